Context: an optimization exercise on an open-source flow, tuned for small area. The choices shown serve that exercise and are no tape-out recipe. In this exercise RTL edits were held to simulation tests only and were not proved equivalent to the original. Runs are listed by start time; runs that overlapped did not see each other's results, and the first one shown may already differ from the original design. Not every run is shown, and edits may drop behaviour that the tests do not exercise. The clock port is modelled as an ideal driver; clocking choices that lean on that would not hold on a real chip. Power is estimated from default activity; no workload was simulated.

File: flow/config.mk
export PLATFORM = sky130hd
export DESIGN_NAME = processor
export DESIGN_NICKNAME = processor
export VERILOG_FILES = /design/flow/design.v
export SDC_FILE = /design/flow/constraint.sdc
export NUM_CORES = 4
export LEC_CHECK = 0
export CAP_MARGIN = 20
export CORE_MARGIN = 2
export CORE_UTILIZATION = 40
export SLEW_MARGIN = 20
File: flow/run.sh
#!/bin/bash
# synth_recipe.tcl (not shown) runs the flow's synth.tcl, then flattens the netlist and writes it again
# the make line also repeats each setting of config.mk as NAME=value (left out here)
make -C /OpenROAD-flow-scripts/flow DESIGN_CONFIG=/design/flow/config.mk WORK_HOME=/design/flow/orfs CLKGATE_MAP_FILE= SYNTH_SCRIPT=/design/flow/synth_recipe.tcl finish
File: flow/constraint.sdc
create_clock -name core_clock -period 20.0 [get_ports {clk}]
set_input_delay 4.0000 -clock core_clock [delete_from_list [all_inputs] [get_ports {clk}]]
set_output_delay 4.0000 -clock core_clock [all_outputs]
set_load 0.01 [all_outputs]
File: flow/design.v
module controller (input clk,
                   input reset,
                   input posedge_sample_clock,
                   input note_is_last,
                   input osc_choice_is_noise,
                   input event_key_press,
                   input event_key_release,
                   input event_increase,
                   input event_decrease,
                   input event_menu_change,
                   input current_menu_volume,
                   input current_menu_filter,
                   input current_menu_osc,
                   input should_write_out_history,
                   output reg en_previous_sample_clock,
                   output reg en_note,
                   output reg en_note_on,
                   output reg en_note_phase,
                   output reg en_note_duration,
                   output reg en_osc_choice,
                   output reg en_osc_noise,
                   output reg en_osc_out,
                   output reg en_filter_choice,
                   output reg en_filter,
                   output reg en_volume,
                   output reg en_mix,
                   output reg en_mix_out,
                   output reg en_menu_choice,
                   output reg en_out_history_index,
                   output reg en_wait_history_index,
                   output reg s_menu_choice,
                   output reg s_previous_sample_clock,
                   output reg [1:0] s_note,
                   output reg s_note_on,
                   output reg s_note_phase,
                   output reg s_note_duration,
                   output reg s_osc_choice,
                   output reg s_osc_noise,
                   output reg [1:0] s_osc_out,
                   output reg [2:0] s_ram_raddr,
                   output reg [2:0] s_ram_waddr,
                   output reg [2:0] s_ram_din,
                   output reg s_filter_choice,
                   output reg s_filter,
                   output reg s_clear_evt,
                   output reg s_volume,
                   output reg s_mix,
                   output reg s_mix_out,
                   output reg s_out_history_index,
                   output reg s_wait_history_index,
                   output reg en_ram_w);
    parameter INIT                              = 6'd0;
    parameter WAIT                              = 6'd1;
    parameter OSC_READ_CHOICE_0                 = 6'd2;
    parameter OSC_READ_CHOICE_1                 = 6'd3;
    parameter OSC_ADVANCE_PHASE                 = 6'd4;
    parameter OSC_LOOKUP                        = 6'd5;
    parameter OSC_NOISE_OUT_0                   = 6'd7;
    parameter OSC_NOISE_OUT_1                   = 6'd8;
    parameter FILTER_READ_CHOICE_0              = 6'd9;
    parameter FILTER_READ_CHOICE_1              = 6'd10;
    parameter FILTER                            = 6'd11;
    parameter EVT_KEY_PRESS_0                   = 6'd12;
    parameter EVT_KEY_PRESS_1                   = 6'd13;
    parameter EVT_KEY_PRESS_2                   = 6'd14;
    parameter EVT_KEY_PRESS_3                   = 6'd15;
    parameter EVT_KEY_RELEASE_0                 = 6'd16;
    parameter EVT_KEY_RELEASE_1                 = 6'd17;
    parameter NOTE_READ_START                   = 6'd18;
    parameter NOTE_READ_0                       = 6'd19;
    parameter NOTE_READ_1                       = 6'd20;
    parameter NOTE_READ_2                       = 6'd21;
    parameter NOTE_READ_3                       = 6'd22;
    parameter NOTE_WRITE_0                      = 6'd23;
    parameter NOTE_WRITE_1                      = 6'd24;
    parameter MIX                               = 6'd25;
    parameter MIX_OUT                           = 6'd26;
    parameter MENU_READ_VOLUME                  = 6'd27;
    parameter MENU_READ_FILTER_CHOICE           = 6'd28;
    parameter MENU_READ_OSC_CHOICE              = 6'd29;
    parameter MENU_READ_CURRENT_MENU            = 6'd30;
    parameter MENU_FINAL_READ                   = 6'd31;
    parameter MENU_UPDATE_CURRENT_MENU          = 6'd32;
    parameter MENU_DETERMINE_CHANGING_PARAMETER = 6'd33;
    parameter MENU_CHANGE_VOLUME                = 6'd34;
    parameter MENU_CHANGE_FILTER_CHOICE         = 6'd35;
    parameter MENU_CHANGE_OSC_CHOICE            = 6'd36;
    parameter MENU_CHANGE_CURRENT_MENU          = 6'd37;
    parameter READ_VOLUME_0                     = 6'd38;
    parameter READ_VOLUME_1                     = 6'd39;
    parameter WRITE_OUT_HISTORY                 = 6'd40;
    parameter WRITE_OUT_INCREMENT_WAIT          = 6'd41;
    parameter WRITE_OUT_INCREMENT_INDEX         = 6'd42;
    reg [5:0] state, next_state;
    always @(posedge clk)
        if (reset)
            state <= INIT;
        else
            state <= next_state;
    always @(*) begin
        en_previous_sample_clock = 0;
        en_note                  = 0;
        en_note_on               = 0;
        en_note_phase            = 0;
        en_note_duration         = 0;
        en_osc_choice            = 0;
        en_osc_noise             = 0;
        en_osc_out               = 0;
        en_menu_choice           = 0;
        en_filter_choice         = 0;
        en_filter                = 0;
        en_volume                = 0;
        en_mix                   = 0;
        en_mix_out               = 0;
        en_out_history_index     = 0;
        en_wait_history_index    = 0;
        s_previous_sample_clock = 0;
        s_note                  = 0;
        s_note_on               = 0;
        s_note_phase            = 0;
        s_note_duration         = 0;
        s_osc_choice            = 0;
        s_osc_noise             = 0;
        s_osc_out               = 0;
        s_menu_choice           = 0;
        s_ram_raddr             = 0;
        s_ram_waddr             = 0;
        s_ram_din               = 0;
        s_filter_choice         = 0;
        s_filter                = 0;
        s_clear_evt             = 0;
        s_volume                = 0;
        s_mix                   = 0;
        s_mix_out               = 0;
        s_out_history_index     = 0;
        s_wait_history_index    = 0;
        en_ram_w = 0;
        case (state)
            INIT: begin
                en_previous_sample_clock = 1;
                en_note                  = 1;
                en_note_on               = 1;
                en_note_phase            = 1;
                en_note_duration         = 1;
                en_osc_choice            = 1;
                en_osc_noise             = 1;
                en_osc_out               = 1;
                en_menu_choice           = 1;
                en_filter_choice         = 1;
                en_filter                = 1;
                en_volume                = 1;
                en_mix                   = 1;
                en_mix_out               = 1;
                en_out_history_index     = 1;
                en_wait_history_index    = 1;
                next_state = WAIT;
            end
            WAIT: begin
                en_previous_sample_clock = 1;
                s_previous_sample_clock  = 1;
                if (posedge_sample_clock)
                    next_state = OSC_READ_CHOICE_0;
                else if (event_key_press)
                    next_state = EVT_KEY_PRESS_0;
                else if (event_key_release)
                    next_state = EVT_KEY_RELEASE_0;
                else if (event_increase | event_decrease | event_menu_change)
                    next_state = MENU_READ_VOLUME;
                else
                    next_state = WAIT;
            end
            EVT_KEY_PRESS_0: begin
                s_clear_evt = 1;  
                en_note = 1;  
                s_note  = 1;  
                next_state = EVT_KEY_PRESS_1;
            end
            EVT_KEY_PRESS_1: begin
                en_ram_w    = 1;  
                s_ram_waddr = 3;  
                s_ram_din   = 1;   
                next_state = EVT_KEY_PRESS_2;
            end
            EVT_KEY_PRESS_2: begin
                en_ram_w    = 1;  
                s_ram_waddr = 4;  
                s_ram_din   = 0;   
                next_state = WAIT;
            end
            EVT_KEY_RELEASE_0: begin
                s_clear_evt = 1;  
                en_note = 1;  
                s_note  = 1;  
                next_state = EVT_KEY_RELEASE_1;
            end
            EVT_KEY_RELEASE_1: begin
                en_ram_w    = 1;  
                s_ram_waddr = 3;  
                s_ram_din   = 0;  
                next_state = WAIT;
            end
            MENU_READ_VOLUME: begin
                s_ram_raddr = 0;
                next_state  = MENU_READ_FILTER_CHOICE;
            end
            MENU_READ_FILTER_CHOICE: begin
                en_volume   = 1;
                s_volume    = 1;
                s_ram_raddr = 1;
                next_state  = MENU_READ_OSC_CHOICE;
            end
            MENU_READ_OSC_CHOICE: begin
                en_filter_choice = 1;
                s_filter_choice  = 1;
                s_ram_raddr      = 2;
                next_state       = MENU_READ_CURRENT_MENU;
            end
            MENU_READ_CURRENT_MENU: begin
                en_osc_choice = 1;
                s_osc_choice  = 1;
                s_ram_raddr   = 5;
                next_state    = MENU_FINAL_READ;
            end
            MENU_FINAL_READ: begin
                en_menu_choice = 1;
                s_menu_choice  = 1;
                next_state     = MENU_DETERMINE_CHANGING_PARAMETER;
            end
            MENU_DETERMINE_CHANGING_PARAMETER: begin
                if (event_menu_change)
                    next_state = MENU_CHANGE_CURRENT_MENU;
                else if (current_menu_volume)
                    next_state = MENU_CHANGE_VOLUME;
                else if (current_menu_filter)
                    next_state = MENU_CHANGE_FILTER_CHOICE;
                else if (current_menu_osc)
                    next_state = MENU_CHANGE_OSC_CHOICE;
                else
                    next_state = WAIT;
            end
            MENU_CHANGE_VOLUME: begin
                s_clear_evt = 1;
                en_ram_w    = 1;
                s_ram_waddr = 0;
                s_ram_din   = 2;
                next_state  = WAIT;
            end
            MENU_CHANGE_FILTER_CHOICE: begin
                s_clear_evt = 1;
                en_ram_w    = 1;
                s_ram_waddr = 1;
                s_ram_din   = 3;
                next_state  = WAIT;
            end
            MENU_CHANGE_OSC_CHOICE: begin
                s_clear_evt = 1;
                en_ram_w    = 1;
                s_ram_waddr = 2;
                s_ram_din   = 4;
                next_state  = WAIT;
            end
            MENU_CHANGE_CURRENT_MENU: begin
                s_clear_evt = 1;
                en_ram_w    = 1;
                s_ram_waddr = 5;
                s_ram_din   = 6;
                next_state  = WAIT;
            end
            OSC_READ_CHOICE_0: begin
                s_ram_raddr = 2;
                next_state  = OSC_READ_CHOICE_1;
            end
            OSC_READ_CHOICE_1: begin
                en_osc_choice = 1;
                s_osc_choice  = 1;
                next_state    = NOTE_READ_START;
            end
            NOTE_READ_START: begin
                en_note = 1;  
                s_note  = 0;  
                en_mix = 1;  
                s_mix  = 0;  
                next_state = NOTE_READ_0;
            end
            NOTE_READ_0: begin
                s_ram_raddr = 3;  
                next_state = NOTE_READ_1;
            end
            NOTE_READ_1: begin
                s_ram_raddr = 4;  
                en_note_on = 1;  
                s_note_on  = 1;  
                next_state = NOTE_READ_2;
            end
            NOTE_READ_2: begin
                en_note_phase = 1;  
                s_note_phase  = 1;  
                if (osc_choice_is_noise)
                    next_state = OSC_NOISE_OUT_0;
                else
                    next_state = OSC_LOOKUP;
            end
            OSC_LOOKUP: begin
                en_osc_out = 1;
                s_osc_out  = 1;
                next_state = MIX;
            end
            OSC_NOISE_OUT_0: begin
                en_osc_noise = 1;
                s_osc_noise  = 1;
                next_state = OSC_NOISE_OUT_1;
            end
            OSC_NOISE_OUT_1: begin
                en_osc_out = 1;
                s_osc_out  = 2;
                next_state = MIX;
            end
            MIX: begin
                en_mix = 1;  
                s_mix  = 1;  
                next_state = NOTE_WRITE_0;
            end
            NOTE_WRITE_0: begin
                en_ram_w    = 1;  
                s_ram_waddr = 4;  
                s_ram_din   = 5;  
                next_state = NOTE_WRITE_1;
            end
            NOTE_WRITE_1: begin
                en_note = 1;  
                s_note  = 2;  
                if (note_is_last)
                    next_state = MIX_OUT;
                else
                    next_state = NOTE_READ_0;
            end
            MIX_OUT: begin
                en_mix_out = 1;
                s_mix_out  = 1;
                next_state = FILTER_READ_CHOICE_0;
            end
            FILTER_READ_CHOICE_0: begin
                s_ram_raddr = 1;
                next_state = FILTER_READ_CHOICE_1;
            end
            FILTER_READ_CHOICE_1: begin
                en_filter_choice = 1;
                s_filter_choice  = 1;
                next_state = FILTER;
            end
            FILTER: begin
                en_filter = 1;
                s_filter  = 1;
                next_state = READ_VOLUME_0;
            end
            READ_VOLUME_0: begin
                s_ram_raddr = 0;
                next_state = READ_VOLUME_1;
            end
            READ_VOLUME_1: begin
                en_volume = 1;
                s_volume = 1;
                if (should_write_out_history)
                    next_state = WRITE_OUT_HISTORY;
                else
                    next_state = WRITE_OUT_INCREMENT_WAIT;
            end
            WRITE_OUT_HISTORY: begin
                en_ram_w = 1;
                s_ram_waddr = 6;
                s_ram_din = 7;  
                next_state = WRITE_OUT_INCREMENT_INDEX;
            end
            WRITE_OUT_INCREMENT_INDEX: begin
                en_out_history_index = 1;  
                s_out_history_index = 1;
                next_state = WRITE_OUT_INCREMENT_WAIT;
            end
            WRITE_OUT_INCREMENT_WAIT: begin
                en_wait_history_index = 1;
                s_wait_history_index = 1;
                next_state = WAIT;
            end
            default: begin
                next_state = INIT;
            end
        endcase
    end
endmodule
module datapath_noise(
    input clk,
    input en_noise,
    input s_noise,
    output reg [31:0] out
    );
    always @(posedge clk)
        if (en_noise)
            if (s_noise)
                out <= {out[30:0], out[1] ^ out[5] ^ out[6] ^ out[31]};
            else
                out <= 32'd4190284019;
endmodule
module datapath_oscillator (input clk,
                            input [4:0] note,
                            input [31:0] note_phase,
                            input [2:0] osc_choice,         
                            input [31:0] osc_rom_dout,      
                            input en_osc_noise,
                            input en_osc_out,
                            input s_osc_noise,
                            input [1:0] s_osc_out,
                            output [31:0] next_note_phase,
                            output [9:0] osc_rom_raddr,     
                            output osc_choice_is_noise,
                            output reg signed [31:0] out);  
    localparam BASE_FREQ_STEP = 32'd89478;
    localparam OSC_CHOICE_NOISE = 4;
    reg [31:0] freq;
    wire [31:0] osc_phase_step;
    wire signed [31:0] noise_out;
    datapath_noise datapath_noise(
    .clk(clk),
    .en_noise(en_osc_noise),
    .s_noise(s_osc_noise),
    .out(noise_out)
    );
    always @(posedge clk)
        if (en_osc_out)
            case (s_osc_out)
                2'd0:    out <= 0;
                2'd1:    out <= osc_rom_dout;
                2'd2:    out <= noise_out;
                default: out <= 0;
            endcase
    assign osc_phase_step = BASE_FREQ_STEP * freq;
    assign next_note_phase = note_phase + osc_phase_step;
    assign osc_rom_raddr = {osc_choice[1:0], note_phase[31:24]};
    assign osc_choice_is_noise = osc_choice == OSC_CHOICE_NOISE;
    always @(*)
        case (note)
            5'd0:    freq = 32'd261;
            5'd1:    freq = 32'd277;
            5'd2:    freq = 32'd294;
            5'd3:    freq = 32'd311;
            5'd4:    freq = 32'd330;
            5'd5:    freq = 32'd349;
            5'd6:    freq = 32'd370;
            5'd7:    freq = 32'd392;
            5'd8:    freq = 32'd415;
            5'd9:    freq = 32'd440;
            5'd10:   freq = 32'd466;
            5'd11:   freq = 32'd494;
            5'd12:   freq = 32'd523;
            5'd13:   freq = 32'd554;
            5'd14:   freq = 32'd587;
            5'd15:   freq = 32'd622;
            5'd16:   freq = 32'd659;
            5'd17:   freq = 32'd698;
            5'd18:   freq = 32'd740;
            5'd19:   freq = 32'd784;
            5'd20:   freq = 32'd831;
            5'd21:   freq = 32'd880;
            5'd22:   freq = 32'd932;
            5'd23:   freq = 32'd988;
            default: freq = 0;
        endcase
endmodule
module datapath_filter (input clk,                      
                        input en_filter,
                        input s_filter,
                        input signed [31:0] in,         
                        input filter_choice,            
                        output reg signed [31:0] out);  
    localparam FILTER_CHOICE_ON  = 0;
    localparam FILTER_CHOICE_OFF = 1;
    localparam LOGALPHA = 3;
    reg signed [32:0] filtered_out;
    always @(posedge clk)
        if (en_filter)
            if (s_filter)
                filtered_out <= (filtered_out + ({in[31], in} - filtered_out) >>> LOGALPHA) >> 1; 
            else
                filtered_out <= 0;
    always @(*)
        case (filter_choice)
            FILTER_CHOICE_ON:   out = filtered_out >> 1;
            FILTER_CHOICE_OFF:  out = in;
            default:            out = in;
        endcase
endmodule
module datapath(input clk,                       
                input sample_clock,              
                input [7:0] evt,                 
                input [31:0] osc_rom_dout,       
                input [31:0] ram_dout,           
                input en_previous_sample_clock,
                input en_note,
                input en_note_on,
                input en_note_phase,
                input en_note_duration,
                input en_osc_choice,
                input en_osc_noise,
                input en_osc_out,
                input en_filter_choice,
                input en_filter,
                input en_volume,
                input en_mix,
                input en_mix_out,
                input en_menu_choice,
                input en_out_history_index,
                input en_wait_history_index,
                input s_menu_choice,
                input s_previous_sample_clock,
                input [1:0] s_note,
                input s_note_on,
                input s_note_phase,
                input s_note_duration,
                input s_osc_choice,
                input s_osc_noise,
                input [1:0] s_osc_out,
                input [2:0] s_ram_raddr,
                input [2:0] s_ram_waddr,
                input [2:0] s_ram_din,
                input s_filter_choice,
                input s_filter,
                input s_clear_evt,
                input s_volume,
                input s_mix,
                input s_mix_out,
                input s_out_history_index,
                input s_wait_history_index,
                output [9:0] osc_rom_raddr,      
                output reg [7:0] ram_raddr,      
                output reg [7:0] ram_waddr,      
                output reg [31:0] ram_din,       
                output clear_evt,                
                output signed [31:0] out,    
                output posedge_sample_clock,     
                output note_is_last,
                output osc_choice_is_noise,
                output event_key_press,
                output event_key_release,
                output event_increase,
                output event_decrease,
                output event_menu_change,
                output current_menu_volume,
                output current_menu_filter,
                output current_menu_osc,
                output should_write_out_history);
    localparam VOLUME_RAM_ADDRESS          = 8'd0;
    localparam FILTER_CHOICE_ADDRESS       = 8'd1;
    localparam OSC_CHOICE_ADDRESS          = 8'd2;
    localparam SETTINGS_MENU_ADDRESS       = 8'd3;
    localparam NOTE_ON_START_ADDRESS       = 8'd4;
    localparam NOTE_PHASE_START_ADDRESS    = NOTE_ON_START_ADDRESS + 8'd24;
    localparam OUT_HISTORY_START_ADDRESS   = NOTE_PHASE_START_ADDRESS + 8'd24;
    localparam EVT_INVALID     = 3'h0;
    localparam EVT_PRESS_KEY   = 3'h1;
    localparam EVT_RELEASE_KEY = 3'h2;
    localparam EVT_INCREASE    = 3'h3;
    localparam EVT_DECREASE    = 3'h4;
    localparam EVT_CHANGE_MENU = 3'h5;
    localparam OSC_CHOICE_NOISE = 4;
    reg previous_sample_clock;
    reg [4:0] note;
    reg note_on;
    reg [31:0] note_phase;
    wire [31:0] next_note_phase;
    reg [2:0] osc_choice;
    wire signed [31:0] osc_out, filter_out;
    wire signed [36:0] osc_out_ext;
    reg signed [36:0] out_mix_sum;
    reg signed [31:0] out_mix;
    reg [1:0] filter_choice;
    reg [1:0] menu_choice;
    reg [2:0] volume;
	reg [2:0] next_volume, next_osc_choice;
    reg [1:0] next_filter_choice;
    wire [1:0] next_menu_choice;
    reg [7:0] out_history_index;
    reg [2:0] wait_history_index;
    always @(posedge clk)
        if (en_previous_sample_clock)
            if (s_previous_sample_clock)
                previous_sample_clock <= sample_clock;
            else
                previous_sample_clock <= 0;
    always @(posedge clk)
        if (en_note)
            case (s_note)
                2'd0: note    <= 5'd0;
                2'd1: note    <= evt[4:0];
                2'd2: note    <= note + 5'd1;
                default: note <= 5'd0;
            endcase
    always @(posedge clk)
        if (en_mix)
            if (s_mix)
                out_mix_sum <= out_mix_sum + (note_on ? osc_out_ext : 37'd0);
            else
                out_mix_sum <= 0;
    always @(posedge clk)
        if (en_mix_out)
            if (s_mix_out)
                out_mix <= out_mix_sum / 24;
            else
                out_mix <= 0;
    always @(posedge clk)
        if (en_filter_choice)
            if (s_filter_choice)
                filter_choice <= ram_dout;
            else
                filter_choice <= 0;
    always @(posedge clk)
        if (en_osc_choice)
            if (s_osc_choice)
                osc_choice <= ram_dout;
            else
                osc_choice <= 0;
    always @(posedge clk)
        if (en_note_on)
            if (s_note_on)
                note_on <= ram_dout;
            else
                note_on <= 0;
    always @(posedge clk)
        if (en_note_phase)
            if (s_note_phase)
                note_phase <= ram_dout;
            else
                note_phase <= 0;
    always @(posedge clk)
        if (en_volume)
            if (s_volume)
                volume <= ram_dout;
            else
                volume <= 0;
    always @(posedge clk)
        if (en_menu_choice)
            if (s_menu_choice)
                menu_choice <= ram_dout;
            else
                menu_choice <= 0;
    always @(posedge clk)
        if (en_out_history_index)
            if (s_out_history_index)
                out_history_index <= (out_history_index == 8'd159) ? 8'd0 : (out_history_index + 8'd1);
            else
                out_history_index <= 0;
    always @(posedge clk)
        if (en_wait_history_index)
            if (s_wait_history_index)
                wait_history_index <= wait_history_index + 1;
            else
                wait_history_index <= 0;
    datapath_oscillator datapath_oscillator(
    .clk(clk),
    .note(note),
    .note_phase(note_phase),
    .osc_choice(osc_choice),
    .osc_rom_dout(osc_rom_dout),
    .en_osc_noise(en_osc_noise),
    .en_osc_out(en_osc_out),
    .s_osc_noise(s_osc_noise),
    .s_osc_out(s_osc_out),
    .next_note_phase(next_note_phase),
    .osc_rom_raddr(osc_rom_raddr),
    .osc_choice_is_noise(osc_choice_is_noise),
    .out(osc_out)
    );
    datapath_filter datapath_filter(
    .clk(clk),
    .en_filter(en_filter),
    .s_filter(s_filter),
    .in(out_mix),
    .filter_choice(filter_choice),
    .out(filter_out)
    );
    assign out = filter_out >>> (3'd4 - volume);
    assign posedge_sample_clock = !previous_sample_clock && sample_clock;
    assign note_is_last = (note == 5'd23);
    always @(*)
        case (s_ram_raddr)
            0: ram_raddr       = VOLUME_RAM_ADDRESS;
            1: ram_raddr       = FILTER_CHOICE_ADDRESS;
            2: ram_raddr       = OSC_CHOICE_ADDRESS;
            3: ram_raddr       = NOTE_ON_START_ADDRESS + {3'd0, note};
            4: ram_raddr       = NOTE_PHASE_START_ADDRESS + {3'd0, note};
            5: ram_raddr       = SETTINGS_MENU_ADDRESS;
            default: ram_raddr = 0;
        endcase
    always @(*)
        case (s_ram_waddr)
            0: ram_waddr       = VOLUME_RAM_ADDRESS;
            1: ram_waddr       = FILTER_CHOICE_ADDRESS;
            2: ram_waddr       = OSC_CHOICE_ADDRESS;
            3: ram_waddr       = NOTE_ON_START_ADDRESS + {3'd0, note};
            4: ram_waddr       = NOTE_PHASE_START_ADDRESS + {3'd0, note};
            5: ram_waddr       = SETTINGS_MENU_ADDRESS;
            6: ram_waddr       = OUT_HISTORY_START_ADDRESS + out_history_index;
            default: ram_waddr = 0;
        endcase
    always @(*)
        case (s_ram_din)
            0: ram_din       = 0;
            1: ram_din       = 1;
            2: ram_din       = next_volume;
            3: ram_din       = next_filter_choice;
            4: ram_din       = next_osc_choice;
            5: ram_din       = next_note_phase;
            6: ram_din       = next_menu_choice;
            7: ram_din       = out;
            default: ram_din = 0;
        endcase
    always @(*)
        if (event_increase) begin
            next_volume = (volume == 3'd4) ? 3'd0 : volume + 3'd1; 
            next_filter_choice = (filter_choice == 1'd1) ? 1'd0 : filter_choice + 1'd1;
            next_osc_choice = (osc_choice == 3'd4) ? 3'd0 : osc_choice + 3'd1;
        end
        else begin
            next_volume = (volume == 3'd0) ? 3'd4 : volume - 3'd1;
            next_filter_choice = (filter_choice == 1'd0) ? 1'd1 : filter_choice - 1'd1;
            next_osc_choice = (osc_choice == 3'd0) ? 3'd4 : osc_choice - 3'd1;
        end
    assign next_menu_choice = (menu_choice == 2'd2) ? 2'd0 : menu_choice + 2'd1;
    assign event_key_press   = evt[7:5] == EVT_PRESS_KEY;
    assign event_key_release = evt[7:5] == EVT_RELEASE_KEY;
    assign event_increase    = evt[7:5] == EVT_INCREASE;
    assign event_decrease    = evt[7:5] == EVT_DECREASE;
    assign event_menu_change = evt[7:5] == EVT_CHANGE_MENU;
    assign current_menu_volume = menu_choice == 2'h0;
    assign current_menu_filter = menu_choice == 2'h1;
    assign current_menu_osc    = menu_choice == 2'h2;
    assign osc_out_ext = {osc_out[31], osc_out[31], osc_out[31], osc_out[31], osc_out[31], osc_out[31:0]};
    assign clear_evt = s_clear_evt;
    assign should_write_out_history = (wait_history_index == 8'd0);
endmodule
module processor (input clk,                   
                  input reset,                 
                  input sample_clock,          
                  input [7:0] evt,             
                  input [31:0] ram_dout,
                  input [31:0] osc_rom_dout,
                  output [7:0] ram_raddr,
                  output [7:0] ram_waddr,
                  output [31:0] ram_din,
                  output ram_wen,
                  output [9:0] osc_rom_raddr,
                  output clear_evt,            
                  output [31:0] out);          
    wire posedge_sample_clock;
    wire note_is_last;
    wire osc_choice_is_noise;
    wire event_key_press;
    wire event_key_release;
    wire event_increase;
    wire event_decrease;
    wire event_menu_change;
    wire current_menu_volume;
    wire current_menu_filter;
    wire current_menu_osc;
    wire should_write_out_history;
    wire en_previous_sample_clock;
    wire en_note;
    wire en_note_on;
    wire en_note_phase;
    wire en_note_duration;
    wire en_osc_choice;
    wire en_osc_noise;
    wire en_osc_out;
    wire en_filter_choice;
    wire en_filter;
    wire en_volume;
    wire en_mix;
    wire en_mix_out;
    wire en_menu_choice;
    wire en_out_history_index;
    wire en_wait_history_index;
    wire s_menu_choice;
    wire s_previous_sample_clock;
    wire [1:0] s_note;
    wire s_note_on;
    wire s_note_phase;
    wire s_note_duration;
    wire s_osc_choice;
    wire s_osc_noise;
    wire [1:0] s_osc_out;
    wire [2:0] s_ram_raddr;
    wire [2:0] s_ram_waddr;
    wire [2:0] s_ram_din;
    wire s_filter_choice;
    wire s_filter;
    wire s_volume;
    wire s_clear_evt;
    wire s_mix;
    wire s_mix_out;
    wire s_out_history_index;
    wire s_wait_history_index;
    controller controller(
    .clk(clk),
    .reset(reset),
    .posedge_sample_clock(posedge_sample_clock),
    .note_is_last(note_is_last),
    .osc_choice_is_noise(osc_choice_is_noise),
    .event_key_press(event_key_press),
    .event_key_release(event_key_release),
    .event_increase(event_increase),
    .event_decrease(event_decrease),
    .event_menu_change(event_menu_change),
    .current_menu_volume(current_menu_volume),
    .current_menu_filter(current_menu_filter),
    .current_menu_osc(current_menu_osc),
    .should_write_out_history(should_write_out_history),
    .en_previous_sample_clock(en_previous_sample_clock),
    .en_note(en_note),
    .en_note_on(en_note_on),
    .en_note_phase(en_note_phase),
    .en_note_duration(en_note_duration),
    .en_osc_choice(en_osc_choice),
    .en_osc_noise(en_osc_noise),
    .en_osc_out(en_osc_out),
    .en_filter_choice(en_filter_choice),
    .en_filter(en_filter),
    .en_volume(en_volume),
    .en_mix(en_mix),
    .en_mix_out(en_mix_out),
    .en_menu_choice(en_menu_choice),
    .en_out_history_index(en_out_history_index),
    .en_wait_history_index(en_wait_history_index),
    .s_menu_choice(s_menu_choice),
    .s_previous_sample_clock(s_previous_sample_clock),
    .s_note(s_note),
    .s_note_on(s_note_on),
    .s_note_phase(s_note_phase),
    .s_note_duration(s_note_duration),
    .s_osc_choice(s_osc_choice),
    .s_osc_noise(s_osc_noise),
    .s_osc_out(s_osc_out),
    .s_ram_raddr(s_ram_raddr),
    .s_ram_waddr(s_ram_waddr),
    .s_ram_din(s_ram_din),
    .s_filter_choice(s_filter_choice),
    .s_filter(s_filter),
    .s_clear_evt(s_clear_evt),
    .s_volume(s_volume),
    .s_mix(s_mix),
    .s_mix_out(s_mix_out),
    .s_out_history_index(s_out_history_index),
    .s_wait_history_index(s_wait_history_index),
    .en_ram_w(ram_wen)
    );
    datapath datapath(
    .clk(clk),
    .sample_clock(sample_clock),
    .evt(evt),
    .osc_rom_dout(osc_rom_dout),
    .ram_dout(ram_dout),
    .en_previous_sample_clock(en_previous_sample_clock),
    .en_note(en_note),
    .en_note_on(en_note_on),
    .en_note_phase(en_note_phase),
    .en_note_duration(en_note_duration),
    .en_osc_choice(en_osc_choice),
    .en_osc_noise(en_osc_noise),
    .en_osc_out(en_osc_out),
    .en_filter_choice(en_filter_choice),
    .en_filter(en_filter),
    .en_volume(en_volume),
    .en_mix(en_mix),
    .en_mix_out(en_mix_out),
    .en_menu_choice(en_menu_choice),
    .en_out_history_index(en_out_history_index),
    .en_wait_history_index(en_wait_history_index),
    .s_menu_choice(s_menu_choice),
    .s_previous_sample_clock(s_previous_sample_clock),
    .s_note(s_note),
    .s_note_on(s_note_on),
    .s_note_phase(s_note_phase),
    .s_note_duration(s_note_duration),
    .s_osc_choice(s_osc_choice),
    .s_osc_noise(s_osc_noise),
    .s_osc_out(s_osc_out),
    .s_ram_raddr(s_ram_raddr),
    .s_ram_waddr(s_ram_waddr),
    .s_ram_din(s_ram_din),
    .s_filter_choice(s_filter_choice),
    .s_filter(s_filter),
    .s_clear_evt(s_clear_evt),
    .s_volume(s_volume),
    .s_mix(s_mix),
    .s_mix_out(s_mix_out),
    .s_out_history_index(s_out_history_index),
    .s_wait_history_index(s_wait_history_index),
    .osc_rom_raddr(osc_rom_raddr),
    .ram_raddr(ram_raddr),
    .ram_waddr(ram_waddr),
    .ram_din(ram_din),
    .clear_evt(clear_evt),
    .out(out),
    .posedge_sample_clock(posedge_sample_clock),
    .note_is_last(note_is_last),
    .osc_choice_is_noise(osc_choice_is_noise),
    .event_key_press(event_key_press),
    .event_key_release(event_key_release),
    .event_increase(event_increase),
    .event_decrease(event_decrease),
    .event_menu_change(event_menu_change),
    .current_menu_volume(current_menu_volume),
    .current_menu_filter(current_menu_filter),
    .current_menu_osc(current_menu_osc),
    .should_write_out_history(should_write_out_history)
    );
endmodule
==> results of run 1 <==
## flip-flops by register name (all words and copies together), names as in the netlist, 2 cells and up
name	flops
datapath.filter_choice	2
datapath.datapath_oscillator.freq	10
datapath.wait_history_index	3
datapath.out_mix	32
datapath.menu_choice	2
datapath.osc_choice	3
datapath.note	5
controller.state	6
datapath.datapath_oscillator.out	32
datapath.note_phase	32
datapath.out_mix_sum	37
datapath.volume	3
datapath.datapath_oscillator.datapath_noise.out	32
datapath.datapath_filter.filtered_out	29
datapath.out_history_index	8
## layout by cell type, fill, tap and decap left out, drive strengths merged, types with 16 or more instances in the layout
cell type | netlist | layout
o22ai | 28 | 28
nor2 | 290 | 290
a21boi | 26 | 26
nor3 | 94 | 94
o31ai | 37 | 37
o211ai | 19 | 19
nor2b | 51 | 51
nand4 | 23 | 23
a21o | 16 | 16
or2 | 17 | 17
edfxtp | 222 | 222
o2bb2ai | 18 | 18
fa | 44 | 44
xor2 | 89 | 89
mux4 | 28 | 28
nand2 | 236 | 236
nor4 | 24 | 24
clkdlybuf4s50 | 0 | 164
a22oi | 44 | 44
inv | 255 | 258
nand2b | 51 | 51
a21oi | 174 | 174
nand3 | 62 | 62
and2 | 95 | 95
o41ai | 23 | 23
clkbuf | 101 | 30
a211oi | 19 | 19
dfxtp | 16 | 16
ha | 238 | 238
and3 | 37 | 37
or3 | 18 | 18
o21ai | 192 | 192
buf | 45 | 27
xnor2 | 106 | 106
a31oi | 26 | 26
mux2i | 53 | 53
## logic make-up (layout without fill, tap and decap cells)
family                   count (synthesis)  count (layout)  synth area share (%)
adder cells (fa/ha/maj)                284             284                  15.1
AND/OR/NAND/NOR                       1020            1020                  19.7
other                                    1               3                0.0146
multiplexers                            91              91                  4.99
buffers and inverters                  401             500                  6.35
flip-flops                             238             238                  27.2
AO/OA/AOI/OAI                          741             741                  19.8
XOR/XNOR                               195             195                  6.75
## per-stage QoR
step	hold slack [ps]	setup WS (ps)
global placement	511	8070
global route	562	6660
finish	528	7310
detailed placement	521	7920
CTS	533	7300
floorplan	506	9470
## layer usage
| metal | vias to the layer above | wire length, um | GRT usage, % |
|---|---|---|---|
| met5 | - | 21 | 0 |
| met1 | 10500 | 33600 | 29.7 |
| met2 | 618 | 31600 | 33.5 |
| met3 | 92 | 3690 | 2.50 |
| met4 | 4 | 1440 | 4.68 |
| li1 | 10900 | - | - |
## cells in the mapped netlist (19+ instances only)
cell type	n
sky130_fd_sc_hd__fa_1	44
sky130_fd_sc_hd__a21oi_1	174
sky130_fd_sc_hd__nor2_1	288
sky130_fd_sc_hd__nor2b_1	51
sky130_fd_sc_hd__a31oi_1	25
sky130_fd_sc_hd__inv_1	255
sky130_fd_sc_hd__buf_4	19
sky130_fd_sc_hd__and2_1	93
sky130_fd_sc_hd__o21ai_0	181
sky130_fd_sc_hd__xor2_1	86
sky130_fd_sc_hd__edfxtp_1	222
sky130_fd_sc_hd__nand2_1	230
sky130_fd_sc_hd__a22oi_1	44
sky130_fd_sc_hd__o31ai_1	31
sky130_fd_sc_hd__nor4_1	19
sky130_fd_sc_hd__nand3_1	61
sky130_fd_sc_hd__clkbuf_1	101
sky130_fd_sc_hd__nand4_1	21
sky130_fd_sc_hd__and3_1	36
sky130_fd_sc_hd__xnor2_1	106
sky130_fd_sc_hd__nor3_1	90
sky130_fd_sc_hd__ha_1	238
sky130_fd_sc_hd__a21boi_0	26
sky130_fd_sc_hd__nand2b_1	51
sky130_fd_sc_hd__o22ai_1	27
sky130_fd_sc_hd__mux2i_1	51
sky130_fd_sc_hd__mux4_2	28
## cell type report
type	instances	share of cell area, %
antenna	1	0.00865
clock buffer	30	2.52
clock inverter	24	0.736
inverter	255	3.31
multi-input combinational	2333	59.2
sequential	238	24.2
tap	846	3.66
timing repair buffer	191	6.45
## worst max-delay path by stage
stage                                                       from                            endpoint  slack (ps)  depth (start not counted)
finish              datapath.datapath_oscillator.freq[8]$_DFF_P_                         ram_din[30]        7310                         35
global route        datapath.datapath_oscillator.freq[8]$_DFF_P_                         ram_din[30]        6660                         35
CTS                 datapath.datapath_oscillator.freq[8]$_DFF_P_                         ram_din[30]        7300                         35
detailed placement        datapath.out_mix_sum[15]$_SDFFCE_PN0P_  datapath.out_mix[22]$_SDFFCE_PN0P_        7920                         32
global placement    datapath.datapath_oscillator.freq[1]$_DFF_P_                         ram_din[30]        8070                         35
floorplan           datapath.datapath_oscillator.freq[5]$_DFF_P_                         ram_din[30]        9470                         33
## worst max-delay path, delay by kind of cell, from the launching register on
kind	cells	cell delay, ps
AO/OA/AOI/OAI	16	3080
XOR/XNOR	2	300
adder cells (fa/ha/maj)	7	2560
buffers and inverters	4	780
flip-flops	1	630
AND/OR/NAND/NOR	6	760
==> metrics.json, run 1 <==
{
  "finalSetupViolCount": 0,
  "setup_slack_of_the_worst_register_to_register_path_ps": 7670,
  "cts_max_path_buffers": 3,
  "timing.hold.worst.class": "flip-flop to flip-flop",
  "first_global_vias": 21300,
  "die_y_um": 257,
  "die_area_mm2": 0.0662,
  "starting_density_of_the_core_pct": 40.6,
  "dr.pass1.iters": 6,
  "hpwlAfterDp_mm": 55.5,
  "finalCritPeriodShare_pct": 63.4,
  "dp_cells": 3862,
  "die_w_um": 257,
  "stdcell_area_mm2": 0.0289,
  "final_core_density_pct": 45.8,
  "cts_tree": "done",
  "worst_r2r_startpoint": "datapath.out_mix_sum[15]$_SDFFCE_PN0P_",
  "cts.sink_count": 238,
  "synth.cell_area_mm2": 0.0257,
  "cts.htree.levels": 1,
  "period_needed_ps": 12690,
  "avgSynthCellArea_um2": 8.63,
  "cts_hold_buffers": 0,
  "synth-async-reset-ratio_pct": 0,
  "synth_warnings": 6,
  "vias": 22100,
  "hold_path_cells": 1,
  "yosysUniqueCellTypes": 113,
  "critical_path.reg2reg.endpoint": "datapath.out_mix[22]$_SDFFCE_PN0P_",
  "crit_path_frequent_cell": "sky130_fd_sc_hd__o21ai_0",
  "timing.critical_path.fanout_max": 8,
  "ys_seq_area_share_pct": 27.2,
  "run_status": "timing/DRC/antenna clean",
  "design.core.area_mm2": 0.0632,
  "worst_clock_skew_ps": 15.0,
  "critPathSlowestCell": "sky130_fd_sc_hd__dfxtp_1",
  "detail_route.drc_violations": 0,
  "clk_pin_slew_worst_paths_ps": 60,
  "max_slew.worst_pin.slew_ps": 1040,
  "post_cts.resized_instances": 0,
  "nature_of_the_critical_path_endpoint": "output pin",
  "worst-endpoint-required_ps": 16000,
  "worstPathArrival_ps": 8690,
  "yosysTopAreaCellShare_pct": 26.0,
  "ys_dominant_reg_cell": "sky130_fd_sc_hd__edfxtp_1",
  "reg2regPathDepth": 32,
  "max_slew_margin_pct": 30.7,
  "critical-path-max-stage-delay_ps": 630,
  "route.final.wire_length_mm": 70.4,
  "port_buffers": 164,
  "dpl-instance-area_mm2": 0.0279,
  "design.final.nets": 3405,
  "drive_above_1_share_pct": 6.61,
  "rsz0062_at_grt": "no",
  "post_drt_wl_per_cell_um": 18.0,
  "maxCapViolCount": 0,
  "row_count": 92,
  "yosys.area.top_type": "sky130_fd_sc_hd__edfxtp_1",
  "flow.area_growth_from_synthesis_pct": 12.7,
  "critical_path_class": "flip-flop to output pin",
  "seq_area_mm2": 0.00699,
  "timing.setup.tns_ps": 0,
  "startpoint_type": "flip-flop",
  "netlist_top_cells_area": "sky130_fd_sc_hd__edfxtp_1 26%, sky130_fd_sc_hd__ha_1 12%, sky130_fd_sc_hd__nor2_1 4.2%",
  "finalHoldViolCount": 0,
  "final_cells": 3918,
  "netlist_instances": 2971,
  "synth_edf_count": 222,
  "gp_congestion": 0.939,
  "synth-seq-cells": 238,
  "clock_latency_at_the_later_pin_of_the_worst_skew_pair_ps": 580,
  "number_of_buffers_created_by_cts": 29,
  "via_per_inst": 5.65,
  "max_clock_freq_mhz": 78.8,
  "multi_input_comb_area_mm2": 0.0171,
  "grt_antenna_before_repair": 2,
  "grt.total_usage_pct": 20.8,
  "cts.root.buffer_cell": "sky130_fd_sc_hd__clkbuf_16",
  "grt_max_degree": 88,
  "antenna_violating_nets_post_route": 0,
  "n_fill_cell": 6081,
  "slew_viol_final": 0,
  "globalRouteOverflowTotal": 0,
  "number_of_buffers_inserted_by_post_cts_setup_repair": 0,
  "first_iteration_detailed_routing_drc_count": 1627,
  "i_o_pins": 167,
  "wire_length_of_the_first_global_routing_pass_mm": 114
}
Power of run 1 is left out: the tool's default activity adds up to more than one toggle a clock period on the data nets, which glitch-free logic cannot reach.
==> inputs of run 2 (changes only) <==
==> flow/design.v (replaced) <==
module processor (input clk,
                  input reset,
                  input sample_clock,
                  input [7:0] evt,
                  input [31:0] ram_dout,
                  input [31:0] osc_rom_dout,
                  output reg [7:0] ram_raddr,
                  output reg [7:0] ram_waddr,
                  output reg [31:0] ram_din,
                  output reg ram_wen,
                  output [9:0] osc_rom_raddr,
                  output reg clear_evt,
                  output [31:0] out);
    localparam [5:0] INIT  = 6'd0,  WAIT  = 6'd1,
                     KP0   = 6'd2,  KP1   = 6'd3,  KP2  = 6'd4,
                     KR0   = 6'd5,  KR1   = 6'd6,
                     MRV   = 6'd7,  MRF   = 6'd8,  MRO  = 6'd9,  MRC = 6'd10,
                     MFR   = 6'd11, MDC   = 6'd12,
                     MCV   = 6'd13, MCF   = 6'd14, MCO  = 6'd15, MCC = 6'd16,
                     ORC0  = 6'd17, ORC1  = 6'd18, NRS  = 6'd19,
                     NR0   = 6'd20, NR1   = 6'd21, NR2  = 6'd22,
                     LK    = 6'd23, N0    = 6'd24, N1   = 6'd25, MIX = 6'd26,
                     NW0   = 6'd27, NW1   = 6'd28, MOUT = 6'd29,
                     FRC0  = 6'd30, FRC1  = 6'd31, FILT = 6'd32,
                     RV0   = 6'd33, RV1   = 6'd34,
                     WOH   = 6'd35, WOII  = 6'd36, WOIW = 6'd37;
    reg [5:0]  state, next_state;
    reg        prev_sc;
    reg [4:0]  note;
    reg [31:0] phase;
    reg [2:0]  osc;
    reg [31:0] lfsr;
    reg [36:0] sum;       
    reg [31:0] om;        
    reg [1:0]  fc;
    reg [1:0]  menu;
    reg [2:0]  vol;
    reg [7:0]  hist;      
    reg [2:0]  widx;
    function [36:0] add37(input [36:0] a, input [36:0] b);
        integer k;
        reg c;
        begin
            c = 1'b0;
            for (k = 0; k < 37; k = k + 1) begin
                add37[k] = a[k] ^ b[k] ^ c;
                c = (a[k] & b[k]) | (c & (a[k] ^ b[k]));
            end
        end
    endfunction
    function [31:0] add32(input [31:0] a, input [31:0] b);
        integer k;
        reg c;
        begin
            c = 1'b0;
            for (k = 0; k < 32; k = k + 1) begin
                add32[k] = a[k] ^ b[k] ^ c;
                c = (a[k] & b[k]) | (c & (a[k] ^ b[k]));
            end
        end
    endfunction
    wire [2:0] et = evt[7:5];
    wire ev_press   = et == 3'd1;
    wire ev_release = et == 3'd2;
    wire ev_inc     = et == 3'd3;
    wire ev_dec     = et == 3'd4;
    wire ev_menu    = et == 3'd5;
    wire is_noise  = osc == 3'd4;
    wire note_last = note == 5'd23;
    always @(posedge clk)
        if (reset) state <= INIT;
        else       state <= next_state;
    always @(*) begin
        next_state = INIT;
        case (state)
            INIT: next_state = WAIT;
            WAIT:
                if (!prev_sc && sample_clock)          next_state = ORC0;
                else if (ev_press)                     next_state = KP0;
                else if (ev_release)                   next_state = KR0;
                else if (ev_inc | ev_dec | ev_menu)    next_state = MRV;
                else                                   next_state = WAIT;
            KP0:  next_state = KP1;
            KP1:  next_state = KP2;
            KP2:  next_state = WAIT;
            KR0:  next_state = KR1;
            KR1:  next_state = WAIT;
            MRV:  next_state = MRF;
            MRF:  next_state = MRO;
            MRO:  next_state = MRC;
            MRC:  next_state = MFR;
            MFR:  next_state = MDC;
            MDC:
                if (ev_menu)           next_state = MCC;
                else if (menu == 2'd0) next_state = MCV;
                else if (menu == 2'd1) next_state = MCF;
                else if (menu == 2'd2) next_state = MCO;
                else                   next_state = WAIT;
            MCV, MCF, MCO, MCC: next_state = WAIT;
            ORC0: next_state = ORC1;
            ORC1: next_state = NRS;
            NRS:  next_state = NR0;
            NR0:  next_state = NR1;
            NR1:  next_state = NR2;
            NR2:  next_state = is_noise ? N0 : LK;
            LK:   next_state = MIX;
            N0:   next_state = N1;
            N1:   next_state = MIX;
            MIX:  next_state = NW0;
            NW0:  next_state = NW1;
            NW1:  next_state = note_last ? MOUT : NR0;
            MOUT: next_state = FRC0;
            FRC0: next_state = FRC1;
            FRC1: next_state = FILT;
            FILT: next_state = RV0;
            RV0:  next_state = RV1;
            RV1:  next_state = (widx == 3'd0) ? WOH : WOIW;
            WOH:  next_state = WOII;
            WOII: next_state = WOIW;
            WOIW: next_state = WAIT;
            default: next_state = INIT;
        endcase
    end
    always @(posedge clk)
        if (state == INIT)      prev_sc <= 1'b0;
        else if (state == WAIT) prev_sc <= sample_clock;
    always @(posedge clk)
        if (state == KP0 || state == KR0) note <= evt[4:0];
        else if (state == NRS)            note <= 5'd0;
        else if (state == NW1)            note <= note + 5'd1;
    always @(posedge clk)
        if (state == INIT)     phase[31:24] <= 8'd0;
        else if (state == NR2) phase[31:24] <= ram_dout[31:24];
    always @(posedge clk)
        if (state == NR2)      phase[23:0] <= ram_dout[23:0];
    always @(posedge clk)
        if (state == INIT)                     osc[1:0] <= 2'd0;
        else if (state == ORC1 || state == MRC) osc[1:0] <= ram_dout[1:0];
    always @(posedge clk)
        if (state == ORC1 || state == MRC)     osc[2] <= ram_dout[2];
    wire [31:0] lfsr_nx = {lfsr[30:0], lfsr[1] ^ lfsr[5] ^ lfsr[6] ^ lfsr[31]};
    always @(posedge clk)
        if (state == INIT)                    lfsr <= 32'd4190284019;
        else if (state == NR1 && is_noise)    lfsr <= lfsr_nx;
    wire [31:0] smp  = is_noise ? lfsr_nx : osc_rom_dout;
    wire        acc  = (state == NR1) && ram_dout[0];
    wire        corr   = (state == NR2) && note_last && sum[36];
    wire        dstep  = (state == MIX || state == NW0 || state == NW1) && note_last;
    wire [36:0] addend = acc  ? {{5{smp[31]}}, smp} :
                         corr ? 37'd23 : 37'd0;
    wire [36:0] base   = (state == NRS) ? 37'd0 : sum;
    reg        rr0;
    reg        r0, r1, nr0, nr1, b;
    reg [10:0] q;
    integer i;
    always @(*) begin
        r1 = sum[36];
        r0 = (state == MIX) ? 1'b0 : rr0;
        for (i = 10; i >= 0; i = i - 1) begin
            b    = sum[25 + i];
            q[i] = r1 | (r0 & b);
            nr0  = (~r1 & ~r0 & b) | (r1 & ~b);
            nr1  = (r0 & ~b) | (r1 & b);
            r0   = nr0;
            r1   = nr1;
        end
    end
    always @(posedge clk)
        if (dstep) begin
            sum <= {r1, sum[24:0], q};
            rr0 <= r0;
        end else
            sum <= add37(base, addend);
    always @(posedge clk)
        if (state == INIT)      om <= 32'd0;
        else if (state == FILT) om <= sum[31:0];
    always @(posedge clk)
        if (state == INIT)                      fc[0] <= 1'b0;
        else if (state == MRO || state == FRC1) fc[0] <= ram_dout[0];
    always @(posedge clk)
        if (state == MRO || state == FRC1)      fc[1] <= ram_dout[1];
    always @(posedge clk)
        if (state == MFR) menu <= ram_dout[1:0];
    always @(posedge clk)
        if (state == INIT)                    vol <= 3'd0;
        else if (state == MRF || state == RV1) vol <= ram_dout[2:0];
    always @(posedge clk)
        if (state == INIT)      hist <= 8'd52;
        else if (state == WOII) hist <= (hist == 8'd211) ? 8'd52 : hist + 8'd1;
    always @(posedge clk)
        if (state == INIT)      widx <= 3'd0;
        else if (state == WOIW) widx <= widx + 3'd1;
    wire        window = (state == FRC0) || (state == FRC1) || (state == FILT);
    wire [31:0] mix    = window ? sum[31:0] : om;
    wire signed [31:0] fout = fc[0] ? mix : {4'd0, om[31], om[31:5]};
    assign out = fout >>> (3'd4 - vol);
    assign osc_rom_raddr = {osc[1:0], phase[31:24]};
    reg [26:0] step;
    always @(*)
        case (note)
            5'd0:  step = 27'd23353758;
            5'd1:  step = 27'd24785406;
            5'd2:  step = 27'd26306532;
            5'd3:  step = 27'd27827658;
            5'd4:  step = 27'd29527740;
            5'd5:  step = 27'd31227822;
            5'd6:  step = 27'd33106860;
            5'd7:  step = 27'd35075376;
            5'd8:  step = 27'd37133370;
            5'd9:  step = 27'd39370320;
            5'd10: step = 27'd41696748;
            5'd11: step = 27'd44202132;
            5'd12: step = 27'd46796994;
            5'd13: step = 27'd49570812;
            5'd14: step = 27'd52523586;
            5'd15: step = 27'd55655316;
            5'd16: step = 27'd58966002;
            5'd17: step = 27'd62455644;
            5'd18: step = 27'd66213720;
            5'd19: step = 27'd70150752;
            5'd20: step = 27'd74356218;
            5'd21: step = 27'd78740640;
            5'd22: step = 27'd83393496;
            5'd23: step = 27'd88404264;
            default: step = 27'd0;
        endcase
    wire [31:0] next_phase = add32(phase, {5'd0, step});
    wire [2:0] next_vol = ev_inc ? ((vol == 3'd4) ? 3'd0 : vol + 3'd1)
                                 : ((vol == 3'd0) ? 3'd4 : vol - 3'd1);
    wire [1:0] next_fc  = ev_inc ? ((fc == 2'd1) ? 2'd0 : fc + 2'd1)
                                 : ((fc == 2'd0) ? 2'd1 : fc - 2'd1);
    wire [2:0] next_osc = ev_inc ? ((osc == 3'd4) ? 3'd0 : osc + 3'd1)
                                 : ((osc == 3'd0) ? 3'd4 : osc - 3'd1);
    wire [1:0] next_menu = (menu == 2'd2) ? 2'd0 : menu + 2'd1;
    always @(*) begin
        ram_raddr = 8'd0;
        ram_waddr = 8'd0;
        ram_din   = 32'd0;
        ram_wen   = 1'b0;
        clear_evt = 1'b0;
        case (state)
            KP0, KR0: clear_evt = 1'b1;
            KP1:  begin ram_wen = 1'b1; ram_waddr = 8'd4 + note;  ram_din = 32'd1; end
            KP2:  begin ram_wen = 1'b1; ram_waddr = 8'd28 + note; end
            KR1:  begin ram_wen = 1'b1; ram_waddr = 8'd4 + note;  end
            MRF:  ram_raddr = 8'd1;
            MRO:  ram_raddr = 8'd2;
            MRC:  ram_raddr = 8'd3;
            MCV:  begin clear_evt = 1'b1; ram_wen = 1'b1; ram_waddr = 8'd0; ram_din = {29'd0, next_vol}; end
            MCF:  begin clear_evt = 1'b1; ram_wen = 1'b1; ram_waddr = 8'd1; ram_din = {30'd0, next_fc}; end
            MCO:  begin clear_evt = 1'b1; ram_wen = 1'b1; ram_waddr = 8'd2; ram_din = {29'd0, next_osc}; end
            MCC:  begin clear_evt = 1'b1; ram_wen = 1'b1; ram_waddr = 8'd3; ram_din = {30'd0, next_menu}; end
            ORC0: ram_raddr = 8'd2;
            NR0:  ram_raddr = 8'd4 + note;
            NR1:  ram_raddr = 8'd28 + note;
            NW0:  begin ram_wen = 1'b1; ram_waddr = 8'd28 + note; ram_din = next_phase; end
            FRC0: ram_raddr = 8'd1;
            WOH:  begin ram_wen = 1'b1; ram_waddr = hist; ram_din = out; end
            default: ;
        endcase
    end
endmodule
--- a/flow/config.mk
+++ b/flow/config.mk
@@ -5,6 +5,7 @@
 export SDC_FILE = /design/flow/constraint.sdc
 export NUM_CORES = 4
 export LEC_CHECK = 0
+export ABC_AREA = 1
 export CAP_MARGIN = 20
 export CORE_MARGIN = 2
 export CORE_UTILIZATION = 40
==> run 2 against run 1 <==
Sequential cell count fell by 45. Sequential share of layout area rose by 3.1 points. Via count fell by 43%. Synthesized cell count fell by 39%.
==> metrics.json, run 2 <==
{
  "worstHoldStart": "prev_sc$_SDFFE_PP0P_",
  "cts.sink_count": 193,
  "design.final.nets": 2088,
  "timing.setup.tns_ps": 0,
  "yosys.cell_count.top_type": "sky130_fd_sc_hd__nand2_1",
  "i_o_pins": 167,
  "flow.area_growth_from_synthesis_pct": 19.0,
  "die_w_um": 184,
  "number_of_buffers_created_by_cts": 17,
  "post_drt_wl_per_cell_um": 18.6,
  "wire_length_of_the_first_global_routing_pass_mm": 67.5,
  "grt_max_degree": 62,
  "via_per_inst": 5.39,
  "finalCritPeriodShare_pct": 93.7,
  "first_global_vias": 12200,
  "clock_latency_at_the_later_pin_of_the_worst_skew_pair_ps": 450,
  "design.core.area_mm2": 0.0317,
  "ys_seq_area_share_pct": 32.4,
  "timing.critical_path.fanout_max": 11,
  "nature_of_the_critical_path_endpoint": "flip-flop",
  "cts_max_path_buffers": 2,
  "synth-async-reset-ratio_pct": 0,
  "netlist_instances": 1813,
  "reg2regPathDepth": 56,
  "clk_pin_slew_worst_paths_ps": 80,
  "first_iteration_detailed_routing_drc_count": 1062,
  "synth-seq-cells": 193,
  "avgSynthCellArea_um2": 7.15,
  "drive_above_1_share_pct": 5.39,
  "max_slew.worst_pin.slew_ps": 1030,
  "ys_dominant_reg_cell": "sky130_fd_sc_hd__dfxtp_1",
  "yosysUniqueCellTypes": 56,
  "worst_ir_drop_vdd_mv": 0.0833,
  "total_power_uw": 1630,
  "hold_path_cells": 2,
  "starting_density_of_the_core_pct": 40.9,
  "port_buffers": 164,
  "synth_warnings": 1,
  "finalHoldViolCount": 0,
  "power_leakage_uw": 0.00698,
  "die_area_mm2": 0.0339,
  "cp-startpoint": "ram_dout[0]",
  "globalRouteOverflowTotal": 0,
  "route.final.wire_length_mm": 43.3,
  "period_needed_ps": 18740,
  "cts.htree.levels": 4,
  "setup_slack_of_the_worst_register_to_register_path_ps": 4350,
  "max_slew_margin_pct": 30.7,
  "largest_reg_flops": 37,
  "antenna_violating_nets_post_route": 0,
  "finalSetupViolCount": 0,
  "maxCapViolCount": 0,
  "worstPathArrival_ps": 19140,
  "netlist_top_cells_area": "sky130_fd_sc_hd__dfxtp_1 25%, sky130_fd_sc_hd__nand2_1 12%, sky130_fd_sc_hd__fa_1 9.3%",
  "mostFrequentLayoutCells": "424 x sky130_fd_sc_hd__nand2_1, 234 x sky130_fd_sc_hd__o21ai_0, 229 x sky130_fd_sc_hd__inv_1",
  "grt.total_usage_pct": 26.0,
  "rsz0062_at_grt": "no",
  "crit_path_frequent_cell": "sky130_fd_sc_hd__fa_1",
  "row_count": 65,
  "dr.pass1.iters": 5,
  "hpwlAfterDp_mm": 33.3,
  "die_y_um": 184,
  "critical-path-max-stage-delay_ps": 550,
  "worst_r2r_startpoint": "state[1]$_SDFF_PP0_",
  "max_flop_register": "sum",
  "max_clock_freq_mhz": 53.4,
  "startpoint_type": "primary input",
  "worst_clock_skew_ps": 12.1,
  "critPathSlowestCell": "sky130_fd_sc_hd__clkdlybuf4s50_1",
  "cts_hold_buffers": 0,
  "whs_endpoint": "prev_sc$_SDFFE_PP0P_",
  "yosysTopAreaCellShare_pct": 24.5,
  "number_of_buffers_inserted_by_post_cts_setup_repair": 0,
  "critical_path.reg2reg.endpoint": "sum[36]$_DFF_P_",
  "run_status": "timing/DRC/antenna clean",
  "synth.cell_area_mm2": 0.0130,
  "vias": 12500,
  "cts_tree": "done",
  "post_cts.resized_instances": 0,
  "worst-endpoint-required_ps": 20400,
  "antenna-diode-count": 0,
  "gp_congestion": 0.951,
  "cts.root.buffer_cell": "sky130_fd_sc_hd__clkbuf_16",
  "detail_route.drc_violations": 0,
  "yosys.area.top_type": "sky130_fd_sc_hd__dfxtp_1",
  "ys_top_cells_by_count": "424 x sky130_fd_sc_hd__nand2_1, 234 x sky130_fd_sc_hd__o21ai_0, 229 x sky130_fd_sc_hd__inv_1, 159 x sky130_fd_sc_hd__dfxtp_1, 151 x sky130_fd_sc_hd__a21oi_1",
  "synth_edf_count": 34,
  "slew_viol_final": 0,
  "grt_antenna_before_repair": 2,
  "layout.cells.most_common": "sky130_fd_sc_hd__nand2_1",
  "critical_path_class": "primary input to flip-flop",
  "timing.hold.worst.class": "flip-flop to flip-flop",
  "power_density_mw_per_mm2": 106
}
==> run 2: cell count changes after synthesis, moves of 73 or more <==
cell                       delta
sky130_fd_sc_hd__nor2_1     -192
sky130_fd_sc_hd__nand2_1    +194
sky130_fd_sc_hd__ha_1       -200
sky130_fd_sc_hd__xor2_1      -78
sky130_fd_sc_hd__and2_1      -93
sky130_fd_sc_hd__dfxtp_1    +143
sky130_fd_sc_hd__edfxtp_1   -188
sky130_fd_sc_hd__xnor2_1    -101
sky130_fd_sc_hd__nor3_1      -73
==> run 2: power breakdown <==
part           switching, uW  internal, uW
Clock                    162           190
Combinational            523           245
Sequential              48.9           464
Total                    734           899
==> run 2: area by class of cell <==
type | count | area, um^2
flip-flops and latches | 193 | 4200
repair buffers | 180 | 1760
multi-input cells | 1279 | 7440
fillers | 3223 | 16300
clock inverters | 8 | 62.6
inverters | 244 | 916
clock buffers | 24 | 536
well taps | 402 | 503
==> run 2: how the worst max path moves through the flow <==
stage	to	slack, ps	cells after the start
floorplan	sum[36]$_DFF_P_	2280	50
global placement	sum[36]$_DFF_P_	980	51
detailed placement	sum[36]$_DFF_P_	810	51
CTS	sum[36]$_DFF_P_	1310	51
global route	sum[36]$_DFF_P_	510	51
finish	sum[36]$_DFF_P_	1260	51
==> run 2: cell families (layout without fill, tap and decap cells) <==
family	after synthesis	after routing	synth area share [%]
xor gates and xnor gates	13	13	0.878
buffers and inverters	342	456	10.4
adders and majority gates	98	98	12.9
muxes	7	7	0.540
other	1	2	0.0289
and+or+nand+nor	667	667	22.1
DFF	193	193	32.4
AOI/OAI and AO/OA	492	492	20.7
==> run 2: metrics by stage <==
stage | util [%] | std cells | setup WS [ps] | hold slack, ps | instance area [um^2]
global route | 48.6 | 2330 | 515 | 480 | 15400
floorplan | - | 1814 | 2280 | 422 | 13000
global placement | 46.7 | 2298 | 980 | 441 | 14800
finish | 48.6 | 2330 | 1260 | 458 | 15400
detailed placement | 46.7 | 2298 | 811 | 445 | 14800
CTS | 48.6 | 2330 | 1310 | 456 | 15400
==> run 2: layer usage <==
layer / share of wire, % / wire [um] / track usage (%) / vias up
met1: 44 / 19000 / 33.9 / 5950
met5: 0.062 / 27 / 0 / -
li1: - / - / - / 6152
met4: 2.3 / 1010 / 8.00 / 4
met3: 6.8 / 2930 / 6.12 / 61
met2: 47 / 20400 / 42.7 / 382
==> run 2: critical path, delay by kind of cell <==
kind | cells | cell delay [ps]
fa+ha+maj | 36 | 12880
buf+inv | 8 | 1080
simple gates | 3 | 540
xor+xnor | 2 | 350
compound gates | 2 | 270
==> inputs of run 3 (changes only) <==
--- a/flow/config.mk
+++ b/flow/config.mk
@@ -6,7 +6,7 @@
 export NUM_CORES = 4
 export LEC_CHECK = 0
 export ABC_AREA = 1
-export CAP_MARGIN = 20
+export CAP_MARGIN = 0
 export CORE_MARGIN = 2
-export CORE_UTILIZATION = 40
-export SLEW_MARGIN = 20
+export CORE_UTILIZATION = 60
+export SLEW_MARGIN = 0
==> run 3 against run 2 <==
Still clean. Via count up 4.6%. Core utilization increased by 24 points. Global-route usage rose by 11 points. Critical path depth unchanged. Critical endpoint unchanged. Largest cell class unchanged.
==> metrics.json, run 3 <==
{
  "power_density_mw_per_mm2": 107,
  "yosysTopAreaCellShare_pct": 24.5,
  "vias": 13100,
  "final.hold.worst_slack_ps": 460,
  "largest_reg_flops": 37,
  "synth_compound_area_share_pct": 20.7,
  "yosys.cell_count.top_type": "sky130_fd_sc_hd__nand2_1",
  "netlist_top_cells_area": "sky130_fd_sc_hd__dfxtp_1 25%, sky130_fd_sc_hd__nand2_1 12%, sky130_fd_sc_hd__fa_1 9.3%",
  "run_status": "timing/DRC/antenna clean",
  "clk_pin_slew_worst_paths_ps": 80,
  "hpwlAfterDp_mm": 31.7,
  "cts_max_path_buffers": 2,
  "grt_max_degree": 62,
  "startpoint_type": "primary input",
  "port_buffers": 164,
  "flow.area_growth_from_synthesis_pct": 17.5,
  "mostFrequentLayoutCells": "424 x sky130_fd_sc_hd__nand2_1, 234 x sky130_fd_sc_hd__o21ai_0, 229 x sky130_fd_sc_hd__inv_1",
  "cts.htree.levels": 4,
  "avgSynthCellArea_um2": 7.15,
  "critical-path-max-stage-delay_ps": 620,
  "worst_ir_drop_vdd_mv": 0.0768,
  "i_o_pins": 167,
  "synth.cell_area_mm2": 0.0130,
  "row_count": 53,
  "max_slew.worst_pin.slew_ps": 1160,
  "max_slew_margin_pct": 22.5,
  "timing.setup.tns_ps": 0,
  "die_y_um": 151,
  "ys_seq_area_share_pct": 32.4,
  "layout.cells.most_common": "sky130_fd_sc_hd__nand2_1",
  "post-route-worst-setup-slack_ps": 1150,
  "ys_top_cells_by_count": "424 x sky130_fd_sc_hd__nand2_1, 234 x sky130_fd_sc_hd__o21ai_0, 229 x sky130_fd_sc_hd__inv_1, 159 x sky130_fd_sc_hd__dfxtp_1, 151 x sky130_fd_sc_hd__a21oi_1",
  "finalSetupViolCount": 0,
  "synth_xor_xnor_area_share_pct": 0.878,
  "wire_length_of_the_first_global_routing_pass_mm": 64.8,
  "antenna_violating_nets_post_route": 0,
  "maxCapViolCount": 0,
  "cts_hold_buffers": 0,
  "dr.pass1.iters": 8,
  "clock_latency_at_the_later_pin_of_the_worst_skew_pair_ps": 450,
  "first_iteration_detailed_routing_drc_count": 1183,
  "stdcell_area_mm2": 0.0152,
  "synth_adder_area_share_pct": 12.9,
  "worst-endpoint-required_ps": 20390,
  "antenna-diode-count": 0,
  "timing.critical_path.fanout_max": 29,
  "detail_route.drc_violations": 0,
  "nature_of_the_critical_path_endpoint": "flip-flop",
  "cts.root.buffer_cell": "sky130_fd_sc_hd__clkbuf_16",
  "worst_clock_skew_ps": 18.8,
  "ys_dominant_reg_cell": "sky130_fd_sc_hd__dfxtp_1",
  "critical_path_class": "primary input to flip-flop",
  "finalHoldViolCount": 0,
  "n_fill_cell": 1709,
  "synth_edf_count": 34,
  "yosysUniqueCellTypes": 56,
  "netlist_instances": 1813,
  "grt.total_usage_pct": 37.1,
  "total_power_uw": 1630,
  "preCtsSetupSlack_ps": 927,
  "gp_congestion": 0.989,
  "synth_warnings": 1,
  "power_leakage_uw": 0.00698,
  "dpl-instance-area_mm2": 0.0147,
  "crit_path_frequent_cell": "sky130_fd_sc_hd__fa_1",
  "rsz0062_at_grt": "no",
  "finalCritPeriodShare_pct": 94.2,
  "route.final.wire_length_mm": 42.1,
  "muxShareOfSynthArea_pct": 0.540,
  "number_of_buffers_created_by_cts": 17,
  "worstPathArrival_ps": 19240,
  "number_of_buffers_inserted_by_post_cts_setup_repair": 0,
  "synth-simple-area-share_pct": 22.1,
  "die_area_mm2": 0.0228,
  "post_drt_wl_per_cell_um": 19.1,
  "yosys.area.top_type": "sky130_fd_sc_hd__dfxtp_1",
  "via_per_inst": 5.96,
  "max_clock_freq_mhz": 53.1,
  "critPathSlowestCell": "sky130_fd_sc_hd__clkdlybuf4s50_1",
  "period_needed_ps": 18850,
  "drive_above_1_share_pct": 5.40,
  "die_w_um": 151,
  "synth-seq-cells": 193,
  "design.final.nets": 2087,
  "timing.hold.worst.class": "flip-flop to flip-flop",
  "first_global_vias": 12200,
  "starting_density_of_the_core_pct": 61.5,
  "slew_viol_final": 0,
  "synth_top_family_by_area": "simple AND/OR/NAND/NOR gates",
  "post_cts.resized_instances": 0,
  "synth-async-reset-ratio_pct": 0,
  "grt_antenna_before_repair": 1,
  "cts_tree": "done",
  "max_flop_register": "sum",
  "globalRouteOverflowTotal": 0,
  "cts.sink_count": 193,
  "design.core.area_mm2": 0.0211
}
[run 3: final timing paths]
| path | start | end | slack [ps] | cells past startpoint |
|---|---|---|---|---|
| worst min-delay path | prev_sc$_SDFFE_PP0P_ | prev_sc$_SDFFE_PP0P_ | 460 | 2 |
| worst min register to register | prev_sc$_SDFFE_PP0P_ | prev_sc$_SDFFE_PP0P_ | 460 | 2 |
| worst max register to register | state[0]$_SDFF_PP0_ | sum[36]$_DFF_P_ | 4130 | 57 |
| worst max-delay path | ram_dout[0] | sum[36]$_DFF_P_ | 1150 | 51 |
[run 3: metrics by stage]
step	utilization, %	cells
2_1_floorplan	-	1814
3_3_place_gp	69.5	2170
3_5_place_dp	69.5	2170
4_1_cts	72.3	2202
5_1_grt	72.3	2202
6_report	72.3	2202
[run 3: routing by layer]
layer  share of wire, %  wire length (um)  up-vias  track usage, %
li1                   -                 -     6144               -
met1                 40             16900     6188            47.4
met2                 47             19800      652            61.8
met3                8.0              3360      142            6.36
met4                4.9              2050        2            17.1
met5              0.038                16        -               0
[run 3: worst max-delay path, delay by kind of cell]
family | cells | cell delay [ps]
buf+inv | 8 | 1230
simple gates | 3 | 290
xor+xnor | 2 | 380
fa+ha+maj | 36 | 13080
compound gates | 2 | 250
[run 3: cell families (layout without fill, tap and decap cells)]
logic type / Yosys count / after routing
compound gates: 492 / 492
buf+inv: 342 / 455
simple gates: 667 / 667
flops: 193 / 193
mux: 7 / 7
xor+xnor: 13 / 13
fa+ha+maj: 98 / 98
other cells: 1 / 2
[run 3: final cells by class]
class / count / area [um^2] / share of cell area [%]
sequential: 193 / 4200 / 27.6
inverter: 244 / 916 / 6.01
tap: 275 / 344 / 2.26
clock buffer: 19 / 444 / 2.91
clock inverter: 13 / 139 / 0.911
multi-input combinational: 1279 / 7440 / 48.8
timing repair buffer: 179 / 1750 / 11.5
[run 3: report_power, final]
part / internal (uW) / leakage [uW] / switching [uW]
clock: 171 / 0.000291 / 174
sequential: 464 / 0.00160 / 49.7
combinational: 246 / 0.00508 / 528
==> inputs of run 4 (changes only) <==
==> flow/design.v (replaced) <==
module processor (input clk,
                  input reset,
                  input sample_clock,
                  input [7:0] evt,
                  input [31:0] ram_dout,
                  input [31:0] osc_rom_dout,
                  output [7:0] ram_raddr,
                  output [7:0] ram_waddr,
                  output [31:0] ram_din,
                  output ram_wen,
                  output [9:0] osc_rom_raddr,
                  output clear_evt,
                  output [31:0] out);
    localparam [5:0] INIT  = 6'd0;
    localparam [5:0] WAIT  = 6'd1;
    localparam [5:0] KP0   = 6'd2;
    localparam [5:0] KP1   = 6'd3;
    localparam [5:0] KP2   = 6'd4;
    localparam [5:0] KR0   = 6'd5;
    localparam [5:0] KR1   = 6'd6;
    localparam [5:0] MRV   = 6'd7;
    localparam [5:0] MRF   = 6'd8;
    localparam [5:0] MRO   = 6'd9;
    localparam [5:0] MRC   = 6'd10;
    localparam [5:0] MFR   = 6'd11;
    localparam [5:0] MDC   = 6'd12;
    localparam [5:0] MCV   = 6'd13;
    localparam [5:0] MCF   = 6'd14;
    localparam [5:0] MCO   = 6'd15;
    localparam [5:0] MCC   = 6'd16;
    localparam [5:0] ORC0  = 6'd17;
    localparam [5:0] ORC1  = 6'd18;
    localparam [5:0] NRS   = 6'd19;
    localparam [5:0] NR0   = 6'd20;
    localparam [5:0] NR1   = 6'd21;
    localparam [5:0] NR2   = 6'd22;
    localparam [5:0] LK    = 6'd23;
    localparam [5:0] N0    = 6'd24;
    localparam [5:0] N1    = 6'd25;
    localparam [5:0] MIX   = 6'd26;
    localparam [5:0] NW0   = 6'd27;
    localparam [5:0] NW1   = 6'd28;
    localparam [5:0] MOUT  = 6'd29;
    localparam [5:0] FRC0  = 6'd30;
    localparam [5:0] FRC1  = 6'd31;
    localparam [5:0] FILT  = 6'd32;
    localparam [5:0] RV0   = 6'd33;
    localparam [5:0] RV1   = 6'd34;
    localparam [5:0] WOH   = 6'd35;
    localparam [5:0] WOII  = 6'd36;
    localparam [5:0] WOIW  = 6'd37;
    reg [5:0]  state, next_state;
    reg        prev_sc;
    reg [4:0]  note;
    reg [31:0] phase;
    reg [2:0]  osc;
    reg [31:0] lfsr;
    reg [36:0] sum;       
    reg        rr0;       
    reg [31:0] om;        
    reg [1:0]  fc;
    reg [1:0]  menu;
    reg [2:0]  vol;
    reg [7:0]  hist;      
    reg [2:0]  widx;
    function [36:0] add37(input [36:0] a, input [36:0] b);
        integer k;
        reg c;
        begin
            c = 1'b0;
            for (k = 0; k < 37; k = k + 1) begin
                add37[k] = a[k] ^ b[k] ^ c;
                c = (a[k] & b[k]) | (c & (a[k] ^ b[k]));
            end
        end
    endfunction
    function [31:0] add32(input [31:0] a, input [31:0] b);
        integer k;
        reg c;
        begin
            c = 1'b0;
            for (k = 0; k < 32; k = k + 1) begin
                add32[k] = a[k] ^ b[k] ^ c;
                c = (a[k] & b[k]) | (c & (a[k] ^ b[k]));
            end
        end
    endfunction
    wire [2:0] et = evt[7:5];
    wire ev_press   = et == 3'd1;
    wire ev_release = et == 3'd2;
    wire ev_inc     = et == 3'd3;
    wire ev_dec     = et == 3'd4;
    wire ev_menu    = et == 3'd5;
    wire is_noise  = osc == 3'd4;
    wire note_last = note == 5'd23;
    always @(posedge clk)
        if (reset) state <= INIT;
        else       state <= next_state;
    always @(*) begin
        next_state = 6'bx;
        case (state)
            INIT: next_state = WAIT;
            WAIT:
                if (!prev_sc && sample_clock)          next_state = ORC0;
                else if (ev_press)                     next_state = KP0;
                else if (ev_release)                   next_state = KR0;
                else if (ev_inc | ev_dec | ev_menu)    next_state = MRV;
                else                                   next_state = WAIT;
            KP0:  next_state = KP1;
            KP1:  next_state = KP2;
            KP2:  next_state = WAIT;
            KR0:  next_state = KR1;
            KR1:  next_state = WAIT;
            MRV:  next_state = MRF;
            MRF:  next_state = MRO;
            MRO:  next_state = MRC;
            MRC:  next_state = MFR;
            MFR:  next_state = MDC;
            MDC:
                if (ev_menu)           next_state = MCC;
                else if (menu == 2'd0) next_state = MCV;
                else if (menu == 2'd1) next_state = MCF;
                else if (menu == 2'd2) next_state = MCO;
                else                   next_state = WAIT;
            MCV, MCF, MCO, MCC: next_state = WAIT;
            ORC0: next_state = ORC1;
            ORC1: next_state = NRS;
            NRS:  next_state = NR0;
            NR0:  next_state = NR1;
            NR1:  next_state = NR2;
            NR2:  next_state = is_noise ? N0 : LK;
            LK:   next_state = MIX;
            N0:   next_state = N1;
            N1:   next_state = MIX;
            MIX:  next_state = NW0;
            NW0:  next_state = NW1;
            NW1:  next_state = note_last ? MOUT : NR0;
            MOUT: next_state = FRC0;
            FRC0: next_state = FRC1;
            FRC1: next_state = FILT;
            FILT: next_state = RV0;
            RV0:  next_state = RV1;
            RV1:  next_state = (widx == 3'd0) ? WOH : WOIW;
            WOH:  next_state = WOII;
            WOII: next_state = WOIW;
            WOIW: next_state = WAIT;
            default: next_state = 6'bx;
        endcase
    end
    wire st_init = state == INIT;
    wire st_wait = state == WAIT;
    wire st_kp0  = state == KP0;
    wire st_kp1  = state == KP1;
    wire st_kp2  = state == KP2;
    wire st_kr0  = state == KR0;
    wire st_kr1  = state == KR1;
    wire st_mrv  = state == MRV;
    wire st_mrf  = state == MRF;
    wire st_mro  = state == MRO;
    wire st_mrc  = state == MRC;
    wire st_mfr  = state == MFR;
    wire st_mdc  = state == MDC;
    wire st_mcv  = state == MCV;
    wire st_mcf  = state == MCF;
    wire st_mco  = state == MCO;
    wire st_mcc  = state == MCC;
    wire st_orc0 = state == ORC0;
    wire st_orc1 = state == ORC1;
    wire st_nrs  = state == NRS;
    wire st_nr0  = state == NR0;
    wire st_nr1  = state == NR1;
    wire st_nr2  = state == NR2;
    wire st_lk   = state == LK;
    wire st_n0   = state == N0;
    wire st_n1   = state == N1;
    wire st_mix  = state == MIX;
    wire st_nw0  = state == NW0;
    wire st_nw1  = state == NW1;
    wire st_mout = state == MOUT;
    wire st_frc0 = state == FRC0;
    wire st_frc1 = state == FRC1;
    wire st_filt = state == FILT;
    wire st_rv0  = state == RV0;
    wire st_rv1  = state == RV1;
    wire st_woh  = state == WOH;
    wire st_woii = state == WOII;
    wire st_woiw = state == WOIW;
    always @(posedge clk)
        if (st_init)      prev_sc <= 1'b0;
        else if (st_wait) prev_sc <= sample_clock;
    always @(posedge clk)
        if (st_kp0 || st_kr0) note <= evt[4:0];
        else if (st_nrs)      note <= 5'd0;
        else if (st_nw1)      note <= note + 5'd1;
    always @(posedge clk)
        if (st_init)     phase[31:24] <= 8'd0;
        else if (st_nr2) phase[31:24] <= ram_dout[31:24];
    always @(posedge clk)
        if (st_nr2)      phase[23:0] <= ram_dout[23:0];
    always @(posedge clk)
        if (st_init)                osc[1:0] <= 2'd0;
        else if (st_orc1 || st_mrc) osc[1:0] <= ram_dout[1:0];
    always @(posedge clk)
        if (st_orc1 || st_mrc)      osc[2] <= ram_dout[2];
    wire [31:0] lfsr_nx = {lfsr[30:0], lfsr[1] ^ lfsr[5] ^ lfsr[6] ^ lfsr[31]};
    always @(posedge clk)
        if (st_init)                lfsr <= 32'd4190284019;
        else if (st_nr1 && is_noise) lfsr <= lfsr_nx;
    wire acc_rom   = st_nr1 && ram_dout[0] && !is_noise;
    wire acc_noise = st_nr1 && ram_dout[0] && is_noise;
    wire [31:0] smp = ({32{acc_rom}} & osc_rom_dout) | ({32{acc_noise}} & lfsr_nx);
    wire        corr   = st_nr2 && note_last && sum[36];
    wire        dstep  = (st_mix || st_nw0 || st_nw1) && note_last;
    wire        keep   = !st_nrs && !dstep;
    wire [36:0] addend = {{5{smp[31]}}, smp[31:5], smp[4:0] | {corr, 1'b0, corr, corr, corr}};
    reg        r0, r1, nr0, nr1, b;
    reg [10:0] q;
    integer i;
    always @(*) begin
        r1 = sum[36];
        r0 = st_mix ? 1'b0 : rr0;
        for (i = 10; i >= 0; i = i - 1) begin
            b    = sum[25 + i];
            q[i] = r1 | (r0 & b);
            nr0  = (~r1 & ~r0 & b) | (r1 & ~b);
            nr1  = (r0 & ~b) | (r1 & b);
            r0   = nr0;
            r1   = nr1;
        end
    end
    wire [36:0] shifted = {r1, sum[24:0], q};
    wire [36:0] base    = ({37{keep}} & sum) | ({37{dstep}} & shifted);
    always @(posedge clk)
        sum <= add37(base, addend);
    always @(posedge clk)
        if (dstep) rr0 <= r0;
    always @(posedge clk)
        if (st_init)      om <= 32'd0;
        else if (st_filt) om <= sum[31:0];
    always @(posedge clk)
        if (st_init)                fc[0] <= 1'b0;
        else if (st_mro || st_frc1) fc[0] <= ram_dout[0];
    always @(posedge clk)
        if (st_mro || st_frc1)      fc[1] <= ram_dout[1];
    always @(posedge clk)
        if (st_mfr) menu <= ram_dout[1:0];
    always @(posedge clk)
        if (st_init)               vol <= 3'd0;
        else if (st_mrf || st_rv1) vol <= ram_dout[2:0];
    always @(posedge clk)
        if (st_init)      hist <= 8'd52;
        else if (st_woii) hist <= (hist == 8'd211) ? 8'd52 : hist + 8'd1;
    always @(posedge clk)
        if (st_init)      widx <= 3'd0;
        else if (st_woiw) widx <= widx + 3'd1;
    wire        window = st_frc0 || st_frc1 || st_filt;
    wire [31:0] mix    = (window && fc[0]) ? sum[31:0] : om;
    wire signed [31:0] fout = fc[0] ? mix : {4'd0, om[31], om[31:5]};
    assign out = fout >>> (3'd4 - vol);
    assign osc_rom_raddr = {osc[1:0], phase[31:24]};
    reg [26:0] step;
    always @(*)
        case (note)
            5'd0:  step = 27'd23353758;
            5'd1:  step = 27'd24785406;
            5'd2:  step = 27'd26306532;
            5'd3:  step = 27'd27827658;
            5'd4:  step = 27'd29527740;
            5'd5:  step = 27'd31227822;
            5'd6:  step = 27'd33106860;
            5'd7:  step = 27'd35075376;
            5'd8:  step = 27'd37133370;
            5'd9:  step = 27'd39370320;
            5'd10: step = 27'd41696748;
            5'd11: step = 27'd44202132;
            5'd12: step = 27'd46796994;
            5'd13: step = 27'd49570812;
            5'd14: step = 27'd52523586;
            5'd15: step = 27'd55655316;
            5'd16: step = 27'd58966002;
            5'd17: step = 27'd62455644;
            5'd18: step = 27'd66213720;
            5'd19: step = 27'd70150752;
            5'd20: step = 27'd74356218;
            5'd21: step = 27'd78740640;
            5'd22: step = 27'd83393496;
            5'd23: step = 27'd88404264;
            default: step = 27'd0;
        endcase
    wire [31:0] next_phase = add32(phase, {5'd0, step});
    wire [2:0] next_vol = ev_inc ? ((vol == 3'd4) ? 3'd0 : vol + 3'd1)
                                 : ((vol == 3'd0) ? 3'd4 : vol - 3'd1);
    wire [1:0] next_fc  = ev_inc ? ((fc == 2'd1) ? 2'd0 : fc + 2'd1)
                                 : ((fc == 2'd0) ? 2'd1 : fc - 2'd1);
    wire [2:0] next_osc = ev_inc ? ((osc == 3'd4) ? 3'd0 : osc + 3'd1)
                                 : ((osc == 3'd0) ? 3'd4 : osc - 3'd1);
    wire [1:0] next_menu = (menu == 2'd2) ? 2'd0 : menu + 2'd1;
    wire wr = st_kp1 || st_kp2 || st_kr1 || st_mcv || st_mcf || st_mco || st_mcc || st_nw0 || st_woh;
    wire [7:0] addr = ((st_nr0 || st_kp1 || st_kr1) ? 8'd4 + note : 8'd0)
                    | ((st_nr1 || st_kp2 || st_nw0) ? 8'd28 + note : 8'd0)
                    | (st_woh ? hist : 8'd0)
                    | {6'd0, (st_mro || st_mrc || st_orc0 || st_mco || st_mcc),
                             (st_mrf || st_mrc || st_frc0 || st_mcf || st_mcc)};
    assign ram_wen   = wr;
    assign ram_waddr = addr;
    assign ram_raddr = wr ? 8'd0 : addr;
    assign clear_evt = st_kp0 || st_kr0 || st_mcv || st_mcf || st_mco || st_mcc;
    assign ram_din   = (st_nw0 ? next_phase : 32'd0)
                     | (st_woh ? out : 32'd0)
                     | {29'd0, (st_mcv ? next_vol : 3'd0) | (st_mco ? next_osc : 3'd0)
                             | {1'b0, st_mcf ? next_fc : 2'd0} | {1'b0, st_mcc ? next_menu : 2'd0}
                             | {2'b0, st_kp1}};
endmodule
--- a/flow/config.mk
+++ b/flow/config.mk
@@ -6,7 +6,7 @@
 export NUM_CORES = 4
 export LEC_CHECK = 0
 export ABC_AREA = 1
-export CAP_MARGIN = 0
+export CAP_MARGIN = 20
 export CORE_MARGIN = 2
-export CORE_UTILIZATION = 60
-export SLEW_MARGIN = 0
+export CORE_UTILIZATION = 40
+export SLEW_MARGIN = 20
==> run 4 against run 3 <==
Still clean. Clock skew down 4.3 ps. Global-route usage down 11 points. Hold slack about the same. Critical path depth down 6. Sequential cell count unchanged. Maximum frequency down 0.95%. Final cell count about the same. Wire length up 3.3%. Area after synthesis down 3.3%. Synthesized cell count down 7.3%. Register-to-register slack worse by 2300 ps. Via count down 7.9%. Largest cell class unchanged.
==> metrics.json, run 4 <==
{
  "run_status": "timing/DRC/antenna clean",
  "dr.pass1.iters": 8,
  "power.share.clock_pct": 19.6,
  "detail_route.drc_violations": 0,
  "netlist_top_cells_area": "sky130_fd_sc_hd__dfxtp_1 25%, sky130_fd_sc_hd__fa_1 9.6%, sky130_fd_sc_hd__nand2_1 9.2%",
  "critPathTopFamily": "adder cells",
  "timing.setup.tns_ps": 0,
  "ys_top_cells_by_count": "308 x sky130_fd_sc_hd__nand2_1, 229 x sky130_fd_sc_hd__o21ai_0, 221 x sky130_fd_sc_hd__inv_1, 159 x sky130_fd_sc_hd__dfxtp_1, 127 x sky130_fd_sc_hd__nor2_1",
  "maxCapViolCount": 0,
  "critPathSlowestCell": "sky130_fd_sc_hd__clkdlybuf4s50_1",
  "number_of_buffers_created_by_cts": 17,
  "max_slew_margin_pct": 36.3,
  "cts.sink_count": 193,
  "antenna_violating_nets_post_route": 0,
  "power_leakage_uw": 0.00644,
  "preCtsSetupSlack_ps": 600,
  "grt.total_usage_pct": 26.5,
  "total_switching_power_uw": 850,
  "worstPathBufferInverterCount": 3,
  "finalSetupViolCount": 0,
  "timing.critical_path.fanout_max": 13,
  "timing.hold.worst.class": "flip-flop to flip-flop",
  "power_density_mw_per_mm2": 120,
  "via_per_inst": 5.49,
  "yosys.cell_count.top_type": "sky130_fd_sc_hd__nand2_1",
  "vias": 12100,
  "netlist_instances": 1681,
  "p_seq_share_pct": 29.0,
  "starting_density_of_the_core_pct": 40.8,
  "share_comb_of_total_power_pct": 51.4,
  "cts.htree.levels": 4,
  "first_iteration_detailed_routing_drc_count": 1071,
  "n_fill_cell": 3147,
  "antenna-diode-count": 0,
  "layout.cells.most_common": "sky130_fd_sc_hd__nand2_1",
  "internal_power_uw": 953,
  "total_power_uw": 1800,
  "drt-met1-wl_mm": 20.1,
  "synth-async-reset-ratio_pct": 0,
  "design.core.area_mm2": 0.0307,
  "row_count": 64,
  "startpoint_type": "primary input",
  "number_of_buffers_inserted_by_post_cts_setup_repair": 0,
  "crit_path_frequent_cell": "sky130_fd_sc_hd__fa_1",
  "cts_max_path_buffers": 2,
  "synth_compound_area_share_pct": 20.7,
  "yosys.area.top_type": "sky130_fd_sc_hd__dfxtp_1",
  "first_global_vias": 11700,
  "ys_seq_area_share_pct": 33.5,
  "yosysUniqueCellTypes": 59,
  "synth_xor_xnor_area_share_pct": 1.05,
  "detailroute.wirelength.met2_mm": 20.2,
  "worstPathArrival_ps": 19380,
  "flow.area_growth_from_synthesis_pct": 20.0,
  "finalHoldViolCount": 0,
  "finalCritPeriodShare_pct": 95.1,
  "synth_adder_area_share_pct": 13.5,
  "i_o_pins": 167,
  "design.final.nets": 1968,
  "cts.root.buffer_cell": "sky130_fd_sc_hd__clkbuf_16",
  "synth.cell_area_mm2": 0.0125,
  "post_drt_wl_per_cell_um": 19.8,
  "worst_ir_drop_vdd_mv": 0.0864,
  "worst-endpoint-required_ps": 20350,
  "period_needed_ps": 19030,
  "die_w_um": 181,
  "wire_length_of_the_first_global_routing_pass_mm": 66.9,
  "synth-simple-area-share_pct": 20.1,
  "drive_above_1_share_pct": 6.47,
  "hpwlAfterDp_mm": 34.3,
  "cts_hold_buffers": 0,
  "nature_of_the_critical_path_endpoint": "flip-flop",
  "rsz0062_at_grt": "no",
  "avgSynthCellArea_um2": 7.46,
  "synth-seq-cells": 193,
  "critical-path-max-stage-delay_ps": 420,
  "grt_antenna_before_repair": 0,
  "cts_tree": "done",
  "critical_path_class": "primary input to flip-flop",
  "gp_congestion": 0.937,
  "wl_met3_mm": 2.45,
  "globalRouteOverflowTotal": 0,
  "mostFrequentLayoutCells": "308 x sky130_fd_sc_hd__nand2_1, 228 x sky130_fd_sc_hd__o21ai_0, 220 x sky130_fd_sc_hd__inv_1",
  "synth_edf_count": 34,
  "max_clock_freq_mhz": 52.6,
  "highest_layer": "met4",
  "synth_warnings": 1,
  "post-route-worst-setup-slack_ps": 972,
  "die_area_mm2": 0.0328,
  "synth_top_family_by_area": "compound AO/OA/AOI/OAI gates",
  "port_buffers": 164,
  "largest_reg_flops": 37,
  "yosysTopAreaCellShare_pct": 25.4,
  "max_slew.worst_pin.slew_ps": 955,
  "swShare_pct": 47.1,
  "ys_dominant_reg_cell": "sky130_fd_sc_hd__dfxtp_1",
  "post_cts.resized_instances": 0,
  "muxShareOfSynthArea_pct": 0.798,
  "clock_latency_at_the_later_pin_of_the_worst_skew_pair_ps": 460,
  "route.final.wire_length_mm": 43.5,
  "worst_clock_skew_ps": 14.5,
  "slew_viol_final": 0,
  "clk_pin_slew_worst_paths_ps": 70,
  "max_flop_register": "sum",
  "grt_max_degree": 86,
  "die_y_um": 181
}
==> run 4: layout make-up <==
type	count	area, um^2	share of cell area (%)
Clock inverter	13	130	0.864
Sequential cell	193	4200	27.9
Inverter	244	916	6.08
Clock buffer	19	475	3.16
Timing Repair Buffer	182	1780	11.8
Multi-Input combinational cell	1156	7060	46.9
Tap cell	396	495	3.29
==> run 4: per-layer routing <==
layer / track usage, % / up-vias
li1: - / 5785
met1: 37.1 / 5865
met2: 42.5 / 390
met3: 4.56 / 47
met4: 6.41 / 0
met5: 0 / -
==> run 4: worst reg2reg max path: cells and delay by family (launching register included) <==
family          cells  cell delay (ps)
fa+ha+maj          36            14060
buf+inv             9             1870
simple gates        7             1410
flops               1              360
xor+xnor            1              210
compound gates      2              200
==> run 4: logic make-up after synthesis <==
logic type	count (synthesis)
buf+inv	333
mux	10
compound gates	450
simple gates	580
fa+ha+maj	99
flops	193
xor+xnor	15
other cells	1
==> run 4: through the flow <==
stage / utilization [%] / std cells / cell area, um^2 / hold slack, ps
floorplan: - / 1682 / 12500 / 429
global placement: 47.0 / 2171 / 14500 / 440
detailed placement: 47.0 / 2171 / 14500 / 444
CTS: 49.0 / 2203 / 15100 / 463
global route: 49.0 / 2203 / 15100 / 503
finish: 49.0 / 2203 / 15100 / 460
==> run 4: worst paths after layout <==
path / start / to / slack [ps] / cells past startpoint
max: ram_dout[0] / sum[36]$_DFF_P_ / 970 / 45
min: lfsr[30]$_SDFFE_PP1P_ / lfsr[30]$_SDFFE_PP1P_ / 460 / 2
max reg2reg: state[3]$_SDFF_PP0_ / sum[36]$_DFF_P_ / 1820 / 55
min reg2reg: lfsr[30]$_SDFFE_PP1P_ / lfsr[30]$_SDFFE_PP1P_ / 460 / 2
==> run 4: power by group through the flow <==
stage	Combinational (uW)	Sequential, uW	Clock, uW
after global routing	1030	530	375
after CTS	918	522	360
after detailed placement	912	531	0
after floorplan	612	513	0
final	927	523	352
after global placement	914	529	0
==> inputs of run 5 (changes only) <==
==> flow/flow/run.sh (new file) <==
#!/bin/bash
# Own layout flow: the standard flow (standard.sh, its synthesis unchanged), with the
# port buffers made of the smallest buffer and no dummy loads in the clock tree.
set -euo pipefail
export BUFFER_PORTS_ARGS="-buffer_cell sky130_fd_sc_hd__buf_1"
export CTS_ARGS="-sink_clustering_enable -repair_clock_nets -dont_use_dummy_load"
bash standard.sh > standard_flow.log 2>&1
==> flow/standard.sh (new file) <==
#!/bin/bash
# synth_recipe.tcl (not shown) runs the flow's synth.tcl, then flattens the netlist and writes it again
# the make line also repeats each setting of config.mk as NAME=value (left out here)
make -C /OpenROAD-flow-scripts/flow DESIGN_CONFIG=/design/flow/config.mk WORK_HOME=/design/flow/orfs CLKGATE_MAP_FILE= SYNTH_SCRIPT=/design/flow/synth_recipe.tcl "${@:-finish}"
removed: flow/run.sh
==> run 5 against run 4 <==
Still clean on timing, DRC and antenna. Die area is the same. Wire length decreased by 4.4%. Final cell count is 0.64% lower. Global-route usage decreased by 0.67 points. First-iteration DRC count is 24% higher. Critical endpoint unchanged. Largest power group unchanged.
==> metrics.json, run 5 <==
{
  "run_status": "timing/DRC/antenna clean",
  "drt-met1-wl_mm": 18.6,
  "synth-seq-cells": 193,
  "die_y_um": 181,
  "route.final.wire_length_mm": 41.6,
  "yosys.cell_count.top_type": "sky130_fd_sc_hd__nand2_1",
  "crit_path_frequent_cell": "sky130_fd_sc_hd__fa_1",
  "via_per_inst": 5.42,
  "design.final.nets": 1969,
  "post_cts.resized_instances": 0,
  "synth.cell_area_mm2": 0.0125,
  "antenna_violating_nets_post_route": 0,
  "worst_ir_drop_vdd_mv": 0.145,
  "antenna-diode-count": 0,
  "p_seq_share_pct": 31.0,
  "number_of_buffers_created_by_cts": 17,
  "mostFrequentLayoutCells": "308 x sky130_fd_sc_hd__nand2_1, 228 x sky130_fd_sc_hd__o21ai_0, 220 x sky130_fd_sc_hd__inv_1",
  "die_w_um": 181,
  "critPathSlowestCell": "sky130_fd_sc_hd__fa_1",
  "worst-endpoint-required_ps": 20330,
  "ys_seq_area_share_pct": 33.5,
  "i_o_pins": 167,
  "globalRouteOverflowTotal": 0,
  "power.share.clock_pct": 16.9,
  "worstPathArrival_ps": 19030,
  "clock_latency_at_the_later_pin_of_the_worst_skew_pair_ps": 450,
  "startpoint_type": "primary input",
  "dp_cells": 2172,
  "cts.htree.levels": 4,
  "worstPathBufferInverterCount": 5,
  "power_density_mw_per_mm2": 122,
  "total_switching_power_uw": 804,
  "largest_reg_flops": 37,
  "die_area_mm2": 0.0328,
  "n_fill_cell": 3189,
  "cts.sink_count": 193,
  "max_slew.worst_pin.slew_ps": 957,
  "dr.pass1.iters": 5,
  "critical-path-max-stage-delay_ps": 420,
  "netlist_top_cells_area": "sky130_fd_sc_hd__dfxtp_1 25%, sky130_fd_sc_hd__fa_1 9.6%, sky130_fd_sc_hd__nand2_1 9.2%",
  "dpl-instance-area_mm2": 0.0134,
  "max_clock_freq_mhz": 53.5,
  "yosysUniqueCellTypes": 59,
  "power_leakage_uw": 0.00596,
  "post_drt_wl_per_cell_um": 19.0,
  "timing.hold.worst.class": "flip-flop to flip-flop",
  "yosys.area.top_type": "sky130_fd_sc_hd__dfxtp_1",
  "swShare_pct": 47.7,
  "slew_viol_final": 0,
  "max_slew_margin_pct": 36.1,
  "stdcell_area_mm2": 0.0139,
  "wl_met3_mm": 2.74,
  "timing.critical_path.fanout_max": 18,
  "cts_max_path_buffers": 2,
  "maxCapViolCount": 0,
  "ys_top_cells_by_count": "308 x sky130_fd_sc_hd__nand2_1, 229 x sky130_fd_sc_hd__o21ai_0, 221 x sky130_fd_sc_hd__inv_1, 159 x sky130_fd_sc_hd__dfxtp_1, 127 x sky130_fd_sc_hd__nor2_1",
  "number_of_buffers_inserted_by_post_cts_setup_repair": 0,
  "drive_above_1_share_pct": 5.74,
  "starting_density_of_the_core_pct": 40.8,
  "synth_edf_count": 34,
  "synth-async-reset-ratio_pct": 0,
  "grt_antenna_before_repair": 1,
  "finalCritPeriodShare_pct": 93.5,
  "layout.cells.most_common": "sky130_fd_sc_hd__nand2_1",
  "worst_clock_skew_ps": 23.5,
  "grt.total_usage_pct": 25.8,
  "clk_pin_slew_worst_paths_ps": 60,
  "gp_congestion": 0.953,
  "timing.setup.tns_ps": 0,
  "row_count": 64,
  "cts_hold_buffers": 0,
  "first_iteration_detailed_routing_drc_count": 1327,
  "synth_warnings": 1,
  "detailroute.wirelength.met2_mm": 19.3,
  "netlist_instances": 1681,
  "design.core.area_mm2": 0.0307,
  "yosysTopAreaCellShare_pct": 25.4,
  "critical_path_class": "primary input to flip-flop",
  "final_cells": 2189,
  "cts_tree": "done",
  "finalHoldViolCount": 0,
  "port_buffers": 164,
  "max_flop_register": "sum",
  "critPathTopFamily": "adder cells",
  "rsz0062_at_grt": "no",
  "avgSynthCellArea_um2": 7.46,
  "first_global_vias": 11600,
  "internal_power_uw": 883,
  "highest_layer": "met5",
  "wire_length_of_the_first_global_routing_pass_mm": 65.3,
  "detail_route.drc_violations": 0,
  "finalSetupViolCount": 0,
  "vias": 11900,
  "nature_of_the_critical_path_endpoint": "flip-flop",
  "share_comb_of_total_power_pct": 52.1,
  "flow.area_growth_from_synthesis_pct": 10.5,
  "period_needed_ps": 18700,
  "ys_dominant_reg_cell": "sky130_fd_sc_hd__dfxtp_1",
  "cts.root.buffer_cell": "sky130_fd_sc_hd__clkbuf_16",
  "hpwlAfterDp_mm": 33.0,
  "grt_max_degree": 85
}
## run 5: cell counts after synthesis
Identical to the previous run, type by type.
## run 5: metal layers
layer  vias to the layer above  global-route usage [%]
met1                      5620                    34.6
met2                       400                    41.8
met3                        63                    5.22
met4                         2                    7.93
li1                       5784                       -
met5                         -                       0
## run 5: layout make-up
type	instances	area (um^2)	share of cell area (%)
inverter	244	916	6.61
clock buffer	17	425	3.07
sequential	193	4200	30.3
tap	396	495	3.58
timing repair buffer	183	758	5.47
multi-input combinational	1156	7060	50.9
## run 5: worst register-to-register path: cells and delay by family (launching register included)
family          cells  cell delay, ps
fa+ha+maj          36           14020
buf+inv             9            1860
simple gates        7            1350
flops               1             360
compound gates      2             220
xor+xnor            1             200
## run 5: cells by family (layout without fill, tap and decap cells)
kind of cell	count (synthesis)	in the layout	synth area share [%]
AO/OA/AOI/OAI	450	450	20.7
XOR/XNOR	15	15	1.05
buffers and inverters	333	444	10.4
adder cells (fa/ha/maj)	99	99	13.5
multiplexers	10	10	0.798
other	1	2	0.0299
flip-flops	193	193	33.5
AND/OR/NAND/NOR	580	580	20.1
## run 5: per-stage QoR
| step | total power, uW | worst slack [ps] | utilization [%] | hold WS [ps] |
|---|---|---|---|---|
| 5_1_grt | 1820 | 758 | 45.1 | 489 |
| 4_1_cts | 1680 | 1410 | 45.1 | 461 |
| 3_3_place_gp | 1390 | 1170 | 43.7 | 439 |
| 2_1_floorplan | 1130 | 1510 | - | 429 |
| 3_5_place_dp | 1400 | 961 | 43.7 | 449 |
| 6_report | 1690 | 1300 | 45.1 | 457 |
## run 5: final timing paths
kind	start	endpoint	slack (ps)	cells after the start
setup / recovery	ram_dout[0]	sum[36]$_DFF_P_	1300	45
hold / removal	lfsr[28]$_SDFFE_PP1P_	lfsr[28]$_SDFFE_PP1P_	460	2
setup reg to reg	state[3]$_SDFF_PP0_	sum[36]$_DFF_P_	1870	55
hold reg to reg	lfsr[28]$_SDFFE_PP1P_	lfsr[28]$_SDFFE_PP1P_	460	2
## run 5: power groups by stage
stage	clock network [uW]	registers, uW	logic, uW
finish	285	523	879
global route	307	530	986
CTS	293	522	868
detailed placement	0	531	865
global placement	0	529	865
floorplan	0	513	612
==> inputs of run 6 (changes only) <==
==> flow/flow/run.sh (replaced) <==
#!/bin/bash
# Own layout flow: the standard flow (standard.sh) with three changes:
#  - synthesis is the standard synthesis script, except that ABC maps the logic with
#    flow/abc_deep.script (deeper area optimisation, no timing-driven buffering or upsizing)
#    in place of ORFS's abc_area.script; registers are mapped before ABC runs, so they are the
#    standard synthesis's;
#  - the port buffers are the smallest buffer (buf_1);
#  - clock tree synthesis adds no dummy loads.
# Every tool's output goes to standard_flow.log here and to ORFS's own logs under orfs/logs.
set -euo pipefail
HERE=$(pwd)
export BUFFER_PORTS_ARGS="-buffer_cell sky130_fd_sc_hd__buf_1"
export CTS_ARGS="-sink_clustering_enable -repair_clock_nets -dont_use_dummy_load"
cat > "$HERE/own_synth.tcl" <<EOT
proc abc {args} {
  set i [lsearch -exact \$args -script]
  if {\$i >= 0} { lset args [expr {\$i + 1}] $HERE/flow/abc_deep.script }
  yosys abc {*}\$args
}
source $HERE/synth_recipe.tcl
EOT
sed "s#SYNTH_SCRIPT=[^ ]*#SYNTH_SCRIPT=$HERE/own_synth.tcl#" standard.sh > own_standard.sh
grep -q "SYNTH_SCRIPT=$HERE/own_synth.tcl" own_standard.sh
bash own_standard.sh > standard_flow.log 2>&1
==> flow/flow/abc_deep.script (new file) <==
strash
&get -n
&deepsyn -T 60
&put
dch -f
map -a
amap
topo
dnsize -c
==> run 6 against run 5 <==
Still clean on timing, DRC and antenna. Register-to-register slack got worse by 870 ps. Die area decreased by 9.1%. Setup slack got worse by 300 ps. Hold slack got worse by 17 ps. Via count decreased by 6.5%. Critical path depth increased by 16. Clock skew increased by 12 ps. Area after synthesis decreased by 9.3%. Largest power group unchanged. Highest routed layer is now met4.
==> metrics.json, run 6 <==
{
  "internal_power_uw": 894,
  "dpl-instance-area_mm2": 0.0125,
  "worstPathArrival_ps": 19290,
  "worst-endpoint-required_ps": 20300,
  "n_fill_cell": 2808,
  "worst_clock_skew_ps": 35.7,
  "largest_reg_flops": 37,
  "first_iteration_detailed_routing_drc_count": 1457,
  "busiest_layer": "met2",
  "flow.area_growth_from_synthesis_pct": 13.6,
  "cts_hold_buffers": 0,
  "gp_congestion": 0.966,
  "ys_top_cells_by_count": "255 x sky130_fd_sc_hd__clkinv_1, 159 x sky130_fd_sc_hd__dfxtp_1, 144 x sky130_fd_sc_hd__o22ai_1, 143 x sky130_fd_sc_hd__nor2_1, 125 x sky130_fd_sc_hd__o21ai_0",
  "finalHoldViolCount": 0,
  "dr.pass1.iters": 7,
  "layout.cells.most_common": "sky130_fd_sc_hd__clkinv_1",
  "synth_warnings": 1,
  "share_comb_of_total_power_pct": 52.1,
  "row_count": 61,
  "ys_seq_area_share_pct": 37.0,
  "netlist_top_cells_area": "sky130_fd_sc_hd__dfxtp_1 28%, sky130_fd_sc_hd__fa_1 11%, sky130_fd_sc_hd__edfxtp_1 9.0%",
  "cts.root.buffer_cell": "sky130_fd_sc_hd__clkbuf_16",
  "antenna_violating_nets_post_route": 0,
  "route.final.wire_length_mm": 40.1,
  "timing.setup.tns_ps": 0,
  "critical_path_class": "flip-flop to flip-flop",
  "grt.total_usage_pct": 26.7,
  "number_of_buffers_created_by_cts": 17,
  "drive_above_1_share_pct": 2.30,
  "cts_max_path_buffers": 2,
  "synth.cell_area_mm2": 0.0114,
  "critPathSlowestCell": "sky130_fd_sc_hd__dfxtp_1",
  "maxCapViolCount": 0,
  "design.final.nets": 1700,
  "slew_viol_final": 0,
  "rsz0062_at_grt": "no",
  "die_w_um": 173,
  "clk_pin_slew_worst_paths_ps": 90,
  "yosys.cell_count.top_type": "sky130_fd_sc_hd__clkinv_1",
  "max_clock_freq_mhz": 52.6,
  "globalRouteOverflowTotal": 0,
  "crit_path_frequent_cell": "sky130_fd_sc_hd__fa_1",
  "max_slew_margin_pct": 27.5,
  "power.share.clock_pct": 17.1,
  "cts.htree.levels": 4,
  "grt_antenna_before_repair": 1,
  "number_of_buffers_inserted_by_post_cts_setup_repair": 0,
  "grt_use_met3_pct": 4.33,
  "grt_use_met1_pct": 36.8,
  "clock_latency_at_the_later_pin_of_the_worst_skew_pair_ps": 440,
  "nature_of_the_critical_path_endpoint": "flip-flop",
  "ys_dominant_reg_cell": "sky130_fd_sc_hd__dfxtp_1",
  "use_met2_pct": 42.5,
  "first_global_vias": 10500,
  "die_y_um": 173,
  "power_density_mw_per_mm2": 131,
  "cts.sink_count": 193,
  "startpoint_type": "flip-flop",
  "power_leakage_uw": 0.00449,
  "run_status": "timing/DRC/antenna clean",
  "avgSynthCellArea_um2": 8.47,
  "critical-path-max-stage-delay_ps": 460,
  "antenna-diode-count": 0,
  "max_slew.worst_pin.slew_ps": 1090,
  "hpwlAfterDp_mm": 31.2,
  "yosysTopAreaCellShare_pct": 28.0,
  "p_seq_share_pct": 30.9,
  "via_per_inst": 5.83,
  "yosys.area.top_type": "sky130_fd_sc_hd__dfxtp_1",
  "wire_length_of_the_first_global_routing_pass_mm": 62.0,
  "netlist_instances": 1343,
  "detail_route.drc_violations": 0,
  "total_switching_power_uw": 805,
  "worst_ir_drop_vdd_mv": 0.0594,
  "finalSetupViolCount": 0,
  "synth_edf_count": 34,
  "cts_tree": "done",
  "finalCritPeriodShare_pct": 95.0,
  "stdcell_area_mm2": 0.0129,
  "synth-async-reset-ratio_pct": 0,
  "timing.hold.worst.class": "flip-flop to flip-flop",
  "mostFrequentLayoutCells": "254 x sky130_fd_sc_hd__clkinv_1, 164 x sky130_fd_sc_hd__buf_1, 159 x sky130_fd_sc_hd__dfxtp_1",
  "starting_density_of_the_core_pct": 40.8,
  "vias": 11100,
  "max_flop_register": "sum",
  "synth-seq-cells": 193,
  "port_buffers": 164,
  "grt_max_degree": 35,
  "yosysUniqueCellTypes": 51,
  "die_area_mm2": 0.0298,
  "design.core.area_mm2": 0.0279,
  "period_needed_ps": 19000,
  "post_drt_wl_per_cell_um": 21.1,
  "swShare_pct": 47.4,
  "timing.critical_path.fanout_max": 11,
  "i_o_pins": 167
}
==> run 6: kinds of logic after synthesis <==
family | count (synthesis) | share of synthesized area, %
adders and majority gates | 99 | 14.8
other | 1 | 0.0330
AOI/OAI and AO/OA | 481 | 28.2
DFF | 193 | 37.0
buffers and inverters | 267 | 9.21
xor gates and xnor gates | 1 | 0.0770
and+or+nand+nor | 301 | 10.7
==> run 6: repair_timing <==
item / in CTS / in global routing
resized for setup: 0 / 5
endpoints found under the setup margin: 0 / 1
hold endpoints to repair: 0 / 0
==> run 6: area by class of cell <==
cell class / instances / area [um^2] / share of cell area [%]
multi-input combinational: 884 / 6160 / 47.7
timing repair buffer: 175 / 698 / 5.40
sequential: 193 / 4200 / 32.5
inverter: 255 / 961 / 7.44
tap: 378 / 473 / 3.66
clock buffer: 17 / 425 / 3.29
==> run 6: power groups by stage <==
stage	clock (uW)	sequential (uW)	combinational [uW]
2_1_floorplan	0	515	572
3_3_place_gp	0	530	868
3_5_place_dp	0	531	860
4_1_cts	295	522	864
5_1_grt	308	531	970
6_report	290	524	884
==> run 6: layer usage <==
| metal | wire length, um | vias to the layer above | part of all wire [%] |
|---|---|---|---|
| li1 | - | 5198 | - |
| met1 | 17800 | 5352 | 44 |
| met2 | 18500 | 471 | 46 |
| met3 | 2520 | 71 | 6.3 |
| met4 | 1300 | 0 | 3.3 |
| met5 | 0 | - | 0 |
==> run 6: worst max-delay path: cells and delay by family, from the launching register on <==
| family | cells | cell delay [ps] |
|---|---|---|
| AOI/OAI and AO/OA | 15 | 2930 |
| adders and majority gates | 36 | 14080 |
| buffers and inverters | 2 | 400 |
| DFF | 1 | 460 |
| and+or+nand+nor | 8 | 950 |
==> run 6: final timing paths <==
path                              start                    end  slack [ps]  cells past startpoint
setup reg to reg    state[5]$_SDFF_PP0_        sum[36]$_DFF_P_        1000                     61
setup / recovery    state[5]$_SDFF_PP0_        sum[36]$_DFF_P_        1000                     61
hold reg to reg   lfsr[26]$_SDFFE_PP0P_  lfsr[27]$_SDFFE_PP1P_         440                      2
hold / removal    lfsr[26]$_SDFFE_PP0P_  lfsr[27]$_SDFFE_PP1P_         440                      2
==> run 6: stage by stage <==
stage | util (%) | instances | setup WS, ps | hold slack [ps] | power (uW)
3_3_place_gp | 44.8 | 1885 | 950 | 434 | 1400
3_5_place_dp | 44.8 | 1885 | 751 | 446 | 1390
2_1_floorplan | - | 1344 | 1470 | 425 | 1090
6_report | 46.4 | 1902 | 1000 | 439 | 1700
4_1_cts | 46.3 | 1902 | 1000 | 442 | 1680
5_1_grt | 46.4 | 1902 | 15.2 | 462 | 1810
==> inputs of run 7 (changes only) <==
--- a/flow/flow/run.sh
+++ b/flow/flow/run.sh
@@ -10,7 +10,7 @@
 set -euo pipefail
 HERE=$(pwd)
 export BUFFER_PORTS_ARGS="-buffer_cell sky130_fd_sc_hd__buf_1"
-export CTS_ARGS="-sink_clustering_enable -repair_clock_nets -dont_use_dummy_load"
+export CTS_ARGS="-sink_clustering_enable -repair_clock_nets -dont_use_dummy_load -buf_list {sky130_fd_sc_hd__clkbuf_8}"
 cat > "$HERE/own_synth.tcl" <<EOT
 proc abc {args} {
   set i [lsearch -exact \$args -script]
--- a/flow/config.mk
+++ b/flow/config.mk
@@ -8,5 +8,5 @@
 export ABC_AREA = 1
 export CAP_MARGIN = 20
 export CORE_MARGIN = 2
-export CORE_UTILIZATION = 40
+export CORE_UTILIZATION = 65
 export SLEW_MARGIN = 20
==> run 7 against run 6 <==
Sequential share of layout area grew 0.98 points. Sequential cell count did not move. Final cell count fell by 7.9%. Global-route usage increased by 15 points. Core utilization grew 27 points. Non-clock buffer count rose by 2. Clock skew up 12 ps. Maximum frequency fell by 1.1%. Sequential power fell by 0.8%. Setup slack got worse by 210 ps. Critical endpoint unchanged. Largest cell class unchanged. Largest power group unchanged.
==> metrics.json, run 7 <==
{
  "cts.root.buffer_cell": "sky130_fd_sc_hd__clkbuf_8",
  "ys_dominant_reg_cell": "sky130_fd_sc_hd__dfxtp_1",
  "synth.cell_area_mm2": 0.0114,
  "yosys.cell_count.top_type": "sky130_fd_sc_hd__clkinv_1",
  "finalHoldViolCount": 0,
  "nature_of_the_critical_path_endpoint": "flip-flop",
  "synth_warnings": 1,
  "dr.pass1.iters": 12,
  "crit_path_frequent_cell": "sky130_fd_sc_hd__fa_1",
  "synth-seq-cells": 193,
  "max_slew_margin_pct": 30.0,
  "avgSynthCellArea_um2": 8.47,
  "n_fill_cell": 1351,
  "critPathSlowestCell": "sky130_fd_sc_hd__fa_1",
  "number_of_buffers_inserted_by_post_cts_setup_repair": 0,
  "detail_route.drc_violations": 0,
  "netlist_top_cells_area": "sky130_fd_sc_hd__dfxtp_1 28%, sky130_fd_sc_hd__fa_1 11%, sky130_fd_sc_hd__edfxtp_1 9.0%",
  "via_per_inst": 6.71,
  "post_drt_wl_per_cell_um": 22.1,
  "cts.htree.levels": 4,
  "cts_max_path_buffers": 2,
  "startpoint_type": "flip-flop",
  "gp_congestion": 1.00,
  "worst_clock_skew_ps": 48.1,
  "post-route-worst-setup-slack_ps": 796,
  "first_iteration_detailed_routing_drc_count": 2250,
  "max_slew.worst_pin.slew_ps": 1050,
  "timing.hold.worst.class": "flip-flop to flip-flop",
  "preCtsSetupSlack_ps": 726,
  "first_global_vias": 10700,
  "finalCritPeriodShare_pct": 96.0,
  "power_leakage_uw": 0.00442,
  "starting_density_of_the_core_pct": 66.2,
  "critical_path_class": "flip-flop to flip-flop",
  "drive_above_1_share_pct": 2.23,
  "globalRouteOverflowTotal": 0,
  "grt_max_degree": 38,
  "total_power_uw": 1600,
  "design.final.nets": 1702,
  "die_y_um": 136,
  "die_area_mm2": 0.0186,
  "critical-path-max-stage-delay_ps": 430,
  "cts.sink_count": 193,
  "cts_hold_buffers": 0,
  "number_of_buffers_created_by_cts": 17,
  "power_density_mw_per_mm2": 128,
  "flow.area_growth_from_synthesis_pct": 10.2,
  "worst-endpoint-required_ps": 20340,
  "yosysUniqueCellTypes": 51,
  "synth-async-reset-ratio_pct": 0,
  "finalSetupViolCount": 0,
  "ys_seq_area_share_pct": 37.0,
  "worst_ir_drop_vdd_mv": 0.101,
  "cts_tree": "done",
  "timing.critical_path.fanout_max": 11,
  "design.core.area_mm2": 0.0172,
  "yosys.area.top_type": "sky130_fd_sc_hd__dfxtp_1",
  "period_needed_ps": 19200,
  "row_count": 48,
  "clock_latency_at_the_later_pin_of_the_worst_skew_pair_ps": 490,
  "synth_edf_count": 34,
  "mostFrequentLayoutCells": "255 x sky130_fd_sc_hd__clkinv_1, 164 x sky130_fd_sc_hd__buf_1, 159 x sky130_fd_sc_hd__dfxtp_1",
  "grt_antenna_before_repair": 0,
  "max_flop_register": "sum",
  "timing.setup.tns_ps": 0,
  "worstPathArrival_ps": 19540,
  "i_o_pins": 167,
  "wire_length_of_the_first_global_routing_pass_mm": 58.4,
  "antenna-diode-count": 0,
  "port_buffers": 164,
  "max_clock_freq_mhz": 52.1,
  "largest_reg_flops": 37,
  "rsz0062_at_grt": "no",
  "layout.cells.most_common": "sky130_fd_sc_hd__clkinv_1",
  "run_status": "timing/DRC/antenna clean",
  "antenna_violating_nets_post_route": 0,
  "netlist_instances": 1343,
  "yosysTopAreaCellShare_pct": 28.0,
  "ys_top_cells_by_count": "255 x sky130_fd_sc_hd__clkinv_1, 159 x sky130_fd_sc_hd__dfxtp_1, 144 x sky130_fd_sc_hd__o22ai_1, 143 x sky130_fd_sc_hd__nor2_1, 125 x sky130_fd_sc_hd__o21ai_0",
  "final.hold.worst_slack_ps": 435,
  "grt.total_usage_pct": 41.5,
  "maxCapViolCount": 0,
  "route.final.wire_length_mm": 38.6,
  "vias": 11700,
  "clk_pin_slew_worst_paths_ps": 120,
  "die_w_um": 136,
  "slew_viol_final": 0,
  "post_cts.resized_instances": 0,
  "hpwlAfterDp_mm": 29.9
}
[run 7: cell families (layout without fill, tap and decap cells)]
family | count (synthesis) | after routing | synth area share [%]
XOR/XNOR | 1 | 1 | 0.0770
AND/OR/NAND/NOR | 301 | 301 | 10.7
buffers and inverters | 267 | 449 | 9.21
other | 1 | 2 | 0.0330
AO/OA/AOI/OAI | 481 | 481 | 28.2
flip-flops | 193 | 193 | 37.0
adder cells (fa/ha/maj) | 99 | 99 | 14.8
[run 7: report_power, final]
part,switching (uW),internal [uW]
sequential,44.2,476
combinational,615,269
clock,124,75.4
total,783,820
[run 7: critical path, delay by kind of cell (launching register included)]
kind                     cells  cell delay [ps]
adder cells (fa/ha/maj)     36            14270
AO/OA/AOI/OAI               15             3120
AND/OR/NAND/NOR              7              900
buffers and inverters        3              440
flip-flops                   1              370
[run 7: area by class of cell]
type,instances,area [um^2],area share (%)
clock buffers,17,234,1.87
inverters,255,957,7.63
multi-input cells,884,6150,49.0
flip-flops and latches,193,4200,33.5
well taps,225,282,2.25
repair buffers,177,713,5.69
[run 7: path summary, 6_finish.rpt]
kind              cells past startpoint                    to  slack (ps)                 start
setup / recovery                     61       sum[36]$_DFF_P_         800   state[5]$_SDFF_PP0_
hold / removal                        2  lfsr[5]$_SDFFE_PP1P_         430  lfsr[4]$_SDFFE_PP1P_
setup reg to reg                     61       sum[36]$_DFF_P_         800   state[5]$_SDFF_PP0_
hold reg to reg                       2  lfsr[5]$_SDFFE_PP1P_         430  lfsr[4]$_SDFFE_PP1P_
[run 7: routing by layer]
layer	vias to the layer above	part of all wire (%)	global-route usage [%]
met5	-	0	0
met3	131	13	9.13
li1	5214	-	-
met2	909	44	63.6
met1	5491	40	58.2
met4	0	3.4	14.8
[run 7: through the flow]
step	cell area, um^2	cells	utilization, %
6_report	12500	1751	73.0
5_1_grt	12500	1751	73.0
4_1_cts	12500	1751	73.0
3_5_place_dp	12300	1734	71.6
3_3_place_gp	12300	1734	71.6
2_1_floorplan	11400	1344	-
==> inputs of run 8 (changes only) <==
--- a/flow/design.v
+++ b/flow/design.v
@@ -218,7 +218,7 @@
     integer i;
     always @(*) begin
         r1 = sum[36];
-        r0 = st_mix ? 1'b0 : rr0;
+        r0 = rr0;
         for (i = 10; i >= 0; i = i - 1) begin
             b    = sum[25 + i];
             q[i] = r1 | (r0 & b);
@@ -233,7 +233,8 @@
     always @(posedge clk)
         sum <= add37(base, addend);
     always @(posedge clk)
-        if (dstep) rr0 <= r0;
+        if (st_nr2)     rr0 <= 1'b0;
+        else if (dstep) rr0 <= r0;
     always @(posedge clk)
         if (st_init)      om <= 32'd0;
         else if (st_filt) om <= sum[31:0];
@@ -258,35 +259,32 @@
     wire signed [31:0] fout = fc[0] ? mix : {4'd0, om[31], om[31:5]};
     assign out = fout >>> (3'd4 - vol);
     assign osc_rom_raddr = {osc[1:0], phase[31:24]};
-    reg [26:0] step;
-    always @(*)
-        case (note)
-            5'd0:  step = 27'd23353758;
-            5'd1:  step = 27'd24785406;
-            5'd2:  step = 27'd26306532;
-            5'd3:  step = 27'd27827658;
-            5'd4:  step = 27'd29527740;
-            5'd5:  step = 27'd31227822;
-            5'd6:  step = 27'd33106860;
-            5'd7:  step = 27'd35075376;
-            5'd8:  step = 27'd37133370;
-            5'd9:  step = 27'd39370320;
-            5'd10: step = 27'd41696748;
-            5'd11: step = 27'd44202132;
-            5'd12: step = 27'd46796994;
-            5'd13: step = 27'd49570812;
-            5'd14: step = 27'd52523586;
-            5'd15: step = 27'd55655316;
-            5'd16: step = 27'd58966002;
-            5'd17: step = 27'd62455644;
-            5'd18: step = 27'd66213720;
-            5'd19: step = 27'd70150752;
-            5'd20: step = 27'd74356218;
-            5'd21: step = 27'd78740640;
-            5'd22: step = 27'd83393496;
-            5'd23: step = 27'd88404264;
-            default: step = 27'd0;
-        endcase
+    wire [26:0] step = 
+          ({27{note == 5'd0}} & 27'd23353758)
+        | ({27{note == 5'd1}} & 27'd24785406)
+        | ({27{note == 5'd2}} & 27'd26306532)
+        | ({27{note == 5'd3}} & 27'd27827658)
+        | ({27{note == 5'd4}} & 27'd29527740)
+        | ({27{note == 5'd5}} & 27'd31227822)
+        | ({27{note == 5'd6}} & 27'd33106860)
+        | ({27{note == 5'd7}} & 27'd35075376)
+        | ({27{note == 5'd8}} & 27'd37133370)
+        | ({27{note == 5'd9}} & 27'd39370320)
+        | ({27{note == 5'd10}} & 27'd41696748)
+        | ({27{note == 5'd11}} & 27'd44202132)
+        | ({27{note == 5'd12}} & 27'd46796994)
+        | ({27{note == 5'd13}} & 27'd49570812)
+        | ({27{note == 5'd14}} & 27'd52523586)
+        | ({27{note == 5'd15}} & 27'd55655316)
+        | ({27{note == 5'd16}} & 27'd58966002)
+        | ({27{note == 5'd17}} & 27'd62455644)
+        | ({27{note == 5'd18}} & 27'd66213720)
+        | ({27{note == 5'd19}} & 27'd70150752)
+        | ({27{note == 5'd20}} & 27'd74356218)
+        | ({27{note == 5'd21}} & 27'd78740640)
+        | ({27{note == 5'd22}} & 27'd83393496)
+        | ({27{note == 5'd23}} & 27'd88404264)
+        ;
     wire [31:0] next_phase = add32(phase, {5'd0, step});
     wire [2:0] next_vol = ev_inc ? ((vol == 3'd4) ? 3'd0 : vol + 3'd1)
                                  : ((vol == 3'd0) ? 3'd4 : vol - 3'd1);
--- a/flow/flow/run.sh
+++ b/flow/flow/run.sh
@@ -5,7 +5,7 @@
 #    in place of ORFS's abc_area.script; registers are mapped before ABC runs, so they are the
 #    standard synthesis's;
 #  - the port buffers are the smallest buffer (buf_1);
-#  - clock tree synthesis adds no dummy loads.
+#  - clock tree synthesis uses clkbuf_8 only and adds no dummy loads.
 # Every tool's output goes to standard_flow.log here and to ORFS's own logs under orfs/logs.
 set -euo pipefail
 HERE=$(pwd)
==> run 8 against run 7 <==
Still clean on timing, DRC and antenna. Final cell count shrank 7.3%. Die area shrank 7.0%. Area after synthesis down 7.2%. Combinational power shrank 28%. Via count fell by 4.4%. Sequential share of layout area shrank 2.1 points. Critical path type is now primary input to flip-flop. Largest cell class unchanged.
==> metrics.json, run 8 <==
{
  "period_needed_ps": 19360,
  "i_o_pins": 167,
  "critical-path-max-stage-delay_ps": 460,
  "power.share.clock_pct": 14.7,
  "cts.root.buffer_cell": "sky130_fd_sc_hd__clkbuf_8",
  "netlist_instances": 1227,
  "vias": 11200,
  "critPathSlowestCell": "sky130_fd_sc_hd__fa_1",
  "worst_ir_drop_vdd_mv": 0.0724,
  "die_area_mm2": 0.0173,
  "finalHoldViolCount": 0,
  "die_y_um": 131,
  "route.final.wire_length_mm": 36.1,
  "design.final.nets": 1576,
  "starting_density_of_the_core_pct": 66.4,
  "startpoint_type": "primary input",
  "finalSetupViolCount": 0,
  "worst-endpoint-required_ps": 20330,
  "cts.htree.levels": 4,
  "netlist_top_cells_area": "sky130_fd_sc_hd__dfxtp_1 25%, sky130_fd_sc_hd__fa_1 11%, sky130_fd_sc_hd__edfxtp_1 9.4%",
  "worst_clock_skew_ps": 45.1,
  "total_switching_power_uw": 571,
  "max_clock_freq_mhz": 51.7,
  "clock_latency_at_the_later_pin_of_the_worst_skew_pair_ps": 480,
  "number_of_buffers_created_by_cts": 17,
  "die_w_um": 131,
  "post_drt_wl_per_cell_um": 22.2,
  "row_count": 46,
  "avgSynthCellArea_um2": 8.60,
  "max_slew.worst_pin.slew_ps": 1010,
  "nature_of_the_critical_path_endpoint": "flip-flop",
  "design.core.area_mm2": 0.0159,
  "power_leakage_uw": 0.00411,
  "gp_congestion": 1.03,
  "globalRouteOverflowTotal": 0,
  "highest_layer": "met4",
  "ys_dominant_reg_cell": "sky130_fd_sc_hd__dfxtp_1",
  "drive_above_1_share_pct": 2.49,
  "number_of_buffers_inserted_by_post_cts_setup_repair": 0,
  "ys_top_cells_by_count": "220 x sky130_fd_sc_hd__clkinv_1, 150 x sky130_fd_sc_hd__o22ai_1, 134 x sky130_fd_sc_hd__dfxtp_1, 119 x sky130_fd_sc_hd__nor2_1, 92 x sky130_fd_sc_hd__o21ai_0",
  "finalCritPeriodShare_pct": 96.8,
  "timing.setup.tns_ps": 0,
  "swShare_pct": 45.9,
  "grt.total_usage_pct": 41.3,
  "largest_reg_flops": 37,
  "preCtsSetupSlack_ps": 421,
  "rsz0062_at_grt": "no",
  "timing.critical_path.fanout_max": 29,
  "detailroute.wirelength.met2_mm": 15.9,
  "first_global_vias": 10200,
  "dpl-instance-area_mm2": 0.0115,
  "synth_warnings": 1,
  "antenna-diode-count": 0,
  "timing.hold.worst.class": "flip-flop to flip-flop",
  "slew_viol_final": 0,
  "yosysUniqueCellTypes": 48,
  "cts_tree": "done",
  "hpwlAfterDp_mm": 27.6,
  "mostFrequentLayoutCells": "220 x sky130_fd_sc_hd__clkinv_1, 164 x sky130_fd_sc_hd__buf_1, 150 x sky130_fd_sc_hd__o22ai_1",
  "layout.cells.most_common": "sky130_fd_sc_hd__clkinv_1",
  "yosys.cell_count.top_type": "sky130_fd_sc_hd__clkinv_1",
  "power_density_mw_per_mm2": 106,
  "flow.area_growth_from_synthesis_pct": 10.8,
  "drt-met1-wl_mm": 14.0,
  "max_slew_margin_pct": 32.5,
  "max_flop_register": "sum",
  "grt_max_degree": 40,
  "synth.cell_area_mm2": 0.0106,
  "post_cts.resized_instances": 0,
  "worstPathArrival_ps": 19690,
  "detail_route.drc_violations": 0,
  "post-route-worst-setup-slack_ps": 639,
  "antenna_violating_nets_post_route": 0,
  "port_buffers": 164,
  "clk_pin_slew_worst_paths_ps": 110,
  "total_power_uw": 1240,
  "crit_path_frequent_cell": "sky130_fd_sc_hd__fa_1",
  "ys_seq_area_share_pct": 34.8,
  "synth-async-reset-ratio_pct": 0,
  "grt_antenna_before_repair": 0,
  "share_comb_of_total_power_pct": 51.2,
  "wl_met3_mm": 4.38,
  "cts.sink_count": 167,
  "setup_slack_of_the_worst_register_to_register_path_ps": 1060,
  "cts_hold_buffers": 0,
  "yosys.area.top_type": "sky130_fd_sc_hd__dfxtp_1",
  "critical_path_class": "primary input to flip-flop",
  "first_iteration_detailed_routing_drc_count": 1614,
  "stdcell_area_mm2": 0.0117,
  "via_per_inst": 6.92,
  "wire_length_of_the_first_global_routing_pass_mm": 55.9,
  "internal_power_uw": 672,
  "cts_max_path_buffers": 2,
  "maxCapViolCount": 0,
  "synth-seq-cells": 167,
  "synth_edf_count": 33,
  "dr.pass1.iters": 7,
  "p_seq_share_pct": 34.0,
  "run_status": "timing/DRC/antenna clean",
  "yosysTopAreaCellShare_pct": 25.4
}
==> run 8: changes by cell type after synthesis, moves of 12 or more <==
cell	previous run	this run
sky130_fd_sc_hd__a21oi_1	49	35
sky130_fd_sc_hd__a22o_1	4	26
sky130_fd_sc_hd__nand2_1	116	86
sky130_fd_sc_hd__or3_1	3	15
sky130_fd_sc_hd__nor2_1	143	119
sky130_fd_sc_hd__o21ai_0	125	92
sky130_fd_sc_hd__a32o_1	10	28
sky130_fd_sc_hd__clkinv_1	255	220
sky130_fd_sc_hd__dfxtp_1	159	134
==> run 8: stage by stage <==
step	cells	hold WS (ps)	util (%)
floorplan	1228	426	-
global placement	1607	437	72.1
detailed placement	1607	450	72.1
CTS	1624	453	73.6
global route	1624	476	73.6
finish	1624	453	73.6
==> run 8: layer usage <==
metal  GRT usage, %  vias to the layer above
met5              0                        -
met4           17.9                        0
met3           7.06                      173
met2           64.7                      942
met1           56.6                     5202
li1               -                     4916
==> run 8: power groups by stage <==
| stage | Sequential [uW] | Clock, uW | Combinational, uW |
|---|---|---|---|
| finish | 423 | 183 | 637 |
| global placement | 427 | 0 | 588 |
| global route | 427 | 195 | 695 |
| floorplan | 419 | 0 | 407 |
| detailed placement | 429 | 0 | 613 |
| CTS | 421 | 183 | 616 |
==> run 8: final cells by class <==
class,instances,area (um^2)
inverter,220,826
timing repair buffer,175,698
tap,216,270
sequential,167,3670
clock buffer,17,234
fill,1214,4190
multi-input combinational,829,5990
==> run 8: cells by family after synthesis <==
group	count (synthesis)	synth area share (%)
AO/OA/AOI/OAI	451	29.7
AND/OR/NAND/NOR	284	11.7
buffers and inverters	232	8.68
flip-flops	167	34.8
adder cells (fa/ha/maj)	91	15.1
XOR/XNOR	1	0.0830
other	1	0.0355
==> run 8: worst paths after layout <==
kind                               from                    end  cells after the start
setup / recovery            ram_dout[0]        sum[36]$_DFF_P_                     45
hold / removal    lfsr[14]$_SDFFE_PP0P_  lfsr[15]$_SDFFE_PP1P_                      2
setup reg to reg        sum[35]$_DFF_P_        sum[36]$_DFF_P_                     57
hold reg to reg   lfsr[14]$_SDFFE_PP0P_  lfsr[15]$_SDFFE_PP1P_                      2
==> run 8: critical path, delay by kind of cell <==
kind / cells / cell delay [ps]
AND/OR/NAND/NOR: 1 / 50
buffers and inverters: 5 / 790
AO/OA/AOI/OAI: 3 / 530
adder cells (fa/ha/maj): 36 / 14290
==> inputs of run 9 (changes only) <==
--- a/flow/flow/run.sh
+++ b/flow/flow/run.sh
@@ -10,7 +10,7 @@
 set -euo pipefail
 HERE=$(pwd)
 export BUFFER_PORTS_ARGS="-buffer_cell sky130_fd_sc_hd__buf_1"
-export CTS_ARGS="-sink_clustering_enable -repair_clock_nets -dont_use_dummy_load -buf_list {sky130_fd_sc_hd__clkbuf_8}"
+export CTS_ARGS="-sink_clustering_enable -repair_clock_nets -dont_use_dummy_load -buf_list {sky130_fd_sc_hd__clkbuf_8} -sink_clustering_size 30 -sink_clustering_max_diameter 150"
 cat > "$HERE/own_synth.tcl" <<EOT
 proc abc {args} {
   set i [lsearch -exact \$args -script]
==> run 9 against run 8 <==
Maximum frequency up 0.58%. Die area grew 0.46%. Clock skew increased by 6.7 ps. Total power down 1.1%. Setup slack improved by 110 ps. Sequential share of layout area down 0.18 points. Synthesized cell count increased by 2.4%. Area after synthesis is 0.49% higher. Core utilization grew 0.17 points. Sequential cell count unchanged. Wire length decreased by 0.95%. Register-to-register slack got worse by 50 ps. Critical endpoint unchanged. Highest routed layer unchanged.
==> metrics.json, run 9 <==
{
  "layout.cells.most_common": "sky130_fd_sc_hd__clkinv_1",
  "cts_hold_buffers": 0,
  "detail_route.drc_violations": 0,
  "die_w_um": 132,
  "yosysUniqueCellTypes": 48,
  "swShare_pct": 46.2,
  "timing.setup.tns_ps": 0,
  "antenna-diode-count": 0,
  "power_leakage_uw": 0.00415,
  "finalSetupViolCount": 0,
  "synth_edf_count": 33,
  "grt_antenna_before_repair": 0,
  "worst-endpoint-required_ps": 20340,
  "p_seq_share_pct": 34.4,
  "max_slew.worst_pin.slew_ps": 1030,
  "maxCapViolCount": 0,
  "synth-seq-cells": 167,
  "number_of_buffers_inserted_by_post_cts_setup_repair": 0,
  "timing.hold.worst.class": "flip-flop to flip-flop",
  "ys_top_cells_by_count": "229 x sky130_fd_sc_hd__clkinv_1, 138 x sky130_fd_sc_hd__o22ai_1, 134 x sky130_fd_sc_hd__dfxtp_1, 130 x sky130_fd_sc_hd__nor2_1, 108 x sky130_fd_sc_hd__o21ai_0",
  "crit_path_frequent_cell": "sky130_fd_sc_hd__fa_1",
  "critical_path_class": "primary input to flip-flop",
  "drive_above_1_share_pct": 2.64,
  "design.final.nets": 1606,
  "dpl-instance-area_mm2": 0.0115,
  "worst_r2r_startpoint": "sum[35]$_DFF_P_",
  "first_iteration_detailed_routing_drc_count": 1745,
  "worstHoldStart": "lfsr[4]$_SDFFE_PP1P_",
  "run_status": "timing/DRC/antenna clean",
  "row_count": 46,
  "finalCritPeriodShare_pct": 96.2,
  "worst_clock_skew_ps": 51.8,
  "preCtsSetupSlack_ps": 510,
  "slew_viol_final": 0,
  "die_y_um": 132,
  "mostFrequentLayoutCells": "229 x sky130_fd_sc_hd__clkinv_1, 164 x sky130_fd_sc_hd__buf_1, 138 x sky130_fd_sc_hd__o22ai_1",
  "share_comb_of_total_power_pct": 50.5,
  "design.core.area_mm2": 0.0159,
  "worstPathArrival_ps": 19590,
  "rsz0062_at_grt": "no",
  "period_needed_ps": 19250,
  "cts_tree": "done",
  "first_global_vias": 10500,
  "hpwlAfterDp_mm": 27.7,
  "worst_ir_drop_vdd_mv": 0.0706,
  "netlist_top_cells_area": "sky130_fd_sc_hd__dfxtp_1 25%, sky130_fd_sc_hd__fa_1 11%, sky130_fd_sc_hd__edfxtp_1 9.3%",
  "antenna_violating_nets_post_route": 0,
  "dp_cells": 1637,
  "ys_dominant_reg_cell": "sky130_fd_sc_hd__dfxtp_1",
  "power_density_mw_per_mm2": 105,
  "post_cts.resized_instances": 0,
  "final_cells": 1654,
  "i_o_pins": 167,
  "clock_latency_at_the_later_pin_of_the_worst_skew_pair_ps": 490,
  "timing.critical_path.fanout_max": 29,
  "critical-path-max-stage-delay_ps": 440,
  "max_flop_register": "sum",
  "highest_layer": "met4",
  "critPathSlowestCell": "sky130_fd_sc_hd__fa_1",
  "internal_power_uw": 662,
  "finalHoldViolCount": 0,
  "gp_congestion": 1.06,
  "wire_length_of_the_first_global_routing_pass_mm": 55.5,
  "max_slew_margin_pct": 29.3,
  "stdcell_area_mm2": 0.0118,
  "clk_pin_slew_worst_paths_ps": 80,
  "cts.htree.levels": 4,
  "post-route-worst-setup-slack_ps": 751,
  "route.final.wire_length_mm": 35.8,
  "yosysTopAreaCellShare_pct": 25.3,
  "ys_seq_area_share_pct": 34.6,
  "globalRouteOverflowTotal": 0,
  "startpoint_type": "primary input",
  "cts.root.buffer_cell": "sky130_fd_sc_hd__clkbuf_8",
  "detailroute.wirelength.met2_mm": 16.2,
  "final.hold.worst_slack_ps": 453,
  "drt-met1-wl_mm": 13.4,
  "total_switching_power_uw": 568,
  "starting_density_of_the_core_pct": 66.5,
  "vias": 11200,
  "avgSynthCellArea_um2": 8.44,
  "wl_met3_mm": 4.43,
  "power.share.clock_pct": 15.2,
  "cp-startpoint": "ram_dout[0]",
  "post_drt_wl_per_cell_um": 21.6,
  "number_of_buffers_created_by_cts": 17,
  "flow.area_growth_from_synthesis_pct": 10.9,
  "yosys.area.top_type": "sky130_fd_sc_hd__dfxtp_1",
  "synth-async-reset-ratio_pct": 0,
  "synth.cell_area_mm2": 0.0106,
  "grt_max_degree": 39,
  "port_buffers": 164,
  "largest_reg_flops": 37,
  "max_clock_freq_mhz": 51.9,
  "dr.pass1.iters": 12,
  "cts.sink_count": 167,
  "via_per_inst": 6.75,
  "yosys.cell_count.top_type": "sky130_fd_sc_hd__clkinv_1",
  "nature_of_the_critical_path_endpoint": "flip-flop",
  "grt.total_usage_pct": 40.8,
  "die_area_mm2": 0.0174,
  "cts_max_path_buffers": 2,
  "netlist_instances": 1256,
  "synth_warnings": 1
}
run 9: cell types whose count changed after synthesis, sizes merged, moves of 4 or more:
cell / delta
a21oi: +5
clkinv: +9
o21a: +6
nor2: +11
o22a: +7
a31oi: +6
nand3: -4
a32o: -20
o22ai: -12
o21ai: +16
run 9: cell families (layout without fill, tap and decap cells):
kind of cell	after synthesis	after routing	synth area share, %
AOI/OAI and AO/OA	455	455	28.9
xor gates and xnor gates	1	1	0.0826
adders and majority gates	91	91	15.0
buffers and inverters	241	422	8.95
DFF	167	167	34.6
other	1	2	0.0354
and+or+nand+nor	300	300	12.4
run 9: cell type report:
type / instances / area, um^2
Timing Repair Buffer: 176 / 709
Tap cell: 216 / 270
Fill cell: 1183 / 4180
Sequential cell: 167 / 3670
Clock buffer: 17 / 234
Inverter: 229 / 860
Multi-Input combinational cell: 849 / 6020
run 9: stage by stage:
stage               total power [uW]  utilization [%]
floorplan                        825                -
global placement                1000             72.3
detailed placement              1030             72.3
CTS                             1210             73.8
global route                    1300             73.8
finish                          1230             73.8
run 9: final timing paths:
check / to / slack [ps] / depth (start not counted)
worst max-delay path: sum[36]$_DFF_P_ / 750 / 46
worst max register to register: sum[36]$_DFF_P_ / 1010 / 61
worst min register to register: lfsr[5]$_SDFFE_PP1P_ / 450 / 2
worst min-delay path: lfsr[5]$_SDFFE_PP1P_ / 450 / 2
run 9: critical path: cells and delay by family:
family	cells	cell delay (ps)
buffers and inverters	4	610
and+or+nand+nor	3	200
adders and majority gates	36	14440
AOI/OAI and AO/OA	3	300
run 9: metal layers:
layer / vias up / track usage, %
met3: 160 / 11.0
met1: 5105 / 52.5
met4: 0 / 17.3
met2: 923 / 65.6
li1: 4980 / -
met5: - / 0
run 9: power by group through the flow:
stage / clock network [uW] / registers, uW / logic, uW
3_5_place_dp: 0 / 428 / 599
2_1_floorplan: 0 / 418 / 407
3_3_place_gp: 0 / 425 / 577
5_1_grt: 197 / 425 / 679
6_report: 187 / 423 / 621
4_1_cts: 186 / 420 / 601
==> inputs of run 10 (changes only) <==
--- a/flow/design.v
+++ b/flow/design.v
@@ -97,7 +97,7 @@
         if (reset) state <= INIT;
         else       state <= next_state;
     always @(*) begin
-        next_state = 6'bx;
+        next_state = INIT;
         case (state)
             INIT: next_state = WAIT;
             WAIT:
@@ -144,7 +144,7 @@
             WOH:  next_state = WOII;
             WOII: next_state = WOIW;
             WOIW: next_state = WAIT;
-            default: next_state = 6'bx;
+            default: next_state = INIT;
         endcase
     end
     wire st_init = state == INIT;
--- a/flow/flow/run.sh
+++ b/flow/flow/run.sh
@@ -10,7 +10,7 @@
 set -euo pipefail
 HERE=$(pwd)
 export BUFFER_PORTS_ARGS="-buffer_cell sky130_fd_sc_hd__buf_1"
-export CTS_ARGS="-sink_clustering_enable -repair_clock_nets -dont_use_dummy_load -buf_list {sky130_fd_sc_hd__clkbuf_8} -sink_clustering_size 30 -sink_clustering_max_diameter 150"
+export CTS_ARGS="-sink_clustering_enable -repair_clock_nets -dont_use_dummy_load -buf_list {sky130_fd_sc_hd__clkbuf_8}"
 cat > "$HERE/own_synth.tcl" <<EOT
 proc abc {args} {
   set i [lsearch -exact \$args -script]
==> run 10 against run 9 <==
Global-route usage grew 0.24 points. Largest cell class unchanged. Largest power group unchanged. Total power rose by 21%. Register-to-register slack better by 50 ps. Final cell count is 0.24% lower. Still clean on timing, DRC and antenna. Die area decreased by 0.70%.
==> metrics.json, run 10 <==
{
  "synth-seq-cells": 167,
  "ys_seq_area_share_pct": 34.9,
  "reg2regPathDepth": 60,
  "yosysTopAreaCellShare_pct": 25.5,
  "timing.setup.tns_ps": 0,
  "starting_density_of_the_core_pct": 66.3,
  "post_cts.resized_instances": 0,
  "detail_route.drc_violations": 0,
  "finalCritPeriodShare_pct": 94.8,
  "critical-path-max-stage-delay_ps": 450,
  "max_flop_register": "sum",
  "timing.critical_path.fanout_max": 30,
  "preCtsSetupSlack_ps": 805,
  "worstHoldStart": "lfsr[27]$_SDFFE_PP1P_",
  "max_slew.worst_pin.slew_ps": 991,
  "period_needed_ps": 18960,
  "i_o_pins": 167,
  "nature_of_the_critical_path_endpoint": "flip-flop",
  "cts.sink_count": 167,
  "hold_path_cells": 2,
  "mostFrequentLayoutCells": "195 x sky130_fd_sc_hd__clkinv_1, 164 x sky130_fd_sc_hd__buf_1, 136 x sky130_fd_sc_hd__o21ai_0",
  "synth_warnings": 1,
  "number_of_buffers_inserted_by_post_cts_setup_repair": 0,
  "critical_path_class": "primary input to flip-flop",
  "largest_reg_flops": 37,
  "globalRouteOverflowTotal": 0,
  "run_status": "timing/DRC/antenna clean",
  "gp_congestion": 1.02,
  "cts_max_path_buffers": 2,
  "maxCapViolCount": 0,
  "number_of_buffers_created_by_cts": 17,
  "startpoint_type": "primary input",
  "cts_hold_buffers": 0,
  "first_iteration_detailed_routing_drc_count": 1485,
  "power_density_mw_per_mm2": 127,
  "wire_length_of_the_first_global_routing_pass_mm": 55.2,
  "die_area_mm2": 0.0172,
  "post_drt_wl_per_cell_um": 21.6,
  "netlist_instances": 1252,
  "cts_tree": "done",
  "antenna-diode-count": 0,
  "worst_r2r_startpoint": "sum[35]$_DFF_P_",
  "slew_viol_final": 0,
  "max_clock_freq_mhz": 52.8,
  "netlist_top_cells_area": "sky130_fd_sc_hd__dfxtp_1 25%, sky130_fd_sc_hd__fa_1 11%, sky130_fd_sc_hd__edfxtp_1 9.4%",
  "final_core_density_pct": 73.4,
  "via_per_inst": 6.66,
  "finalSetupViolCount": 0,
  "post-route-worst-setup-slack_ps": 1040,
  "clk_pin_slew_worst_paths_ps": 110,
  "power_leakage_uw": 0.00418,
  "ys_dominant_reg_cell": "sky130_fd_sc_hd__dfxtp_1",
  "grt.total_usage_pct": 41.1,
  "worst_clock_skew_ps": 41.4,
  "antenna_violating_nets_post_route": 0,
  "first_global_vias": 10200,
  "synth-async-reset-ratio_pct": 0,
  "cts.root.buffer_cell": "sky130_fd_sc_hd__clkbuf_8",
  "cp-startpoint": "ram_dout[0]",
  "route.final.wire_length_mm": 35.6,
  "drive_above_1_share_pct": 2.16,
  "grt_antenna_before_repair": 0,
  "rsz0062_at_grt": "no",
  "cts.htree.levels": 4,
  "design.final.nets": 1602,
  "hpwlAfterDp_mm": 27.5,
  "vias": 11000,
  "grt_max_degree": 38,
  "critPathSlowestCell": "sky130_fd_sc_hd__fa_1",
  "avgSynthCellArea_um2": 8.41,
  "yosys.area.top_type": "sky130_fd_sc_hd__dfxtp_1",
  "total_power_uw": 1480,
  "row_count": 46,
  "flow.area_growth_from_synthesis_pct": 10.8,
  "die_y_um": 131,
  "yosysUniqueCellTypes": 51,
  "worst-endpoint-required_ps": 20340,
  "port_buffers": 164,
  "dr.pass1.iters": 9,
  "layout.cells.most_common": "sky130_fd_sc_hd__clkinv_1",
  "die_w_um": 131,
  "synth.cell_area_mm2": 0.0105,
  "clock_latency_at_the_later_pin_of_the_worst_skew_pair_ps": 490,
  "crit_path_frequent_cell": "sky130_fd_sc_hd__fa_1",
  "worstPathArrival_ps": 19300,
  "worst_ir_drop_vdd_mv": 0.0856,
  "yosys.cell_count.top_type": "sky130_fd_sc_hd__clkinv_1",
  "timing.hold.worst.class": "flip-flop to flip-flop",
  "design.core.area_mm2": 0.0159,
  "synth_edf_count": 33,
  "max_slew_margin_pct": 33.8,
  "finalHoldViolCount": 0,
  "ys_top_cells_by_count": "195 x sky130_fd_sc_hd__clkinv_1, 136 x sky130_fd_sc_hd__o21ai_0, 134 x sky130_fd_sc_hd__dfxtp_1, 127 x sky130_fd_sc_hd__nor2_1"
}
-- run 10: metal layers --
layer,global-route usage [%],vias to the layer above,routed length [um]
met5,0,-,0
met4,16.2,0,1400
met3,9.84,120,4090
met2,63.2,811,15900
met1,56.3,5143,14200
li1,-,4917,-
-- run 10: final cells by class --
cell class | count | area, um^2
clock buffers | 17 | 234
fillers | 1252 | 4220
inverters | 195 | 732
multi-input cells | 879 | 6050
flip-flops and latches | 167 | 3670
well taps | 216 | 270
repair buffers | 176 | 706
-- run 10: logic make-up after synthesis --
group / count (synthesis) / share of synthesized area (%)
compound gates: 457 / 28.5
simple gates: 328 / 13.5
buf+inv: 207 / 7.81
flops: 167 / 34.9
fa+ha+maj: 91 / 15.1
xor+xnor: 1 / 0.0832
other cells: 1 / 0.0356
-- run 10: final timing paths --
path | endpoint | slack [ps]
min reg2reg | lfsr[28]$_SDFFE_PP1P_ | 450
min | lfsr[28]$_SDFFE_PP1P_ | 450
max | sum[36]$_DFF_P_ | 1040
max reg2reg | sum[36]$_DFF_P_ | 1060
-- run 10: report_power, final --
| group | internal [uW] | switching (uW) | total (uW) |
|---|---|---|---|
| Combinational | 293 | 567 | 860 |
| Clock | 75.1 | 113 | 189 |
| Sequential | 392 | 44.0 | 436 |
| Total | 760 | 724 | 1480 |
-- run 10: per-stage QoR --
stage | instances | hold WS [ps] | area [um^2]
after floorplan | 1253 | 425 | 10500
after global placement | 1633 | 434 | 11400
after detailed placement | 1633 | 447 | 11400
after CTS | 1650 | 446 | 11700
after global routing | 1650 | 474 | 11700
final | 1650 | 447 | 11700
-- run 10: critical path, delay by kind of cell --
family	cells	cell delay (ps)
fa+ha+maj	35	14150
buf+inv	2	450
compound gates	3	390
simple gates	3	300
==> inputs of run 11 (changes only) <==
--- a/flow/flow/run.sh
+++ b/flow/flow/run.sh
@@ -5,7 +5,8 @@
 #    in place of ORFS's abc_area.script; registers are mapped before ABC runs, so they are the
 #    standard synthesis's;
 #  - the port buffers are the smallest buffer (buf_1);
-#  - clock tree synthesis uses clkbuf_8 only and adds no dummy loads.
+#  - clock tree synthesis uses clkbuf_8 only and adds no dummy loads; then flow/cts_down.tcl
+#    turns the leaf clock buffers that can be into clkbuf_4.
 # Every tool's output goes to standard_flow.log here and to ORFS's own logs under orfs/logs.
 set -euo pipefail
 HERE=$(pwd)
@@ -21,4 +22,6 @@
 EOT
 sed "s#SYNTH_SCRIPT=[^ ]*#SYNTH_SCRIPT=$HERE/own_synth.tcl#" standard.sh > own_standard.sh
 grep -q "SYNTH_SCRIPT=$HERE/own_synth.tcl" own_standard.sh
+bash own_standard.sh cts > standard_flow_to_cts.log 2>&1
+RES="$HERE/orfs/results/sky130hd/processor/base" openroad -no_init -exit "$HERE/flow/cts_down.tcl" > cts_down.log 2>&1
 bash own_standard.sh > standard_flow.log 2>&1
==> flow/flow/cts_down.tcl (new file) <==
# Downsizes leaf clock buffers (clkbuf_8 to clkbuf_4) of the clock tree that CTS built, one
# at a time, keeping each change only while every flip-flop clock pin's estimated slew stays
# under 0.115 ns. Reads and rewrites results/4_cts.odb.
set platform /OpenROAD-flow-scripts/flow/platforms/sky130hd
read_lef $platform/lef/sky130_fd_sc_hd.tlef
read_lef $platform/lef/sky130_fd_sc_hd_merged.lef
read_liberty $platform/lib/sky130_fd_sc_hd__tt_025C_1v80.lib
read_db $::env(RES)/4_cts.odb
read_sdc $::env(RES)/4_cts.sdc
source $platform/setRC.tcl
set_propagated_clock [all_clocks]
estimate_parasitics -placement
proc maxslew {} {
  set mx 0
  foreach pin [get_pins -hierarchical */CLK] {
    set s [get_property $pin slew_max]
    if {$s > $mx} { set mx $s }
  }
  return $mx
}
puts "max clock pin slew before: [maxslew]"
set small [get_lib_cells */sky130_fd_sc_hd__clkbuf_4]
set big [get_lib_cells */sky130_fd_sc_hd__clkbuf_8]
set n 0
foreach inst [get_cells clkbuf_*] {
  if {[get_property $inst ref_name] ne "sky130_fd_sc_hd__clkbuf_8"} { continue }
  if {[string match "clkbuf_0_*" [get_property $inst name]]} { continue }
  replace_cell $inst $small
  estimate_parasitics -placement
  if {[maxslew] > 0.115} {
    replace_cell $inst $big
    estimate_parasitics -placement
  } else {
    incr n
  }
}
puts "downsized $n clock buffers; max clock pin slew after: [maxslew]"
write_db $::env(RES)/4_cts.odb
--- a/flow/config.mk
+++ b/flow/config.mk
@@ -8,5 +8,5 @@
 export ABC_AREA = 1
 export CAP_MARGIN = 20
 export CORE_MARGIN = 2
-export CORE_UTILIZATION = 65
+export CORE_UTILIZATION = 50
 export SLEW_MARGIN = 20
==> run 11 against run 10 <==
Sequential power about the same. Via count fell by 4.3%. Area after synthesis unchanged. Non-clock buffer count did not move. Core utilization fell by 17 points. Critical path type unchanged.
==> metrics.json, run 11 <==
{
  "max_clock_freq_mhz": 53.6,
  "first_global_vias": 9564,
  "multi_input_comb_area_mm2": 0.00605,
  "synth-simple-area-share_pct": 13.5,
  "timing.critical_path.fanout_max": 6,
  "nature_of_the_critical_path_endpoint": "flip-flop",
  "post_cts.resized_instances": 0,
  "grt_antenna_before_repair": 0,
  "seq_area_mm2": 0.00367,
  "die_area_mm2": 0.0222,
  "hpwlAfterDp_mm": 28.5,
  "synth.cell_area_mm2": 0.0105,
  "cts.root.buffer_cell": "sky130_fd_sc_hd__clkbuf_8",
  "muxShareOfSynthArea_pct": 0,
  "antenna_violating_nets_post_route": 0,
  "largest_reg_flops": 37,
  "power_leakage_uw": 0.00418,
  "ys_dominant_reg_cell": "sky130_fd_sc_hd__dfxtp_1",
  "ys_seq_area_share_pct": 34.9,
  "period_needed_ps": 18660,
  "ys_top_cells_by_count": "195 x sky130_fd_sc_hd__clkinv_1, 136 x sky130_fd_sc_hd__o21ai_0, 134 x sky130_fd_sc_hd__dfxtp_1, 127 x sky130_fd_sc_hd__nor2_1",
  "maxCapViolCount": 0,
  "grt.total_usage_pct": 32.5,
  "cts_hold_buffers": 0,
  "vias": 10500,
  "synth_adder_area_share_pct": 15.1,
  "finalSetupViolCount": 0,
  "via_per_inst": 6.15,
  "power_density_mw_per_mm2": 126,
  "first_iteration_detailed_routing_drc_count": 1051,
  "mostFrequentLayoutCells": "195 x sky130_fd_sc_hd__clkinv_1, 164 x sky130_fd_sc_hd__buf_1, 136 x sky130_fd_sc_hd__o21ai_0",
  "timing.hold.worst.class": "flip-flop to flip-flop",
  "post_drt_wl_per_cell_um": 21.2,
  "synth-seq-cells": 167,
  "cts.htree.levels": 4,
  "clk_pin_slew_worst_paths_ps": 110,
  "clock_latency_at_the_later_pin_of_the_worst_skew_pair_ps": 480,
  "avgSynthCellArea_um2": 8.41,
  "grt_max_degree": 38,
  "finalHoldViolCount": 0,
  "synth-async-reset-ratio_pct": 0,
  "n_fill_cell": 2026,
  "design.core.area_mm2": 0.0208,
  "port_buffers": 164,
  "cts.sink_count": 167,
  "cts_max_path_buffers": 2,
  "rsz0062_at_grt": "no",
  "max_flop_register": "sum",
  "timing.setup.tns_ps": 0,
  "synth_top_family_by_area": "compound AO/OA/AOI/OAI gates",
  "gp_congestion": 1.01,
  "critical_path_class": "primary input to flip-flop",
  "i_o_pins": 167,
  "run_status": "timing/DRC/antenna clean",
  "yosysTopAreaCellShare_pct": 25.5,
  "netlist_instances": 1252,
  "yosys.area.top_type": "sky130_fd_sc_hd__dfxtp_1",
  "wire_length_of_the_first_global_routing_pass_mm": 54.8,
  "setup_slack_of_the_worst_register_to_register_path_ps": 1460,
  "die_y_um": 149,
  "synth_compound_area_share_pct": 28.5,
  "number_of_buffers_created_by_cts": 17,
  "worst-endpoint-required_ps": 20320,
  "worstPathArrival_ps": 18980,
  "max_slew.worst_pin.slew_ps": 955,
  "cts_tree": "done",
  "crit_path_frequent_cell": "sky130_fd_sc_hd__fa_1",
  "antenna-diode-count": 0,
  "slew_viol_final": 0,
  "worst_clock_skew_ps": 47.1,
  "critPathTopFamily": "adder cells",
  "synth_xor_xnor_area_share_pct": 0.0832,
  "worst_ir_drop_vdd_mv": 0.0796,
  "starting_density_of_the_core_pct": 50.6,
  "row_count": 53,
  "netlist_top_cells_area": "sky130_fd_sc_hd__dfxtp_1 25%, sky130_fd_sc_hd__fa_1 11%, sky130_fd_sc_hd__edfxtp_1 9.4%",
  "yosys.cell_count.top_type": "sky130_fd_sc_hd__clkinv_1",
  "final_core_density_pct": 56.4,
  "number_of_buffers_inserted_by_post_cts_setup_repair": 0,
  "startpoint_type": "primary input",
  "die_w_um": 149,
  "synth_warnings": 1,
  "route.final.wire_length_mm": 36.2,
  "design.final.nets": 1602,
  "layout.cells.most_common": "sky130_fd_sc_hd__clkinv_1",
  "drive_above_1_share_pct": 2.23,
  "max_slew_margin_pct": 36.0,
  "critPathSlowestCell": "sky130_fd_sc_hd__fa_1",
  "detail_route.drc_violations": 0,
  "synth_edf_count": 33,
  "flow.area_growth_from_synthesis_pct": 11.5,
  "worstPathBufferInverterCount": 1,
  "globalRouteOverflowTotal": 0,
  "dr.pass1.iters": 6,
  "yosysUniqueCellTypes": 51,
  "critical-path-max-stage-delay_ps": 430,
  "finalCritPeriodShare_pct": 93.3
}
-- run 11: cell counts after synthesis --
Identical to the previous run, type by type.
-- run 11: report_power, final --
group	leakage, uW	internal (uW)	switching [uW]	total [uW]
registers	0.00138	392	41.6	433
clock network	0.000122	75.2	113	188
logic	0.00267	292	567	859
total	0.00418	759	721	1480
-- run 11: worst paths after layout --
path	from	to	depth (start not counted)
worst max register to register	rr0$_SDFFE_PP0P_	sum[36]$_DFF_P_	58
worst min-delay path	lfsr[12]$_SDFFE_PP0P_	lfsr[13]$_SDFFE_PP1P_	2
worst max-delay path	ram_dout[0]	sum[36]$_DFF_P_	41
worst min register to register	lfsr[12]$_SDFFE_PP0P_	lfsr[13]$_SDFFE_PP1P_	2
-- run 11: cell type report --
type                    instances  area share [%]
multi-input cells             879            51.5
inverters                     195            6.24
clock buffers                  17            1.99
well taps                     275            2.93
repair buffers                176            6.01
flip-flops and latches        167            31.3
-- run 11: logic make-up (layout without fill, tap and decap cells) --
family,Yosys count,count (layout)
AOI/OAI and AO/OA,457,457
and+or+nand+nor,328,328
DFF,167,167
buffers and inverters,207,388
xor gates and xnor gates,1,1
other,1,2
adders and majority gates,91,91
-- run 11: metal layers --
metal / GRT usage, % / part of all wire [%] / up-vias / wire length [um]
li1: - / - / 4940 / -
met1: 48.1 / 46 / 5000 / 16600
met2: 49.0 / 44 / 506 / 15800
met3: 6.09 / 8.3 / 68 / 3010
met4: 8.81 / 2.1 / 0 / 774
met5: 0 / 0 / - / 0
-- run 11: metrics by stage --
step | hold slack [ps] | instances | power [uW] | instance area, um^2 | worst slack [ps]
after floorplan | 425 | 1253 | 993 | 10500 | 1490
after global placement | 435 | 1692 | 1280 | 11500 | 1190
after detailed placement | 443 | 1692 | 1280 | 11500 | 969
after CTS | 447 | 1709 | 1470 | 11700 | 1350
after global routing | 478 | 1709 | 1590 | 11700 | 617
final | 451 | 1709 | 1480 | 11700 | 1340
-- run 11: worst register-to-register path: cells and delay by family, from the launching register on --
family	cells	cell delay, ps
AOI/OAI and AO/OA	13	2670
buffers and inverters	2	230
adders and majority gates	36	14160
DFF	1	350
and+or+nand+nor	7	1010
==> inputs of run 12 (changes only) <==
--- a/flow/flow/cts_down.tcl
+++ b/flow/flow/cts_down.tcl
@@ -1,7 +1,8 @@
 # Downsizes leaf clock buffers (clkbuf_8 to clkbuf_4) of the clock tree that CTS built, one
-# at a time, keeping each change only while every flip-flop clock pin's estimated slew stays
-# under 0.115 ns. Reads and rewrites results/4_cts.odb.
-set platform /OpenROAD-flow-scripts/flow/platforms/sky130hd
+# at a time, keeping each change only while no flip-flop clock pin's estimated slew goes over
+# the larger of 0.110 ns and the largest before any change. Reads and rewrites
+# results/4_cts.odb.
+set platform $::env(FLOW_HOME)/platforms/sky130hd
 read_lef $platform/lef/sky130_fd_sc_hd.tlef
 read_lef $platform/lef/sky130_fd_sc_hd_merged.lef
 read_liberty $platform/lib/sky130_fd_sc_hd__tt_025C_1v80.lib
@@ -18,7 +19,9 @@
   }
   return $mx
 }
-puts "max clock pin slew before: [maxslew]"
+set before [maxslew]
+set limit [expr {max($before, 0.110)}]
+puts "max clock pin slew before: $before; limit $limit"
 set small [get_lib_cells */sky130_fd_sc_hd__clkbuf_4]
 set big [get_lib_cells */sky130_fd_sc_hd__clkbuf_8]
 set n 0
@@ -27,7 +30,7 @@
   if {[string match "clkbuf_0_*" [get_property $inst name]]} { continue }
   replace_cell $inst $small
   estimate_parasitics -placement
-  if {[maxslew] > 0.115} {
+  if {[maxslew] > $limit} {
     replace_cell $inst $big
     estimate_parasitics -placement
   } else {
==> run 12 against run 11 <==
Setup slack worse by 41 ps. Final cell count unchanged. Combinational power increased by 0.6%. Non-clock buffer count unchanged. Clock skew is 10 ps lower. Largest power group unchanged. Clock power shrank 11%. Critical endpoint is now ram_din[30].
==> metrics.json, run 12 <==
{
  "vias": 10500,
  "ys_dominant_reg_cell": "sky130_fd_sc_hd__dfxtp_1",
  "startpoint_type": "flip-flop",
  "synth_adder_area_share_pct": 15.1,
  "critPathSlowestCell": "sky130_fd_sc_hd__edfxtp_1",
  "cts.htree.levels": 4,
  "final_cells": 1709,
  "finalHoldViolCount": 0,
  "mostFrequentLayoutCells": "195 x sky130_fd_sc_hd__clkinv_1, 164 x sky130_fd_sc_hd__buf_1, 136 x sky130_fd_sc_hd__o21ai_0",
  "antenna-diode-count": 0,
  "first_iteration_detailed_routing_drc_count": 1111,
  "max_slew_margin_pct": 36.9,
  "design.core.area_mm2": 0.0208,
  "max_clock_freq_mhz": 53.5,
  "final.hold.worst_slack_ps": 445,
  "netlist_top_cells_area": "sky130_fd_sc_hd__dfxtp_1 25%, sky130_fd_sc_hd__fa_1 11%, sky130_fd_sc_hd__edfxtp_1 9.4%",
  "post-route-worst-setup-slack_ps": 1300,
  "i_o_pins": 167,
  "period_needed_ps": 18700,
  "synth-async-reset-ratio_pct": 0,
  "preCtsSetupSlack_ps": 969,
  "dr.pass1.iters": 8,
  "ys_top_cells_by_count": "195 x sky130_fd_sc_hd__clkinv_1, 136 x sky130_fd_sc_hd__o21ai_0, 134 x sky130_fd_sc_hd__dfxtp_1, 127 x sky130_fd_sc_hd__nor2_1",
  "nature_of_the_critical_path_endpoint": "output pin",
  "cts_max_path_buffers": 2,
  "clk_pin_slew_worst_paths_ps": 120,
  "critical_path_class": "flip-flop to output pin",
  "post_cts.resized_instances": 0,
  "number_of_buffers_inserted_by_post_cts_setup_repair": 0,
  "final_core_density_pct": 56.1,
  "post_drt_wl_per_cell_um": 21.3,
  "antenna_violating_nets_post_route": 0,
  "hpwlAfterDp_mm": 28.5,
  "globalRouteOverflowTotal": 0,
  "netlist_instances": 1252,
  "timing.hold.worst.class": "flip-flop to flip-flop",
  "detail_route.drc_violations": 0,
  "port_buffers": 164,
  "starting_density_of_the_core_pct": 50.6,
  "first_global_vias": 9561,
  "worst_ir_drop_vdd_mv": 0.0794,
  "rsz0062_at_grt": "no",
  "crit_path_frequent_cell": "sky130_fd_sc_hd__fa_1",
  "finalCritPeriodShare_pct": 93.5,
  "maxCapViolCount": 0,
  "synth_edf_count": 33,
  "critical-path-max-stage-delay_ps": 650,
  "yosysUniqueCellTypes": 51,
  "synth_warnings": 1,
  "flow.area_growth_from_synthesis_pct": 11.0,
  "power_density_mw_per_mm2": 125,
  "design.final.nets": 1602,
  "synth_xor_xnor_area_share_pct": 0.0832,
  "grt.total_usage_pct": 32.6,
  "max_flop_register": "sum",
  "synth.cell_area_mm2": 0.0105,
  "worstPathBufferInverterCount": 7,
  "cts_tree": "done",
  "layout.cells.most_common": "sky130_fd_sc_hd__clkinv_1",
  "avgSynthCellArea_um2": 8.41,
  "worst_clock_skew_ps": 36.7,
  "clock_latency_at_the_later_pin_of_the_worst_skew_pair_ps": 470,
  "gp_congestion": 1.01,
  "synth-seq-cells": 167,
  "muxShareOfSynthArea_pct": 0,
  "wire_length_of_the_first_global_routing_pass_mm": 54.9,
  "cts_hold_buffers": 0,
  "cts.sink_count": 167,
  "max_slew.worst_pin.slew_ps": 941,
  "setup_slack_of_the_worst_register_to_register_path_ps": 1420,
  "yosys.area.top_type": "sky130_fd_sc_hd__dfxtp_1",
  "dp_cells": 1692,
  "synth_top_family_by_area": "compound AO/OA/AOI/OAI gates",
  "finalSetupViolCount": 0,
  "ys_seq_area_share_pct": 34.9,
  "worstPathArrival_ps": 14700,
  "timing.critical_path.fanout_max": 18,
  "synth-simple-area-share_pct": 13.5,
  "timing.setup.tns_ps": 0,
  "n_fill_cell": 2038,
  "grt_max_degree": 38,
  "number_of_buffers_created_by_cts": 17,
  "cts.root.buffer_cell": "sky130_fd_sc_hd__clkbuf_8",
  "via_per_inst": 6.17,
  "run_status": "timing/DRC/antenna clean",
  "largest_reg_flops": 37,
  "route.final.wire_length_mm": 36.4,
  "die_area_mm2": 0.0222,
  "row_count": 53,
  "critPathTopFamily": "adder cells",
  "slew_viol_final": 0,
  "yosysTopAreaCellShare_pct": 25.5,
  "drive_above_1_share_pct": 2.23,
  "power_leakage_uw": 0.00416,
  "synth_compound_area_share_pct": 28.5,
  "grt_antenna_before_repair": 0,
  "worst-endpoint-required_ps": 16000,
  "die_w_um": 149,
  "die_y_um": 149,
  "yosys.cell_count.top_type": "sky130_fd_sc_hd__clkinv_1"
}
[run 12: changes by cell type in the layout (fill, tap and decap cells not counted)]
cell                       previous run  this run
sky130_fd_sc_hd__clkbuf_4             0         9
sky130_fd_sc_hd__clkbuf_8            17         8
[run 12: cells by family after synthesis]
logic type | Yosys count
adders and majority gates | 91
and+or+nand+nor | 328
other | 1
buffers and inverters | 207
xor gates and xnor gates | 1
AOI/OAI and AO/OA | 457
DFF | 167
[run 12: routing by layer]
| layer | vias to the layer above | global-route usage (%) | routed length, um |
|---|---|---|---|
| met3 | 59 | 5.50 | 3050 |
| li1 | 4938 | - | - |
| met2 | 518 | 48.9 | 15900 |
| met4 | 0 | 8.95 | 770 |
| met5 | - | 0 | 0 |
| met1 | 5024 | 48.6 | 16700 |
[run 12: final timing paths]
kind / start / endpoint / cells past startpoint
hold / removal: lfsr[12]$_SDFFE_PP0P_ / lfsr[13]$_SDFFE_PP1P_ / 2
setup / recovery: note[4]$_DFFE_PP_ / ram_din[30] / 43
hold reg to reg: lfsr[12]$_SDFFE_PP0P_ / lfsr[13]$_SDFFE_PP1P_ / 2
setup reg to reg: rr0$_SDFFE_PP0P_ / sum[36]$_DFF_P_ / 58
[run 12: final cells by class]
type                            instances  area, um^2  share of cell area, %
Multi-Input combinational cell        879        6050                   51.8
Sequential cell                       167        3670                   31.4
Timing Repair Buffer                  176         706                   6.04
Inverter                              195         732                   6.27
Clock buffer                           17         178                   1.52
Tap cell                              275         344                   2.95
[run 12: tightest hold or removal path: cells and delay by family (launching register included)]
| kind | cells | cell delay, ps |
|---|---|---|
| DFF | 1 | 310 |
| AOI/OAI and AO/OA | 1 | 60 |
| buffers and inverters | 1 | 70 |
[run 12: power by group]
group	internal (uW)	leakage (uW)	switching, uW	total [uW]
Combinational	293	0.00267	571	864
Sequential	391	0.00138	41.0	432
Clock	56.6	0.0000989	110	167
[run 12: through the flow]
step	total power, uW	area, um^2
floorplan	993	10500
global placement	1280	11500
detailed placement	1280	11500
CTS	1470	11700
global route	1570	11700
finish	1460	11700
==> inputs of run 13 (changes only) <==
--- a/flow/flow/cts_down.tcl
+++ b/flow/flow/cts_down.tcl
@@ -1,7 +1,3 @@
-# Downsizes leaf clock buffers (clkbuf_8 to clkbuf_4) of the clock tree that CTS built, one
-# at a time, keeping each change only while no flip-flop clock pin's estimated slew goes over
-# the larger of 0.110 ns and the largest before any change. Reads and rewrites
-# results/4_cts.odb.
 set platform $::env(FLOW_HOME)/platforms/sky130hd
 read_lef $platform/lef/sky130_fd_sc_hd.tlef
 read_lef $platform/lef/sky130_fd_sc_hd_merged.lef
@@ -20,7 +16,7 @@
   return $mx
 }
 set before [maxslew]
-set limit [expr {max($before, 0.110)}]
+set limit [expr {min(max($before, 0.110), 0.118)}]
 puts "max clock pin slew before: $before; limit $limit"
 set small [get_lib_cells */sky130_fd_sc_hd__clkbuf_4]
 set big [get_lib_cells */sky130_fd_sc_hd__clkbuf_8]
==> run 13 against run 12 <==
Area after synthesis unchanged. Sequential power about the same. Total power unchanged. Design area unchanged. Clock-buffer cell count unchanged. Combinational power about the same. Die area unchanged. Final cell count unchanged. Clock power about the same. Core utilization unchanged. First-iteration DRC count unchanged. Sequential share of layout area unchanged. Critical path type unchanged.
==> metrics.json, run 13 <==
{
  "run_status": "timing/DRC/antenna clean",
  "detail_route.drc_violations": 0,
  "startpoint_type": "flip-flop",
  "synth-async-reset-ratio_pct": 0,
  "cp-startpoint": "note[4]$_DFFE_PP_",
  "wl_met3_mm": 3.05,
  "max_clock_freq_mhz": 53.5,
  "finalSetupViolCount": 0,
  "slew_viol_final": 0,
  "detailroute.wirelength.met2_mm": 15.9,
  "post_drt_wl_per_cell_um": 21.3,
  "rsz0062_at_grt": "no",
  "grt.total_usage_pct": 32.6,
  "first_iteration_detailed_routing_drc_count": 1111,
  "preCtsSetupSlack_ps": 969,
  "die_w_um": 149,
  "power_leakage_uw": 0.00416,
  "max_slew_margin_pct": 36.9,
  "antenna_violating_nets_post_route": 0,
  "crit_path_frequent_cell": "sky130_fd_sc_hd__fa_1",
  "max_flop_register": "sum",
  "design.core.area_mm2": 0.0208,
  "die_area_mm2": 0.0222,
  "worst-endpoint-required_ps": 16000,
  "highest_layer": "met4",
  "synth_edf_count": 33,
  "starting_density_of_the_core_pct": 50.6,
  "period_needed_ps": 18700,
  "yosysTopAreaCellShare_pct": 25.5,
  "clk_pin_slew_worst_paths_ps": 120,
  "max_slew.worst_pin.slew_ps": 941,
  "critical_path_class": "flip-flop to output pin",
  "design.final.nets": 1602,
  "timing.hold.worst.class": "flip-flop to flip-flop",
  "mostFrequentLayoutCells": "195 x sky130_fd_sc_hd__clkinv_1, 164 x sky130_fd_sc_hd__buf_1, 136 x sky130_fd_sc_hd__o21ai_0",
  "largest_reg_flops": 37,
  "worstPathArrival_ps": 14700,
  "dr.pass1.iters": 8,
  "vias": 10500,
  "yosysUniqueCellTypes": 51,
  "cts_hold_buffers": 0,
  "maxCapViolCount": 0,
  "yosys.cell_count.top_type": "sky130_fd_sc_hd__clkinv_1",
  "cts.htree.levels": 4,
  "wire_length_of_the_first_global_routing_pass_mm": 54.9,
  "critical-path-max-stage-delay_ps": 650,
  "number_of_buffers_created_by_cts": 17,
  "netlist_instances": 1252,
  "hpwlAfterDp_mm": 28.5,
  "avgSynthCellArea_um2": 8.41,
  "gp_congestion": 1.01,
  "timing.critical_path.to": "ram_din[30]",
  "timing.setup.tns_ps": 0,
  "via_per_inst": 6.17,
  "reg2regPathDepth": 58,
  "critical_path.reg2reg.endpoint": "sum[36]$_DFF_P_",
  "worst_ir_drop_vdd_mv": 0.0794,
  "die_y_um": 149,
  "ys_dominant_reg_cell": "sky130_fd_sc_hd__dfxtp_1",
  "power_density_mw_per_mm2": 125,
  "critPathSlowestCell": "sky130_fd_sc_hd__edfxtp_1",
  "synth.cell_area_mm2": 0.0105,
  "post_cts.resized_instances": 0,
  "row_count": 53,
  "ys_top_cells_by_count": "195 x sky130_fd_sc_hd__clkinv_1, 136 x sky130_fd_sc_hd__o21ai_0, 134 x sky130_fd_sc_hd__dfxtp_1, 127 x sky130_fd_sc_hd__nor2_1",
  "globalRouteOverflowTotal": 0,
  "grt_max_degree": 38,
  "nature_of_the_critical_path_endpoint": "output pin",
  "synth-seq-cells": 167,
  "post-route-worst-setup-slack_ps": 1300,
  "cts.root.buffer_cell": "sky130_fd_sc_hd__clkbuf_8",
  "cts.sink_count": 167,
  "drt-met1-wl_mm": 16.7,
  "i_o_pins": 167,
  "grt_antenna_before_repair": 0,
  "netlist_top_cells_area": "sky130_fd_sc_hd__dfxtp_1 25%, sky130_fd_sc_hd__fa_1 11%, sky130_fd_sc_hd__edfxtp_1 9.4%",
  "antenna-diode-count": 0,
  "layout.cells.most_common": "sky130_fd_sc_hd__clkinv_1",
  "cts_max_path_buffers": 2,
  "timing.critical_path.fanout_max": 18,
  "flow.area_growth_from_synthesis_pct": 11.0,
  "cts_tree": "done",
  "finalHoldViolCount": 0,
  "ys_seq_area_share_pct": 34.9,
  "clock_latency_at_the_later_pin_of_the_worst_skew_pair_ps": 470,
  "synth_warnings": 1,
  "route.final.wire_length_mm": 36.4,
  "setup_slack_of_the_worst_register_to_register_path_ps": 1420,
  "port_buffers": 164,
  "worst_r2r_startpoint": "rr0$_SDFFE_PP0P_",
  "finalCritPeriodShare_pct": 93.5,
  "yosys.area.top_type": "sky130_fd_sc_hd__dfxtp_1",
  "worst_clock_skew_ps": 36.7,
  "final_core_density_pct": 56.1,
  "first_global_vias": 9561,
  "drive_above_1_share_pct": 2.23,
  "number_of_buffers_inserted_by_post_cts_setup_repair": 0
}
## run 13: cell counts after synthesis
No cell type changed its count.
## run 13: power breakdown
part	leakage, uW	switching (uW)	internal [uW]	total (uW)
Sequential	0.00138	41.0	391	432
Combinational	0.00267	571	293	864
Clock	0.0000989	110	56.6	167
Total	0.00416	722	741	1460
## run 13: cells by family (layout without fill, tap and decap cells)
group	after synthesis	count (layout)	share of synthesized area, %
xor gates and xnor gates	1	1	0.0832
buffers and inverters	207	388	7.81
DFF	167	167	34.9
other	1	2	0.0356
and+or+nand+nor	328	328	13.5
adders and majority gates	91	91	15.1
AOI/OAI and AO/OA	457	457	28.5
## run 13: per-stage QoR
step           hold slack (ps)  total power [uW]  instance area (um^2)  instances
2_1_floorplan              425               993                 10500       1253
3_3_place_gp               435              1280                 11500       1692
3_5_place_dp               443              1280                 11500       1692
4_1_cts                    447              1470                 11700       1709
5_1_grt                    478              1570                 11700       1709
6_report                   445              1460                 11700       1709
## run 13: cell type report
type	count	area, um^2
Fill cell	2038	9140
Sequential cell	167	3670
Timing Repair Buffer	176	706
Tap cell	275	344
Multi-Input combinational cell	879	6050
Clock buffer	17	178
Inverter	195	732
## run 13: how the worst min path moves through the flow
stage / start / endpoint / cells past startpoint
final: lfsr[12]$_SDFFE_PP0P_ / lfsr[13]$_SDFFE_PP1P_ / 2
after global routing: lfsr[25]$_SDFFE_PP0P_ / lfsr[26]$_SDFFE_PP0P_ / 2
after CTS: lfsr[12]$_SDFFE_PP0P_ / lfsr[13]$_SDFFE_PP1P_ / 2
after detailed placement: om[1]$_SDFFE_PP0P_ / om[1]$_SDFFE_PP0P_ / 2
after global placement: om[3]$_SDFFE_PP0P_ / om[3]$_SDFFE_PP0P_ / 2
after floorplan: om[2]$_SDFFE_PP0P_ / om[2]$_SDFFE_PP0P_ / 2
## run 13: critical path: cells and delay by family (launching register included)
kind	cells	cell delay [ps]
fa+ha+maj	29	10820
flops	1	650
buf+inv	7	1200
compound gates	2	320
simple gates	5	1250
## run 13: routing by layer
layer | track usage, % | vias up
met2 | 48.9 | 518
li1 | - | 4938
met4 | 8.95 | 0
met3 | 5.50 | 59
met5 | 0 | -
met1 | 48.6 | 5024
==> inputs of run 14 (changes only) <==
--- a/flow/design.v
+++ b/flow/design.v
@@ -210,17 +210,17 @@
     wire acc_noise = st_nr1 && ram_dout[0] && is_noise;
     wire [31:0] smp = ({32{acc_rom}} & osc_rom_dout) | ({32{acc_noise}} & lfsr_nx);
     wire        corr   = st_nr2 && note_last && sum[36];
-    wire        dstep  = (st_mix || st_nw0 || st_nw1) && note_last;
+    wire        dstep  = ((st_lk || st_n1 || st_mix || st_nw0 || st_nw1) && note_last) || st_mout;
     wire        keep   = !st_nrs && !dstep;
     wire [36:0] addend = {{5{smp[31]}}, smp[31:5], smp[4:0] | {corr, 1'b0, corr, corr, corr}};
     reg        r0, r1, nr0, nr1, b;
-    reg [10:0] q;
+    reg [6:0]  q;
     integer i;
     always @(*) begin
         r1 = sum[36];
         r0 = rr0;
-        for (i = 10; i >= 0; i = i - 1) begin
-            b    = sum[25 + i];
+        for (i = 6; i >= 0; i = i - 1) begin
+            b    = sum[29 + i];
             q[i] = r1 | (r0 & b);
             nr0  = (~r1 & ~r0 & b) | (r1 & ~b);
             nr1  = (r0 & ~b) | (r1 & b);
@@ -228,7 +228,7 @@
             r1   = nr1;
         end
     end
-    wire [36:0] shifted = {r1, sum[24:0], q};
+    wire [36:0] shifted = {r1, sum[28:0], q};
     wire [36:0] base    = ({37{keep}} & sum) | ({37{dstep}} & shifted);
     always @(posedge clk)
         sum <= add37(base, addend);
@@ -237,7 +237,7 @@
         else if (dstep) rr0 <= r0;
     always @(posedge clk)
         if (st_init)      om <= 32'd0;
-        else if (st_filt) om <= sum[31:0];
+        else if (st_filt) om <= sum[33:2];
     always @(posedge clk)
         if (st_init)                fc[0] <= 1'b0;
         else if (st_mro || st_frc1) fc[0] <= ram_dout[0];
@@ -255,7 +255,7 @@
         if (st_init)      widx <= 3'd0;
         else if (st_woiw) widx <= widx + 3'd1;
     wire        window = st_frc0 || st_frc1 || st_filt;
-    wire [31:0] mix    = (window && fc[0]) ? sum[31:0] : om;
+    wire [31:0] mix    = (window && fc[0]) ? sum[33:2] : om;
     wire signed [31:0] fout = fc[0] ? mix : {4'd0, om[31], om[31:5]};
     assign out = fout >>> (3'd4 - vol);
     assign osc_rom_raddr = {osc[1:0], phase[31:24]};
==> run 14 against run 13 <==
Largest cell class unchanged. Still clean on timing, DRC and antenna. Combinational power decreased by 23%. First-iteration DRC count increased by 1.7%. Total power shrank 12%. Core utilization is 1.1 points higher. Sequential cell count stayed put. Register-to-register slack got worse by 140 ps. Setup slack worse by 150 ps. Clock power increased by 11%. Sequential share of layout area is 0.11 points higher. Clock-buffer cell count stayed put.
==> metrics.json, run 14 <==
{
  "critical_path_class": "primary input to flip-flop",
  "post-route-worst-setup-slack_ps": 1150,
  "timing.critical_path.fanout_max": 23,
  "critPathTopFamily": "adder cells",
  "period_needed_ps": 18850,
  "finalCritPeriodShare_pct": 94.2,
  "critical-path-max-stage-delay_ps": 420,
  "via_per_inst": 6.18,
  "stdcell_area_mm2": 0.0116,
  "power_leakage_uw": 0.00411,
  "whs_endpoint": "widx[2]$_SDFFE_PP0P_",
  "synth-async-reset-ratio_pct": 0,
  "worst-endpoint-required_ps": 20330,
  "synth.cell_area_mm2": 0.0104,
  "number_of_buffers_created_by_cts": 17,
  "grt_antenna_before_repair": 0,
  "antenna_violating_nets_post_route": 0,
  "synth-seq-cells": 167,
  "cts.root.buffer_cell": "sky130_fd_sc_hd__clkbuf_8",
  "drive_above_1_share_pct": 2.62,
  "setup_slack_of_the_worst_register_to_register_path_ps": 1280,
  "avgSynthCellArea_um2": 8.73,
  "cts_tree": "done",
  "n_fill_cell": 1956,
  "worst_clock_skew_ps": 38.0,
  "cts_max_path_buffers": 2,
  "worstHoldStart": "widx[2]$_SDFFE_PP0P_",
  "synth_warnings": 1,
  "startpoint_type": "primary input",
  "yosys.cell_count.top_type": "sky130_fd_sc_hd__clkinv_1",
  "max_slew.worst_pin.slew_ps": 1040,
  "yosysTopAreaCellShare_pct": 25.7,
  "row_count": 52,
  "worstPathArrival_ps": 19180,
  "final.hold.worst_slack_ps": 454,
  "grt_max_degree": 39,
  "die_area_mm2": 0.0220,
  "hpwlAfterDp_mm": 26.9,
  "wl_met3_mm": 2.60,
  "drt-met1-wl_mm": 16.2,
  "cts.htree.levels": 4,
  "starting_density_of_the_core_pct": 51.2,
  "globalRouteOverflowTotal": 0,
  "timing.setup.tns_ps": 0,
  "maxCapViolCount": 0,
  "layout.cells.most_common": "sky130_fd_sc_hd__clkinv_1",
  "critical_path.reg2reg.endpoint": "sum[36]$_DFF_P_",
  "first_global_vias": 9378,
  "flow.area_growth_from_synthesis_pct": 11.7,
  "vias": 10200,
  "crit_path_frequent_cell": "sky130_fd_sc_hd__fa_1",
  "critPathSlowestCell": "sky130_fd_sc_hd__fa_1",
  "post_cts.resized_instances": 0,
  "rsz0062_at_grt": "no",
  "run_status": "timing/DRC/antenna clean",
  "worstPathBufferInverterCount": 2,
  "yosys.area.top_type": "sky130_fd_sc_hd__dfxtp_1",
  "slew_viol_final": 0,
  "dr.pass1.iters": 8,
  "clock_latency_at_the_later_pin_of_the_worst_skew_pair_ps": 470,
  "design.core.area_mm2": 0.0204,
  "port_buffers": 164,
  "post_drt_wl_per_cell_um": 21.0,
  "reg2regPathDepth": 53,
  "power_density_mw_per_mm2": 110,
  "timing.hold.worst.class": "flip-flop to flip-flop",
  "yosysUniqueCellTypes": 49,
  "preCtsSetupSlack_ps": 779,
  "mostFrequentLayoutCells": "213 x sky130_fd_sc_hd__clkinv_1, 164 x sky130_fd_sc_hd__buf_1, 150 x sky130_fd_sc_hd__o22ai_1",
  "worst_ir_drop_vdd_mv": 0.0628,
  "i_o_pins": 167,
  "ys_top_cells_by_count": "213 x sky130_fd_sc_hd__clkinv_1, 150 x sky130_fd_sc_hd__o22ai_1, 134 x sky130_fd_sc_hd__dfxtp_1, 118 x sky130_fd_sc_hd__nor2_1",
  "detail_route.drc_violations": 0,
  "clk_pin_slew_worst_paths_ps": 90,
  "wire_length_of_the_first_global_routing_pass_mm": 52.9,
  "finalHoldViolCount": 0,
  "detailroute.wirelength.met2_mm": 15.0,
  "synth_edf_count": 33,
  "max_flop_register": "sum",
  "ys_dominant_reg_cell": "sky130_fd_sc_hd__dfxtp_1",
  "first_iteration_detailed_routing_drc_count": 1130,
  "netlist_top_cells_area": "sky130_fd_sc_hd__dfxtp_1 26%, sky130_fd_sc_hd__fa_1 12%, sky130_fd_sc_hd__edfxtp_1 9.5%",
  "max_slew_margin_pct": 30.8,
  "worst_r2r_startpoint": "note[3]$_DFFE_PP_",
  "highest_layer": "met4",
  "grt.total_usage_pct": 31.3,
  "design.final.nets": 1544,
  "nature_of_the_critical_path_endpoint": "flip-flop",
  "dpl-instance-area_mm2": 0.0114,
  "route.final.wire_length_mm": 34.5,
  "die_y_um": 148,
  "cts.sink_count": 167,
  "hold_path_cells": 2,
  "finalSetupViolCount": 0,
  "netlist_instances": 1194,
  "largest_reg_flops": 37,
  "antenna-diode-count": 0,
  "max_clock_freq_mhz": 53.1,
  "gp_congestion": 0.981,
  "die_w_um": 148,
  "cts_hold_buffers": 0,
  "number_of_buffers_inserted_by_post_cts_setup_repair": 0,
  "ys_seq_area_share_pct": 35.3
}
[run 14: changes by cell type after synthesis, sizes merged, moves of 15 or more]
cell,previous run,this run
a222oi,18,33
a32o,8,27
clkinv,195,213
nand2,120,73
o21ai,136,73
o22ai,120,150
[run 14: kinds of logic (layout without fill, tap and decap cells)]
kind of cell / Yosys count / after routing / synth area share [%]
other cells: 1 / 2 / 0.0360
buf+inv: 225 / 406 / 8.54
simple gates: 277 / 277 / 11.8
xor+xnor: 1 / 1 / 0.0841
compound gates: 432 / 432 / 29.0
flops: 167 / 167 / 35.3
fa+ha+maj: 91 / 91 / 15.3
[run 14: report_power, final]
group	switching [uW]	internal (uW)
clock	111	75.2
sequential	32.3	394
combinational	446	222
total	590	691
[run 14: area by class of cell]
| type | instances | area (um^2) | share of cell area (%) |
|---|---|---|---|
| multi-input cells | 803 | 5890 | 50.6 |
| flip-flops and latches | 167 | 3670 | 31.6 |
| inverters | 213 | 800 | 6.87 |
| repair buffers | 176 | 706 | 6.06 |
| well taps | 270 | 338 | 2.90 |
| clock buffers | 17 | 234 | 2.01 |
[run 14: metrics by stage]
step,std cells,utilization (%),power [uW]
2_1_floorplan,1195,-,860
3_3_place_gp,1629,56.0,1080
3_5_place_dp,1629,56.0,1090
6_report,1646,57.2,1280
4_1_cts,1646,57.2,1280
5_1_grt,1646,57.2,1380
[run 14: how the worst max path moves through the flow]
stage	startpoint	endpoint	slack, ps	depth (start not counted)
final	ram_dout[0]	sum[36]$_DFF_P_	1150	42
after global routing	note[3]$_DFFE_PP_	sum[36]$_DFF_P_	510	53
after CTS	ram_dout[0]	sum[36]$_DFF_P_	1240	42
after detailed placement	ram_dout[0]	sum[36]$_DFF_P_	780	42
after global placement	ram_dout[0]	sum[36]$_DFF_P_	940	42
after floorplan	ram_dout[0]	sum[36]$_DFF_P_	1500	42
[run 14: worst register-to-register path: cells and delay by family, from the launching register on]
family	cells	cell delay [ps]
AOI/OAI and AO/OA	5	1280
adders and majority gates	37	14240
buffers and inverters	7	1580
DFF	1	450
and+or+nand+nor	4	1030
[run 14: routing by layer]
metal	track usage (%)	up-vias
li1	-	4826
met1	47.1	4832
met2	47.0	468
met5	0	-
met4	7.38	0
met3	5.43	48
==> inputs of run 15 (changes only) <==
--- a/flow/flow/cts_down.tcl
+++ b/flow/flow/cts_down.tcl
@@ -16,7 +16,7 @@
   return $mx
 }
 set before [maxslew]
-set limit [expr {min(max($before, 0.110), 0.118)}]
+set limit [expr {min(max($before, 0.110), 0.120)}]
 puts "max clock pin slew before: $before; limit $limit"
 set small [get_lib_cells */sky130_fd_sc_hd__clkbuf_4]
 set big [get_lib_cells */sky130_fd_sc_hd__clkbuf_8]
==> run 15 against run 14 <==
Sequential share of layout area grew 0.071 points. Hold slack lost 24 ps. Total power shrank 38%. Sequential power shrank 8.7%. Register-to-register slack gained 870 ps. Highest routed layer unchanged. Combinational power shrank 66%. Final cell count grew 2.5%. Synthesized cell count grew 3.4%. Clock-buffer cell count is the same. Largest power group is now registers. Die area grew 0.11%.
==> metrics.json, run 15 <==
{
  "run_status": "timing/DRC/antenna clean",
  "rsz0062_at_grt": "no",
  "layout.cells.most_common": "sky130_fd_sc_hd__clkinv_1",
  "whs_endpoint": "lfsr[24]$_SDFFE_PP1P_",
  "seq_area_mm2": 0.00367,
  "final_core_density_pct": 57.0,
  "synth-async-reset-ratio_pct": 0,
  "design.core.area_mm2": 0.0204,
  "power_density_mw_per_mm2": 67.9,
  "number_of_buffers_created_by_cts": 17,
  "multi_input_comb_area_mm2": 0.00588,
  "hpwlAfterDp_mm": 26.5,
  "globalRouteOverflowTotal": 0,
  "post_cts.resized_instances": 0,
  "ys_top_cells_by_count": "219 x sky130_fd_sc_hd__clkinv_1, 139 x sky130_fd_sc_hd__nor2_1, 134 x sky130_fd_sc_hd__dfxtp_1, 128 x sky130_fd_sc_hd__o22ai_1, 107 x sky130_fd_sc_hd__o21ai_0",
  "route.final.wire_length_mm": 34.0,
  "detail_route.drc_violations": 0,
  "setup_slack_of_the_worst_register_to_register_path_ps": 2150,
  "dr.pass1.iters": 8,
  "critPathSlowestCell": "sky130_fd_sc_hd__fa_1",
  "max_slew.worst_pin.slew_ps": 878,
  "critPathTopFamily": "adder cells",
  "n_fill_cell": 1946,
  "synth_edf_count": 33,
  "clk_pin_slew_worst_paths_ps": 120,
  "flow.area_growth_from_synthesis_pct": 11.4,
  "worst_ir_drop_vdd_mv": 0.0495,
  "synth.cell_area_mm2": 0.0104,
  "maxCapViolCount": 0,
  "timing.critical_path.fanout_max": 5,
  "yosysTopAreaCellShare_pct": 25.7,
  "period_needed_ps": 18680,
  "synth_xor_xnor_area_share_pct": 0.0840,
  "hold_path_cells": 2,
  "vias": 10300,
  "die_area_mm2": 0.0220,
  "worst_clock_skew_ps": 31.0,
  "power_leakage_uw": 0.00413,
  "synth_top_family_by_area": "compound AO/OA/AOI/OAI gates",
  "yosys.area.top_type": "sky130_fd_sc_hd__dfxtp_1",
  "row_count": 52,
  "slew_viol_final": 0,
  "synth_adder_area_share_pct": 15.2,
  "startpoint_type": "primary input",
  "worstPathArrival_ps": 19030,
  "drive_above_1_share_pct": 2.54,
  "cts_max_path_buffers": 2,
  "avgSynthCellArea_um2": 8.45,
  "cts_hold_buffers": 0,
  "synth_compound_area_share_pct": 27.9,
  "yosysUniqueCellTypes": 45,
  "critical_path.reg2reg.endpoint": "sum[36]$_DFF_P_",
  "post_drt_wl_per_cell_um": 20.1,
  "max_clock_freq_mhz": 53.5,
  "grt_max_degree": 37,
  "first_iteration_detailed_routing_drc_count": 1383,
  "die_w_um": 148,
  "first_global_vias": 9613,
  "max_flop_register": "sum",
  "crit_path_frequent_cell": "sky130_fd_sc_hd__fa_1",
  "muxShareOfSynthArea_pct": 0,
  "grt_antenna_before_repair": 0,
  "synth-seq-cells": 167,
  "synth-simple-area-share_pct": 12.7,
  "finalSetupViolCount": 0,
  "clock_latency_at_the_later_pin_of_the_worst_skew_pair_ps": 460,
  "mostFrequentLayoutCells": "219 x sky130_fd_sc_hd__clkinv_1, 164 x sky130_fd_sc_hd__buf_1, 138 x sky130_fd_sc_hd__nor2_1",
  "cts.htree.levels": 4,
  "wire_length_of_the_first_global_routing_pass_mm": 52.6,
  "antenna_violating_nets_post_route": 0,
  "worstHoldStart": "lfsr[23]$_SDFFE_PP1P_",
  "gp_congestion": 1.02,
  "max_slew_margin_pct": 41.1,
  "timing.setup.tns_ps": 0,
  "worstPathBufferInverterCount": 3,
  "finalCritPeriodShare_pct": 93.4,
  "cts_tree": "done",
  "ys_dominant_reg_cell": "sky130_fd_sc_hd__dfxtp_1",
  "starting_density_of_the_core_pct": 51.2,
  "design.final.nets": 1585,
  "worst-endpoint-required_ps": 20340,
  "antenna-diode-count": 0,
  "reg2regPathDepth": 49,
  "cts.sink_count": 167,
  "timing.hold.worst.class": "flip-flop to flip-flop",
  "via_per_inst": 6.11,
  "die_y_um": 148,
  "critical_path_class": "primary input to flip-flop",
  "netlist_instances": 1234,
  "cts.root.buffer_cell": "sky130_fd_sc_hd__clkbuf_8",
  "i_o_pins": 167,
  "finalHoldViolCount": 0,
  "number_of_buffers_inserted_by_post_cts_setup_repair": 0,
  "ys_seq_area_share_pct": 35.2,
  "port_buffers": 164,
  "nature_of_the_critical_path_endpoint": "flip-flop",
  "grt.total_usage_pct": 30.9,
  "synth_warnings": 1,
  "largest_reg_flops": 37,
  "critical-path-max-stage-delay_ps": 440,
  "yosys.cell_count.top_type": "sky130_fd_sc_hd__clkinv_1",
  "netlist_top_cells_area": "sky130_fd_sc_hd__dfxtp_1 26%, sky130_fd_sc_hd__fa_1 12%, sky130_fd_sc_hd__edfxtp_1 9.5%",
  "worst_r2r_startpoint": "note[3]$_DFFE_PP_"
}
run 15: worst max path at each step:
stage	startpoint	to	slack [ps]	cells past startpoint
after global placement	ram_dout[0]	sum[36]$_DFF_P_	1190	43
after CTS	note[3]$_DFFE_PP_	ram_din[31]	1300	47
after floorplan	ram_dout[0]	sum[36]$_DFF_P_	1480	42
final	ram_dout[0]	sum[36]$_DFF_P_	1320	43
after detailed placement	ram_dout[0]	sum[36]$_DFF_P_	970	43
after global routing	note[2]$_DFFE_PP_	ram_din[31]	660	47
run 15: final cells by class:
cell class                 count  share of cell area, %
multi-input combinational    837                   50.6
timing repair buffer         177                   6.20
inverter                     219                   7.08
sequential                   167                   31.6
tap                          270                   2.91
clock buffer                  17                   1.58
run 15: through the flow:
step	cells	setup WS (ps)	area, um^2	hold WS, ps	power (uW)
global placement	1669	1190	11400	438	621
finish	1687	1320	11600	430	788
CTS	1686	1300	11600	433	809
global route	1687	663	11600	451	833
floorplan	1235	1480	10400	424	543
detailed placement	1669	975	11400	445	623
run 15: power by group:
group | switching, uW | leakage, uW | internal, uW
registers | 17.6 | 0.00139 | 372
logic | 160 | 0.00264 | 70.3
clock network | 110 | 0.000102 | 58.7
total | 288 | 0.00413 | 501
run 15: per-layer routing:
layer	track usage [%]	wire (um)
met2	46.8	14800
met4	10.2	972
met3	5.12	2810
met1	45.2	15400
met5	0	0
run 15: kinds of logic (layout without fill, tap and decap cells):
kind of cell    Yosys count  in the layout
fa+ha+maj                91             91
simple gates            311            311
flops                   167            167
buf+inv                 231            413
other cells               1              2
xor+xnor                  1              1
compound gates          432            432
run 15: worst reg2reg max path: cells and delay by family (launching register included):
kind	cells	cell delay (ps)
compound gates	5	820
flops	1	480
simple gates	4	1280
buf+inv	4	890
fa+ha+maj	36	14290

[re-timing with driven ports]
The results above use ideal ports. As a check the final layouts listed here were re-extracted and re-timed, cells and wires unchanged.
Step 1 sets driving cells, clkbuf_16 on the clock port and buf_2 on the other inputs (assumed; they add their load-dependent delay and slew).
Step 2, shift: input delay + t, output delay - t, t = (earliest + latest rising clock arrival at the registers) / 2. This alone moves slack from input paths to output paths.
Slacks: no drivers / after step 1 / after step 2; pairs: no drivers / after step 1.
| run | t (ns) | slack for setup (ns) | worst data-port slew with drivers (ns) |
|---|---|---|---|
| run 1 | 0.635 | 7.312 / 7.251 / 7.672 | 0.08 |
| run 2 | 0.502 | 1.260 / 1.295 / 0.792 | 0.06 |
| run 3 | 0.495 | 1.154 / 1.177 / 0.682 | 0.06 |
| run 4 | 0.508 | 0.972 / 0.999 / 0.491 | 0.07 |
| run 5 | 0.491 | 1.303 / 1.333 / 0.842 | 0.05 |
| run 6 | 0.476 | 1.003 / 1.003 / 0.605 | 0.05 |
| run 7 | 0.506 | 0.796 / 0.796 / 0.456 | 0.06 |
| run 8 | 0.497 | 0.639 / 0.658 / 0.160 | 0.05 |
| run 9 | 0.504 | 0.751 / 0.776 / 0.272 | 0.04 |
| run 10 | 0.508 | 1.044 / 1.059 / 0.556 | 0.05 |
| run 11 | 0.506 | 1.345 / 1.334 / 0.861 | 0.06 |
| run 12 | 0.493 | 1.304 / 1.258 / 0.874 | 0.06 |
| run 13 | 0.493 | 1.304 / 1.258 / 0.874 | 0.06 |
| run 14 | 0.493 | 1.152 / 1.173 / 0.680 | 0.06 |
| run 15 | 0.480 | 1.316 / 1.280 / 0.855 | 0.06 |
After both steps every run listed still meets setup and hold. The setup slack of run 10, which loses most, moves by +0.015 ns with the drivers and by -0.488 ns with both steps.
